What follows belongs to an exercise in optimizing a design on an open flow for small area; a production flow would make more cautious choices.
At most, simulation tests tie the RTL to the original design; equivalence was not proved.
Order is by start time. A run may have started before the one above it ended, and the first run may already hold edits.
Some runs may be left out. An edit can pass the tests and still lose a function that they never use.
The RTL of run 1 was laid out without a check of its function.

==> run.sh <==
#!/bin/bash
# synth_recipe.tcl (not shown) runs the flow's synth.tcl, then flattens the netlist and writes it again
# the make line also repeats each setting of config.mk as NAME=value (left out here)
make -C /OpenROAD-flow-scripts/flow DESIGN_CONFIG=/design/flow/config.mk WORK_HOME=/design/flow/orfs CLKGATE_MAP_FILE= SYNTH_SCRIPT=/design/flow/synth_recipe.tcl finish
==> config.mk <==
export PLATFORM = sky130hd
export DESIGN_NAME = serial_protocol_converter
export DESIGN_NICKNAME = serial_protocol_converter
export VERILOG_FILES = /design/flow/design.v
export SDC_FILE = /design/flow/constraint.sdc
export NUM_CORES = 4
export LEC_CHECK = 0
export CAP_MARGIN = 20
export CORE_MARGIN = 2
export CORE_UTILIZATION = 40
export SLEW_MARGIN = 20
==> design.v <==
module pwm_module (
    input  wire        clk,
    input  wire        rst_n,
    input  wire [15:0] period,    
    input  wire [15:0] duty,      
    output reg         pwm_out
);
    reg [15:0] cnt;
    wire [31:0] prod = period * {16'd0, duty};  
    wire [31:0] mul = ( {16'd0, period} * {16'd0, duty} );
    wire [15:0] thresh = mul[31:16];  
    always @(posedge clk or negedge rst_n) begin
        if (!rst_n) begin
            cnt <= 16'd0;
            pwm_out <= 1'b0;
        end else begin
            if (period == 16'd0) begin
                cnt <= 16'd0;
                pwm_out <= 1'b0;
            end else begin
                if (cnt >= period - 1) begin
                    cnt <= 16'd0;
                end else begin
                    cnt <= cnt + 1'b1;
                end
                if (thresh == 16'd0) begin
                    pwm_out <= 1'b0;
                end else begin
                    pwm_out <= (cnt < thresh) ? 1'b1 : 1'b0;
                end
            end
        end
    end
endmodule
module i2c_controller (
    input               clk,
    input               rst_n,
    input  [31:0]       config_reg,
    input  [31:0]       tx_data,
    output reg [31:0]   rx_data,
    input               start,
    output reg          done
);
localparam IDLE = 2'd0;
localparam BUSY = 2'd1;
localparam DONE = 2'd2;
reg [1:0] state;
reg [15:0] counter;
always @(posedge clk or negedge rst_n) begin
    if (!rst_n) begin
        state <= IDLE;
        counter <= 16'd0;
        done <= 1'b0;
        rx_data <= 32'd0;
    end else begin
        case (state)
            IDLE: begin
                done <= 1'b0;
                if (start) begin
                    state <= BUSY;
                    counter <= 16'd0;
                end
            end
            BUSY: begin
                counter <= counter + 1'b1;
                if (counter == 16'd200) begin
                    rx_data <= tx_data;  
                    done <= 1'b1;
                    state <= DONE;
                end
            end
            DONE: begin
                done <= 1'b0;
                state <= IDLE;
            end
            default: state <= IDLE;
        endcase
    end
end
endmodule
module uart_controller (
    input               clk,
    input               rst_n,
    input  [31:0]       config_reg,
    input  [31:0]       tx_data,
    output reg [31:0]   rx_data,
    input               tx_start,
    output reg          tx_done,
    output reg          rx_ready,
    output reg          tx,        
    input               rx         
);
parameter DEFAULT_BAUD_DIV = 434;  
wire [15:0] baud_div_w = (config_reg[15:0] == 16'd0) ? DEFAULT_BAUD_DIV[15:0] : config_reg[15:0];
reg [15:0] baud_cnt_tx;
reg [3:0]  tx_bit_idx;
reg [9:0]  tx_shift;  
reg        tx_active;
reg [15:0] baud_cnt_rx;
reg [3:0]  rx_bit_idx;
reg [7:0]  rx_shift;
reg        rx_active;
reg        rx_sync0, rx_sync1;  
reg        rx_sample_en;
reg [15:0] rx_sample_cnt;
always @(posedge clk or negedge rst_n) begin
    if (!rst_n) begin
        rx_sync0 <= 1'b1;
        rx_sync1 <= 1'b1;
    end else begin
        rx_sync0 <= rx;
        rx_sync1 <= rx_sync0;
    end
end
always @(posedge clk or negedge rst_n) begin
    if (!rst_n) begin
        baud_cnt_tx <= 16'd0;
        tx_bit_idx <= 4'd0;
        tx_shift <= 10'b1111111111;
        tx_active <= 1'b0;
        tx <= 1'b1;  
        tx_done <= 1'b0;
    end else begin
        tx_done <= 1'b0;
        if (!tx_active) begin
            if (tx_start) begin
                tx_shift <= {1'b1, tx_data[7:0], 1'b0};
                tx_bit_idx <= 4'd0;
                baud_cnt_tx <= 16'd0;
                tx_active <= 1'b1;
                tx <= 1'b0;  
            end else begin
                tx <= 1'b1;
            end
        end else begin
            if (baud_cnt_tx >= baud_div_w - 1) begin
                baud_cnt_tx <= 16'd0;
                tx <= tx_shift[0];
                tx_shift <= {1'b1, tx_shift[9:1]};  
                tx_bit_idx <= tx_bit_idx + 1'b1;
                if (tx_bit_idx == 4'd9) begin
                    tx_active <= 1'b0;
                    tx_done <= 1'b1;  
                    tx <= 1'b1;  
                end
            end else begin
                baud_cnt_tx <= baud_cnt_tx + 1'b1;
            end
        end
    end
end
localparam RX_STATE_IDLE = 2'd0;
localparam RX_STATE_START = 2'd1;
localparam RX_STATE_DATA = 2'd2;
localparam RX_STATE_STOP = 2'd3;
reg [1:0] rx_state;
always @(posedge clk or negedge rst_n) begin
    if (!rst_n) begin
        rx_state <= RX_STATE_IDLE;
        baud_cnt_rx <= 16'd0;
        rx_bit_idx <= 4'd0;
        rx_shift <= 8'd0;
        rx_active <= 1'b0;
        rx_ready <= 1'b0;
        rx_data <= 32'd0;
    end else begin
        rx_ready <= 1'b0;
        case (rx_state)
            RX_STATE_IDLE: begin
                if (rx_sync1 == 1'b0) begin
                    baud_cnt_rx <= (baud_div_w >> 1);
                    rx_state <= RX_STATE_START;
                end
            end
            RX_STATE_START: begin
                if (baud_cnt_rx == 16'd0) begin
                    if (rx_sync1 == 1'b0) begin
                        rx_bit_idx <= 4'd0;
                        baud_cnt_rx <= baud_div_w - 1;
                        rx_state <= RX_STATE_DATA;
                    end else begin
                        rx_state <= RX_STATE_IDLE;
                    end
                end else begin
                    baud_cnt_rx <= baud_cnt_rx - 1'b1;
                end
            end
            RX_STATE_DATA: begin
                if (baud_cnt_rx == 16'd0) begin
                    rx_shift <= {rx_sync1, rx_shift[7:1]};  
                    rx_bit_idx <= rx_bit_idx + 1'b1;
                    baud_cnt_rx <= baud_div_w - 1;
                    if (rx_bit_idx == 4'd7) begin
                        rx_state <= RX_STATE_STOP;
                    end
                end else begin
                    baud_cnt_rx <= baud_cnt_rx - 1'b1;
                end
            end
            RX_STATE_STOP: begin
                if (baud_cnt_rx == 16'd0) begin
                    rx_data <= {24'd0, rx_shift};  
                    rx_ready <= 1'b1;  
                    rx_state <= RX_STATE_IDLE;
                end else begin
                    baud_cnt_rx <= baud_cnt_rx - 1'b1;
                end
            end
            default: rx_state <= RX_STATE_IDLE;
        endcase
    end
end
endmodule
module serial_protocol_converter (
    input               clk,
    input               rst_n,
    input [7:0]         cmd_opcode,
    input [15:0]        cmd_addr,
    input [31:0]        cmd_data,
    input               cmd_valid,
    output reg          spi_sclk,
    output reg          spi_mosi,
    input               spi_miso,
    output reg [3:0]    spi_cs,
    input               uart_rx,
    output              uart_tx,
    output [7:0]        pwm_out,
    output reg [31:0]   tx_data,
    output reg          tx_en,
    input               tx_done
);
reg [31:0]   spi_config_reg;   
reg [31:0]   spi_tx_reg;       
reg [31:0]   spi_rx_reg;       
reg [31:0]   i2c_config_reg;   
reg [31:0]   i2c_tx_reg;       
wire [31:0]  i2c_rx_reg;       
reg [31:0]   uart_config_reg;  
reg [31:0]   uart_tx_reg;      
wire [31:0]  uart_rx_reg;      
reg [31:0]   pwm_config_reg[7:0];  
wire         i2c_done;
wire         uart_tx_done;
wire         uart_rx_ready;
localparam IDLE   = 3'd0;
localparam SPI_TX = 3'd1;
localparam SPI_RX = 3'd2;
localparam I2C_TX = 3'd3;
localparam I2C_RX = 3'd4;
localparam UART_TX= 3'd5;
localparam UART_RX= 3'd6;
reg [2:0] current_state, next_state;
integer idx;
always @(posedge clk or negedge rst_n) begin
    if (!rst_n) begin
        spi_config_reg <= 32'd0;
        spi_tx_reg <= 32'd0;
        i2c_config_reg <= 32'd0;
        i2c_tx_reg <= 32'd0;
        uart_config_reg <= 32'd0;
        uart_tx_reg <= 32'd0;
        for (idx = 0; idx < 8; idx = idx + 1) begin
            pwm_config_reg[idx] <= 32'd0;
        end
        tx_data <= 32'd0;
        tx_en <= 1'b0;
    end else if (cmd_valid) begin
        case (cmd_opcode)
            8'h01: spi_config_reg <= cmd_data;
            8'h02: spi_tx_reg <= cmd_data;
            8'h03: i2c_config_reg <= cmd_data;
            8'h04: i2c_tx_reg <= cmd_data;
            8'h05: uart_config_reg <= cmd_data;
            8'h06: uart_tx_reg <= cmd_data;
            8'h07: begin
                if (cmd_addr < 8) begin
                    pwm_config_reg[cmd_addr] <= cmd_data;
                end
            end
            8'h08: begin
                case (cmd_addr)
                    16'h0001: tx_data <= spi_rx_reg;
                    16'h0002: tx_data <= i2c_rx_reg;
                    16'h0003: tx_data <= uart_rx_reg;
                    default:  tx_data <= 32'd0;
                endcase
                tx_en <= 1'b1;
            end
            default: ;
        endcase
    end else if (tx_done) begin
        tx_en <= 1'b0;
    end
end
reg [5:0] spi_bit_cnt;
reg [31:0] spi_shift_reg;
always @(posedge clk or negedge rst_n) begin
    if (!rst_n) begin
        spi_sclk <= 1'b0;
        spi_mosi <= 1'b0;
        spi_cs <= 4'hF;
        spi_bit_cnt <= 6'd0;
        spi_shift_reg <= 32'd0;
        spi_rx_reg <= 32'd0;
    end else begin
        case (current_state)
            IDLE: begin
                spi_sclk <= 1'b0;
                if (cmd_valid && cmd_opcode == 8'h02) begin
                    spi_cs <= ~(1 << (cmd_addr[1:0]));  
                    spi_shift_reg <= spi_tx_reg;
                    spi_bit_cnt <= 6'd31;
                end
            end
            SPI_TX: begin
                spi_sclk <= ~spi_sclk;
                if (spi_sclk) begin
                    spi_mosi <= spi_shift_reg[31];
                    spi_shift_reg <= {spi_shift_reg[30:0], spi_miso};
                    if (spi_bit_cnt == 0) begin
                        spi_cs <= 4'hF;
                        spi_rx_reg <= {spi_shift_reg[30:0], spi_miso};
                        spi_bit_cnt <= 6'd0;
                    end else begin
                        spi_bit_cnt <= spi_bit_cnt - 1'b1;
                    end
                end
            end
            default: begin
                spi_sclk <= 1'b0;
                spi_mosi <= 1'b0;
                spi_cs <= 4'hF;
            end
        endcase
    end
end
i2c_controller i2c_controller_inst (
    .clk        (clk),
    .rst_n      (rst_n),
    .config_reg (i2c_config_reg),
    .tx_data    (i2c_tx_reg),
    .rx_data    (i2c_rx_reg),
    .start      (cmd_valid && cmd_opcode == 8'h04),
    .done       (i2c_done)
);
uart_controller uart_controller_inst (
    .clk        (clk),
    .rst_n      (rst_n),
    .config_reg (uart_config_reg),
    .tx_data    (uart_tx_reg),
    .rx_data    (uart_rx_reg),
    .tx_start   (cmd_valid && cmd_opcode == 8'h06),
    .tx_done    (uart_tx_done),
    .rx_ready   (uart_rx_ready),
    .tx         (uart_tx),
    .rx         (uart_rx)
);
generate
    genvar j;
    for (j = 0; j < 8; j = j + 1) begin : pwm_generator
        pwm_module pwm_module_inst (
            .clk        (clk),
            .rst_n      (rst_n),
            .period     (pwm_config_reg[j][31:16]),
            .duty       (pwm_config_reg[j][15:0]),
            .pwm_out    (pwm_out[j])
        );
    end
endgenerate
always @(*) begin
    case (current_state)
        IDLE: begin
            if (cmd_valid && cmd_opcode == 8'h02)
                next_state = SPI_TX;
            else if (cmd_valid && cmd_opcode == 8'h04)
                next_state = I2C_TX;
            else if (cmd_valid && cmd_opcode == 8'h06)
                next_state = UART_TX;
            else
                next_state = IDLE;
        end
        SPI_TX: begin
            if (spi_bit_cnt == 0 && spi_sclk)
                next_state = IDLE;
            else
                next_state = SPI_TX;
        end
        default: next_state = IDLE;
    endcase
end
always @(posedge clk or negedge rst_n) begin
    if (!rst_n)
        current_state <= IDLE;
    else
        current_state <= next_state;
end
endmodule
==> constraint.sdc <==
create_clock -name core_clock -period 10.0 [get_ports {clk}]
set_input_delay 2.0000 -clock core_clock [delete_from_list [all_inputs] [get_ports {clk}]]
set_output_delay 2.0000 -clock core_clock [all_outputs]
set_load 0.01 [all_outputs]
==> results of run 1 <==
cell families (layout without fill, tap and decap cells):
group | Yosys count | count (layout) | share of synthesized area
multiplexers | 407 | 407 | 0.0441
AND/OR/NAND/NOR | 3497 | 3497 | 0.164
AO/OA/AOI/OAI | 1006 | 1006 | 0.0629
XOR/XNOR | 392 | 392 | 0.0333
other | 0 | 14 | 0
flip-flops | 713 | 713 | 0.173
buffers and inverters | 2476 | 2256 | 0.0907
adder cells (fa/ha/maj) | 2646 | 2646 | 0.432
cells in the mapped netlist, types with 12 or more instances:
library cell  instances  area, um2
dfrtp_1             697      17400
and3_1               68        425
clkbuf_1            480       1800
and2_1              939       5870
buf_2                30        150
o21ai_1              22        110
inv_1              1934       7260
dfstp_2              16        420
o22ai_1              18        113
nor4_1               32        200
o21a_1               28        210
a21o_1              153       1150
nand2b_1             44        275
or4_1                14        105
nor2b_1              55        344
mux2_2              387       4360
nand2_1            1539       5780
nand4_1             103        644
nand3_1             136        681
mux2i_1              20        200
xnor2_1             226       1980
buf_1                17       63.8
or3_1                22        138
ha_1               1102      13800
o21bai_1             19        143
xor2_1              165       1450
fa_1               1544      30900
nor2_1              383       1440
o31ai_1              19        143
o211ai_1             20        150
a211oi_1             32        240
a22oi_1              36        270
a31oi_1              52        325
nor3_1               80        400
a21oi_1             256       1280
or2_2                12       75.1
and4_1               19        166
o21ai_0             225       1130
cell usage in the layout (no fill, tap or decap), types with 20 or more instances in the layout:
cell type / netlist / final
inv_1: 1934 / 1934
fa_1: 1544 / 1544
nand2_1: 1539 / 1538
ha_1: 1102 / 1101
and2_1: 939 / 938
dfrtp_1: 697 / 697
mux2_2: 387 / 387
nor2_1: 383 / 375
a21oi_1: 256 / 255
xnor2_1: 226 / 226
o21ai_0: 225 / 225
xor2_1: 165 / 165
a21o_1: 153 / 153
nand3_1: 136 / 135
nand4_1: 103 / 103
clkdlybuf4s50_1: 0 / 98
clkbuf_16: 0 / 86
nor3_1: 80 / 79
and3_1: 68 / 67
nor2b_1: 55 / 55
buf_4: 11 / 53
a31oi_1: 52 / 52
nand2b_1: 44 / 44
a22oi_1: 36 / 36
a211oi_1: 32 / 32
nor4_1: 32 / 32
o21a_1: 28 / 28
or3_1: 22 / 22
o21ai_1: 22 / 22
o211ai_1: 20 / 20
mux2i_1: 20 / 20
worst max-delay path: cells and delay by family, from the launching register on:
family	cells	cell delay (ns)
xor+xnor	1	0.21
compound gates	9	1.86
fa+ha+maj	8	3.67
flops	1	1.08
buf+inv	3	0.14
simple gates	10	1.26
area by class of cell:
cell class | count | area, um2
repair buffers | 166 | 1530
flip-flops and latches | 713 | 17900
diodes | 14 | 35.0
multi-input cells | 7948 | 76300
clock buffers | 111 | 2400
fillers | 25000 | 147000
well taps | 3384 | 4230
inverters | 1935 | 7260
clock inverters | 44 | 524
per-layer routing:
layer	part of all wire	wire [um]
met4	0.041	11400
met5	0.000029	8
met2	0.48	134000
met3	0.056	15600
met1	0.42	117000
metrics by stage:
stage / std cells / util / hold slack [ns] / instance area, um2
6_report: 14300 / 0.429 / 0.428 / 110000
5_1_grt: 14300 / 0.429 / 0.435 / 110000
4_1_cts: 14300 / 0.428 / 0.441 / 110000
3_5_place_dp: 14100 / 0.417 / 0.419 / 107000
3_3_place_gp: 14100 / 0.417 / 0.418 / 107000
2_1_floorplan: 11100 / - / 0.345 / 103000
worst max path at each step:
stage                          start                                        to  depth (start not counted)
2_1_floorplan  pwm_config_reg[4][23]  pwm_generator[4].pwm_module_inst.pwm_out                         31
5_1_grt        pwm_config_reg[0][23]  pwm_generator[0].pwm_module_inst.pwm_out                         32
3_5_place_dp   pwm_config_reg[6][25]  pwm_generator[6].pwm_module_inst.pwm_out                         31
6_report       pwm_config_reg[6][25]  pwm_generator[6].pwm_module_inst.pwm_out                         31
4_1_cts        pwm_config_reg[6][25]  pwm_generator[6].pwm_module_inst.pwm_out                         31
3_3_place_gp   pwm_config_reg[6][25]  pwm_generator[6].pwm_module_inst.pwm_out                         31
==> summary.txt, run 1 <==
number of global-route vias before repair=82.3k; Initial Util=0.403; final setup fails=0; Port Buf Inserts=109; 1st-iter DRT viols=approximately 4.5k; fraction of layout cells with a size suffix above 1=0.0638; Residual DRC=0; Final Max Slew Viols=0; Synth Instances=11.1k; sequential area share after synthesis=0.173; R2R Path End=pwm_generator[6].pwm_module_inst.pwm_out; antenna violations before repair=22; clock latency (worst-skew pair)=0.74 ns; EDFF count, synth=0; clock slew at reported path FFs=0.06 ns; setup bufs post-CTS=0; Clock Path Buffers=3; drt pass-1 iters=5; Required @ worst endpoint=10.60 ns; hold crit path type=reg -> reg; Tcrit/Tclk final=0.836; Worst R2R Setup Slack=1.64 ns; CP Capture Type=flop; Seq cells post-synth=713; GR Util met2=0.369; num ports=110; CTS Root Cell=clkbuf_16; Avg Cell Area, Syn=9.29 um2; Critical Path Slowest Stage Cell=dfrtp_1; Setup TNS=0 ns; Max Freq=120 MHz; Syn Std Cell Area=103,000 um2; cts bufs inserted=86; worst slack at placement=about 1.7 ns; GP Congestion=0.885; Die ar.=about 260,000 um2; Crit Path Class=reg -> reg; worst reg2reg path startpoint=pwm_config_reg[6][25]; Max stage delay on crit path=approximately 1.1 ns; post-cts sizing count=0; status=complete, no violations; synth-to-layout area growth=6.45%; crit path max fanout=22; final WL=about 280 mm; Die Y-Extent=about 500 um; first-pass GRT wire length=roughly 450 mm; Max-slew headroom=0.254; CP dominant cell by count=fa_1; Max-cap violations=0; core area=257,000 um2; Via Count=75.7k; Layout Skew=0.0330 ns; Worst Hold Depth=0; Post-DP HPWL=slightly above 200 mm; crit path launch type=flop; Primary FF master, synth=dfrtp_1; worst-margin pin slew=1.12 ns; GRT Total Usage=0.217; HP Start=uart_controller_inst.rx_sync0; syn nets=~14k; Tmin final=8.36 ns; max FFs per register=between 200 and 300; placement row count=186; largest net degree at the start of global routing=162; GRT met1 Usage=0.277; Sink Count=713; Netlist cell types=101; Endpoint, Worst Hold=uart_controller_inst.rx_sync1; Final Hold Fails=0; CTS tree=yes; async set-or-reset flop fraction in the synthesized netlist=1.00; CP arrival=8.96 ns; GRT busiest layer=met2; grt met3 use=0.0329; antenna-violating nets left=0; routed len/inst=19.4 um; unrepaired setup endpoints after global routing=no; cells on worst reg2reg path=31; nets@finish=around 14k; Die W=a little over 500 um; hold buffers post-CTS=0; yosys warns=6; GR Overflow Total=0; vias per cell=approximately 5.3; H-tree depth=3; post-route setup slack=between 1.5 and 2 ns
Power of run 1 is not shown: the default activity estimate is doubtful for this run.
==> inputs of run 2 (changes only) <==
==> design.v (replaced) <==
module serial_protocol_converter (
    input               clk,
    input               rst_n,
    input [7:0]         cmd_opcode,
    input [15:0]        cmd_addr,
    input [31:0]        cmd_data,
    input               cmd_valid,
    output reg          spi_sclk,
    output reg          spi_mosi,
    input               spi_miso,
    output reg [3:0]    spi_cs,
    input               uart_rx,
    output reg          uart_tx,
    output [7:0]        pwm_out,
    output reg [31:0]   tx_data,
    output reg          tx_en,
    input               tx_done
);
wire op_hi0 = (cmd_opcode[7:4] == 4'h0);
wire cmd_02 = cmd_valid & op_hi0 & (cmd_opcode[3:0] == 4'h2);
wire cmd_04 = cmd_valid & op_hi0 & (cmd_opcode[3:0] == 4'h4);
wire cmd_05 = cmd_valid & op_hi0 & (cmd_opcode[3:0] == 4'h5);
wire cmd_06 = cmd_valid & op_hi0 & (cmd_opcode[3:0] == 4'h6);
wire cmd_07 = cmd_valid & op_hi0 & (cmd_opcode[3:0] == 4'h7);
wire cmd_08 = cmd_valid & op_hi0 & (cmd_opcode[3:0] == 4'h8);
reg [31:0] spi_tx_reg;
reg [31:0] i2c_tx_reg;       
reg        i2c_tx_v;
reg [15:0] uart_div;         
reg [7:0]  uart_tx_reg;
wire        div_zero = (cmd_data[15:0] == 16'd0);
wire [15:0] div_in   = cmd_data[15:0] | (div_zero ? 16'd434 : 16'd0);
always @(posedge clk or negedge rst_n) begin
    if (!rst_n) begin
        spi_tx_reg  <= 32'd0;
        i2c_tx_v    <= 1'b0;
        uart_div    <= 16'd434;
        uart_tx_reg <= 8'd0;
    end else begin
        if (cmd_02) spi_tx_reg  <= cmd_data;
        if (cmd_04) i2c_tx_v    <= 1'b1;
        if (cmd_05) uart_div    <= div_in;
        if (cmd_06) uart_tx_reg <= cmd_data[7:0];
    end
end
always @(posedge clk) begin
    if (cmd_04) i2c_tx_reg <= cmd_data;
end
reg        spi_busy, spi_oth;
reg [4:0]  spi_bit_cnt;
reg [31:0] spi_shift_reg;
reg [31:0] spi_rx_reg;       
reg        spi_rx_v;
wire spi_idle = ~spi_busy & ~spi_oth;
wire spi_last = spi_sclk & (spi_bit_cnt == 5'd0);
wire spi_load = spi_idle & cmd_02;
wire spi_step = spi_busy & spi_sclk;
always @(posedge clk or negedge rst_n) begin
    if (!rst_n) begin
        spi_busy <= 1'b0;
        spi_oth  <= 1'b0;
        spi_sclk <= 1'b0;
        spi_mosi <= 1'b0;
        spi_cs   <= 4'hF;
        spi_rx_v <= 1'b0;
    end else begin
        spi_busy <= spi_idle ? cmd_02 : (spi_busy & ~spi_last);
        spi_oth  <= spi_idle & ~cmd_02 & (cmd_04 | cmd_06);
        spi_sclk <= spi_busy & ~spi_sclk;
        if (spi_oth)
            spi_mosi <= 1'b0;
        else if (spi_step)
            spi_mosi <= spi_shift_reg[31];
        if (spi_oth | (spi_step & (spi_bit_cnt == 5'd0)))
            spi_cs <= 4'hF;
        else if (spi_load)
            spi_cs <= ~(4'b0001 << cmd_addr[1:0]);
        if (spi_step & (spi_bit_cnt == 5'd0))
            spi_rx_v <= 1'b1;
    end
end
always @(posedge clk) begin
    if (spi_load) begin
        spi_shift_reg <= spi_tx_reg;
        spi_bit_cnt   <= 5'd31;
    end else if (spi_step) begin
        spi_shift_reg <= {spi_shift_reg[30:0], spi_miso};
        spi_bit_cnt   <= spi_bit_cnt - 5'd1;
    end
    if (spi_step & (spi_bit_cnt == 5'd0))
        spi_rx_reg <= {spi_shift_reg[30:0], spi_miso};
end
reg        i2c_busy;
reg [7:0]  i2c_cnt;
reg [31:0] i2c_rx_reg;       
reg        i2c_rx_v;
wire i2c_at200 = (i2c_cnt == 8'h0B);
wire i2c_at201 = (i2c_cnt == 8'h16);
always @(posedge clk or negedge rst_n) begin
    if (!rst_n) begin
        i2c_busy <= 1'b0;
        i2c_rx_v <= 1'b0;
    end else begin
        if (!i2c_busy)
            i2c_busy <= cmd_04;
        else if (i2c_at201)
            i2c_busy <= 1'b0;
        if (i2c_busy & i2c_at200)
            i2c_rx_v <= i2c_tx_v;
    end
end
always @(posedge clk) begin
    if (!i2c_busy)
        i2c_cnt <= 8'd0;
    else
        i2c_cnt <= {i2c_cnt[6:0], ~(i2c_cnt[7] ^ i2c_cnt[5] ^ i2c_cnt[4] ^ i2c_cnt[3])};
    if (i2c_busy & i2c_at200)
        i2c_rx_reg <= i2c_tx_reg;
end
reg        utx_active;
reg [15:0] utx_cnt;
reg [9:0]  utx_shift;        
wire [16:0] utx_inc  = {1'b0, utx_cnt} + 17'd1;
wire        utx_tick = (utx_inc >= {1'b0, uart_div});
always @(posedge clk or negedge rst_n) begin
    if (!rst_n) begin
        utx_active <= 1'b0;
        uart_tx    <= 1'b1;
    end else begin
        if (!utx_active) begin
            utx_active <= cmd_06;
            uart_tx    <= ~cmd_06;
        end else if (utx_tick) begin
            uart_tx <= utx_shift[0];
            if (utx_shift[9:1] == 9'd0)
                utx_active <= 1'b0;
        end
    end
end
always @(posedge clk) begin
    if (!utx_active) begin
        utx_cnt   <= 16'd0;
        utx_shift <= {1'b1, uart_tx_reg, 1'b0};
    end else if (utx_tick) begin
        utx_cnt   <= 16'd0;
        utx_shift <= {1'b0, utx_shift[9:1]};
    end else begin
        utx_cnt   <= utx_inc[15:0];
    end
end
localparam RX_IDLE = 2'd0, RX_START = 2'd1, RX_DATA = 2'd2, RX_STOP = 2'd3;
reg        rx_sync0, rx_sync1;
reg [1:0]  rx_state;
reg [15:0] urx_cnt;          
reg [7:0]  rx_shift;         
reg [7:0]  rx_data;          
reg        rx_data_v;
wire urx_hi0  = (urx_cnt[15:1] == 15'd0);
wire urx_zero = urx_hi0 & ~urx_cnt[0];
wire urx_one  = urx_hi0 &  urx_cnt[0];
always @(posedge clk or negedge rst_n) begin
    if (!rst_n) begin
        rx_sync0  <= 1'b1;
        rx_sync1  <= 1'b1;
        rx_state  <= RX_IDLE;
        rx_data_v <= 1'b0;
    end else begin
        rx_sync0 <= uart_rx;
        rx_sync1 <= rx_sync0;
        case (rx_state)
            RX_IDLE:  if (!rx_sync1) rx_state <= RX_START;
            RX_START: if (urx_zero) rx_state <= rx_sync1 ? RX_IDLE : RX_DATA;
            RX_DATA:  if (urx_one & rx_shift[0]) rx_state <= RX_STOP;
            default:  if (urx_one) begin
                          rx_state  <= RX_IDLE;
                          rx_data_v <= 1'b1;
                      end
        endcase
    end
end
always @(posedge clk) begin
    case (rx_state)
        RX_IDLE: urx_cnt <= {1'b0, uart_div[15:1]};
        RX_START: begin
            if (urx_zero) begin
                urx_cnt  <= uart_div;
                rx_shift <= 8'h80;
            end else
                urx_cnt <= urx_cnt - 16'd1;
        end
        RX_DATA: begin
            if (urx_one) begin
                urx_cnt  <= uart_div;
                rx_shift <= {rx_sync1, rx_shift[7:1]};
            end else
                urx_cnt <= urx_cnt - 16'd1;
        end
        default: begin
            if (urx_one)
                rx_data <= rx_shift;
            else
                urx_cnt <= urx_cnt - 16'd1;
        end
    endcase
end
wire addr_hi0 = (cmd_addr[15:2] == 14'd0);
wire sel_spi  = addr_hi0 & (cmd_addr[1:0] == 2'd1) & spi_rx_v;
wire sel_i2c  = addr_hi0 & (cmd_addr[1:0] == 2'd2) & i2c_rx_v;
wire sel_uart = addr_hi0 & (cmd_addr[1:0] == 2'd3) & rx_data_v;
wire [31:0] rd_data = ({32{sel_spi}} & spi_rx_reg)
                    | ({32{sel_i2c}} & i2c_rx_reg)
                    | {24'd0, {8{sel_uart}} & rx_data};
always @(posedge clk or negedge rst_n) begin
    if (!rst_n) begin
        tx_data <= 32'd0;
        tx_en   <= 1'b0;
    end else begin
        if (cmd_08) begin
            tx_data <= rd_data;
            tx_en   <= 1'b1;
        end else if (!cmd_valid && tx_done)
            tx_en   <= 1'b0;
    end
end
wire [31:0] pwm_prod   = cmd_data[31:16] * cmd_data[15:0];
wire        pwm_wr     = cmd_07 & (cmd_addr[15:3] == 13'd0);
reg [7:0]  pwm_v;            
reg [7:0]  pwm_q;
assign pwm_out = pwm_q;
always @(posedge clk or negedge rst_n) begin
    if (!rst_n)
        pwm_v <= 8'd0;
    else if (pwm_wr)
        pwm_v[cmd_addr[2:0]] <= 1'b1;
end
genvar j;
generate
    for (j = 0; j < 8; j = j + 1) begin : pwm_ch
        reg [15:0] period;
        reg [15:0] thresh;   
        reg [15:0] cnt;
        wire        we   = pwm_wr & (cmd_addr[2:0] == j);
        wire [16:0] inc  = {1'b0, cnt} + 17'd1;
        wire        wrap = ~pwm_v[j] | (inc >= {1'b0, period});
        always @(posedge clk) begin
            if (we) begin
                period <= cmd_data[31:16];
                thresh <= pwm_prod[31:16];
            end
            cnt <= wrap ? 16'd0 : inc[15:0];
        end
        always @(posedge clk or negedge rst_n) begin
            if (!rst_n)
                pwm_q[j] <= 1'b0;
            else
                pwm_q[j] <= pwm_v[j] & (cnt < thresh);
        end
    end
endgenerate
endmodule
==> run 2 against run 1 <==
Effect of this change: count of clock-buffer cells in the layout up 1; global-route usage down 1.6 points; final area down 58%; fmax down 5.7%; synthesized cell count down 68%; largest cell class unchanged; highest routed layer is now met4.
==> summary.txt, run 2 <==
count leader, synth=inv_1; crit path launch type=primary input; status=complete, no violations; Endpoint, Worst Hold=rx_sync1; fill count=~9.4k; unrepaired setup endpoints after global routing=no; Synth top cells by count=inv_1 (526), edfxtp_1 (424), ha_1 (382); hold buffers post-CTS=0; Port Buf Inserts=109; GR Overflow Total=0; final WL=between 100 and 150 mm; Post-DP HPWL=72.0 mm; nets@finish=4,412; worst-margin pin slew=1.13 ns; EDFF count, synth=roughly 420; drt pass-1 iters=7; placement row count=116; Max-cap violations=0; Die ar.=104,000 um2; synth-to-layout area growth=13.9%; DP Area=between 40,000 and 50,000 um2; Tmin final=8.86 ns; CTS tree=yes; Setup TNS=0 ns; Synth area leaders=edfxtp_1 (31%), ha_1 (12%), fa_1 (9.5%); Clock Path Buffers=3; crit path max fanout=17; Residual DRC=0; Via Count=~27k; CP dominant cell by count=fa_1; Die Y-Extent=around 320 um; clock slew at reported path FFs=0.06 ns; Syn Std Cell Area=40,600 um2; Max-slew headroom=0.246; R2R Path End=utx_shift[3]; CP Capture Type=flop; cells on worst reg2reg path=14; clock latency (worst-skew pair)=~0.63 ns; H-tree depth=3; core area=between 100,000 and 150,000 um2; Max stage delay on crit path=1.05 ns; crit path buf inv count=2; met2 WL=between 40 and 50 mm; 1st-iter DRT viols=1,948; Initial Util=0.404; Post-Layout Inst Area=46,300 um2; post-cts sizing count=0; Worst Hold Depth=0; GP Congestion=0.839; met1 WL=46.2 mm; Critical Path Slowest Stage Cell=clkdlybuf4s50_1; Netlist cell types=74; worst slack at placement=0.573 ns; Synth Instances=3,619; num ports=110; Final Max Slew Viols=0; CP arrival=9.17 ns; antenna violations before repair=3; GRT Total Usage=0.200; cts bufs inserted=79; Tcrit/Tclk final=0.886; Worst R2R Setup Slack=6.33 ns; Required @ worst endpoint=10.30 ns; wire length on met3=4.74 mm; most common cell after layout, fill and taps aside=inv_1; uppermost layer routed=met4; Die W=between 300 and 400 um; CP Launch Point=cmd_data[14]; Top delay family on crit path=adder cells; first-pass GRT wire length=159 mm; syn nets=between 4k and 5k; most frequent cells in the layout=inv_1 (526), edfxtp_1 (424), ha_1 (382); fraction of layout cells with a size suffix above 1=0.0862; Final Hold Fails=0; area share of the largest cell type after synthesis=0.313; sequential area share after synthesis=0.469; Crit Path Class=in -> reg; setup bufs post-CTS=0; antenna-violating nets left=0; final setup fails=0; number of global-route vias before repair=27.2k; async set-or-reset flop fraction in the synthesized netlist=0.175; Max Freq=113 MHz; Seq cells post-synth=707; critical-path cell list=clkdlybuf4s50_1 > nand2_1 > fa_1 > fa_1 > inv_1 > fa_1 > fa_1 > fa_1 > fa_1 > ha_1 > a2111oi_0 > o21ai_0 > a32oi_1 > o311ai_1 > a21oi_2 > o21ai_0 > xor2_1; largest net degree at the start of global routing=85; post-route setup slack=1.14 ns; routed len/inst=19.5 um; vias per cell=about 5.1; Layout Skew=0.0220 ns; hold crit path type=reg -> reg; Avg Cell Area, Syn=about 11 um2; HP Start=rx_sync0; worst reg2reg path startpoint=utx_cnt[2]; yosys warns=1; Hold WS=0.348 ns; Yosys top cell by area=edfxtp_1; CTS Root Cell=clkbuf_16; FF/Latch Area=19,000 um2; footprint of the multi-input gates=19,200 um2; Sink Count=707; Primary FF master, synth=edfxtp_1
==> run 2: cell types whose count changed after synthesis, moves of 387 or more <==
| cell | delta |
|---|---|
| inv_1 | -1408 |
| fa_1 | -1351 |
| edfxtp_1 | +424 |
| and2_1 | -796 |
| dfrtp_1 | -585 |
| clkbuf_1 | -387 |
| nand2_1 | -1236 |
| ha_1 | -720 |
==> run 2: logic make-up (layout without fill, tap and decap cells) <==
| kind of cell | Yosys count | in the layout | synth area share |
|---|---|---|---|
| and+or+nand+nor | 976 | 976 | 0.123 |
| other | 0 | 3 | 0 |
| AOI/OAI and AO/OA | 487 | 487 | 0.0793 |
| adders and majority gates | 575 | 575 | 0.213 |
| buffers and inverters | 636 | 859 | 0.0602 |
| DFF | 707 | 707 | 0.469 |
| xor gates and xnor gates | 161 | 161 | 0.0347 |
| muxes | 77 | 77 | 0.0213 |
==> run 2: cell type report <==
class	count	share of cell area
Clock buffer	112	0.0503
Timing Repair Buffer	185	0.0362
Inverter	526	0.0427
Tap cell	1357	0.0367
Multi-Input combinational cell	2276	0.415
Antenna cell	3	0.000162
Sequential cell	707	0.411
Clock inverter	36	0.00806
==> run 2: how the worst max path moves through the flow <==
stage,cells past startpoint,to
after floorplan,22,pwm_ch[0].thresh[15]
after global placement,19,pwm_ch[3].thresh[3]
after detailed placement,17,pwm_ch[3].thresh[11]
after CTS,17,pwm_ch[7].thresh[11]
after global routing,17,pwm_ch[7].thresh[11]
final,17,pwm_ch[7].thresh[11]
==> run 2: routing by layer <==
metal  vias to the layer above  track usage
li1                      12700            -
met1                     13100        0.271
met2                       589        0.336
met3                       151       0.0264
met4                         0       0.0572
met5                         -            0
==> run 2: through the flow <==
stage          utilization  std cells
6_report             0.461       5202
5_1_grt              0.461       5199
4_1_cts              0.461       5199
3_5_place_dp         0.434       5051
3_3_place_gp         0.433       5049
2_1_floorplan            -       3619
Power of run 2 is not shown: the default activity estimate is doubtful for this run.
==> inputs of run 3 (changes only) <==
--- a/design.v
+++ b/design.v
@@ -1,2 +1,1137 @@
+module pwm_thresh_mul(input [15:0] a, input [15:0] b, output [15:0] yn);
+wire s1;
+wire c2;
+wire s3;
+wire c4;
+wire s5;
+wire c6;
+wire s7;
+wire c8;
+wire s9;
+wire c10;
+wire s11;
+wire c12;
+wire s13;
+wire c14;
+wire s15;
+wire c16;
+wire s17;
+wire c18;
+wire s19;
+wire c20;
+wire s21;
+wire c22;
+wire s23;
+wire c24;
+wire s25;
+wire c26;
+wire s27;
+wire c28;
+wire s29;
+wire c30;
+wire s31;
+wire c32;
+wire s33;
+wire c34;
+wire s35;
+wire c36;
+wire s37;
+wire c38;
+wire s39;
+wire c40;
+wire s41;
+wire c42;
+wire s43;
+wire c44;
+wire s45;
+wire c46;
+wire s47;
+wire c48;
+wire s49;
+wire c50;
+wire s51;
+wire c52;
+wire s53;
+wire c54;
+wire s55;
+wire c56;
+wire s57;
+wire c58;
+wire s59;
+wire c60;
+wire s61;
+wire c62;
+wire s63;
+wire c64;
+wire s65;
+wire c66;
+wire s67;
+wire c68;
+wire s69;
+wire c70;
+wire s71;
+wire c72;
+wire s73;
+wire c74;
+wire s75;
+wire c76;
+wire s77;
+wire c78;
+wire s79;
+wire c80;
+wire s81;
+wire c82;
+wire s83;
+wire c84;
+wire s85;
+wire c86;
+wire s87;
+wire c88;
+wire s89;
+wire c90;
+wire s91;
+wire c92;
+wire s93;
+wire c94;
+wire s95;
+wire c96;
+wire s97;
+wire c98;
+wire s99;
+wire c100;
+wire s101;
+wire c102;
+wire s103;
+wire c104;
+wire s105;
+wire c106;
+wire s107;
+wire c108;
+wire s109;
+wire c110;
+wire s111;
+wire c112;
+wire s113;
+wire c114;
+wire s115;
+wire c116;
+wire s117;
+wire c118;
+wire s119;
+wire c120;
+wire s121;
+wire c122;
+wire s123;
+wire c124;
+wire s125;
+wire c126;
+wire s127;
+wire c128;
+wire s129;
+wire c130;
+wire s131;
+wire c132;
+wire s133;
+wire c134;
+wire s135;
+wire c136;
+wire s137;
+wire c138;
+wire s139;
+wire c140;
+wire s141;
+wire c142;
+wire s143;
+wire c144;
+wire s145;
+wire c146;
+wire s147;
+wire c148;
+wire s149;
+wire c150;
+wire s151;
+wire c152;
+wire s153;
+wire c154;
+wire s155;
+wire c156;
+wire s157;
+wire c158;
+wire s159;
+wire c160;
+wire s161;
+wire c162;
+wire s163;
+wire c164;
+wire s165;
+wire c166;
+wire s167;
+wire c168;
+wire s169;
+wire c170;
+wire s171;
+wire c172;
+wire s173;
+wire c174;
+wire s175;
+wire c176;
+wire s177;
+wire c178;
+wire s179;
+wire c180;
+wire s181;
+wire c182;
+wire s183;
+wire c184;
+wire s185;
+wire c186;
+wire s187;
+wire c188;
+wire s189;
+wire c190;
+wire s191;
+wire c192;
+wire s193;
+wire c194;
+wire s195;
+wire c196;
+wire s197;
+wire c198;
+wire s199;
+wire c200;
+wire s201;
+wire c202;
+wire s203;
+wire c204;
+wire s205;
+wire c206;
+wire s207;
+wire c208;
+wire s209;
+wire c210;
+wire s211;
+wire c212;
+wire s213;
+wire c214;
+wire s215;
+wire c216;
+wire s217;
+wire c218;
+wire s219;
+wire c220;
+wire s221;
+wire c222;
+wire s223;
+wire c224;
+wire s225;
+wire c226;
+wire s227;
+wire c228;
+wire s229;
+wire c230;
+wire s231;
+wire c232;
+wire s233;
+wire c234;
+wire s235;
+wire c236;
+wire s237;
+wire c238;
+wire s239;
+wire c240;
+wire s241;
+wire c242;
+wire s243;
+wire c244;
+wire s245;
+wire c246;
+wire s247;
+wire c248;
+wire s249;
+wire c250;
+wire s251;
+wire c252;
+wire s253;
+wire c254;
+wire s255;
+wire c256;
+wire s257;
+wire c258;
+wire s259;
+wire c260;
+wire s261;
+wire c262;
+wire s263;
+wire c264;
+wire s265;
+wire c266;
+wire s267;
+wire c268;
+wire s269;
+wire c270;
+wire s271;
+wire c272;
+wire s273;
+wire c274;
+wire s275;
+wire c276;
+wire s277;
+wire c278;
+wire s279;
+wire c280;
+wire s281;
+wire c282;
+wire s283;
+wire c284;
+wire s285;
+wire c286;
+wire s287;
+wire c288;
+wire s289;
+wire c290;
+wire s291;
+wire c292;
+wire s293;
+wire c294;
+wire s295;
+wire c296;
+wire s297;
+wire c298;
+wire s299;
+wire c300;
+wire s301;
+wire c302;
+wire s303;
+wire c304;
+wire s305;
+wire c306;
+wire s307;
+wire c308;
+wire s309;
+wire c310;
+wire s311;
+wire c312;
+wire s313;
+wire c314;
+wire s315;
+wire c316;
+wire s317;
+wire c318;
+wire s319;
+wire c320;
+wire s321;
+wire c322;
+wire s323;
+wire c324;
+wire s325;
+wire c326;
+wire s327;
+wire c328;
+wire s329;
+wire c330;
+wire s331;
+wire c332;
+wire s333;
+wire c334;
+wire s335;
+wire c336;
+wire s337;
+wire c338;
+wire s339;
+wire c340;
+wire s341;
+wire c342;
+wire s343;
+wire c344;
+wire s345;
+wire c346;
+wire s347;
+wire c348;
+wire s349;
+wire c350;
+wire s351;
+wire c352;
+wire s353;
+wire c354;
+wire s355;
+wire c356;
+wire s357;
+wire c358;
+wire s359;
+wire c360;
+wire s361;
+wire c362;
+wire s363;
+wire c364;
+wire s365;
+wire c366;
+wire s367;
+wire c368;
+wire s369;
+wire c370;
+wire s371;
+wire c372;
+wire s373;
+wire c374;
+wire s375;
+wire c376;
+wire s377;
+wire c378;
+wire s379;
+wire c380;
+wire s381;
+wire c382;
+wire s383;
+wire c384;
+wire s385;
+wire c386;
+wire s387;
+wire c388;
+wire s389;
+wire c390;
+wire s391;
+wire c392;
+wire s393;
+wire c394;
+wire s395;
+wire c396;
+wire s397;
+wire c398;
+wire s399;
+wire c400;
+wire s401;
+wire c402;
+wire s403;
+wire c404;
+wire s405;
+wire c406;
+wire s407;
+wire c408;
+wire s409;
+wire c410;
+wire s411;
+wire c412;
+wire s413;
+wire c414;
+wire s415;
+wire c416;
+wire s417;
+wire c418;
+wire s419;
+wire c420;
+wire c421;
+wire c422;
+wire c423;
+wire c424;
+wire c425;
+wire c426;
+wire c427;
+wire c428;
+wire c429;
+wire c430;
+wire c431;
+wire c432;
+wire c433;
+wire c434;
+wire c435;
+wire c436;
+wire [255:0] pn;
+assign pn[0] = ~(a[0] & b[0]);
+assign pn[1] = ~(a[1] & b[0]);
+assign pn[2] = ~(a[2] & b[0]);
+assign pn[3] = ~(a[3] & b[0]);
+assign pn[4] = ~(a[4] & b[0]);
+assign pn[5] = ~(a[5] & b[0]);
+assign pn[6] = ~(a[6] & b[0]);
+assign pn[7] = ~(a[7] & b[0]);
+assign pn[8] = ~(a[8] & b[0]);
+assign pn[9] = ~(a[9] & b[0]);
+assign pn[10] = ~(a[10] & b[0]);
+assign pn[11] = ~(a[11] & b[0]);
+assign pn[12] = ~(a[12] & b[0]);
+assign pn[13] = ~(a[13] & b[0]);
+assign pn[14] = ~(a[14] & b[0]);
+assign pn[15] = ~(a[15] & b[0]);
+assign pn[16] = ~(a[0] & b[1]);
+assign pn[17] = ~(a[1] & b[1]);
+assign pn[18] = ~(a[2] & b[1]);
+assign pn[19] = ~(a[3] & b[1]);
+assign pn[20] = ~(a[4] & b[1]);
+assign pn[21] = ~(a[5] & b[1]);
+assign pn[22] = ~(a[6] & b[1]);
+assign pn[23] = ~(a[7] & b[1]);
+assign pn[24] = ~(a[8] & b[1]);
+assign pn[25] = ~(a[9] & b[1]);
+assign pn[26] = ~(a[10] & b[1]);
+assign pn[27] = ~(a[11] & b[1]);
+assign pn[28] = ~(a[12] & b[1]);
+assign pn[29] = ~(a[13] & b[1]);
+assign pn[30] = ~(a[14] & b[1]);
+assign pn[31] = ~(a[15] & b[1]);
+assign pn[32] = ~(a[0] & b[2]);
+assign pn[33] = ~(a[1] & b[2]);
+assign pn[34] = ~(a[2] & b[2]);
+assign pn[35] = ~(a[3] & b[2]);
+assign pn[36] = ~(a[4] & b[2]);
+assign pn[37] = ~(a[5] & b[2]);
+assign pn[38] = ~(a[6] & b[2]);
+assign pn[39] = ~(a[7] & b[2]);
+assign pn[40] = ~(a[8] & b[2]);
+assign pn[41] = ~(a[9] & b[2]);
+assign pn[42] = ~(a[10] & b[2]);
+assign pn[43] = ~(a[11] & b[2]);
+assign pn[44] = ~(a[12] & b[2]);
+assign pn[45] = ~(a[13] & b[2]);
+assign pn[46] = ~(a[14] & b[2]);
+assign pn[47] = ~(a[15] & b[2]);
+assign pn[48] = ~(a[0] & b[3]);
+assign pn[49] = ~(a[1] & b[3]);
+assign pn[50] = ~(a[2] & b[3]);
+assign pn[51] = ~(a[3] & b[3]);
+assign pn[52] = ~(a[4] & b[3]);
+assign pn[53] = ~(a[5] & b[3]);
+assign pn[54] = ~(a[6] & b[3]);
+assign pn[55] = ~(a[7] & b[3]);
+assign pn[56] = ~(a[8] & b[3]);
+assign pn[57] = ~(a[9] & b[3]);
+assign pn[58] = ~(a[10] & b[3]);
+assign pn[59] = ~(a[11] & b[3]);
+assign pn[60] = ~(a[12] & b[3]);
+assign pn[61] = ~(a[13] & b[3]);
+assign pn[62] = ~(a[14] & b[3]);
+assign pn[63] = ~(a[15] & b[3]);
+assign pn[64] = ~(a[0] & b[4]);
+assign pn[65] = ~(a[1] & b[4]);
+assign pn[66] = ~(a[2] & b[4]);
+assign pn[67] = ~(a[3] & b[4]);
+assign pn[68] = ~(a[4] & b[4]);
+assign pn[69] = ~(a[5] & b[4]);
+assign pn[70] = ~(a[6] & b[4]);
+assign pn[71] = ~(a[7] & b[4]);
+assign pn[72] = ~(a[8] & b[4]);
+assign pn[73] = ~(a[9] & b[4]);
+assign pn[74] = ~(a[10] & b[4]);
+assign pn[75] = ~(a[11] & b[4]);
+assign pn[76] = ~(a[12] & b[4]);
+assign pn[77] = ~(a[13] & b[4]);
+assign pn[78] = ~(a[14] & b[4]);
+assign pn[79] = ~(a[15] & b[4]);
+assign pn[80] = ~(a[0] & b[5]);
+assign pn[81] = ~(a[1] & b[5]);
+assign pn[82] = ~(a[2] & b[5]);
+assign pn[83] = ~(a[3] & b[5]);
+assign pn[84] = ~(a[4] & b[5]);
+assign pn[85] = ~(a[5] & b[5]);
+assign pn[86] = ~(a[6] & b[5]);
+assign pn[87] = ~(a[7] & b[5]);
+assign pn[88] = ~(a[8] & b[5]);
+assign pn[89] = ~(a[9] & b[5]);
+assign pn[90] = ~(a[10] & b[5]);
+assign pn[91] = ~(a[11] & b[5]);
+assign pn[92] = ~(a[12] & b[5]);
+assign pn[93] = ~(a[13] & b[5]);
+assign pn[94] = ~(a[14] & b[5]);
+assign pn[95] = ~(a[15] & b[5]);
+assign pn[96] = ~(a[0] & b[6]);
+assign pn[97] = ~(a[1] & b[6]);
+assign pn[98] = ~(a[2] & b[6]);
+assign pn[99] = ~(a[3] & b[6]);
+assign pn[100] = ~(a[4] & b[6]);
+assign pn[101] = ~(a[5] & b[6]);
+assign pn[102] = ~(a[6] & b[6]);
+assign pn[103] = ~(a[7] & b[6]);
+assign pn[104] = ~(a[8] & b[6]);
+assign pn[105] = ~(a[9] & b[6]);
+assign pn[106] = ~(a[10] & b[6]);
+assign pn[107] = ~(a[11] & b[6]);
+assign pn[108] = ~(a[12] & b[6]);
+assign pn[109] = ~(a[13] & b[6]);
+assign pn[110] = ~(a[14] & b[6]);
+assign pn[111] = ~(a[15] & b[6]);
+assign pn[112] = ~(a[0] & b[7]);
+assign pn[113] = ~(a[1] & b[7]);
+assign pn[114] = ~(a[2] & b[7]);
+assign pn[115] = ~(a[3] & b[7]);
+assign pn[116] = ~(a[4] & b[7]);
+assign pn[117] = ~(a[5] & b[7]);
+assign pn[118] = ~(a[6] & b[7]);
+assign pn[119] = ~(a[7] & b[7]);
+assign pn[120] = ~(a[8] & b[7]);
+assign pn[121] = ~(a[9] & b[7]);
+assign pn[122] = ~(a[10] & b[7]);
+assign pn[123] = ~(a[11] & b[7]);
+assign pn[124] = ~(a[12] & b[7]);
+assign pn[125] = ~(a[13] & b[7]);
+assign pn[126] = ~(a[14] & b[7]);
+assign pn[127] = ~(a[15] & b[7]);
+assign pn[128] = ~(a[0] & b[8]);
+assign pn[129] = ~(a[1] & b[8]);
+assign pn[130] = ~(a[2] & b[8]);
+assign pn[131] = ~(a[3] & b[8]);
+assign pn[132] = ~(a[4] & b[8]);
+assign pn[133] = ~(a[5] & b[8]);
+assign pn[134] = ~(a[6] & b[8]);
+assign pn[135] = ~(a[7] & b[8]);
+assign pn[136] = ~(a[8] & b[8]);
+assign pn[137] = ~(a[9] & b[8]);
+assign pn[138] = ~(a[10] & b[8]);
+assign pn[139] = ~(a[11] & b[8]);
+assign pn[140] = ~(a[12] & b[8]);
+assign pn[141] = ~(a[13] & b[8]);
+assign pn[142] = ~(a[14] & b[8]);
+assign pn[143] = ~(a[15] & b[8]);
+assign pn[144] = ~(a[0] & b[9]);
+assign pn[145] = ~(a[1] & b[9]);
+assign pn[146] = ~(a[2] & b[9]);
+assign pn[147] = ~(a[3] & b[9]);
+assign pn[148] = ~(a[4] & b[9]);
+assign pn[149] = ~(a[5] & b[9]);
+assign pn[150] = ~(a[6] & b[9]);
+assign pn[151] = ~(a[7] & b[9]);
+assign pn[152] = ~(a[8] & b[9]);
+assign pn[153] = ~(a[9] & b[9]);
+assign pn[154] = ~(a[10] & b[9]);
+assign pn[155] = ~(a[11] & b[9]);
+assign pn[156] = ~(a[12] & b[9]);
+assign pn[157] = ~(a[13] & b[9]);
+assign pn[158] = ~(a[14] & b[9]);
+assign pn[159] = ~(a[15] & b[9]);
+assign pn[160] = ~(a[0] & b[10]);
+assign pn[161] = ~(a[1] & b[10]);
+assign pn[162] = ~(a[2] & b[10]);
+assign pn[163] = ~(a[3] & b[10]);
+assign pn[164] = ~(a[4] & b[10]);
+assign pn[165] = ~(a[5] & b[10]);
+assign pn[166] = ~(a[6] & b[10]);
+assign pn[167] = ~(a[7] & b[10]);
+assign pn[168] = ~(a[8] & b[10]);
+assign pn[169] = ~(a[9] & b[10]);
+assign pn[170] = ~(a[10] & b[10]);
+assign pn[171] = ~(a[11] & b[10]);
+assign pn[172] = ~(a[12] & b[10]);
+assign pn[173] = ~(a[13] & b[10]);
+assign pn[174] = ~(a[14] & b[10]);
+assign pn[175] = ~(a[15] & b[10]);
+assign pn[176] = ~(a[0] & b[11]);
+assign pn[177] = ~(a[1] & b[11]);
+assign pn[178] = ~(a[2] & b[11]);
+assign pn[179] = ~(a[3] & b[11]);
+assign pn[180] = ~(a[4] & b[11]);
+assign pn[181] = ~(a[5] & b[11]);
+assign pn[182] = ~(a[6] & b[11]);
+assign pn[183] = ~(a[7] & b[11]);
+assign pn[184] = ~(a[8] & b[11]);
+assign pn[185] = ~(a[9] & b[11]);
+assign pn[186] = ~(a[10] & b[11]);
+assign pn[187] = ~(a[11] & b[11]);
+assign pn[188] = ~(a[12] & b[11]);
+assign pn[189] = ~(a[13] & b[11]);
+assign pn[190] = ~(a[14] & b[11]);
+assign pn[191] = ~(a[15] & b[11]);
+assign pn[192] = ~(a[0] & b[12]);
+assign pn[193] = ~(a[1] & b[12]);
+assign pn[194] = ~(a[2] & b[12]);
+assign pn[195] = ~(a[3] & b[12]);
+assign pn[196] = ~(a[4] & b[12]);
+assign pn[197] = ~(a[5] & b[12]);
+assign pn[198] = ~(a[6] & b[12]);
+assign pn[199] = ~(a[7] & b[12]);
+assign pn[200] = ~(a[8] & b[12]);
+assign pn[201] = ~(a[9] & b[12]);
+assign pn[202] = ~(a[10] & b[12]);
+assign pn[203] = ~(a[11] & b[12]);
+assign pn[204] = ~(a[12] & b[12]);
+assign pn[205] = ~(a[13] & b[12]);
+assign pn[206] = ~(a[14] & b[12]);
+assign pn[207] = ~(a[15] & b[12]);
+assign pn[208] = ~(a[0] & b[13]);
+assign pn[209] = ~(a[1] & b[13]);
+assign pn[210] = ~(a[2] & b[13]);
+assign pn[211] = ~(a[3] & b[13]);
+assign pn[212] = ~(a[4] & b[13]);
+assign pn[213] = ~(a[5] & b[13]);
+assign pn[214] = ~(a[6] & b[13]);
+assign pn[215] = ~(a[7] & b[13]);
+assign pn[216] = ~(a[8] & b[13]);
+assign pn[217] = ~(a[9] & b[13]);
+assign pn[218] = ~(a[10] & b[13]);
+assign pn[219] = ~(a[11] & b[13]);
+assign pn[220] = ~(a[12] & b[13]);
+assign pn[221] = ~(a[13] & b[13]);
+assign pn[222] = ~(a[14] & b[13]);
+assign pn[223] = ~(a[15] & b[13]);
+assign pn[224] = ~(a[0] & b[14]);
+assign pn[225] = ~(a[1] & b[14]);
+assign pn[226] = ~(a[2] & b[14]);
+assign pn[227] = ~(a[3] & b[14]);
+assign pn[228] = ~(a[4] & b[14]);
+assign pn[229] = ~(a[5] & b[14]);
+assign pn[230] = ~(a[6] & b[14]);
+assign pn[231] = ~(a[7] & b[14]);
+assign pn[232] = ~(a[8] & b[14]);
+assign pn[233] = ~(a[9] & b[14]);
+assign pn[234] = ~(a[10] & b[14]);
+assign pn[235] = ~(a[11] & b[14]);
+assign pn[236] = ~(a[12] & b[14]);
+assign pn[237] = ~(a[13] & b[14]);
+assign pn[238] = ~(a[14] & b[14]);
+assign pn[239] = ~(a[15] & b[14]);
+assign pn[240] = ~(a[0] & b[15]);
+assign pn[241] = ~(a[1] & b[15]);
+assign pn[242] = ~(a[2] & b[15]);
+assign pn[243] = ~(a[3] & b[15]);
+assign pn[244] = ~(a[4] & b[15]);
+assign pn[245] = ~(a[5] & b[15]);
+assign pn[246] = ~(a[6] & b[15]);
+assign pn[247] = ~(a[7] & b[15]);
+assign pn[248] = ~(a[8] & b[15]);
+assign pn[249] = ~(a[9] & b[15]);
+assign pn[250] = ~(a[10] & b[15]);
+assign pn[251] = ~(a[11] & b[15]);
+assign pn[252] = ~(a[12] & b[15]);
+assign pn[253] = ~(a[13] & b[15]);
+assign pn[254] = ~(a[14] & b[15]);
+assign pn[255] = ~(a[15] & b[15]);
+assign s1 = ~(pn[13] ^ pn[28]);
+assign c2 = pn[13] | pn[28];
+assign s3 = pn[14] ^ pn[29] ^ pn[44];
+assign c4 = (pn[14] & pn[29]) | (pn[14] & pn[44]) | (pn[29] & pn[44]);
+assign s5 = ~(pn[59] ^ pn[74]);
+assign c6 = pn[59] | pn[74];
+assign s7 = pn[15] ^ pn[30] ^ pn[45];
+assign c8 = (pn[15] & pn[30]) | (pn[15] & pn[45]) | (pn[30] & pn[45]);
+assign s9 = pn[60] ^ pn[75] ^ pn[90];
+assign c10 = (pn[60] & pn[75]) | (pn[60] & pn[90]) | (pn[75] & pn[90]);
+assign s11 = ~(pn[105] ^ pn[120]);
+assign c12 = pn[105] | pn[120];
+assign s13 = pn[31] ^ pn[46] ^ pn[61];
+assign c14 = (pn[31] & pn[46]) | (pn[31] & pn[61]) | (pn[46] & pn[61]);
+assign s15 = pn[76] ^ pn[91] ^ pn[106];
+assign c16 = (pn[76] & pn[91]) | (pn[76] & pn[106]) | (pn[91] & pn[106]);
+assign s17 = ~(pn[121] ^ pn[136]);
+assign c18 = pn[121] | pn[136];
+assign s19 = pn[47] ^ pn[62] ^ pn[77];
+assign c20 = (pn[47] & pn[62]) | (pn[47] & pn[77]) | (pn[62] & pn[77]);
+assign s21 = pn[92] ^ pn[107] ^ pn[122];
+assign c22 = (pn[92] & pn[107]) | (pn[92] & pn[122]) | (pn[107] & pn[122]);
+assign s23 = pn[63] ^ pn[78] ^ pn[93];
+assign c24 = (pn[63] & pn[78]) | (pn[63] & pn[93]) | (pn[78] & pn[93]);
+assign s25 = ~(pn[9] ^ pn[24]);
+assign c26 = pn[9] | pn[24];
+assign s27 = pn[10] ^ pn[25] ^ pn[40];
+assign c28 = (pn[10] & pn[25]) | (pn[10] & pn[40]) | (pn[25] & pn[40]);
+assign s29 = ~(pn[55] ^ pn[70]);
+assign c30 = pn[55] | pn[70];
+assign s31 = pn[11] ^ pn[26] ^ pn[41];
+assign c32 = (pn[11] & pn[26]) | (pn[11] & pn[41]) | (pn[26] & pn[41]);
+assign s33 = pn[56] ^ pn[71] ^ pn[86];
+assign c34 = (pn[56] & pn[71]) | (pn[56] & pn[86]) | (pn[71] & pn[86]);
+assign s35 = ~(pn[101] ^ pn[116]);
+assign c36 = pn[101] | pn[116];
+assign s37 = pn[12] ^ pn[27] ^ pn[42];
+assign c38 = (pn[12] & pn[27]) | (pn[12] & pn[42]) | (pn[27] & pn[42]);
+assign s39 = pn[57] ^ pn[72] ^ pn[87];
+assign c40 = (pn[57] & pn[72]) | (pn[57] & pn[87]) | (pn[72] & pn[87]);
+assign s41 = pn[102] ^ pn[117] ^ pn[132];
+assign c42 = (pn[102] & pn[117]) | (pn[102] & pn[132]) | (pn[117] & pn[132]);
+assign s43 = ~(pn[147] ^ pn[162]);
+assign c44 = pn[147] | pn[162];
+assign s45 = pn[43] ^ pn[58] ^ pn[73];
+assign c46 = (pn[43] & pn[58]) | (pn[43] & pn[73]) | (pn[58] & pn[73]);
+assign s47 = pn[88] ^ pn[103] ^ pn[118];
+assign c48 = (pn[88] & pn[103]) | (pn[88] & pn[118]) | (pn[103] & pn[118]);
+assign s49 = pn[133] ^ pn[148] ^ pn[163];
+assign c50 = (pn[133] & pn[148]) | (pn[133] & pn[163]) | (pn[148] & pn[163]);
+assign s51 = pn[178] ^ pn[193] ^ pn[208];
+assign c52 = (pn[178] & pn[193]) | (pn[178] & pn[208]) | (pn[193] & pn[208]);
+assign s53 = pn[89] ^ pn[104] ^ pn[119];
+assign c54 = (pn[89] & pn[104]) | (pn[89] & pn[119]) | (pn[104] & pn[119]);
+assign s55 = pn[134] ^ pn[149] ^ pn[164];
+assign c56 = (pn[134] & pn[149]) | (pn[134] & pn[164]) | (pn[149] & pn[164]);
+assign s57 = pn[179] ^ pn[194] ^ pn[209];
+assign c58 = (pn[179] & pn[194]) | (pn[179] & pn[209]) | (pn[194] & pn[209]);
+assign s59 = pn[224] ^ s3 ^ s5;
+assign c60 = (pn[224] & s3) | (pn[224] & s5) | (s3 & s5);
+assign s61 = pn[135] ^ pn[150] ^ pn[165];
+assign c62 = (pn[135] & pn[150]) | (pn[135] & pn[165]) | (pn[150] & pn[165]);
+assign s63 = pn[180] ^ pn[195] ^ pn[210];
+assign c64 = (pn[180] & pn[195]) | (pn[180] & pn[210]) | (pn[195] & pn[210]);
+assign s65 = pn[225] ^ pn[240] ^ s7;
+assign c66 = (pn[225] & pn[240]) | (pn[225] & s7) | (pn[240] & s7);
+assign s67 = s9 ^ s11 ^ c4;
+assign c68 = (s9 & s11) | (s9 & c4) | (s11 & c4);
+assign s69 = pn[151] ^ pn[166] ^ pn[181];
+assign c70 = (pn[151] & pn[166]) | (pn[151] & pn[181]) | (pn[166] & pn[181]);
+assign s71 = pn[196] ^ pn[211] ^ pn[226];
+assign c72 = (pn[196] & pn[211]) | (pn[196] & pn[226]) | (pn[211] & pn[226]);
+assign s73 = pn[241] ^ s13 ^ s15;
+assign c74 = (pn[241] & s13) | (pn[241] & s15) | (s13 & s15);
+assign s75 = s17 ^ c8 ^ c10;
+assign c76 = (s17 & c8) | (s17 & c10) | (c8 & c10);
+assign s77 = pn[137] ^ pn[152] ^ pn[167];
+assign c78 = (pn[137] & pn[152]) | (pn[137] & pn[167]) | (pn[152] & pn[167]);
+assign s79 = pn[182] ^ pn[197] ^ pn[212];
+assign c80 = (pn[182] & pn[197]) | (pn[182] & pn[212]) | (pn[197] & pn[212]);
+assign s81 = pn[227] ^ pn[242] ^ s19;
+assign c82 = (pn[227] & pn[242]) | (pn[227] & s19) | (pn[242] & s19);
+assign s83 = s21 ^ c14 ^ c16;
+assign c84 = (s21 & c14) | (s21 & c16) | (c14 & c16);
+assign s85 = pn[108] ^ pn[123] ^ pn[138];
+assign c86 = (pn[108] & pn[123]) | (pn[108] & pn[138]) | (pn[123] & pn[138]);
+assign s87 = pn[153] ^ pn[168] ^ pn[183];
+assign c88 = (pn[153] & pn[168]) | (pn[153] & pn[183]) | (pn[168] & pn[183]);
+assign s89 = pn[198] ^ pn[213] ^ pn[228];
+assign c90 = (pn[198] & pn[213]) | (pn[198] & pn[228]) | (pn[213] & pn[228]);
+assign s91 = pn[243] ^ s23 ^ c20;
+assign c92 = (pn[243] & s23) | (pn[243] & c20) | (s23 & c20);
+assign s93 = pn[79] ^ pn[94] ^ pn[109];
+assign c94 = (pn[79] & pn[94]) | (pn[79] & pn[109]) | (pn[94] & pn[109]);
+assign s95 = pn[124] ^ pn[139] ^ pn[154];
+assign c96 = (pn[124] & pn[139]) | (pn[124] & pn[154]) | (pn[139] & pn[154]);
+assign s97 = pn[169] ^ pn[184] ^ pn[199];
+assign c98 = (pn[169] & pn[184]) | (pn[169] & pn[199]) | (pn[184] & pn[199]);
+assign s99 = pn[214] ^ pn[229] ^ pn[244];
+assign c100 = (pn[214] & pn[229]) | (pn[214] & pn[244]) | (pn[229] & pn[244]);
+assign s101 = pn[95] ^ pn[110] ^ pn[125];
+assign c102 = (pn[95] & pn[110]) | (pn[95] & pn[125]) | (pn[110] & pn[125]);
+assign s103 = pn[140] ^ pn[155] ^ pn[170];
+assign c104 = (pn[140] & pn[155]) | (pn[140] & pn[170]) | (pn[155] & pn[170]);
+assign s105 = pn[185] ^ pn[200] ^ pn[215];
+assign c106 = (pn[185] & pn[200]) | (pn[185] & pn[215]) | (pn[200] & pn[215]);
+assign s107 = pn[111] ^ pn[126] ^ pn[141];
+assign c108 = (pn[111] & pn[126]) | (pn[111] & pn[141]) | (pn[126] & pn[141]);
+assign s109 = pn[156] ^ pn[171] ^ pn[186];
+assign c110 = (pn[156] & pn[171]) | (pn[156] & pn[186]) | (pn[171] & pn[186]);
+assign s111 = pn[127] ^ pn[142] ^ pn[157];
+assign c112 = (pn[127] & pn[142]) | (pn[127] & pn[157]) | (pn[142] & pn[157]);
+assign s113 = ~(pn[6] ^ pn[21]);
+assign c114 = pn[6] | pn[21];
+assign s115 = pn[7] ^ pn[22] ^ pn[37];
+assign c116 = (pn[7] & pn[22]) | (pn[7] & pn[37]) | (pn[22] & pn[37]);
+assign s117 = ~(pn[52] ^ pn[67]);
+assign c118 = pn[52] | pn[67];
+assign s119 = pn[8] ^ pn[23] ^ pn[38];
+assign c120 = (pn[8] & pn[23]) | (pn[8] & pn[38]) | (pn[23] & pn[38]);
+assign s121 = pn[53] ^ pn[68] ^ pn[83];
+assign c122 = (pn[53] & pn[68]) | (pn[53] & pn[83]) | (pn[68] & pn[83]);
+assign s123 = ~(pn[98] ^ pn[113]);
+assign c124 = pn[98] | pn[113];
+assign s125 = pn[39] ^ pn[54] ^ pn[69];
+assign c126 = (pn[39] & pn[54]) | (pn[39] & pn[69]) | (pn[54] & pn[69]);
+assign s127 = pn[84] ^ pn[99] ^ pn[114];
+assign c128 = (pn[84] & pn[99]) | (pn[84] & pn[114]) | (pn[99] & pn[114]);
+assign s129 = pn[129] ^ pn[144] ^ s25;
+assign c130 = (pn[129] & pn[144]) | (pn[129] & s25) | (pn[144] & s25);
+assign s131 = pn[85] ^ pn[100] ^ pn[115];
+assign c132 = (pn[85] & pn[100]) | (pn[85] & pn[115]) | (pn[100] & pn[115]);
+assign s133 = pn[130] ^ pn[145] ^ pn[160];
+assign c134 = (pn[130] & pn[145]) | (pn[130] & pn[160]) | (pn[145] & pn[160]);
+assign s135 = s27 ^ s29 ^ c26;
+assign c136 = (s27 & s29) | (s27 & c26) | (s29 & c26);
+assign s137 = pn[131] ^ pn[146] ^ pn[161];
+assign c138 = (pn[131] & pn[146]) | (pn[131] & pn[161]) | (pn[146] & pn[161]);
+assign s139 = pn[176] ^ s31 ^ s33;
+assign c140 = (pn[176] & s31) | (pn[176] & s33) | (s31 & s33);
+assign s141 = s35 ^ c28 ^ c30;
+assign c142 = (s35 & c28) | (s35 & c30) | (c28 & c30);
+assign s143 = pn[177] ^ pn[192] ^ s37;
+assign c144 = (pn[177] & pn[192]) | (pn[177] & s37) | (pn[192] & s37);
+assign s145 = s39 ^ s41 ^ s43;
+assign c146 = (s39 & s41) | (s39 & s43) | (s41 & s43);
+assign s147 = c32 ^ c34 ^ c36;
+assign c148 = (c32 & c34) | (c32 & c36) | (c34 & c36);
+assign s149 = s1 ^ s45 ^ s47;
+assign c150 = (s1 & s45) | (s1 & s47) | (s45 & s47);
+assign s151 = s49 ^ s51 ^ c38;
+assign c152 = (s49 & s51) | (s49 & c38) | (s51 & c38);
+assign s153 = c40 ^ c42 ^ c44;
+assign c154 = (c40 & c42) | (c40 & c44) | (c42 & c44);
+assign s155 = c2 ^ s53 ^ s55;
+assign c156 = (c2 & s53) | (c2 & s55) | (s53 & s55);
+assign s157 = s57 ^ s59 ^ c46;
+assign c158 = (s57 & s59) | (s57 & c46) | (s59 & c46);
+assign s159 = c48 ^ c50 ^ c52;
+assign c160 = (c48 & c50) | (c48 & c52) | (c50 & c52);
+assign s161 = c6 ^ s61 ^ s63;
+assign c162 = (c6 & s61) | (c6 & s63) | (s61 & s63);
+assign s163 = s65 ^ s67 ^ c54;
+assign c164 = (s65 & s67) | (s65 & c54) | (s67 & c54);
+assign s165 = c56 ^ c58 ^ c60;
+assign c166 = (c56 & c58) | (c56 & c60) | (c58 & c60);
+assign s167 = c12 ^ s69 ^ s71;
+assign c168 = (c12 & s69) | (c12 & s71) | (s69 & s71);
+assign s169 = s73 ^ s75 ^ c62;
+assign c170 = (s73 & s75) | (s73 & c62) | (s75 & c62);
+assign s171 = c64 ^ c66 ^ c68;
+assign c172 = (c64 & c66) | (c64 & c68) | (c66 & c68);
+assign s173 = c18 ^ s77 ^ s79;
+assign c174 = (c18 & s77) | (c18 & s79) | (s77 & s79);
+assign s175 = s81 ^ s83 ^ c70;
+assign c176 = (s81 & s83) | (s81 & c70) | (s83 & c70);
+assign s177 = c72 ^ c74 ^ c76;
+assign c178 = (c72 & c74) | (c72 & c76) | (c74 & c76);
+assign s179 = c22 ^ s85 ^ s87;
+assign c180 = (c22 & s85) | (c22 & s87) | (s85 & s87);
+assign s181 = s89 ^ s91 ^ c78;
+assign c182 = (s89 & s91) | (s89 & c78) | (s91 & c78);
+assign s183 = c80 ^ c82 ^ c84;
+assign c184 = (c80 & c82) | (c80 & c84) | (c82 & c84);
+assign s185 = c24 ^ s93 ^ s95;
+assign c186 = (c24 & s93) | (c24 & s95) | (s93 & s95);
+assign s187 = s97 ^ s99 ^ c86;
+assign c188 = (s97 & s99) | (s97 & c86) | (s99 & c86);
+assign s189 = c88 ^ c90 ^ c92;
+assign c190 = (c88 & c90) | (c88 & c92) | (c90 & c92);
+assign s191 = pn[230] ^ pn[245] ^ s101;
+assign c192 = (pn[230] & pn[245]) | (pn[230] & s101) | (pn[245] & s101);
+assign s193 = s103 ^ s105 ^ c94;
+assign c194 = (s103 & s105) | (s103 & c94) | (s105 & c94);
+assign s195 = c96 ^ c98 ^ c100;
+assign c196 = (c96 & c98) | (c96 & c100) | (c98 & c100);
+assign s197 = pn[201] ^ pn[216] ^ pn[231];
+assign c198 = (pn[201] & pn[216]) | (pn[201] & pn[231]) | (pn[216] & pn[231]);
+assign s199 = pn[246] ^ s107 ^ s109;
+assign c200 = (pn[246] & s107) | (pn[246] & s109) | (s107 & s109);
+assign s201 = c102 ^ c104 ^ c106;
+assign c202 = (c102 & c104) | (c102 & c106) | (c104 & c106);
+assign s203 = pn[172] ^ pn[187] ^ pn[202];
+assign c204 = (pn[172] & pn[187]) | (pn[172] & pn[202]) | (pn[187] & pn[202]);
+assign s205 = pn[217] ^ pn[232] ^ pn[247];
+assign c206 = (pn[217] & pn[232]) | (pn[217] & pn[247]) | (pn[232] & pn[247]);
+assign s207 = s111 ^ c108 ^ c110;
+assign c208 = (s111 & c108) | (s111 & c110) | (c108 & c110);
+assign s209 = pn[143] ^ pn[158] ^ pn[173];
+assign c210 = (pn[143] & pn[158]) | (pn[143] & pn[173]) | (pn[158] & pn[173]);
+assign s211 = pn[188] ^ pn[203] ^ pn[218];
+assign c212 = (pn[188] & pn[203]) | (pn[188] & pn[218]) | (pn[203] & pn[218]);
+assign s213 = pn[233] ^ pn[248] ^ c112;
+assign c214 = (pn[233] & pn[248]) | (pn[233] & c112) | (pn[248] & c112);
+assign s215 = pn[159] ^ pn[174] ^ pn[189];
+assign c216 = (pn[159] & pn[174]) | (pn[159] & pn[189]) | (pn[174] & pn[189]);
+assign s217 = pn[204] ^ pn[219] ^ pn[234];
+assign c218 = (pn[204] & pn[219]) | (pn[204] & pn[234]) | (pn[219] & pn[234]);
+assign s219 = pn[175] ^ pn[190] ^ pn[205];
+assign c220 = (pn[175] & pn[190]) | (pn[175] & pn[205]) | (pn[190] & pn[205]);
+assign s221 = ~(pn[4] ^ pn[19]);
+assign c222 = pn[4] | pn[19];
+assign s223 = pn[5] ^ pn[20] ^ pn[35];
+assign c224 = (pn[5] & pn[20]) | (pn[5] & pn[35]) | (pn[20] & pn[35]);
+assign s225 = ~(pn[50] ^ pn[65]);
+assign c226 = pn[50] | pn[65];
+assign s227 = pn[36] ^ pn[51] ^ pn[66];
+assign c228 = (pn[36] & pn[51]) | (pn[36] & pn[66]) | (pn[51] & pn[66]);
+assign s229 = pn[81] ^ pn[96] ^ s113;
+assign c230 = (pn[81] & pn[96]) | (pn[81] & s113) | (pn[96] & s113);
+assign s231 = pn[82] ^ pn[97] ^ pn[112];
+assign c232 = (pn[82] & pn[97]) | (pn[82] & pn[112]) | (pn[97] & pn[112]);
+assign s233 = s115 ^ s117 ^ c114;
+assign c234 = (s115 & s117) | (s115 & c114) | (s117 & c114);
+assign s235 = pn[128] ^ s119 ^ s121;
+assign c236 = (pn[128] & s119) | (pn[128] & s121) | (s119 & s121);
+assign s237 = s123 ^ c116 ^ c118;
+assign c238 = (s123 & c116) | (s123 & c118) | (c116 & c118);
+assign s239 = s125 ^ s127 ^ s129;
+assign c240 = (s125 & s127) | (s125 & s129) | (s127 & s129);
+assign s241 = c120 ^ c122 ^ c124;
+assign c242 = (c120 & c122) | (c120 & c124) | (c122 & c124);
+assign s243 = s131 ^ s133 ^ s135;
+assign c244 = (s131 & s133) | (s131 & s135) | (s133 & s135);
+assign s245 = c126 ^ c128 ^ c130;
+assign c246 = (c126 & c128) | (c126 & c130) | (c128 & c130);
+assign s247 = s137 ^ s139 ^ s141;
+assign c248 = (s137 & s139) | (s137 & s141) | (s139 & s141);
+assign s249 = c132 ^ c134 ^ c136;
+assign c250 = (c132 & c134) | (c132 & c136) | (c134 & c136);
+assign s251 = s143 ^ s145 ^ s147;
+assign c252 = (s143 & s145) | (s143 & s147) | (s145 & s147);
+assign s253 = c138 ^ c140 ^ c142;
+assign c254 = (c138 & c140) | (c138 & c142) | (c140 & c142);
+assign s255 = s149 ^ s151 ^ s153;
+assign c256 = (s149 & s151) | (s149 & s153) | (s151 & s153);
+assign s257 = c144 ^ c146 ^ c148;
+assign c258 = (c144 & c146) | (c144 & c148) | (c146 & c148);
+assign s259 = s155 ^ s157 ^ s159;
+assign c260 = (s155 & s157) | (s155 & s159) | (s157 & s159);
+assign s261 = c150 ^ c152 ^ c154;
+assign c262 = (c150 & c152) | (c150 & c154) | (c152 & c154);
+assign s263 = s161 ^ s163 ^ s165;
+assign c264 = (s161 & s163) | (s161 & s165) | (s163 & s165);
+assign s265 = c156 ^ c158 ^ c160;
+assign c266 = (c156 & c158) | (c156 & c160) | (c158 & c160);
+assign s267 = s167 ^ s169 ^ s171;
+assign c268 = (s167 & s169) | (s167 & s171) | (s169 & s171);
+assign s269 = c162 ^ c164 ^ c166;
+assign c270 = (c162 & c164) | (c162 & c166) | (c164 & c166);
+assign s271 = s173 ^ s175 ^ s177;
+assign c272 = (s173 & s175) | (s173 & s177) | (s175 & s177);
+assign s273 = c168 ^ c170 ^ c172;
+assign c274 = (c168 & c170) | (c168 & c172) | (c170 & c172);
+assign s275 = s179 ^ s181 ^ s183;
+assign c276 = (s179 & s181) | (s179 & s183) | (s181 & s183);
+assign s277 = c174 ^ c176 ^ c178;
+assign c278 = (c174 & c176) | (c174 & c178) | (c176 & c178);
+assign s279 = s185 ^ s187 ^ s189;
+assign c280 = (s185 & s187) | (s185 & s189) | (s187 & s189);
+assign s281 = c180 ^ c182 ^ c184;
+assign c282 = (c180 & c182) | (c180 & c184) | (c182 & c184);
+assign s283 = s191 ^ s193 ^ s195;
+assign c284 = (s191 & s193) | (s191 & s195) | (s193 & s195);
+assign s285 = c186 ^ c188 ^ c190;
+assign c286 = (c186 & c188) | (c186 & c190) | (c188 & c190);
+assign s287 = s197 ^ s199 ^ s201;
+assign c288 = (s197 & s199) | (s197 & s201) | (s199 & s201);
+assign s289 = c192 ^ c194 ^ c196;
+assign c290 = (c192 & c194) | (c192 & c196) | (c194 & c196);
+assign s291 = s203 ^ s205 ^ s207;
+assign c292 = (s203 & s205) | (s203 & s207) | (s205 & s207);
+assign s293 = c198 ^ c200 ^ c202;
+assign c294 = (c198 & c200) | (c198 & c202) | (c200 & c202);
+assign s295 = s209 ^ s211 ^ s213;
+assign c296 = (s209 & s211) | (s209 & s213) | (s211 & s213);
+assign s297 = c204 ^ c206 ^ c208;
+assign c298 = (c204 & c206) | (c204 & c208) | (c206 & c208);
+assign s299 = pn[249] ^ s215 ^ s217;
+assign c300 = (pn[249] & s215) | (pn[249] & s217) | (s215 & s217);
+assign s301 = c210 ^ c212 ^ c214;
+assign c302 = (c210 & c212) | (c210 & c214) | (c212 & c214);
+assign s303 = pn[220] ^ pn[235] ^ pn[250];
+assign c304 = (pn[220] & pn[235]) | (pn[220] & pn[250]) | (pn[235] & pn[250]);
+assign s305 = s219 ^ c216 ^ c218;
+assign c306 = (s219 & c216) | (s219 & c218) | (c216 & c218);
+assign s307 = pn[191] ^ pn[206] ^ pn[221];
+assign c308 = (pn[191] & pn[206]) | (pn[191] & pn[221]) | (pn[206] & pn[221]);
+assign s309 = pn[236] ^ pn[251] ^ c220;
+assign c310 = (pn[236] & pn[251]) | (pn[236] & c220) | (pn[251] & c220);
+assign s311 = pn[207] ^ pn[222] ^ pn[237];
+assign c312 = (pn[207] & pn[222]) | (pn[207] & pn[237]) | (pn[222] & pn[237]);
+assign s313 = ~(pn[3] ^ pn[18]);
+assign c314 = pn[3] | pn[18];
+assign s315 = pn[34] ^ pn[49] ^ pn[64];
+assign c316 = (pn[34] & pn[49]) | (pn[34] & pn[64]) | (pn[49] & pn[64]);
+assign s317 = pn[80] ^ s223 ^ s225;
+assign c318 = (pn[80] & s223) | (pn[80] & s225) | (s223 & s225);
+assign s319 = s227 ^ s229 ^ c224;
+assign c320 = (s227 & s229) | (s227 & c224) | (s229 & c224);
+assign s321 = s231 ^ s233 ^ c228;
+assign c322 = (s231 & s233) | (s231 & c228) | (s233 & c228);
+assign s323 = s235 ^ s237 ^ c232;
+assign c324 = (s235 & s237) | (s235 & c232) | (s237 & c232);
+assign s325 = s239 ^ s241 ^ c236;
+assign c326 = (s239 & s241) | (s239 & c236) | (s241 & c236);
+assign s327 = s243 ^ s245 ^ c240;
+assign c328 = (s243 & s245) | (s243 & c240) | (s245 & c240);
+assign s329 = s247 ^ s249 ^ c244;
+assign c330 = (s247 & s249) | (s247 & c244) | (s249 & c244);
+assign s331 = s251 ^ s253 ^ c248;
+assign c332 = (s251 & s253) | (s251 & c248) | (s253 & c248);
+assign s333 = s255 ^ s257 ^ c252;
+assign c334 = (s255 & s257) | (s255 & c252) | (s257 & c252);
+assign s335 = s259 ^ s261 ^ c256;
+assign c336 = (s259 & s261) | (s259 & c256) | (s261 & c256);
+assign s337 = s263 ^ s265 ^ c260;
+assign c338 = (s263 & s265) | (s263 & c260) | (s265 & c260);
+assign s339 = s267 ^ s269 ^ c264;
+assign c340 = (s267 & s269) | (s267 & c264) | (s269 & c264);
+assign s341 = s271 ^ s273 ^ c268;
+assign c342 = (s271 & s273) | (s271 & c268) | (s273 & c268);
+assign s343 = s275 ^ s277 ^ c272;
+assign c344 = (s275 & s277) | (s275 & c272) | (s277 & c272);
+assign s345 = s279 ^ s281 ^ c276;
+assign c346 = (s279 & s281) | (s279 & c276) | (s281 & c276);
+assign s347 = s283 ^ s285 ^ c280;
+assign c348 = (s283 & s285) | (s283 & c280) | (s285 & c280);
+assign s349 = s287 ^ s289 ^ c284;
+assign c350 = (s287 & s289) | (s287 & c284) | (s289 & c284);
+assign s351 = s291 ^ s293 ^ c288;
+assign c352 = (s291 & s293) | (s291 & c288) | (s293 & c288);
+assign s353 = s295 ^ s297 ^ c292;
+assign c354 = (s295 & s297) | (s295 & c292) | (s297 & c292);
+assign s355 = s299 ^ s301 ^ c296;
+assign c356 = (s299 & s301) | (s299 & c296) | (s301 & c296);
+assign s357 = s303 ^ s305 ^ c300;
+assign c358 = (s303 & s305) | (s303 & c300) | (s305 & c300);
+assign s359 = s307 ^ s309 ^ c304;
+assign c360 = (s307 & s309) | (s307 & c304) | (s309 & c304);
+assign s361 = pn[252] ^ s311 ^ c308;
+assign c362 = (pn[252] & s311) | (pn[252] & c308) | (s311 & c308);
+assign s363 = pn[223] ^ pn[238] ^ pn[253];
+assign c364 = (pn[223] & pn[238]) | (pn[223] & pn[253]) | (pn[238] & pn[253]);
+assign s365 = ~(pn[2] ^ pn[17]);
+assign c366 = pn[2] | pn[17];
+assign s367 = pn[33] ^ pn[48] ^ s313;
+assign c368 = (pn[33] & pn[48]) | (pn[33] & s313) | (pn[48] & s313);
+assign s369 = s221 ^ s315 ^ c314;
+assign c370 = (s221 & s315) | (s221 & c314) | (s315 & c314);
+assign s371 = c222 ^ s317 ^ c316;
+assign c372 = (c222 & s317) | (c222 & c316) | (s317 & c316);
+assign s373 = c226 ^ s319 ^ c318;
+assign c374 = (c226 & s319) | (c226 & c318) | (s319 & c318);
+assign s375 = c230 ^ s321 ^ c320;
+assign c376 = (c230 & s321) | (c230 & c320) | (s321 & c320);
+assign s377 = c234 ^ s323 ^ c322;
+assign c378 = (c234 & s323) | (c234 & c322) | (s323 & c322);
+assign s379 = c238 ^ s325 ^ c324;
+assign c380 = (c238 & s325) | (c238 & c324) | (s325 & c324);
+assign s381 = c242 ^ s327 ^ c326;
+assign c382 = (c242 & s327) | (c242 & c326) | (s327 & c326);
+assign s383 = c246 ^ s329 ^ c328;
+assign c384 = (c246 & s329) | (c246 & c328) | (s329 & c328);
+assign s385 = c250 ^ s331 ^ c330;
+assign c386 = (c250 & s331) | (c250 & c330) | (s331 & c330);
+assign s387 = c254 ^ s333 ^ c332;
+assign c388 = (c254 & s333) | (c254 & c332) | (s333 & c332);
+assign s389 = c258 ^ s335 ^ c334;
+assign c390 = (c258 & s335) | (c258 & c334) | (s335 & c334);
+assign s391 = c262 ^ s337 ^ c336;
+assign c392 = (c262 & s337) | (c262 & c336) | (s337 & c336);
+assign s393 = c266 ^ s339 ^ c338;
+assign c394 = (c266 & s339) | (c266 & c338) | (s339 & c338);
+assign s395 = c270 ^ s341 ^ c340;
+assign c396 = (c270 & s341) | (c270 & c340) | (s341 & c340);
+assign s397 = c274 ^ s343 ^ c342;
+assign c398 = (c274 & s343) | (c274 & c342) | (s343 & c342);
+assign s399 = c278 ^ s345 ^ c344;
+assign c400 = (c278 & s345) | (c278 & c344) | (s345 & c344);
+assign s401 = c282 ^ s347 ^ c346;
+assign c402 = (c282 & s347) | (c282 & c346) | (s347 & c346);
+assign s403 = c286 ^ s349 ^ c348;
+assign c404 = (c286 & s349) | (c286 & c348) | (s349 & c348);
+assign s405 = c290 ^ s351 ^ c350;
+assign c406 = (c290 & s351) | (c290 & c350) | (s351 & c350);
+assign s407 = c294 ^ s353 ^ c352;
+assign c408 = (c294 & s353) | (c294 & c352) | (s353 & c352);
+assign s409 = c298 ^ s355 ^ c354;
+assign c410 = (c298 & s355) | (c298 & c354) | (s355 & c354);
+assign s411 = c302 ^ s357 ^ c356;
+assign c412 = (c302 & s357) | (c302 & c356) | (s357 & c356);
+assign s413 = c306 ^ s359 ^ c358;
+assign c414 = (c306 & s359) | (c306 & c358) | (s359 & c358);
+assign s415 = c310 ^ s361 ^ c360;
+assign c416 = (c310 & s361) | (c310 & c360) | (s361 & c360);
+assign s417 = c312 ^ s363 ^ c362;
+assign c418 = (c312 & s363) | (c312 & c362) | (s363 & c362);
+assign s419 = pn[239] ^ pn[254] ^ c364;
+assign c420 = (pn[239] & pn[254]) | (pn[239] & c364) | (pn[254] & c364);
+assign c421 = pn[0] | 1'b1;
+assign c422 = (pn[1] & pn[16]) | (pn[1] & c421) | (pn[16] & c421);
+assign c423 = (pn[32] & s365) | (pn[32] & c422) | (s365 & c422);
+assign c424 = (s367 & c366) | (s367 & c423) | (c366 & c423);
+assign c425 = (s369 & c368) | (s369 & c424) | (c368 & c424);
+assign c426 = (s371 & c370) | (s371 & c425) | (c370 & c425);
+assign c427 = (s373 & c372) | (s373 & c426) | (c372 & c426);
+assign c428 = (s375 & c374) | (s375 & c427) | (c374 & c427);
+assign c429 = (s377 & c376) | (s377 & c428) | (c376 & c428);
+assign c430 = (s379 & c378) | (s379 & c429) | (c378 & c429);
+assign c431 = (s381 & c380) | (s381 & c430) | (c380 & c430);
+assign c432 = (s383 & c382) | (s383 & c431) | (c382 & c431);
+assign c433 = (s385 & c384) | (s385 & c432) | (c384 & c432);
+assign c434 = (s387 & c386) | (s387 & c433) | (c386 & c433);
+assign c435 = (s389 & c388) | (s389 & c434) | (c388 & c434);
+assign c436 = (s391 & c390) | (s391 & c435) | (c390 & c435);
+wire [15:0] ux = ~{1'b1, pn[255], s419, s417, s415, s413, s411, s409, s407, s405, s403, s401, s399, s397, s395, s393};
+wire [15:0] uy = ~{1'b1, c420, c418, c416, c414, c412, c410, c408, c406, c404, c402, c400, c398, c396, c394, c392};
+wire [15:0] us = ux + uy + {15'd0, ~c436};
+assign yn = ~us;
+endmodule
 module serial_protocol_converter (
     input               clk,
@@ -121,6 +1256,19 @@
 reg [15:0] utx_cnt;
 reg [9:0]  utx_shift;        
-wire [16:0] utx_inc  = {1'b0, utx_cnt} + 17'd1;
-wire        utx_tick = (utx_inc >= {1'b0, uart_div});
+wire [16:0] utx_ic;
+wire [15:0] utx_inc;
+wire [16:0] utx_gc;
+assign utx_ic[0] = 1'b1;
+assign utx_gc[0] = 1'b1;
+genvar ub;
+generate
+    for (ub = 0; ub < 16; ub = ub + 1) begin : utx_bits
+        assign utx_inc[ub]  = utx_cnt[ub] ^ utx_ic[ub];
+        assign utx_ic[ub+1] = utx_cnt[ub] & utx_ic[ub];
+        assign utx_gc[ub+1] = (utx_inc[ub] & ~uart_div[ub])
+                            | ((utx_inc[ub] | ~uart_div[ub]) & utx_gc[ub]);
+    end
+endgenerate
+wire utx_tick = utx_ic[16] | utx_gc[16];
 always @(posedge clk or negedge rst_n) begin
     if (!rst_n) begin
@@ -146,5 +1294,5 @@
         utx_shift <= {1'b0, utx_shift[9:1]};
     end else begin
-        utx_cnt   <= utx_inc[15:0];
+        utx_cnt   <= utx_inc;
     end
 end
@@ -156,4 +1304,14 @@
 reg [7:0]  rx_data;          
 reg        rx_data_v;
+wire [16:0] urx_bc;
+wire [15:0] urx_dec;
+assign urx_bc[0] = 1'b1;
+genvar rb;
+generate
+    for (rb = 0; rb < 16; rb = rb + 1) begin : urx_bits
+        assign urx_dec[rb]  = urx_cnt[rb] ^ urx_bc[rb];
+        assign urx_bc[rb+1] = ~urx_cnt[rb] & urx_bc[rb];
+    end
+endgenerate
 wire urx_hi0  = (urx_cnt[15:1] == 15'd0);
 wire urx_zero = urx_hi0 & ~urx_cnt[0];
@@ -187,5 +1345,5 @@
                 rx_shift <= 8'h80;
             end else
-                urx_cnt <= urx_cnt - 16'd1;
+                urx_cnt <= urx_dec;
         end
         RX_DATA: begin
@@ -194,5 +1352,5 @@
                 rx_shift <= {rx_sync1, rx_shift[7:1]};
             end else
-                urx_cnt <= urx_cnt - 16'd1;
+                urx_cnt <= urx_dec;
         end
         default: begin
@@ -200,5 +1358,5 @@
                 rx_data <= rx_shift;
             else
-                urx_cnt <= urx_cnt - 16'd1;
+                urx_cnt <= urx_dec;
         end
     endcase
@@ -223,36 +1381,63 @@
     end
 end
-wire [31:0] pwm_prod   = cmd_data[31:16] * cmd_data[15:0];
-wire        pwm_wr     = cmd_07 & (cmd_addr[15:3] == 13'd0);
-reg [7:0]  pwm_v;            
+wire [15:0] pwm_per  = cmd_data[31:16];
+wire [15:0] pwm_ntin;        
+wire        pwm_wr   = cmd_07 & (cmd_addr[15:3] == 13'd0);
+pwm_thresh_mul pwm_mul (
+    .a  (cmd_data[31:16]),
+    .b  (cmd_data[15:0]),
+    .yn (pwm_ntin)
+);
+wire [16:0] pwm_kc;
+wire [15:0] pwm_kin;
+assign pwm_kc[0] = 1'b1;
+genvar kb;
+generate
+    for (kb = 0; kb < 16; kb = kb + 1) begin : pwm_kbits
+        assign pwm_kin[kb]  = ~pwm_per[kb] ^ pwm_kc[kb];
+        assign pwm_kc[kb+1] = ~pwm_per[kb] & pwm_kc[kb];
+    end
+endgenerate
+wire pwm_vin = (pwm_per != 16'd0);
+reg [7:0]  pwm_v;
 reg [7:0]  pwm_q;
 assign pwm_out = pwm_q;
-always @(posedge clk or negedge rst_n) begin
-    if (!rst_n)
-        pwm_v <= 8'd0;
-    else if (pwm_wr)
-        pwm_v[cmd_addr[2:0]] <= 1'b1;
-end
-genvar j;
+genvar j, b;
 generate
     for (j = 0; j < 8; j = j + 1) begin : pwm_ch
-        reg [15:0] period;
-        reg [15:0] thresh;   
-        reg [15:0] cnt;
-        wire        we   = pwm_wr & (cmd_addr[2:0] == j);
-        wire [16:0] inc  = {1'b0, cnt} + 17'd1;
-        wire        wrap = ~pwm_v[j] | (inc >= {1'b0, period});
+        reg  [15:0] pwm_k;
+        reg  [15:0] pwm_nt;
+        reg  [15:0] cnt;
+        wire        we = pwm_wr & (cmd_addr[2:0] == j);
+        wire [16:0] ic;          
+        wire [15:0] inc;
+        wire [16:0] wc;          
+        wire [16:0] tc;          
+        assign ic[0] = 1'b1;
+        assign wc[0] = 1'b1;
+        assign tc[0] = 1'b1;
+        for (b = 0; b < 16; b = b + 1) begin : bits
+            assign inc[b]  = cnt[b] ^ ic[b];
+            assign ic[b+1] = cnt[b] & ic[b];
+            assign wc[b+1] = (cnt[b] & pwm_k[b])  | ((cnt[b] | pwm_k[b])  & wc[b]);
+            assign tc[b+1] = (cnt[b] & pwm_nt[b]) | ((cnt[b] | pwm_nt[b]) & tc[b]);
+        end
+        wire wrap = ~pwm_v[j] | wc[16];
         always @(posedge clk) begin
             if (we) begin
-                period <= cmd_data[31:16];
-                thresh <= pwm_prod[31:16];
+                pwm_k  <= pwm_kin;
+                pwm_nt <= pwm_ntin;
             end
-            cnt <= wrap ? 16'd0 : inc[15:0];
+            cnt <= wrap ? 16'd0 : inc;
         end
         always @(posedge clk or negedge rst_n) begin
-            if (!rst_n)
+            if (!rst_n) begin
+                pwm_v[j] <= 1'b0;
                 pwm_q[j] <= 1'b0;
-            else
-                pwm_q[j] <= pwm_v[j] & (cnt < thresh);
+            end else begin
+                if (we)
+                    pwm_v[j] <= pwm_vin;
+                pwm_q[j] <= pwm_v[j] & ~tc[16];
+            end
         end
     end
==> run 3 against run 2 <==
Effect of this change: still clean; core utilization rose by 0.45 points; sequential cell count did not move; fmax decreased by 5.7%; first-iteration DRC count shrank 18%; setup slack worse by 0.54 ns; die area down 11%.
==> summary.txt, run 3 <==
vias per cell=about 5.4; footprint of the multi-input gates=roughly 16,000 um2; H-tree depth=3; most frequent cells in the layout=edfxtp_1 (424), and2_1 (355), inv_1 (213); CTS Root Cell=clkbuf_16; crit path max fanout=18; Avg Cell Area, Syn=between 10 and 15 um2; Max Freq=106 MHz; Syn Std Cell Area=36,100 um2; CTS tree=yes; cells on worst reg2reg path=21; count leader, synth=edfxtp_1; Via Count=23.3k; EDFF count, synth=approximately 420; hold buffers post-CTS=0; Synth area leaders=edfxtp_1 (35%), fa_1 (11%), dfxtp_1 (8.8%); placement row count=110; 1st-iter DRT viols=between 1.5k and 2k; grt met3 use=0.0319; Worst R2R Setup Slack=5.41 ns; synth-to-layout area growth=15.5%; yosys warns=1; sequential area share after synthesis=0.527; Tcrit/Tclk final=0.940; final WL=92.2 mm; Die W=305 um; setup bufs post-CTS=0; post-cts sizing count=0; worst reg2reg path startpoint=utx_cnt[0]; Residual DRC=0; worst-margin pin slew=1.05 ns; Final Hold Fails=0; post-route setup slack=0.595 ns; GRT busiest layer=met2; largest net degree at the start of global routing=77; Setup TNS=0 ns; Port Buf Inserts=109; core area=89,700 um2; crit path launch type=primary input; Die ar.=between 90,000 and 100,000 um2; GR Util met2=0.334; fill count=8,022; final setup fails=0; GR Overflow Total=0; FF/Latch Area=19,000 um2; R2R Path End=utx_shift[5]; HP Start=rx_sync0; status=complete, no violations; Clock Path Buffers=3; CP Capture Type=flop; antenna violations before repair=13; Netlist cell types=86; syn nets=3,339; Worst Hold Depth=0; clock latency (worst-skew pair)=0.64 ns; GRT Total Usage=0.199; Die Y-Extent=305 um; hold crit path type=reg -> reg; worst slack at placement=-0.00809 ns; fraction of layout cells with a size suffix above 1=0.115; Layout Skew=0.0386 ns; routed len/inst=~21 um; Yosys top cell by area=edfxtp_1; antenna-violating nets left=0; area share of the largest cell type after synthesis=0.352; Max-cap violations=0; number of global-route vias before repair=24.3k; Sink Count=a little over 700; clock slew at reported path FFs=approximately 0.060 ns; async set-or-reset flop fraction in the synthesized netlist=0.175; Synth Instances=about 2.9k; Synth top cells by count=edfxtp_1 (424), and2_1 (355), inv_1 (213); Post-DP HPWL=64.0 mm; Max-slew headroom=0.294; cts bufs inserted=between 70 and 80; CP arrival=9.74 ns; Endpoint, Worst Hold=rx_sync1; GP Congestion=roughly 0.90; Initial Util=0.403; nets@finish=3,514; unrepaired setup endpoints after global routing=no; drt pass-1 iters=5; Tmin final=9.40 ns; most common cell after layout, fill and taps aside=edfxtp_1; num ports=110; Required @ worst endpoint=10.34 ns; DP Area=39,100 um2; Primary FF master, synth=edfxtp_1; Final Max Slew Viols=0; GRT met1 Usage=0.262; Post-Layout Inst Area=41,800 um2; Seq cells post-synth=707; Crit Path Class=in -> reg; first-pass GRT wire length=between 100 and 150 mm
==> run 3: cell count changes in the layout (fill, tap and decap cells not counted), moves of 75 or more <==
cell / delta
nand3_1: -83
ha_1: -197
xnor2_1: -95
nor2b_1: -75
nand2_1: -199
a21o_1: -87
and2_1: +212
inv_1: -313
==> run 3: cell families (layout without fill, tap and decap cells) <==
| logic type | count (synthesis) | in the layout | synth area share |
|---|---|---|---|
| xor gates and xnor gates | 27 | 27 | 0.00654 |
| other | 0 | 1 | 0 |
| DFF | 707 | 707 | 0.527 |
| adders and majority gates | 424 | 424 | 0.185 |
| and+or+nand+nor | 802 | 802 | 0.121 |
| muxes | 92 | 92 | 0.0286 |
| buffers and inverters | 310 | 551 | 0.0328 |
| AOI/OAI and AO/OA | 533 | 533 | 0.0995 |
==> run 3: metal layers <==
metal	share of wire	vias up	wire, um
met4	0.034	8	3100
met2	0.48	574	44400
li1	-	10700	-
met5	0.00051	-	47
met3	0.051	162	4660
met1	0.43	11800	40000
==> run 3: worst max path at each step <==
stage                 startpoint                   end  slack, ns  cells past startpoint
floorplan            cmd_data[0]  pwm_ch[0].pwm_nt[14]       1.12                     30
global placement    cmd_data[25]  pwm_ch[6].pwm_nt[13]     -0.003                     29
detailed placement  cmd_data[25]  pwm_ch[2].pwm_nt[14]     -0.008                     30
CTS                 cmd_data[25]  pwm_ch[6].pwm_nt[13]       0.59                     29
global route        cmd_data[25]  pwm_ch[7].pwm_nt[14]       0.06                     30
finish              cmd_data[26]  pwm_ch[7].pwm_nt[14]       0.60                     28
==> run 3: through the flow <==
stage	std cells	utilization	hold WS [ns]
floorplan	2895	-	0.345
global placement	4165	0.435	0.351
detailed placement	4166	0.435	0.353
CTS	4312	0.465	0.357
global route	4312	0.465	0.364
finish	4313	0.465	0.357
==> run 3: worst max-delay path: stages <==
cell             delay [ns]
clkdlybuf4s50_1        0.50
buf_4                  0.25
and2_1                 0.17
fa_1                   0.49
inv_1                  0.06
fa_1                   0.53
inv_1                  0.06
fa_1                   0.54
fa_1                   0.45
fa_1                   0.59
fa_1                   0.45
nand2_1                0.13
o21a_1                 0.13
o2111ai_1              0.09
o2111a_1               0.20
fa_1                   0.42
fa_1                   0.41
a21o_1                 0.17
a21oi_1                0.22
o21bai_1               0.10
a21oi_1                0.15
buf_4                  0.14
o21bai_1               0.06
a21oi_1                0.25
o211ai_1               0.17
a31o_2                 0.26
a21oi_1                0.18
xor2_1                 0.58
==> run 3: final cells by class <==
cell class                 count  share of cell area
antenna                        1           0.0000599
clock buffer                 110              0.0525
clock inverter                36              0.0118
inverter                     214              0.0192
multi-input combinational   1878               0.384
sequential                   707               0.456
tap                         1176              0.0352
timing repair buffer         191              0.0417
Power of run 3 is not shown: the default activity estimate is doubtful for this run.
==> inputs of run 4 (changes only) <==
==> design.v (replaced) <==
module pwm_thresh_mul(input [15:0] a, input [15:0] b, output [15:0] y);
wire one1;
wire two2;
wire neg3;
wire x4;
wire x5;
wire x6;
wire x7;
wire x8;
wire x9;
wire x10;
wire x11;
wire x12;
wire x13;
wire x14;
wire x15;
wire x16;
wire x17;
wire x18;
wire x19;
wire x20;
wire nn21;
wire one22;
wire two23;
wire neg24;
wire x25;
wire x26;
wire x27;
wire x28;
wire x29;
wire x30;
wire x31;
wire x32;
wire x33;
wire x34;
wire x35;
wire x36;
wire x37;
wire x38;
wire x39;
wire x40;
wire x41;
wire nn42;
wire one43;
wire two44;
wire neg45;
wire x46;
wire x47;
wire x48;
wire x49;
wire x50;
wire x51;
wire x52;
wire x53;
wire x54;
wire x55;
wire x56;
wire x57;
wire x58;
wire x59;
wire x60;
wire x61;
wire x62;
wire nn63;
wire one64;
wire two65;
wire neg66;
wire x67;
wire x68;
wire x69;
wire x70;
wire x71;
wire x72;
wire x73;
wire x74;
wire x75;
wire x76;
wire x77;
wire x78;
wire x79;
wire x80;
wire x81;
wire x82;
wire x83;
wire nn84;
wire one85;
wire two86;
wire neg87;
wire x88;
wire x89;
wire x90;
wire x91;
wire x92;
wire x93;
wire x94;
wire x95;
wire x96;
wire x97;
wire x98;
wire x99;
wire x100;
wire x101;
wire x102;
wire x103;
wire x104;
wire nn105;
wire one106;
wire two107;
wire neg108;
wire x109;
wire x110;
wire x111;
wire x112;
wire x113;
wire x114;
wire x115;
wire x116;
wire x117;
wire x118;
wire x119;
wire x120;
wire x121;
wire x122;
wire x123;
wire x124;
wire x125;
wire nn126;
wire one127;
wire two128;
wire neg129;
wire x130;
wire x131;
wire x132;
wire x133;
wire x134;
wire x135;
wire x136;
wire x137;
wire x138;
wire x139;
wire x140;
wire x141;
wire x142;
wire x143;
wire x144;
wire x145;
wire x146;
wire nn147;
wire one148;
wire two149;
wire neg150;
wire x151;
wire x152;
wire x153;
wire x154;
wire x155;
wire x156;
wire x157;
wire x158;
wire x159;
wire x160;
wire x161;
wire x162;
wire x163;
wire x164;
wire x165;
wire x166;
wire x167;
wire nn168;
wire x169;
wire x170;
wire x171;
wire x172;
wire x173;
wire x174;
wire x175;
wire x176;
wire x177;
wire x178;
wire x179;
wire x180;
wire x181;
wire x182;
wire x183;
wire x184;
wire s185;
wire c186;
wire s187;
wire c188;
wire s189;
wire c190;
wire s191;
wire c192;
wire s193;
wire c194;
wire s195;
wire c196;
wire s197;
wire c198;
wire s199;
wire c200;
wire s201;
wire c202;
wire s203;
wire c204;
wire s205;
wire c206;
wire s207;
wire c208;
wire s209;
wire c210;
wire s211;
wire c212;
wire s213;
wire c214;
wire s215;
wire c216;
wire s217;
wire c218;
wire s219;
wire c220;
wire s221;
wire c222;
wire s223;
wire c224;
wire s225;
wire c226;
wire s227;
wire c228;
wire s229;
wire c230;
wire s231;
wire c232;
wire s233;
wire c234;
wire s235;
wire c236;
wire s237;
wire c238;
wire s239;
wire c240;
wire s241;
wire c242;
wire s243;
wire c244;
wire s245;
wire c246;
wire s247;
wire c248;
wire s249;
wire c250;
wire s251;
wire c252;
wire s253;
wire c254;
wire s255;
wire c256;
wire s257;
wire c258;
wire s259;
wire c260;
wire s261;
wire c262;
wire s263;
wire c264;
wire s265;
wire c266;
wire s267;
wire c268;
wire s269;
wire c270;
wire s271;
wire c272;
wire s273;
wire c274;
wire s275;
wire c276;
wire s277;
wire c278;
wire s279;
wire c280;
wire s281;
wire c282;
wire s283;
wire c284;
wire s285;
wire c286;
wire s287;
wire c288;
wire s289;
wire c290;
wire s291;
wire c292;
wire s293;
wire c294;
wire s295;
wire c296;
wire s297;
wire c298;
wire s299;
wire c300;
wire s301;
wire c302;
wire s303;
wire c304;
wire s305;
wire c306;
wire s307;
wire c308;
wire s309;
wire c310;
wire s311;
wire c312;
wire s313;
wire c314;
wire s315;
wire c316;
wire s317;
wire c318;
wire s319;
wire c320;
wire s321;
wire c322;
wire s323;
wire c324;
wire s325;
wire c326;
wire s327;
wire c328;
wire s329;
wire c330;
wire s331;
wire c332;
wire s333;
wire c334;
wire s335;
wire c336;
wire s337;
wire c338;
wire s339;
wire c340;
wire s341;
wire c342;
wire s343;
wire c344;
wire s345;
wire c346;
wire s347;
wire c348;
wire s349;
wire c350;
wire s351;
wire c352;
wire s353;
wire c354;
wire s355;
wire c356;
wire s357;
wire c358;
wire s359;
wire c360;
wire s361;
wire c362;
wire s363;
wire c364;
wire s365;
wire c366;
wire s367;
wire c368;
wire s369;
wire c370;
wire s371;
wire c372;
wire s373;
wire c374;
wire s375;
wire c376;
wire s377;
wire c378;
wire s379;
wire c380;
wire s381;
wire c382;
wire s383;
wire c384;
wire s385;
wire c386;
wire s387;
wire c388;
wire s389;
wire c390;
wire s391;
wire c392;
wire s393;
wire c394;
wire s395;
wire c396;
wire s397;
wire c398;
wire s399;
wire c400;
wire s401;
wire c402;
wire s403;
wire c404;
wire s405;
wire c406;
wire s407;
wire c408;
wire s409;
wire c410;
wire s411;
wire c412;
wire s413;
wire c414;
wire s415;
wire c416;
wire s417;
wire c418;
wire s419;
wire c420;
wire s421;
wire c422;
wire s423;
wire c424;
wire s425;
wire c426;
wire s427;
wire c428;
wire s429;
wire c430;
wire s431;
wire c432;
wire s433;
wire c434;
wire s435;
wire c436;
wire s437;
wire c438;
wire s439;
wire c440;
wire s441;
wire c442;
wire s443;
wire c444;
wire s445;
wire c446;
wire s447;
wire c448;
wire s449;
wire c450;
wire s451;
wire c452;
wire k453;
wire k454;
wire k455;
wire k456;
wire k457;
wire k458;
wire k459;
wire k460;
wire k461;
wire k462;
wire k463;
wire k464;
wire k465;
wire k466;
wire k467;
wire k468;
assign one1 = b[0] ^ 1'b0;
assign two2 = (b[1] & ~b[0] & ~1'b0) | (~b[1] & b[0] & 1'b0);
assign neg3 = b[1] & ~(b[0] & 1'b0);
assign x4 = ((one1 & a[0]) | (two2 & 1'b0)) ^ neg3;
assign x5 = ((one1 & a[1]) | (two2 & a[0])) ^ neg3;
assign x6 = ((one1 & a[2]) | (two2 & a[1])) ^ neg3;
assign x7 = ((one1 & a[3]) | (two2 & a[2])) ^ neg3;
assign x8 = ((one1 & a[4]) | (two2 & a[3])) ^ neg3;
assign x9 = ((one1 & a[5]) | (two2 & a[4])) ^ neg3;
assign x10 = ((one1 & a[6]) | (two2 & a[5])) ^ neg3;
assign x11 = ((one1 & a[7]) | (two2 & a[6])) ^ neg3;
assign x12 = ((one1 & a[8]) | (two2 & a[7])) ^ neg3;
assign x13 = ((one1 & a[9]) | (two2 & a[8])) ^ neg3;
assign x14 = ((one1 & a[10]) | (two2 & a[9])) ^ neg3;
assign x15 = ((one1 & a[11]) | (two2 & a[10])) ^ neg3;
assign x16 = ((one1 & a[12]) | (two2 & a[11])) ^ neg3;
assign x17 = ((one1 & a[13]) | (two2 & a[12])) ^ neg3;
assign x18 = ((one1 & a[14]) | (two2 & a[13])) ^ neg3;
assign x19 = ((one1 & a[15]) | (two2 & a[14])) ^ neg3;
assign x20 = ((one1 & 1'b0) | (two2 & a[15])) ^ neg3;
assign nn21 = ~neg3;
assign one22 = b[2] ^ b[1];
assign two23 = (b[3] & ~b[2] & ~b[1]) | (~b[3] & b[2] & b[1]);
assign neg24 = b[3] & ~(b[2] & b[1]);
assign x25 = ((one22 & a[0]) | (two23 & 1'b0)) ^ neg24;
assign x26 = ((one22 & a[1]) | (two23 & a[0])) ^ neg24;
assign x27 = ((one22 & a[2]) | (two23 & a[1])) ^ neg24;
assign x28 = ((one22 & a[3]) | (two23 & a[2])) ^ neg24;
assign x29 = ((one22 & a[4]) | (two23 & a[3])) ^ neg24;
assign x30 = ((one22 & a[5]) | (two23 & a[4])) ^ neg24;
assign x31 = ((one22 & a[6]) | (two23 & a[5])) ^ neg24;
assign x32 = ((one22 & a[7]) | (two23 & a[6])) ^ neg24;
assign x33 = ((one22 & a[8]) | (two23 & a[7])) ^ neg24;
assign x34 = ((one22 & a[9]) | (two23 & a[8])) ^ neg24;
assign x35 = ((one22 & a[10]) | (two23 & a[9])) ^ neg24;
assign x36 = ((one22 & a[11]) | (two23 & a[10])) ^ neg24;
assign x37 = ((one22 & a[12]) | (two23 & a[11])) ^ neg24;
assign x38 = ((one22 & a[13]) | (two23 & a[12])) ^ neg24;
assign x39 = ((one22 & a[14]) | (two23 & a[13])) ^ neg24;
assign x40 = ((one22 & a[15]) | (two23 & a[14])) ^ neg24;
assign x41 = ((one22 & 1'b0) | (two23 & a[15])) ^ neg24;
assign nn42 = ~neg24;
assign one43 = b[4] ^ b[3];
assign two44 = (b[5] & ~b[4] & ~b[3]) | (~b[5] & b[4] & b[3]);
assign neg45 = b[5] & ~(b[4] & b[3]);
assign x46 = ((one43 & a[0]) | (two44 & 1'b0)) ^ neg45;
assign x47 = ((one43 & a[1]) | (two44 & a[0])) ^ neg45;
assign x48 = ((one43 & a[2]) | (two44 & a[1])) ^ neg45;
assign x49 = ((one43 & a[3]) | (two44 & a[2])) ^ neg45;
assign x50 = ((one43 & a[4]) | (two44 & a[3])) ^ neg45;
assign x51 = ((one43 & a[5]) | (two44 & a[4])) ^ neg45;
assign x52 = ((one43 & a[6]) | (two44 & a[5])) ^ neg45;
assign x53 = ((one43 & a[7]) | (two44 & a[6])) ^ neg45;
assign x54 = ((one43 & a[8]) | (two44 & a[7])) ^ neg45;
assign x55 = ((one43 & a[9]) | (two44 & a[8])) ^ neg45;
assign x56 = ((one43 & a[10]) | (two44 & a[9])) ^ neg45;
assign x57 = ((one43 & a[11]) | (two44 & a[10])) ^ neg45;
assign x58 = ((one43 & a[12]) | (two44 & a[11])) ^ neg45;
assign x59 = ((one43 & a[13]) | (two44 & a[12])) ^ neg45;
assign x60 = ((one43 & a[14]) | (two44 & a[13])) ^ neg45;
assign x61 = ((one43 & a[15]) | (two44 & a[14])) ^ neg45;
assign x62 = ((one43 & 1'b0) | (two44 & a[15])) ^ neg45;
assign nn63 = ~neg45;
assign one64 = b[6] ^ b[5];
assign two65 = (b[7] & ~b[6] & ~b[5]) | (~b[7] & b[6] & b[5]);
assign neg66 = b[7] & ~(b[6] & b[5]);
assign x67 = ((one64 & a[0]) | (two65 & 1'b0)) ^ neg66;
assign x68 = ((one64 & a[1]) | (two65 & a[0])) ^ neg66;
assign x69 = ((one64 & a[2]) | (two65 & a[1])) ^ neg66;
assign x70 = ((one64 & a[3]) | (two65 & a[2])) ^ neg66;
assign x71 = ((one64 & a[4]) | (two65 & a[3])) ^ neg66;
assign x72 = ((one64 & a[5]) | (two65 & a[4])) ^ neg66;
assign x73 = ((one64 & a[6]) | (two65 & a[5])) ^ neg66;
assign x74 = ((one64 & a[7]) | (two65 & a[6])) ^ neg66;
assign x75 = ((one64 & a[8]) | (two65 & a[7])) ^ neg66;
assign x76 = ((one64 & a[9]) | (two65 & a[8])) ^ neg66;
assign x77 = ((one64 & a[10]) | (two65 & a[9])) ^ neg66;
assign x78 = ((one64 & a[11]) | (two65 & a[10])) ^ neg66;
assign x79 = ((one64 & a[12]) | (two65 & a[11])) ^ neg66;
assign x80 = ((one64 & a[13]) | (two65 & a[12])) ^ neg66;
assign x81 = ((one64 & a[14]) | (two65 & a[13])) ^ neg66;
assign x82 = ((one64 & a[15]) | (two65 & a[14])) ^ neg66;
assign x83 = ((one64 & 1'b0) | (two65 & a[15])) ^ neg66;
assign nn84 = ~neg66;
assign one85 = b[8] ^ b[7];
assign two86 = (b[9] & ~b[8] & ~b[7]) | (~b[9] & b[8] & b[7]);
assign neg87 = b[9] & ~(b[8] & b[7]);
assign x88 = ((one85 & a[0]) | (two86 & 1'b0)) ^ neg87;
assign x89 = ((one85 & a[1]) | (two86 & a[0])) ^ neg87;
assign x90 = ((one85 & a[2]) | (two86 & a[1])) ^ neg87;
assign x91 = ((one85 & a[3]) | (two86 & a[2])) ^ neg87;
assign x92 = ((one85 & a[4]) | (two86 & a[3])) ^ neg87;
assign x93 = ((one85 & a[5]) | (two86 & a[4])) ^ neg87;
assign x94 = ((one85 & a[6]) | (two86 & a[5])) ^ neg87;
assign x95 = ((one85 & a[7]) | (two86 & a[6])) ^ neg87;
assign x96 = ((one85 & a[8]) | (two86 & a[7])) ^ neg87;
assign x97 = ((one85 & a[9]) | (two86 & a[8])) ^ neg87;
assign x98 = ((one85 & a[10]) | (two86 & a[9])) ^ neg87;
assign x99 = ((one85 & a[11]) | (two86 & a[10])) ^ neg87;
assign x100 = ((one85 & a[12]) | (two86 & a[11])) ^ neg87;
assign x101 = ((one85 & a[13]) | (two86 & a[12])) ^ neg87;
assign x102 = ((one85 & a[14]) | (two86 & a[13])) ^ neg87;
assign x103 = ((one85 & a[15]) | (two86 & a[14])) ^ neg87;
assign x104 = ((one85 & 1'b0) | (two86 & a[15])) ^ neg87;
assign nn105 = ~neg87;
assign one106 = b[10] ^ b[9];
assign two107 = (b[11] & ~b[10] & ~b[9]) | (~b[11] & b[10] & b[9]);
assign neg108 = b[11] & ~(b[10] & b[9]);
assign x109 = ((one106 & a[0]) | (two107 & 1'b0)) ^ neg108;
assign x110 = ((one106 & a[1]) | (two107 & a[0])) ^ neg108;
assign x111 = ((one106 & a[2]) | (two107 & a[1])) ^ neg108;
assign x112 = ((one106 & a[3]) | (two107 & a[2])) ^ neg108;
assign x113 = ((one106 & a[4]) | (two107 & a[3])) ^ neg108;
assign x114 = ((one106 & a[5]) | (two107 & a[4])) ^ neg108;
assign x115 = ((one106 & a[6]) | (two107 & a[5])) ^ neg108;
assign x116 = ((one106 & a[7]) | (two107 & a[6])) ^ neg108;
assign x117 = ((one106 & a[8]) | (two107 & a[7])) ^ neg108;
assign x118 = ((one106 & a[9]) | (two107 & a[8])) ^ neg108;
assign x119 = ((one106 & a[10]) | (two107 & a[9])) ^ neg108;
assign x120 = ((one106 & a[11]) | (two107 & a[10])) ^ neg108;
assign x121 = ((one106 & a[12]) | (two107 & a[11])) ^ neg108;
assign x122 = ((one106 & a[13]) | (two107 & a[12])) ^ neg108;
assign x123 = ((one106 & a[14]) | (two107 & a[13])) ^ neg108;
assign x124 = ((one106 & a[15]) | (two107 & a[14])) ^ neg108;
assign x125 = ((one106 & 1'b0) | (two107 & a[15])) ^ neg108;
assign nn126 = ~neg108;
assign one127 = b[12] ^ b[11];
assign two128 = (b[13] & ~b[12] & ~b[11]) | (~b[13] & b[12] & b[11]);
assign neg129 = b[13] & ~(b[12] & b[11]);
assign x130 = ((one127 & a[0]) | (two128 & 1'b0)) ^ neg129;
assign x131 = ((one127 & a[1]) | (two128 & a[0])) ^ neg129;
assign x132 = ((one127 & a[2]) | (two128 & a[1])) ^ neg129;
assign x133 = ((one127 & a[3]) | (two128 & a[2])) ^ neg129;
assign x134 = ((one127 & a[4]) | (two128 & a[3])) ^ neg129;
assign x135 = ((one127 & a[5]) | (two128 & a[4])) ^ neg129;
assign x136 = ((one127 & a[6]) | (two128 & a[5])) ^ neg129;
assign x137 = ((one127 & a[7]) | (two128 & a[6])) ^ neg129;
assign x138 = ((one127 & a[8]) | (two128 & a[7])) ^ neg129;
assign x139 = ((one127 & a[9]) | (two128 & a[8])) ^ neg129;
assign x140 = ((one127 & a[10]) | (two128 & a[9])) ^ neg129;
assign x141 = ((one127 & a[11]) | (two128 & a[10])) ^ neg129;
assign x142 = ((one127 & a[12]) | (two128 & a[11])) ^ neg129;
assign x143 = ((one127 & a[13]) | (two128 & a[12])) ^ neg129;
assign x144 = ((one127 & a[14]) | (two128 & a[13])) ^ neg129;
assign x145 = ((one127 & a[15]) | (two128 & a[14])) ^ neg129;
assign x146 = ((one127 & 1'b0) | (two128 & a[15])) ^ neg129;
assign nn147 = ~neg129;
assign one148 = b[14] ^ b[13];
assign two149 = (b[15] & ~b[14] & ~b[13]) | (~b[15] & b[14] & b[13]);
assign neg150 = b[15] & ~(b[14] & b[13]);
assign x151 = ((one148 & a[0]) | (two149 & 1'b0)) ^ neg150;
assign x152 = ((one148 & a[1]) | (two149 & a[0])) ^ neg150;
assign x153 = ((one148 & a[2]) | (two149 & a[1])) ^ neg150;
assign x154 = ((one148 & a[3]) | (two149 & a[2])) ^ neg150;
assign x155 = ((one148 & a[4]) | (two149 & a[3])) ^ neg150;
assign x156 = ((one148 & a[5]) | (two149 & a[4])) ^ neg150;
assign x157 = ((one148 & a[6]) | (two149 & a[5])) ^ neg150;
assign x158 = ((one148 & a[7]) | (two149 & a[6])) ^ neg150;
assign x159 = ((one148 & a[8]) | (two149 & a[7])) ^ neg150;
assign x160 = ((one148 & a[9]) | (two149 & a[8])) ^ neg150;
assign x161 = ((one148 & a[10]) | (two149 & a[9])) ^ neg150;
assign x162 = ((one148 & a[11]) | (two149 & a[10])) ^ neg150;
assign x163 = ((one148 & a[12]) | (two149 & a[11])) ^ neg150;
assign x164 = ((one148 & a[13]) | (two149 & a[12])) ^ neg150;
assign x165 = ((one148 & a[14]) | (two149 & a[13])) ^ neg150;
assign x166 = ((one148 & a[15]) | (two149 & a[14])) ^ neg150;
assign x167 = ((one148 & 1'b0) | (two149 & a[15])) ^ neg150;
assign nn168 = ~neg150;
assign x169 = b[15] & a[0];
assign x170 = b[15] & a[1];
assign x171 = b[15] & a[2];
assign x172 = b[15] & a[3];
assign x173 = b[15] & a[4];
assign x174 = b[15] & a[5];
assign x175 = b[15] & a[6];
assign x176 = b[15] & a[7];
assign x177 = b[15] & a[8];
assign x178 = b[15] & a[9];
assign x179 = b[15] & a[10];
assign x180 = b[15] & a[11];
assign x181 = b[15] & a[12];
assign x182 = b[15] & a[13];
assign x183 = b[15] & a[14];
assign x184 = b[15] & a[15];
assign s185 = nn21 ^ x40;
assign c186 = nn21 & x40;
assign s187 = x41 ^ x60;
assign c188 = x41 & x60;
assign s189 = x14 ^ x33;
assign c190 = x14 & x33;
assign s191 = x15 ^ x34;
assign c192 = x15 & x34;
assign s193 = x16 ^ x35 ^ x54;
assign c194 = (x16 & x35) | (x16 & x54) | (x35 & x54);
assign s195 = x73 ^ x92;
assign c196 = x73 & x92;
assign s197 = x17 ^ x36 ^ x55;
assign c198 = (x17 & x36) | (x17 & x55) | (x36 & x55);
assign s199 = x74 ^ x93;
assign c200 = x74 & x93;
assign s201 = x18 ^ x37 ^ x56;
assign c202 = (x18 & x37) | (x18 & x56) | (x37 & x56);
assign s203 = x75 ^ x94 ^ x113;
assign c204 = (x75 & x94) | (x75 & x113) | (x94 & x113);
assign s205 = x132 ^ x151;
assign c206 = x132 & x151;
assign s207 = x19 ^ x38 ^ x57;
assign c208 = (x19 & x38) | (x19 & x57) | (x38 & x57);
assign s209 = x76 ^ x95 ^ x114;
assign c210 = (x76 & x95) | (x76 & x114) | (x95 & x114);
assign s211 = x133 ^ x152;
assign c212 = x133 & x152;
assign s213 = x20 ^ x39 ^ x58;
assign c214 = (x20 & x39) | (x20 & x58) | (x39 & x58);
assign s215 = x77 ^ x96 ^ x115;
assign c216 = (x77 & x96) | (x77 & x115) | (x96 & x115);
assign s217 = x134 ^ x153 ^ x169;
assign c218 = (x134 & x153) | (x134 & x169) | (x153 & x169);
assign s219 = x59 ^ x78 ^ x97;
assign c220 = (x59 & x78) | (x59 & x97) | (x78 & x97);
assign s221 = x116 ^ x135 ^ x154;
assign c222 = (x116 & x135) | (x116 & x154) | (x135 & x154);
assign s223 = x170 ^ 1'b1 ^ s185;
assign c224 = (x170 & 1'b1) | (x170 & s185) | (1'b1 & s185);
assign s225 = x79 ^ x98 ^ x117;
assign c226 = (x79 & x98) | (x79 & x117) | (x98 & x117);
assign s227 = x136 ^ x155 ^ x171;
assign c228 = (x136 & x155) | (x136 & x171) | (x155 & x171);
assign s229 = 1'b1 ^ s187 ^ c186;
assign c230 = (1'b1 & s187) | (1'b1 & c186) | (s187 & c186);
assign s231 = nn42 ^ x61 ^ x80;
assign c232 = (nn42 & x61) | (nn42 & x80) | (x61 & x80);
assign s233 = x99 ^ x118 ^ x137;
assign c234 = (x99 & x118) | (x99 & x137) | (x118 & x137);
assign s235 = x156 ^ x172 ^ c188;
assign c236 = (x156 & x172) | (x156 & c188) | (x172 & c188);
assign s237 = x62 ^ x81 ^ x100;
assign c238 = (x62 & x81) | (x62 & x100) | (x81 & x100);
assign s239 = x119 ^ x138 ^ x157;
assign c240 = (x119 & x138) | (x119 & x157) | (x138 & x157);
assign s241 = x173 ^ 1'b1;
assign c242 = x173 & 1'b1;
assign s243 = nn63 ^ x82 ^ x101;
assign c244 = (nn63 & x82) | (nn63 & x101) | (x82 & x101);
assign s245 = x120 ^ x139 ^ x158;
assign c246 = (x120 & x139) | (x120 & x158) | (x139 & x158);
assign s247 = x83 ^ x102 ^ x121;
assign c248 = (x83 & x102) | (x83 & x121) | (x102 & x121);
assign s249 = x140 ^ x159;
assign c250 = x140 & x159;
assign s251 = nn84 ^ x103 ^ x122;
assign c252 = (nn84 & x103) | (nn84 & x122) | (x103 & x122);
assign s253 = x104 ^ x123;
assign c254 = x104 & x123;
assign s255 = x10 ^ x29;
assign c256 = x10 & x29;
assign s257 = x11 ^ x30;
assign c258 = x11 & x30;
assign s259 = x12 ^ x31 ^ x50;
assign c260 = (x12 & x31) | (x12 & x50) | (x31 & x50);
assign s261 = x69 ^ x88;
assign c262 = x69 & x88;
assign s263 = x13 ^ x32 ^ x51;
assign c264 = (x13 & x32) | (x13 & x51) | (x32 & x51);
assign s265 = x70 ^ x89;
assign c266 = x70 & x89;
assign s267 = x52 ^ x71 ^ x90;
assign c268 = (x52 & x71) | (x52 & x90) | (x71 & x90);
assign s269 = x109 ^ neg108 ^ s189;
assign c270 = (x109 & neg108) | (x109 & s189) | (neg108 & s189);
assign s271 = x53 ^ x72 ^ x91;
assign c272 = (x53 & x72) | (x53 & x91) | (x72 & x91);
assign s273 = x110 ^ s191 ^ c190;
assign c274 = (x110 & s191) | (x110 & c190) | (s191 & c190);
assign s275 = x111 ^ x130 ^ neg129;
assign c276 = (x111 & x130) | (x111 & neg129) | (x130 & neg129);
assign s277 = s193 ^ s195 ^ c192;
assign c278 = (s193 & s195) | (s193 & c192) | (s195 & c192);
assign s279 = x112 ^ x131 ^ s197;
assign c280 = (x112 & x131) | (x112 & s197) | (x131 & s197);
assign s281 = s199 ^ c194 ^ c196;
assign c282 = (s199 & c194) | (s199 & c196) | (c194 & c196);
assign s283 = neg150 ^ s201 ^ s203;
assign c284 = (neg150 & s201) | (neg150 & s203) | (s201 & s203);
assign s285 = s205 ^ c198 ^ c200;
assign c286 = (s205 & c198) | (s205 & c200) | (c198 & c200);
assign s287 = s207 ^ s209 ^ s211;
assign c288 = (s207 & s209) | (s207 & s211) | (s209 & s211);
assign s289 = c202 ^ c204 ^ c206;
assign c290 = (c202 & c204) | (c202 & c206) | (c204 & c206);
assign s291 = s213 ^ s215 ^ s217;
assign c292 = (s213 & s215) | (s213 & s217) | (s215 & s217);
assign s293 = c208 ^ c210 ^ c212;
assign c294 = (c208 & c210) | (c208 & c212) | (c210 & c212);
assign s295 = s219 ^ s221 ^ s223;
assign c296 = (s219 & s221) | (s219 & s223) | (s221 & s223);
assign s297 = c214 ^ c216 ^ c218;
assign c298 = (c214 & c216) | (c214 & c218) | (c216 & c218);
assign s299 = s225 ^ s227 ^ s229;
assign c300 = (s225 & s227) | (s225 & s229) | (s227 & s229);
assign s301 = c220 ^ c222 ^ c224;
assign c302 = (c220 & c222) | (c220 & c224) | (c222 & c224);
assign s303 = s231 ^ s233 ^ s235;
assign c304 = (s231 & s233) | (s231 & s235) | (s233 & s235);
assign s305 = c226 ^ c228 ^ c230;
assign c306 = (c226 & c228) | (c226 & c230) | (c228 & c230);
assign s307 = s237 ^ s239 ^ s241;
assign c308 = (s237 & s239) | (s237 & s241) | (s239 & s241);
assign s309 = c232 ^ c234 ^ c236;
assign c310 = (c232 & c234) | (c232 & c236) | (c234 & c236);
assign s311 = x174 ^ s243 ^ s245;
assign c312 = (x174 & s243) | (x174 & s245) | (s243 & s245);
assign s313 = c238 ^ c240 ^ c242;
assign c314 = (c238 & c240) | (c238 & c242) | (c240 & c242);
assign s315 = x175 ^ 1'b1 ^ s247;
assign c316 = (x175 & 1'b1) | (x175 & s247) | (1'b1 & s247);
assign s317 = s249 ^ c244 ^ c246;
assign c318 = (s249 & c244) | (s249 & c246) | (c244 & c246);
assign s319 = x141 ^ x160 ^ x176;
assign c320 = (x141 & x160) | (x141 & x176) | (x160 & x176);
assign s321 = s251 ^ c248 ^ c250;
assign c322 = (s251 & c248) | (s251 & c250) | (c248 & c250);
assign s323 = x142 ^ x161 ^ x177;
assign c324 = (x142 & x161) | (x142 & x177) | (x161 & x177);
assign s325 = 1'b1 ^ s253 ^ c252;
assign c326 = (1'b1 & s253) | (1'b1 & c252) | (s253 & c252);
assign s327 = nn105 ^ x124 ^ x143;
assign c328 = (nn105 & x124) | (nn105 & x143) | (x124 & x143);
assign s329 = x162 ^ x178 ^ c254;
assign c330 = (x162 & x178) | (x162 & c254) | (x178 & c254);
assign s331 = x125 ^ x144 ^ x163;
assign c332 = (x125 & x144) | (x125 & x163) | (x144 & x163);
assign s333 = x179 ^ 1'b1;
assign c334 = x179 & 1'b1;
assign s335 = nn126 ^ x145 ^ x164;
assign c336 = (nn126 & x145) | (nn126 & x164) | (x145 & x164);
assign s337 = x146 ^ x165;
assign c338 = x146 & x165;
assign s339 = x8 ^ x27;
assign c340 = x8 & x27;
assign s341 = x9 ^ x28;
assign c342 = x9 & x28;
assign s343 = x48 ^ x67 ^ neg66;
assign c344 = (x48 & x67) | (x48 & neg66) | (x67 & neg66);
assign s345 = x49 ^ x68 ^ s257;
assign c346 = (x49 & x68) | (x49 & s257) | (x68 & s257);
assign s347 = neg87 ^ s259 ^ s261;
assign c348 = (neg87 & s259) | (neg87 & s261) | (s259 & s261);
assign s349 = s263 ^ s265 ^ c260;
assign c350 = (s263 & s265) | (s263 & c260) | (s265 & c260);
assign s351 = s267 ^ s269 ^ c264;
assign c352 = (s267 & s269) | (s267 & c264) | (s269 & c264);
assign s353 = s271 ^ s273 ^ c268;
assign c354 = (s271 & s273) | (s271 & c268) | (s273 & c268);
assign s355 = s275 ^ s277 ^ c272;
assign c356 = (s275 & s277) | (s275 & c272) | (s277 & c272);
assign s357 = s279 ^ s281 ^ c276;
assign c358 = (s279 & s281) | (s279 & c276) | (s281 & c276);
assign s359 = s283 ^ s285 ^ c280;
assign c360 = (s283 & s285) | (s283 & c280) | (s285 & c280);
assign s361 = s287 ^ s289 ^ c284;
assign c362 = (s287 & s289) | (s287 & c284) | (s289 & c284);
assign s363 = s291 ^ s293 ^ c288;
assign c364 = (s291 & s293) | (s291 & c288) | (s293 & c288);
assign s365 = s295 ^ s297 ^ c292;
assign c366 = (s295 & s297) | (s295 & c292) | (s297 & c292);
assign s367 = s299 ^ s301 ^ c296;
assign c368 = (s299 & s301) | (s299 & c296) | (s301 & c296);
assign s369 = s303 ^ s305 ^ c300;
assign c370 = (s303 & s305) | (s303 & c300) | (s305 & c300);
assign s371 = s307 ^ s309 ^ c304;
assign c372 = (s307 & s309) | (s307 & c304) | (s309 & c304);
assign s373 = s311 ^ s313 ^ c308;
assign c374 = (s311 & s313) | (s311 & c308) | (s313 & c308);
assign s375 = s315 ^ s317 ^ c312;
assign c376 = (s315 & s317) | (s315 & c312) | (s317 & c312);
assign s377 = s319 ^ s321 ^ c316;
assign c378 = (s319 & s321) | (s319 & c316) | (s321 & c316);
assign s379 = s323 ^ s325 ^ c320;
assign c380 = (s323 & s325) | (s323 & c320) | (s325 & c320);
assign s381 = s327 ^ s329 ^ c324;
assign c382 = (s327 & s329) | (s327 & c324) | (s329 & c324);
assign s383 = s331 ^ s333 ^ c328;
assign c384 = (s331 & s333) | (s331 & c328) | (s333 & c328);
assign s385 = x180 ^ s335 ^ c332;
assign c386 = (x180 & s335) | (x180 & c332) | (s335 & c332);
assign s387 = x181 ^ 1'b1 ^ s337;
assign c388 = (x181 & 1'b1) | (x181 & s337) | (1'b1 & s337);
assign s389 = nn147 ^ x166 ^ x182;
assign c390 = (nn147 & x166) | (nn147 & x182) | (x166 & x182);
assign s391 = x167 ^ x183;
assign c392 = x167 & x183;
assign s393 = x6 ^ x25;
assign c394 = x6 & x25;
assign s395 = x7 ^ x26;
assign c396 = x7 & x26;
assign s397 = x46 ^ neg45 ^ s339;
assign c398 = (x46 & neg45) | (x46 & s339) | (neg45 & s339);
assign s399 = x47 ^ s341 ^ c340;
assign c400 = (x47 & s341) | (x47 & c340) | (s341 & c340);
assign s401 = s255 ^ s343 ^ c342;
assign c402 = (s255 & s343) | (s255 & c342) | (s343 & c342);
assign s403 = c256 ^ s345 ^ c344;
assign c404 = (c256 & s345) | (c256 & c344) | (s345 & c344);
assign s405 = c258 ^ s347 ^ c346;
assign c406 = (c258 & s347) | (c258 & c346) | (s347 & c346);
assign s407 = c262 ^ s349 ^ c348;
assign c408 = (c262 & s349) | (c262 & c348) | (s349 & c348);
assign s409 = c266 ^ s351 ^ c350;
assign c410 = (c266 & s351) | (c266 & c350) | (s351 & c350);
assign s411 = c270 ^ s353 ^ c352;
assign c412 = (c270 & s353) | (c270 & c352) | (s353 & c352);
assign s413 = c274 ^ s355 ^ c354;
assign c414 = (c274 & s355) | (c274 & c354) | (s355 & c354);
assign s415 = c278 ^ s357 ^ c356;
assign c416 = (c278 & s357) | (c278 & c356) | (s357 & c356);
assign s417 = c282 ^ s359 ^ c358;
assign c418 = (c282 & s359) | (c282 & c358) | (s359 & c358);
assign s419 = c286 ^ s361 ^ c360;
assign c420 = (c286 & s361) | (c286 & c360) | (s361 & c360);
assign s421 = c290 ^ s363 ^ c362;
assign c422 = (c290 & s363) | (c290 & c362) | (s363 & c362);
assign s423 = c294 ^ s365 ^ c364;
assign c424 = (c294 & s365) | (c294 & c364) | (s365 & c364);
assign s425 = c298 ^ s367 ^ c366;
assign c426 = (c298 & s367) | (c298 & c366) | (s367 & c366);
assign s427 = c302 ^ s369 ^ c368;
assign c428 = (c302 & s369) | (c302 & c368) | (s369 & c368);
assign s429 = c306 ^ s371 ^ c370;
assign c430 = (c306 & s371) | (c306 & c370) | (s371 & c370);
assign s431 = c310 ^ s373 ^ c372;
assign c432 = (c310 & s373) | (c310 & c372) | (s373 & c372);
assign s433 = c314 ^ s375 ^ c374;
assign c434 = (c314 & s375) | (c314 & c374) | (s375 & c374);
assign s435 = c318 ^ s377 ^ c376;
assign c436 = (c318 & s377) | (c318 & c376) | (s377 & c376);
assign s437 = c322 ^ s379 ^ c378;
assign c438 = (c322 & s379) | (c322 & c378) | (s379 & c378);
assign s439 = c326 ^ s381 ^ c380;
assign c440 = (c326 & s381) | (c326 & c380) | (s381 & c380);
assign s441 = c330 ^ s383 ^ c382;
assign c442 = (c330 & s383) | (c330 & c382) | (s383 & c382);
assign s443 = c334 ^ s385 ^ c384;
assign c444 = (c334 & s385) | (c334 & c384) | (s385 & c384);
assign s445 = c336 ^ s387 ^ c386;
assign c446 = (c336 & s387) | (c336 & c386) | (s387 & c386);
assign s447 = c338 ^ s389 ^ c388;
assign c448 = (c338 & s389) | (c338 & c388) | (s389 & c388);
assign s449 = 1'b1 ^ s391 ^ c390;
assign c450 = (1'b1 & s391) | (1'b1 & c390) | (s391 & c390);
assign s451 = nn168 ^ x184 ^ c392;
assign c452 = (nn168 & x184) | (nn168 & c392) | (x184 & c392);
assign k453 = (x4 & neg3) | (x4 & 1'b0) | (neg3 & 1'b0);
assign k454 = (x5 & 1'b0) | (x5 & k453) | (1'b0 & k453);
assign k455 = (neg24 & s393) | (neg24 & k454) | (s393 & k454);
assign k456 = (s395 & c394) | (s395 & k455) | (c394 & k455);
assign k457 = (s397 & c396) | (s397 & k456) | (c396 & k456);
assign k458 = (s399 & c398) | (s399 & k457) | (c398 & k457);
assign k459 = (s401 & c400) | (s401 & k458) | (c400 & k458);
assign k460 = (s403 & c402) | (s403 & k459) | (c402 & k459);
assign k461 = (s405 & c404) | (s405 & k460) | (c404 & k460);
assign k462 = (s407 & c406) | (s407 & k461) | (c406 & k461);
assign k463 = (s409 & c408) | (s409 & k462) | (c408 & k462);
assign k464 = (s411 & c410) | (s411 & k463) | (c410 & k463);
assign k465 = (s413 & c412) | (s413 & k464) | (c412 & k464);
assign k466 = (s415 & c414) | (s415 & k465) | (c414 & k465);
assign k467 = (s417 & c416) | (s417 & k466) | (c416 & k466);
assign k468 = (s419 & c418) | (s419 & k467) | (c418 & k467);
wire [15:0] ux = {s451, s449, s447, s445, s443, s441, s439, s437, s435, s433, s431, s429, s427, s425, s423, s421};
wire [15:0] uy = {c450, c448, c446, c444, c442, c440, c438, c436, c434, c432, c430, c428, c426, c424, c422, c420};
assign y = ux + uy + {15'd0, k468};
endmodule
module serial_protocol_converter (
    input               clk,
    input               rst_n,
    input [7:0]         cmd_opcode,
    input [15:0]        cmd_addr,
    input [31:0]        cmd_data,
    input               cmd_valid,
    output reg          spi_sclk,
    output reg          spi_mosi,
    input               spi_miso,
    output reg [3:0]    spi_cs,
    input               uart_rx,
    output reg          uart_tx,
    output [7:0]        pwm_out,
    output reg [31:0]   tx_data,
    output reg          tx_en,
    input               tx_done
);
wire op_hi0 = (cmd_opcode[7:4] == 4'h0);
wire cmd_02 = cmd_valid & op_hi0 & (cmd_opcode[3:0] == 4'h2);
wire cmd_04 = cmd_valid & op_hi0 & (cmd_opcode[3:0] == 4'h4);
wire cmd_05 = cmd_valid & op_hi0 & (cmd_opcode[3:0] == 4'h5);
wire cmd_06 = cmd_valid & op_hi0 & (cmd_opcode[3:0] == 4'h6);
wire cmd_07 = cmd_valid & op_hi0 & (cmd_opcode[3:0] == 4'h7);
wire cmd_08 = cmd_valid & op_hi0 & (cmd_opcode[3:0] == 4'h8);
reg [31:0] spi_tx_reg;       
reg        spi_tx_v;
reg [31:0] i2c_tx_reg;       
reg        i2c_tx_v;
reg [15:0] uart_div;         
reg [7:0]  uart_tx_reg;      
reg        uart_tx_v;
wire        div_zero = (cmd_data[15:0] == 16'd0);
wire [15:0] div_in   = cmd_data[15:0] | (div_zero ? 16'd434 : 16'd0);
always @(posedge clk or negedge rst_n) begin
    if (!rst_n) begin
        spi_tx_v    <= 1'b0;
        i2c_tx_v    <= 1'b0;
        uart_div    <= 16'd434;
        uart_tx_v   <= 1'b0;
    end else begin
        if (cmd_02) spi_tx_v    <= 1'b1;
        if (cmd_04) i2c_tx_v    <= 1'b1;
        if (cmd_05) uart_div    <= div_in;
        if (cmd_06) uart_tx_v   <= 1'b1;
    end
end
always @(posedge clk) begin
    if (cmd_02) spi_tx_reg  <= cmd_data;
    if (cmd_04) i2c_tx_reg  <= cmd_data;
    if (cmd_06) uart_tx_reg <= cmd_data[7:0];
end
reg        spi_busy, spi_oth;
reg [4:0]  spi_bit_cnt;
reg [31:0] spi_shift_reg;
reg [31:0] spi_rx_reg;       
reg        spi_rx_v;
wire spi_idle = ~spi_busy & ~spi_oth;
wire spi_last = spi_sclk & (spi_bit_cnt == 5'd0);
wire spi_load = spi_idle & cmd_02;
wire spi_step = spi_busy & spi_sclk;
always @(posedge clk or negedge rst_n) begin
    if (!rst_n) begin
        spi_busy <= 1'b0;
        spi_oth  <= 1'b0;
        spi_sclk <= 1'b0;
        spi_mosi <= 1'b0;
        spi_cs   <= 4'hF;
        spi_rx_v <= 1'b0;
    end else begin
        spi_busy <= spi_idle ? cmd_02 : (spi_busy & ~spi_last);
        spi_oth  <= spi_idle & ~cmd_02 & (cmd_04 | cmd_06);
        spi_sclk <= spi_busy & ~spi_sclk;
        if (spi_oth)
            spi_mosi <= 1'b0;
        else if (spi_step)
            spi_mosi <= spi_shift_reg[31];
        if (spi_oth | (spi_step & (spi_bit_cnt == 5'd0)))
            spi_cs <= 4'hF;
        else if (spi_load)
            spi_cs <= ~(4'b0001 << cmd_addr[1:0]);
        if (spi_step & (spi_bit_cnt == 5'd0))
            spi_rx_v <= 1'b1;
    end
end
always @(posedge clk) begin
    if (spi_load) begin
        spi_shift_reg <= spi_tx_reg & {32{spi_tx_v}};
        spi_bit_cnt   <= 5'd31;
    end else if (spi_step) begin
        spi_shift_reg <= {spi_shift_reg[30:0], spi_miso};
        spi_bit_cnt   <= spi_bit_cnt - 5'd1;
    end
    if (spi_step & (spi_bit_cnt == 5'd0))
        spi_rx_reg <= {spi_shift_reg[30:0], spi_miso};
end
reg        i2c_busy;
reg [7:0]  i2c_cnt;
reg [31:0] i2c_rx_reg;       
reg        i2c_rx_v;
wire i2c_at200 = (i2c_cnt == 8'h0B);
wire i2c_at201 = (i2c_cnt == 8'h16);
always @(posedge clk or negedge rst_n) begin
    if (!rst_n) begin
        i2c_busy <= 1'b0;
        i2c_rx_v <= 1'b0;
    end else begin
        if (!i2c_busy)
            i2c_busy <= cmd_04;
        else if (i2c_at201)
            i2c_busy <= 1'b0;
        if (i2c_busy & i2c_at200)
            i2c_rx_v <= i2c_tx_v;
    end
end
always @(posedge clk) begin
    if (!i2c_busy)
        i2c_cnt <= 8'd0;
    else
        i2c_cnt <= {i2c_cnt[6:0], ~(i2c_cnt[7] ^ i2c_cnt[5] ^ i2c_cnt[4] ^ i2c_cnt[3])};
    if (i2c_busy & i2c_at200)
        i2c_rx_reg <= i2c_tx_reg;
end
reg        utx_active;
reg [15:0] utx_cnt;
reg [9:0]  utx_shift;        
wire [16:0] utx_ic;
wire [15:0] utx_inc;
wire [16:0] utx_gc;
assign utx_ic[0] = 1'b1;
assign utx_gc[0] = 1'b1;
genvar ub;
generate
    for (ub = 0; ub < 16; ub = ub + 1) begin : utx_bits
        assign utx_inc[ub]  = utx_cnt[ub] ^ utx_ic[ub];
        assign utx_ic[ub+1] = utx_cnt[ub] & utx_ic[ub];
        assign utx_gc[ub+1] = (utx_inc[ub] & ~uart_div[ub])
                            | ((utx_inc[ub] | ~uart_div[ub]) & utx_gc[ub]);
    end
endgenerate
wire utx_tick = utx_ic[16] | utx_gc[16];
always @(posedge clk or negedge rst_n) begin
    if (!rst_n) begin
        utx_active <= 1'b0;
        uart_tx    <= 1'b1;
    end else begin
        if (!utx_active) begin
            utx_active <= cmd_06;
            uart_tx    <= ~cmd_06;
        end else if (utx_tick) begin
            uart_tx <= utx_shift[0];
            if (utx_shift[9:1] == 9'd0)
                utx_active <= 1'b0;
        end
    end
end
always @(posedge clk) begin
    if (!utx_active) begin
        utx_cnt   <= 16'd0;
        utx_shift <= {1'b1, uart_tx_reg & {8{uart_tx_v}}, 1'b0};
    end else if (utx_tick) begin
        utx_cnt   <= 16'd0;
        utx_shift <= {1'b0, utx_shift[9:1]};
    end else begin
        utx_cnt   <= utx_inc;
    end
end
localparam RX_IDLE = 2'd0, RX_START = 2'd1, RX_DATA = 2'd2, RX_STOP = 2'd3;
reg        rx_sync0, rx_sync1;
reg [1:0]  rx_state;
reg [15:0] urx_cnt;          
reg [7:0]  rx_shift;         
reg [7:0]  rx_data;          
reg        rx_data_v;
wire [16:0] urx_bc;
wire [15:0] urx_dec;
assign urx_bc[0] = 1'b1;
genvar rb;
generate
    for (rb = 0; rb < 16; rb = rb + 1) begin : urx_bits
        assign urx_dec[rb]  = urx_cnt[rb] ^ urx_bc[rb];
        assign urx_bc[rb+1] = ~urx_cnt[rb] & urx_bc[rb];
    end
endgenerate
wire urx_hi0  = (urx_cnt[15:1] == 15'd0);
wire urx_zero = urx_hi0 & ~urx_cnt[0];
wire urx_one  = urx_hi0 &  urx_cnt[0];
always @(posedge clk or negedge rst_n) begin
    if (!rst_n) begin
        rx_sync0  <= 1'b1;
        rx_sync1  <= 1'b1;
        rx_state  <= RX_IDLE;
        rx_data_v <= 1'b0;
    end else begin
        rx_sync0 <= uart_rx;
        rx_sync1 <= rx_sync0;
        case (rx_state)
            RX_IDLE:  if (!rx_sync1) rx_state <= RX_START;
            RX_START: if (urx_zero) rx_state <= rx_sync1 ? RX_IDLE : RX_DATA;
            RX_DATA:  if (urx_one & rx_shift[0]) rx_state <= RX_STOP;
            default:  if (urx_one) begin
                          rx_state  <= RX_IDLE;
                          rx_data_v <= 1'b1;
                      end
        endcase
    end
end
always @(posedge clk) begin
    case (rx_state)
        RX_IDLE: urx_cnt <= {1'b0, uart_div[15:1]};
        RX_START: begin
            if (urx_zero) begin
                urx_cnt  <= uart_div;
                rx_shift <= 8'h80;
            end else
                urx_cnt <= urx_dec;
        end
        RX_DATA: begin
            if (urx_one) begin
                urx_cnt  <= uart_div;
                rx_shift <= {rx_sync1, rx_shift[7:1]};
            end else
                urx_cnt <= urx_dec;
        end
        default: begin
            urx_cnt <= urx_dec;
            if (urx_one)
                rx_data <= rx_shift;
        end
    endcase
end
wire addr_hi0 = (cmd_addr[15:2] == 14'd0);
wire sel_spi  = addr_hi0 & (cmd_addr[1:0] == 2'd1) & spi_rx_v;
wire sel_i2c  = addr_hi0 & (cmd_addr[1:0] == 2'd2) & i2c_rx_v;
wire sel_uart = addr_hi0 & (cmd_addr[1:0] == 2'd3) & rx_data_v;
wire [31:0] rd_data = ({32{sel_spi}} & spi_rx_reg)
                    | ({32{sel_i2c}} & i2c_rx_reg)
                    | {24'd0, {8{sel_uart}} & rx_data};
reg [31:0] tx_data_r;
reg        tx_data_v;
always @(*) tx_data = tx_data_r & {32{tx_data_v}};
always @(posedge clk) begin
    if (cmd_08)
        tx_data_r <= rd_data;
end
always @(posedge clk or negedge rst_n) begin
    if (!rst_n) begin
        tx_data_v <= 1'b0;
        tx_en     <= 1'b0;
    end else begin
        if (cmd_08) begin
            tx_data_v <= 1'b1;
            tx_en     <= 1'b1;
        end else if (!cmd_valid && tx_done)
            tx_en     <= 1'b0;
    end
end
wire [15:0] pwm_per  = cmd_data[31:16];
wire [15:0] pwm_thr;         
wire        pwm_wr   = cmd_07 & (cmd_addr[15:3] == 13'd0);
pwm_thresh_mul pwm_mul (
    .a  (cmd_data[31:16]),
    .b  (cmd_data[15:0]),
    .y  (pwm_thr)
);
wire [16:0] pwm_kc;
wire [15:0] pwm_kin;
assign pwm_kc[0] = 1'b1;
genvar kb;
generate
    for (kb = 0; kb < 16; kb = kb + 1) begin : pwm_kbits
        assign pwm_kin[kb]  = ~pwm_per[kb] ^ pwm_kc[kb];
        assign pwm_kc[kb+1] = ~pwm_per[kb] & pwm_kc[kb];
    end
endgenerate
wire pwm_vin = (pwm_per != 16'd0);
reg [7:0]  pwm_v;
reg [7:0]  pwm_q;
assign pwm_out = pwm_q;
genvar j, b;
generate
    for (j = 0; j < 8; j = j + 1) begin : pwm_ch
        reg  [15:0] pwm_k;
        reg  [15:0] pwm_nt;
        reg  [15:0] cnt;
        wire        we = pwm_wr & (cmd_addr[2:0] == j);
        wire [16:0] ic;          
        wire [15:0] inc;
        wire [16:0] wc;          
        wire [16:0] tc;          
        assign ic[0] = 1'b1;
        assign wc[0] = 1'b1;
        assign tc[0] = 1'b1;
        for (b = 0; b < 16; b = b + 1) begin : bits
            assign inc[b]  = cnt[b] ^ ic[b];
            assign ic[b+1] = cnt[b] & ic[b];
            assign wc[b+1] = (cnt[b] & pwm_k[b])  | ((cnt[b] | pwm_k[b])  & wc[b]);
            assign tc[b+1] = (cnt[b] & pwm_nt[b]) | ((cnt[b] | pwm_nt[b]) & tc[b]);
        end
        wire wrap = ~pwm_v[j] | wc[16];
        always @(posedge clk) begin
            if (we) begin
                pwm_k  <= pwm_kin;
                pwm_nt <= ~pwm_thr;
            end
            cnt <= wrap ? 16'd0 : inc;
        end
        always @(posedge clk or negedge rst_n) begin
            if (!rst_n) begin
                pwm_v[j] <= 1'b0;
                pwm_q[j] <= 1'b0;
            end else begin
                if (we)
                    pwm_v[j] <= pwm_vin;
                pwm_q[j] <= pwm_v[j] & ~tc[16];
            end
        end
    end
endgenerate
endmodule
--- a/config.mk
+++ b/config.mk
@@ -9,3 +9,6 @@
 export CORE_MARGIN = 2
 export CORE_UTILIZATION = 40
+export CTS_BUF_LIST = sky130_fd_sc_hd__clkbuf_8
+export CTS_CLUSTER_DIAMETER = 60
+export CTS_CLUSTER_SIZE = 16
 export SLEW_MARGIN = 20
==> run 4 against run 3 <==
Effect of this change: final area decreased by 5.4%; sequential share of layout area increased by 3.3 points; via count decreased by 0.17%; synthesized area decreased by 2.9%.
==> summary.txt, run 4 <==
Synth Instances=2,876; H-tree depth=2; fraction of layout cells with a size suffix above 1=0.0987; main combinational cell family by area after synthesis=adder cells; GRT Total Usage=0.196; Max Freq=between 100 and 150 MHz; Clock Path Buffers=3; GR Overflow Total=0; Required @ worst endpoint=around 10 ns; async set-or-reset flop fraction in the synthesized netlist=0.0775; sequential area share after synthesis=0.550; Initial Util=0.404; Post-DP HPWL=roughly 61 mm; post-synthesis xor/xnor area fraction=0.0372; status=complete, no violations; worst reg2reg path startpoint=utx_cnt[0]; Max-cap violations=0; Worst Setup EP=pwm_ch[0].pwm_nt[14]; unrepaired setup endpoints after global routing=no; CTS tree=yes; clock slew at reported path FFs=0.11 ns; Final Hold Fails=0; Tcrit/Tclk final=0.939; Netlist cell types=82; CP Launch Point=cmd_data[5]; Worst Hold Depth=0; worst-margin pin slew=1.02 ns; area share of fa/ha/maj cells after synthesis=0.145; post-synthesis mux area share=0.00998; Setup TNS=0 ns; GP Congestion=0.875; count leader, synth=edfxtp_1; Max-slew headroom=0.319; Synth top cells by count=edfxtp_1 (480), inv_1 (212), ha_1 (203); core area=86,900 um2; Crit Path Class=in -> reg; drt pass-1 iters=9; antenna violations before repair=15; first-pass GRT wire length=roughly 140 mm; Die W=300 um; hold crit path type=reg -> reg; number of global-route vias before repair=23.5k; Seq cells post-synth=710; area share of the largest cell type after synthesis=0.411; cts bufs inserted=60; post-synthesis compound-gate area fraction=0.127; final WL=between 80 and 90 mm; Sink Count=710; uppermost layer routed=met5; most frequent cells in the layout=edfxtp_1 (480), inv_1 (234), ha_1 (203); setup bufs post-CTS=0; vias per cell=5.47; clock latency (worst-skew pair)=0.71 ns; final setup fails=0; synth-to-layout area growth=12.5%; routed len/inst=~21 um; met1 WL=39.3 mm; hold buffers post-CTS=0; wire length on met3=5.43 mm; CTS Root Cell=clkbuf_8; Avg Cell Area, Syn=12.2 um2; cells on worst reg2reg path=21; antenna-violating nets left=0; Residual DRC=0; num ports=110; post-cts sizing count=0; Final Max Slew Viols=0; Die Y-Extent=about 300 um; 1st-iter DRT viols=about 1.9k; crit path max fanout=9; CP Capture Type=flop; Primary FF master, synth=edfxtp_1; Syn Std Cell Area=between 30,000 and 40,000 um2; R2R Path End=utx_shift[5]; syn nets=3,244; CP arrival=9.82 ns; Layout Skew=0.0488 ns; met2 WL=40.9 mm; placement row count=108; Die ar.=90,200 um2; nets@finish=3,406; most common cell after layout, fill and taps aside=edfxtp_1; Worst R2R Setup Slack=3.94 ns; Tmin final=9.39 ns; Synth Area in Simple Gates=0.0952; Port Buf Inserts=between 100 and 150; largest net degree at the start of global routing=80; Yosys top cell by area=edfxtp_1; Synth area leaders=edfxtp_1 (41%), dfxtp_1 (10%), ha_1 (7.2%); yosys warns=1; crit path launch type=primary input; Via Count=23.2k; EDFF count, synth=480
-- run 4: cell types whose count changed in the layout (fill, tap and decap cells not counted), moves of 69 or more --
cell,change
a22oi_1,+85
and2_1,-229
clkbuf_16,-79
dfrtp_1,-69
fa_1,-94
mux2_2,-75
nand2_1,+82
-- run 4: critical path: stages --
cell and delay [ns]:
clkdlybuf4s50_1 0.70, nor2b_2 0.39, buf_4 0.23, xor2_1 0.23, fa_1 0.49, fa_1 0.56
inv_1 0.06, fa_1 0.49, a31oi_1 0.15, o22ai_1 0.18, maj3_1 0.41, o311a_1 0.31
a2111oi_0 0.36, nor3_1 0.14, fa_1 0.45, fa_1 0.42, a21o_1 0.17, a21oi_1 0.20
o21bai_1 0.09, a21oi_1 0.20, o21bai_1 0.09, a21oi_1 0.21, o21bai_1 0.09, a21oi_1 0.20
o21ai_0 0.19, a2111oi_0 0.48, nor3_1 0.12, buf_4 0.21
-- run 4: worst min-delay path by stage --
| stage | to | from |
|---|---|---|
| after floorplan | rx_sync1 | rx_sync0 |
| after global placement | rx_sync1 | rx_sync0 |
| after detailed placement | rx_sync1 | rx_sync0 |
| after CTS | rx_sync1 | rx_sync0 |
| after global routing | rx_sync1 | rx_sync0 |
| final | rx_sync1 | rx_sync0 |
-- run 4: cells by family (layout without fill, tap and decap cells) --
| family | count (synthesis) | in the layout |
|---|---|---|
| AOI/OAI and AO/OA | 643 | 643 |
| xor gates and xnor gates | 149 | 149 |
| adders and majority gates | 353 | 353 |
| buffers and inverters | 335 | 549 |
| DFF | 710 | 710 |
| muxes | 33 | 33 |
| other | 0 | 4 |
| and+or+nand+nor | 653 | 653 |
-- run 4: layout make-up --
type                            instances  area, um2
Sequential cell                       710      19300
Inverter                              214        803
Clock buffer                           64        881
Fill cell                            7771      47400
Antenna cell                            4       10.0
Multi-Input combinational cell       1831      14600
Tap cell                             1155       1450
Clock inverter                         50        419
Timing Repair Buffer                  221       1980
-- run 4: per-layer routing --
| layer | GRT usage | vias up |
|---|---|---|
| met1 | 0.278 | 11600 |
| met2 | 0.320 | 656 |
| li1 | - | 10800 |
| met3 | 0.0226 | 129 |
| met4 | 0.0520 | 2 |
| met5 | 0 | - |
-- run 4: per-stage QoR --
| stage | cell area [um2] | std cells | worst slack (ns) | utilization | hold WS [ns] |
|---|---|---|---|---|---|
| floorplan | 35100 | 2876 | 0.618 | - | 0.345 |
| global placement | 38100 | 4129 | 0.179 | 0.439 | 0.346 |
| detailed placement | 38200 | 4131 | 0.0593 | 0.439 | 0.347 |
| CTS | 39500 | 4245 | 0.795 | 0.454 | 0.363 |
| global route | 39500 | 4246 | 0.296 | 0.454 | 0.370 |
| finish | 39500 | 4249 | 0.605 | 0.454 | 0.362 |
Power of run 4 is not shown: the default activity estimate is doubtful for this run.
==> inputs of run 5 (changes only) <==
--- a/config.mk
+++ b/config.mk
@@ -9,6 +9,6 @@
 export CORE_MARGIN = 2
 export CORE_UTILIZATION = 40
-export CTS_BUF_LIST = sky130_fd_sc_hd__clkbuf_8
-export CTS_CLUSTER_DIAMETER = 60
-export CTS_CLUSTER_SIZE = 16
+export CTS_BUF_LIST = sky130_fd_sc_hd__clkbuf_16
+export CTS_CLUSTER_DIAMETER = 100
+export CTS_CLUSTER_SIZE = 30
 export SLEW_MARGIN = 20
==> run 5 against run 4 <==
Effect of this change: still clean; synthesized cell count unchanged; final area down 1.1%; sequential cell count unchanged; first-iteration DRC count up 12%; die area unchanged; sequential share of layout area up 0.56 points; setup slack worse by 0.048 ns; via count down 1.2%; hold slack better by 0.0011 ns.
==> summary.txt, run 5 <==
status=complete, no violations; fill count=between 7k and 8k; Residual DRC=0; Die ar.=90,200 um2; uppermost layer routed=met5; GR Overflow Total=0; met1 WL=39.3 mm; setup bufs post-CTS=0; worst-margin pin slew=about 1 ns; placement row count=108; Max Freq=106 MHz; footprint of the multi-input gates=14,600 um2; num ports=110; clock latency (worst-skew pair)=0.61 ns; fraction of layout cells with a size suffix above 1=0.0816; H-tree depth=1; CTS tree=yes; Max stage delay on crit path=0.60 ns; Syn Std Cell Area=~35,000 um2; Clock Path Buffers=3; Port Buf Inserts=109; Layout Skew=about 0.03 ns; final setup fails=0; Critical Path Slowest Stage Cell=clkdlybuf4s50_1; routed len/inst=between 20 and 25 um; wire length on met3=5.23 mm; first-pass GRT wire length=135 mm; Die W=300 um; CP arrival=9.81 ns; Post-DP HPWL=61.1 mm; largest net degree at the start of global routing=80; Max-slew headroom=0.320; area share of the largest cell type after synthesis=0.411; CP Capture Type=flop; Worst R2R Setup Slack=slightly below 4 ns; Final Hold Fails=0; Synth area leaders=edfxtp_1 (41%), dfxtp_1 (10%), ha_1 (7.2%); Avg Cell Area, Syn=12.2 um2; clock slew at reported path FFs=0.11 ns; GP Congestion=0.875; antenna-violating nets left=0; Max-cap violations=0; Yosys top cell by area=edfxtp_1; Synth Instances=2,876; 1st-iter DRT viols=2,144; Tcrit/Tclk final=0.944; core area=86,900 um2; Crit Path Class=in -> reg; Primary FF master, synth=edfxtp_1; unrepaired setup endpoints after global routing=no; Via Count=23.0k; Die Y-Extent=300 um; GRT Total Usage=0.193; most frequent cells in the layout=edfxtp_1 (480), inv_1 (229), ha_1 (203); Synth top cells by count=edfxtp_1 (480), inv_1 (212), ha_1 (203); nets@finish=3,374; Netlist cell types=82; yosys warns=1; synth-to-layout area growth=11.2%; EDFF count, synth=480; crit path launch type=primary input; Sink Count=around 700; Seq cells post-synth=710; syn nets=between 3k and 4k; drt pass-1 iters=7; post-cts sizing count=0; number of global-route vias before repair=around 23k; async set-or-reset flop fraction in the synthesized netlist=0.0775; most common cell after layout, fill and taps aside=edfxtp_1; met2 WL=39.9 mm; Required @ worst endpoint=between 10 and 15 ns; cts bufs inserted=28; hold buffers post-CTS=0; final WL=86.9 mm; crit path max fanout=9; Initial Util=0.404; hold crit path type=reg -> reg; antenna violations before repair=16; Setup TNS=0 ns; Final Max Slew Viols=0; vias per cell=5.48; Tmin final=9.44 ns; count leader, synth=edfxtp_1; FF/Latch Area=19,300 um2; sequential area share after synthesis=0.550; CTS Root Cell=clkbuf_16
==> run 5: kinds of logic after synthesis <==
group	share of synthesized area
DFF	0.550
and+or+nand+nor	0.0952
muxes	0.00998
AOI/OAI and AO/OA	0.127
xor gates and xnor gates	0.0372
adders and majority gates	0.145
buffers and inverters	0.0363
==> run 5: final cells by class <==
cell class,count,area share
Antenna cell,3,0.000192
Clock buffer,30,0.0192
Clock inverter,21,0.00272
Inverter,214,0.0206
Multi-Input combinational cell,1831,0.375
Sequential cell,710,0.495
Tap cell,1155,0.0370
Timing Repair Buffer,221,0.0508
==> run 5: routing by layer <==
metal / track usage / up-vias
li1: - / 10700
met1: 0.274 / 11400
met2: 0.311 / 638
met3: 0.0214 / 125
met4: 0.0574 / 4
met5: 0 / -
==> run 5: metrics by stage <==
| step | std cells | setup slack (ns) | area, um2 | hold WS [ns] | utilization |
|---|---|---|---|---|---|
| after floorplan | 2876 | 0.618 | 35100 | 0.345 | - |
| after global placement | 4129 | 0.179 | 38100 | 0.346 | 0.439 |
| after detailed placement | 4131 | 0.0593 | 38200 | 0.347 | 0.439 |
| after CTS | 4182 | 0.703 | 39000 | 0.364 | 0.449 |
| after global routing | 4183 | 0.208 | 39000 | 0.372 | 0.449 |
| final | 4185 | 0.557 | 39000 | 0.363 | 0.449 |
==> run 5: path summary, 6_finish.rpt <==
path,from,endpoint,cells after the start
max in group asynchronous,rst_n,utx_active,1
min in group asynchronous,rst_n,tx_en,1
setup / recovery,cmd_data[5],pwm_ch[7].pwm_nt[14],30
hold reg to reg,rx_sync0,rx_sync1,0
setup reg to reg,utx_cnt[0],utx_shift[5],21
hold / removal,rx_sync0,rx_sync1,0
==> run 5: critical path, delay by kind of cell <==
| family | cells | cell delay (ns) |
|---|---|---|
| xor+xnor | 1 | 0.18 |
| buf+inv | 3 | 0.87 |
| compound gates | 17 | 3.52 |
| simple gates | 3 | 0.41 |
| fa+ha+maj | 6 | 2.82 |
Power of run 5 is not shown: the default activity estimate is doubtful for this run.
==> inputs of run 6 (changes only) <==
--- a/config.mk
+++ b/config.mk
@@ -8,5 +8,5 @@
 export CAP_MARGIN = 20
 export CORE_MARGIN = 2
-export CORE_UTILIZATION = 40
+export CORE_UTILIZATION = 60
 export CTS_BUF_LIST = sky130_fd_sc_hd__clkbuf_16
 export CTS_CLUSTER_DIAMETER = 100
==> run 6 against run 5 <==
Effect of this change: via count is 0.51% higher; core utilization is 22 points higher; global-route usage grew 8.9 points; sequential cell count stayed put; critical path type unchanged; critical endpoint is now pwm_ch[1].pwm_nt[14].
==> summary.txt, run 6 <==
status=complete, no violations; Worst R2R Setup Slack=4.01 ns; Avg Cell Area, Syn=between 10 and 15 um2; worst slack at placement=0.0600 ns; number of global-route vias before repair=22.5k; CTS Root Cell=clkbuf_16; async set-or-reset flop fraction in the synthesized netlist=0.0775; post-cts sizing count=0; synth-to-layout area growth=9.65%; nets@finish=~3.4k; CP dominant cell by count=fa_1; Final Hold Fails=0; Initial Util=0.607; Tcrit/Tclk final=0.936; num ports=110; Tmin final=9.36 ns; Die W=around 250 um; cts bufs inserted=29; Port Buf Inserts=roughly 110; sequential area share after synthesis=0.550; Die Y-Extent=around 250 um; drt pass-1 iters=6; yosys warns=1; Syn Std Cell Area=35,100 um2; GRT Total Usage=0.282; Via Count=23.1k; Max Freq=107 MHz; Post-DP HPWL=approximately 59 mm; hold buffers post-CTS=0; cells on worst reg2reg path=21; clock latency (worst-skew pair)=0.65 ns; area share of the largest cell type after synthesis=0.411; final WL=between 80 and 90 mm; Final Max Slew Viols=0; crit path launch type=primary input; GR Overflow Total=0; Synth Instances=2,876; clock slew at reported path FFs=around 0.12 ns; syn nets=3,244; Max-slew headroom=0.267; CP Capture Type=flop; Clock Path Buffers=3; Setup TNS=0 ns; 1st-iter DRT viols=1,919; vias per cell=roughly 6.1; Netlist cell types=82; H-tree depth=1; Hold WS=0.364 ns; crit path max fanout=20; largest net degree at the start of global routing=79; Crit Path Class=in -> reg; Die ar.=60,500 um2; Synth top cells by count=edfxtp_1 (480), inv_1 (212), ha_1 (203); setup bufs post-CTS=0; GP Congestion=between 0.8 and 0.9; first-pass GRT wire length=130 mm; Layout Skew=0.0285 ns; most frequent cells in the layout=edfxtp_1 (480), inv_1 (229), ha_1 (203); Synth area leaders=edfxtp_1 (41%), dfxtp_1 (10%), ha_1 (7.2%); post-route setup slack=between 0.6 and 0.7 ns; CP arrival=9.75 ns; final setup fails=0; Primary FF master, synth=edfxtp_1; Worst Hold Depth=0; Sink Count=710; Yosys top cell by area=edfxtp_1; core area=57,800 um2; hold crit path type=reg -> reg; Required @ worst endpoint=just over 10 ns; Residual DRC=0; Max stage delay on crit path=0.60 ns; Critical Path Slowest Stage Cell=clkdlybuf4s50_1; placement row count=88; CTS tree=yes; Seq cells post-synth=710; EDFF count, synth=480; count leader, synth=edfxtp_1; most common cell after layout, fill and taps aside=edfxtp_1; Max-cap violations=0; routed len/inst=22.1 um; fraction of layout cells with a size suffix above 1=0.0795; antenna violations before repair=7; unrepaired setup endpoints after global routing=no; antenna-violating nets left=0; worst-margin pin slew=between 1 and 1.5 ns
[run 6: cells by family after synthesis]
logic type	count (synthesis)	share of synthesized area
flip-flops	710	0.550
AND/OR/NAND/NOR	653	0.0952
AO/OA/AOI/OAI	643	0.127
adder cells (fa/ha/maj)	353	0.145
buffers and inverters	335	0.0363
XOR/XNOR	149	0.0372
multiplexers	33	0.00998
[run 6: area by class of cell]
class | count | area, um2
clock buffer | 29 | 726
inverter | 214 | 803
fill | 4381 | 19300
antenna | 2 | 5.00
sequential | 710 | 19300
timing repair buffer | 208 | 1850
multi-input combinational | 1831 | 14600
tap | 765 | 957
clock inverter | 25 | 195
[run 6: worst max-delay path: cells and delay by family]
| family | cells | cell delay, ns |
|---|---|---|
| buffers and inverters | 6 | 1.39 |
| adder cells (fa/ha/maj) | 6 | 2.93 |
| AND/OR/NAND/NOR | 5 | 0.82 |
| AO/OA/AOI/OAI | 13 | 2.61 |
[run 6: layer usage]
layer | wire length (um) | track usage
met1 | 37200 | 0.414
met2 | 38600 | 0.447
met3 | 5860 | 0.0372
met4 | 2140 | 0.0695
met5 | 0 | 0
[run 6: worst paths after layout]
kind,from,end
max,cmd_data[1],pwm_ch[1].pwm_nt[14]
min,rx_sync0,rx_sync1
max reg2reg,utx_cnt[0],utx_shift[3]
min reg2reg,rx_sync0,rx_sync1
max in group asynchronous,rst_n,spi_tx_v
min in group asynchronous,rst_n,tx_en
[run 6: per-stage QoR]
stage | utilization | instances | instance area, um2
floorplan | - | 2876 | 35100
global placement | 0.649 | 3727 | 37500
detailed placement | 0.650 | 3728 | 37600
CTS | 0.666 | 3782 | 38500
global route | 0.666 | 3782 | 38500
finish | 0.666 | 3784 | 38500
Power of run 6 is not shown: the default activity estimate is doubtful for this run.
==> inputs of run 7 (changes only) <==
--- a/config.mk
+++ b/config.mk
@@ -6,5 +6,5 @@
 export NUM_CORES = 4
 export LEC_CHECK = 0
-export CAP_MARGIN = 20
+export CAP_MARGIN = 0
 export CORE_MARGIN = 2
 export CORE_UTILIZATION = 60
@@ -12,3 +12,4 @@
 export CTS_CLUSTER_DIAMETER = 100
 export CTS_CLUSTER_SIZE = 30
-export SLEW_MARGIN = 20
+export GPL_TIMING_DRIVEN = 0
+export SLEW_MARGIN = 0
==> run 7 against run 6 <==
Effect of this change: sequential share of layout area shrank 0.34 points; sequential cell count is the same; cell count grew 0.90%; first-iteration DRC count grew 22%; critical endpoint is now pwm_ch[2].pwm_nt[14]; hold slack gained 0.011 ns; setup slack lost 0.34 ns; final area grew 0.67%; core utilization grew 0.44 points; die area is the same.
==> summary.txt, run 7 <==
CP dominant cell by count=fa_1; Worst R2R Setup Slack=3.95 ns; GRT Total Usage=0.289; FF/Latch Area=19,300 um2; first-pass GRT wire length=roughly 130 mm; status=complete, no violations; Synth top cells by count=edfxtp_1 (480), inv_1 (212), ha_1 (203); Critical Path Slowest Stage Cell=clkdlybuf4s50_1; Seq cells post-synth=710; 1st-iter DRT viols=about 2.3k; CTS Root Cell=clkbuf_16; Final Hold Fails=0; Final Max Slew Viols=0; CP Launch Point=cmd_data[29]; Hold WS=0.375 ns; clock latency (worst-skew pair)=0.62 ns; Required @ worst endpoint=10.39 ns; area share of the largest cell type after synthesis=0.411; largest net degree at the start of global routing=37; Crit Path Class=in -> reg; hold buffers post-CTS=0; cts bufs inserted=29; Sink Count=710; async set-or-reset flop fraction in the synthesized netlist=0.0775; footprint of the multi-input gates=14,800 um2; drt pass-1 iters=8; Max-slew headroom=0.0855; R2R Path End=utx_shift[4]; Syn Std Cell Area=~35,000 um2; antenna-violating nets left=0; synth-to-layout area growth=10.4%; antenna violations before repair=12; most common cell after layout, fill and taps aside=edfxtp_1; Netlist cell types=82; count leader, synth=edfxtp_1; final setup fails=0; CP arrival=10.09 ns; fraction of layout cells with a size suffix above 1=0.0806; Post-DP HPWL=63.0 mm; Worst Setup EP=pwm_ch[2].pwm_nt[14]; EDFF count, synth=480; fill count=4,300; Die W=about 250 um; cells on worst reg2reg path=21; clock slew at reported path FFs=0.11 ns; num ports=110; Avg Cell Area, Syn=12.2 um2; Synth area leaders=edfxtp_1 (41%), dfxtp_1 (10%), ha_1 (7.2%); yosys warns=1; CP Capture Type=flop; final WL=85.9 mm; syn nets=roughly 3.2k; Residual DRC=0; vias per cell=6.15; Initial Util=0.607; worst-margin pin slew=1.36 ns; sequential area share after synthesis=0.550; Primary FF master, synth=edfxtp_1; nets@finish=3,397; Clock Path Buffers=3; Die Y-Extent=246 um; Max-cap violations=0; most frequent cells in the layout=edfxtp_1 (480), inv_1 (228), ha_1 (201); unrepaired setup endpoints after global routing=no; Synth Instances=2,876; Layout Skew=between 0.03 and 0.04 ns; hold crit path type=reg -> reg; routed len/inst=22.5 um; Tmin final=9.70 ns; H-tree depth=1; number of global-route vias before repair=~23k; GR Overflow Total=0; Die ar.=between 60,000 and 70,000 um2; Max stage delay on crit path=approximately 0.64 ns; Via Count=between 20k and 25k; CTS tree=yes; Tcrit/Tclk final=0.970; Yosys top cell by area=edfxtp_1; Max Freq=roughly 100 MHz; core area=57,800 um2; crit path launch type=primary input; GP Congestion=slightly below 1; crit path max fanout=10; worst reg2reg path startpoint=utx_cnt[0]; placement row count=88; Port Buf Inserts=107
==> run 7: cell counts after synthesis <==
Identical to the previous run, type by type.
==> run 7: through the flow <==
step	setup WS (ns)	setup TNS, ns	util	cells	area [um2]
2_1_floorplan	0.618	0	-	2876	35100
6_report	0.301	0	0.670	3818	38800
4_1_cts	0.0131	0	0.669	3816	38600
3_5_place_dp	-2.20	-102.61	0.650	3769	37600
3_3_place_gp	-3.29	-161.63	0.642	3748	37100
5_1_grt	0.00567	0	0.670	3818	38800
==> run 7: cell type report <==
cell class,count,area share
antenna,1,0.0000646
multi-input combinational,1831,0.382
clock buffer,29,0.0187
buffer,110,0.0141
inverter,214,0.0207
clock inverter,25,0.00500
sequential,710,0.498
timing repair buffer,133,0.0364
tap,765,0.0247
==> run 7: how the worst min path moves through the flow <==
stage                     startpoint       end  slack, ns  cells past startpoint
after floorplan             rx_sync0  rx_sync1       0.35                      0
after CTS                   rx_sync0  rx_sync1       0.37                      0
after detailed placement    rx_sync0  rx_sync1       0.35                      0
final                       rx_sync0  rx_sync1       0.38                      0
after global routing        rx_sync0  rx_sync1       0.38                      0
after global placement      rx_sync0  rx_sync1       0.35                      0
==> run 7: critical path, delay by kind of cell <==
kind / cells / cell delay (ns)
AOI/OAI and AO/OA: 13 / 2.83
adders and majority gates: 6 / 2.79
buffers and inverters: 5 / 2.06
and+or+nand+nor: 2 / 0.21
muxes: 1 / 0.16
==> run 7: logic make-up after synthesis <==
group	count (synthesis)	share of synthesized area
buffers and inverters	335	0.0363
and+or+nand+nor	653	0.0952
AOI/OAI and AO/OA	643	0.127
xor gates and xnor gates	149	0.0372
adders and majority gates	353	0.145
muxes	33	0.00998
DFF	710	0.550
==> run 7: what timing repair did <==
action	4_1_cts	5_1_grt
resized for setup	101	50
pin swaps	1	4
buffers inserted	1	4
cloned	0	0
setup endpoints to repair	64	40
==> run 7: metal layers <==
metal  wire, um  global-route usage  vias up  part of all wire
met5          0                   0        -                 0
met4       1970              0.0701        0             0.023
met3       6860              0.0462      119             0.080
met2      38600               0.442      832              0.45
met1      38500               0.434    11700              0.45
li1           -                   -    10800                 -
Power of run 7 is not shown: the default activity estimate is doubtful for this run.
==> inputs of run 8 (changes only) <==
--- a/config.mk
+++ b/config.mk
@@ -12,4 +12,3 @@
 export CTS_CLUSTER_DIAMETER = 100
 export CTS_CLUSTER_SIZE = 30
-export GPL_TIMING_DRIVEN = 0
 export SLEW_MARGIN = 0
==> run 8 against run 7 <==
Effect of this change: setup slack better by 0.29 ns; sequential share of layout area rose by 0.42 points; fmax rose by 3.1%; hold slack got worse by 0.012 ns; critical endpoint is now pwm_ch[1].pwm_nt[14]; wire length down 2.7%; still clean on timing, DRC and antenna; highest routed layer unchanged; cell count fell by 0.94%; via count shrank 2.0%.
==> summary.txt, run 8 <==
CP dominant cell by count=a21oi_1; nets@finish=3,361; num ports=110; clock latency (worst-skew pair)=about 0.66 ns; Worst Setup EP=pwm_ch[1].pwm_nt[14]; GP Congestion=slightly below 0.9; Layout Skew=between 0.02 and 0.03 ns; cells on worst reg2reg path=21; Critical Path Slowest Stage Cell=clkdlybuf4s50_1; Die Y-Extent=246 um; Max Freq=roughly 110 MHz; sequential area share after synthesis=0.550; CTS Root Cell=clkbuf_16; Tmin final=9.40 ns; crit path buf inv count=6; Residual DRC=0; Port Buf Inserts=109; number of global-route vias before repair=22.7k; routed len/inst=22.1 um; Setup TNS=0 ns; GR Overflow Total=0; Final Hold Fails=0; final WL=roughly 84 mm; hold crit path type=reg -> reg; Initial Util=0.607; Synth area leaders=edfxtp_1 (41%), dfxtp_1 (10%), ha_1 (7.2%); async set-or-reset flop fraction in the synthesized netlist=0.0775; Worst R2R Setup Slack=a little over 4 ns; most frequent cells in the layout=edfxtp_1 (480), inv_1 (229), ha_1 (203); hold buffers post-CTS=0; footprint of the multi-input gates=approximately 15,000 um2; yosys warns=1; H-tree depth=1; Max-cap violations=0; R2R Path End=utx_shift[3]; status=complete, no violations; post-route insts no fill=3,782; Die W=~250 um; Worst path depth=33; Post-DP HPWL=a little under 60 mm; antenna violations before repair=7; Yosys top cell by area=edfxtp_1; count leader, synth=edfxtp_1; vias per cell=6.08; syn nets=around 3.2k; cts bufs inserted=29; Max-slew headroom=0.167; Tcrit/Tclk final=0.940; Sink Count=710; Required @ worst endpoint=10.39 ns; most common cell after layout, fill and taps aside=edfxtp_1; Placed Cells incl. Taps=roughly 3.7k; CP Capture Type=flop; 1st-iter DRT viols=2,002; GRT Total Usage=0.282; Avg Cell Area, Syn=12.2 um2; Netlist cell types=~80; Crit Path Class=in -> reg; setup bufs post-CTS=0; clock slew at reported path FFs=0.11 ns; Die ar.=about 60,000 um2; core area=57,800 um2; Top delay family on crit path=compound AO/OA/AOI/OAI gates; Synth top cells by count=edfxtp_1 (480), inv_1 (212), ha_1 (203); drt pass-1 iters=9; Seq cells post-synth=710; Primary FF master, synth=edfxtp_1; Syn Std Cell Area=about 35,000 um2; Worst Hold Depth=0; Synth Instances=2,876; unrepaired setup endpoints after global routing=no; fraction of layout cells with a size suffix above 1=0.0782; worst reg2reg path startpoint=utx_cnt[0]; largest net degree at the start of global routing=79; worst-margin pin slew=~1.2 ns; antenna-violating nets left=0; crit path max fanout=14; CP arrival=9.79 ns; CTS tree=yes; crit path launch type=primary input; area share of the largest cell type after synthesis=0.411; first-pass GRT wire length=130 mm; Clock Path Buffers=3; post-cts sizing count=0; FF/Latch Area=19,300 um2; Final Max Slew Viols=0; synth-to-layout area growth=9.45%; final setup fails=0; EDFF count, synth=480; Via Count=23.0k; fill count=4,349; placement row count=88; Max stage delay on crit path=approximately 0.6 ns; CP Launch Point=cmd_data[3]
## run 8: cell type report
cell class              instances  area share
flip-flops and latches        710       0.502
multi-input cells            1831       0.381
repair buffers                207      0.0475
well taps                     765      0.0249
inverters                     214      0.0209
clock buffers                  29      0.0189
clock inverters                25     0.00446
diodes                          1   0.0000651
## run 8: worst min path at each step
stage | start | endpoint | slack, ns
3_3_place_gp | rx_sync0 | rx_sync1 | 0.35
6_report | rx_sync0 | rx_sync1 | 0.36
3_5_place_dp | rx_sync0 | rx_sync1 | 0.35
4_1_cts | rx_sync0 | rx_sync1 | 0.36
5_1_grt | rx_sync0 | rx_sync1 | 0.37
2_1_floorplan | rx_sync0 | rx_sync1 | 0.35
## run 8: layer usage
layer / global-route usage / up-vias / share of wire
met5: 0 / - / 0
li1: - / 10700 / -
met1: 0.408 / 11400 / 0.44
met4: 0.0740 / 0 / 0.029
met2: 0.451 / 752 / 0.46
met3: 0.0402 / 130 / 0.069
## run 8: cell families after synthesis
kind of cell    Yosys count  synth area share
compound gates          643             0.127
xor+xnor                149            0.0372
fa+ha+maj               353             0.145
buf+inv                 335            0.0363
flops                   710             0.550
mux                      33           0.00998
simple gates            653            0.0952
## run 8: through the flow
step	util	hold slack [ns]	cell area [um2]	setup slack, ns
2_1_floorplan	-	0.345	35100	0.618
3_3_place_gp	0.649	0.348	37500	0.0954
3_5_place_dp	0.649	0.347	37500	0.0339
4_1_cts	0.665	0.364	38400	0.702
5_1_grt	0.665	0.372	38400	0.0348
6_report	0.665	0.363	38400	0.595
## run 8: worst reg2reg max path, cell delays in order, from the launching register on
cell      delay, ns
dfxtp_1        0.35
ha_1           0.20
ha_1           0.18
ha_1           0.18
ha_1           0.19
ha_1           0.20
ha_1           0.20
ha_1           0.19
ha_1           0.19
ha_1           0.18
ha_1           0.18
ha_1           0.18
ha_1           0.19
ha_1           0.18
ha_1           0.29
nor2b_1        0.14
o31a_1         0.31
maj3_1         0.36
nor2_1         0.25
nand2_1        0.25
nor2_1         0.50
clkinv_1       0.62
Power of run 8 is not shown: the default activity estimate is doubtful for this run.
==> inputs of run 9 (changes only) <==
==> flow/run.sh (new file) <==
#!/bin/bash
# Own layout flow: the standard flow (standard.sh) with two changes.
#  1. After the standard synthesis, flow/polarity.py re-chooses the polarity of
#     the full-adder cells (a full adder is self-dual) so that fewer inverters
#     are needed between them. Registers and logic function are unchanged.
#  2. Ports are buffered with sky130_fd_sc_hd__buf_1 (every port still gets a
#     buffer, as in the standard flow).
# Each tool's output goes to a log file of its own in this folder.
set -euo pipefail
R=orfs/results/${FLOW_PLATFORM}/serial_protocol_converter/base
bash standard.sh synth > synth.log 2>&1
cp "$R/1_2_yosys.v" "$R/1_2_yosys_std.v"
python3 flow/polarity.py "$R/1_2_yosys_std.v" "$R/1_2_yosys_pol.v" > polarity.log 2>&1
mv "$R/1_2_yosys_pol.v" "$R/1_2_yosys.v"
bash standard.sh BUFFER_PORTS_ARGS="-buffer_cell sky130_fd_sc_hd__buf_1" finish > layout.log 2>&1
==> flow/polarity.py (new file) <==
#!/usr/bin/env python3
"""Full-adder polarity assignment on a mapped sky130 netlist.

A full adder is self-dual: FA(~a,~b,~c) = (~sum, ~carry).  Yosys's adder
extraction picks each adder's polarity on its own, which leaves inverters
between adders.  This script chooses a polarity for every fa cell so that
the fewest inverters are needed, removes the design's inverters (except
those that drive ports or assigns) and rebuilds one inverter per net that
still needs an inverted copy.  The logic function is unchanged.

usage: polarity.py IN.v OUT.v
"""
import re, sys, random

src = open(sys.argv[1]).read()
m = re.search(r'^module\s+(\S+)\s*\((.*?)\);', src, re.S | re.M)
body_start = m.end()
body_end = src.rindex('endmodule')
head, body, tail = src[:body_start], src[body_start:body_end], src[body_end:]

# statements end with ';' ; cell instances contain '(' ... ');'
stmts = []
i = 0
# split body into statements, respecting escaped identifiers (which end at whitespace)
buf = ''
n = len(body)
while i < n:
    ch = body[i]
    if ch == '\\':
        j = i
        while j < n and not body[j].isspace():
            j += 1
        buf += body[i:j]
        i = j
        continue
    buf += ch
    i += 1
    if ch == ';':
        stmts.append(buf)
        buf = ''
trailing = buf

cell_re = re.compile(r'^\s*(\S+)\s+(\S+)\s*\((.*)\)\s*;\s*$', re.S)
pin_re = re.compile(r'\.(\w+)\s*\(\s*((?:\\\S+\s*(?:\[\d+\])?|[^()\s]+(?:\s*\[\d+\])?)?)\s*\)')

def norm(net):
    return re.sub(r'\s+', ' ', net.strip())

cells = []   # dicts: idx, type, name, pins(list of (pin, net)), raw
others = []  # (idx, text)
ports = set()
assign_nets = set()
decl_wires = {}
for k, st in enumerate(stmts):
    s = st.strip()
    if re.match(r'^(input|output|inout)\b', s):
        for w in re.findall(r'(\\\S+|[A-Za-z_][\w$]*)\s*(?:;|,)', s.split(']')[-1] if ']' in s.split()[1] else s):
            pass
        name = s.rstrip(';').split()[-1]
        ports.add(name)
        others.append((k, st)); continue
    if s.startswith('wire') or s.startswith('reg'):
        name = s.rstrip(';').split()[-1]
        decl_wires[name] = k
        others.append((k, st)); continue
    if s.startswith('assign'):
        for tok in re.findall(r'\\\S+|[A-Za-z_][\w$.]*', s[6:]):
            assign_nets.add(tok)
        others.append((k, st)); continue
    mm = cell_re.match(st)
    if mm and mm.group(1).startswith('sky130_fd_sc_hd__'):
        pins = [(p, norm(v)) for p, v in pin_re.findall(mm.group(3))]
        cells.append(dict(idx=k, type=mm.group(1), name=mm.group(2), pins=pins))
    else:
        others.append((k, st))

def base(net):
    # name of the declared vector/scalar a net belongs to
    if net.startswith('\\'):
        return net.split(' ')[0]
    return net.split('[')[0].strip()

OUTP = {'X', 'Y', 'Q', 'Q_N', 'COUT', 'SUM'}
isinv = lambda t: re.match(r'sky130_fd_sc_hd__(clk)?inv_\d+$', t) is not None
isfa = lambda t: t == 'sky130_fd_sc_hd__fa_1' or re.match(r'sky130_fd_sc_hd__fa_\d+$', t) is not None

driver = {}
for c in cells:
    for p, v in c['pins']:
        if p in OUTP and v:
            driver[v] = (c, p)

def keep_inv(c):
    y = dict(c['pins'])['Y']
    return base(y) in ports or y in assign_nets or base(y) in assign_nets

removed = [c for c in cells if isinv(c['type']) and not keep_inv(c)]
removed_ids = set(id(c) for c in removed)

def root(net):
    par = 0
    seen = 0
    while net in driver and id(driver[net][0]) in removed_ids:
        net = dict(driver[net][0]['pins'])['A']
        par ^= 1
        seen += 1
        if seen > 100: raise SystemExit('inverter loop')
    return net, par

fas = [c for c in cells if isfa(c['type'])]
fid = {id(c): i for i, c in enumerate(fas)}
f = [0] * len(fas)

# consumers: (cell, pin index, root, par)
cons = []
for c in cells:
    if id(c) in removed_ids: continue
    for pi, (p, v) in enumerate(c['pins']):
        if p in OUTP or not v: continue
        if re.match(r"^\d+'[hbd]", v): continue
        r, par = root(v)
        cons.append((c, pi, r, par))
by_root = {}
for e in cons:
    by_root.setdefault(e[2], []).append(e)

def fdrv(r):
    d = driver.get(r)
    if d and id(d[0]) in fid: return f[fid[id(d[0])]]
    return 0
def fcons(c):
    return f[fid[id(c)]] if id(c) in fid else 0
def need(r):
    fd = fdrv(r)
    for c, pi, rr, par in by_root.get(r, ()):
        if par ^ fcons(c) != fd: return 1
    return 0

# roots touched by each fa
touch = []
for c in fas:
    rs = set()
    for p, v in c['pins']:
        if not v or re.match(r"^\d+'[hbd]", v): continue
        if p in OUTP: rs.add(v)
        else: rs.add(root(v)[0])
    touch.append(rs)

def cost():
    return sum(need(r) for r in by_root)

before = cost()
best = list(f); bestc = before
rng = random.Random(1)
for restart in range(20):
    if restart:
        f[:] = [rng.randint(0, 1) if rng.random() < 0.3 else b for b in best]
    improved = True
    while improved:
        improved = False
        order = list(range(len(fas))); rng.shuffle(order)
        for i in order:
            old = sum(need(r) for r in touch[i])
            f[i] ^= 1
            new = sum(need(r) for r in touch[i])
            if new < old: improved = True
            elif new == old and rng.random() < 0.1: pass
            else: f[i] ^= 1
    c_ = cost()
    if c_ < bestc: bestc = c_; best = list(f)
f[:] = best
after = cost()

# rewrite
newinv = {}
extra_wires = []
extra_cells = []
def inv_of(r):
    if r not in newinv:
        nm = f'_pol{len(newinv)}_'
        newinv[r] = nm
        extra_wires.append(f'  wire {nm};\n')
        ra = r + ' ' if r.startswith('\\') else r
        extra_cells.append(f'  sky130_fd_sc_hd__inv_1 _polinv{len(newinv)}_ (\n    .A({ra}),\n    .Y({nm})\n  );\n')
    return newinv[r]
newpins = {}
for c, pi, r, par in cons:
    want_phys_inverted = (par ^ fcons(c)) != fdrv(r)
    newpins[(id(c), pi)] = inv_of(r) if want_phys_inverted else r
out_stmts = {}
for c in cells:
    if id(c) in removed_ids:
        out_stmts[c['idx']] = ''
        continue
    fl = fcons(c)
    pins = []
    for pi, (p, v) in enumerate(c['pins']):
        if (id(c), pi) in newpins:
            v = newpins[(id(c), pi)]
        elif fl and re.match(r"^1'h[01]$", v):
            v = "1'h1" if v.endswith('0') else "1'h0"
        if v.startswith('\\'): v += ' '
        pins.append(f'    .{p}({v})')
    out_stmts[c['idx']] = f"\n  {c['type']} {c['name']} (\n" + ',\n'.join(pins) + '\n  );'
# which nets are still used
used = set()
for k, txt in out_stmts.items():
    for v in re.findall(r'\.\w+\(([^()]*)\)', txt):
        used.add(base(norm(v)))
for r in newinv: used.add(base(r))
for k, st in others:
    if not st.strip().startswith('wire'):
        for tok in re.findall(r'\\\S+|[A-Za-z_][\w$]*', st):
            used.add(tok)
res = [head]
for k, st in enumerate(stmts):
    if k in out_stmts:
        res.append(out_stmts[k])
    else:
        s = st.strip()
        if s.startswith('wire'):
            name = s.rstrip(';').split()[-1]
            if name not in used and name not in ports:
                continue
        res.append(st)
res.append('\n' + ''.join(extra_wires) + ''.join(extra_cells))
res.append(trailing)
res.append(tail)
open(sys.argv[2], 'w').write(''.join(res))
print(f'fa cells {len(fas)}, flipped {sum(f)}, inverters removed {len(removed)}, '
      f'kept {sum(1 for c in cells if isinv(c["type"])) - len(removed)}, rebuilt {len(newinv)} '
      f'(needed before {before}, after {after})')
==> standard.sh (new file) <==
#!/bin/bash
# synth_recipe.tcl (not shown) runs the flow's synth.tcl, then flattens the netlist and writes it again
# the make line also repeats each setting of config.mk as NAME=value (left out here)
make -C /OpenROAD-flow-scripts/flow DESIGN_CONFIG=/design/flow/config.mk WORK_HOME=/design/flow/orfs CLKGATE_MAP_FILE= SYNTH_SCRIPT=/design/flow/synth_recipe.tcl "${@:-finish}"
--- a/config.mk
+++ b/config.mk
@@ -6,5 +6,5 @@
 export NUM_CORES = 4
 export LEC_CHECK = 0
-export CAP_MARGIN = 0
+export CAP_MARGIN = 20
 export CORE_MARGIN = 2
 export CORE_UTILIZATION = 60
@@ -12,3 +12,3 @@
 export CTS_CLUSTER_DIAMETER = 100
 export CTS_CLUSTER_SIZE = 30
-export SLEW_MARGIN = 0
+export SLEW_MARGIN = 20
removed: run.sh
==> run 9 against run 8 <==
Effect of this change: fmax increased by 0.77%; first-iteration DRC count increased by 9.2%; synthesized cell count is 1.8% lower; sequential share of layout area is 0.98 points higher; die area shrank 0.54%; final area decreased by 1.9%; clock skew grew 0.0062 ns; register-to-register slack better by 0.37 ns; largest cell class unchanged; still clean on timing, DRC and antenna.
==> summary.txt, run 9 <==
post-cts sizing count=0; CTS tree=yes; Syn Std Cell Area=34,900 um2; core area=between 50,000 and 60,000 um2; Setup TNS=0 ns; final setup fails=0; CTS Root Cell=clkbuf_16; Die W=245 um; antenna-violating nets left=0; crit path launch type=primary input; Layout Skew=0.0337 ns; Avg Cell Area, Syn=approximately 12 um2; syn nets=between 3k and 4k; Port Buf Inserts=109; R2R Path End=utx_shift[6]; Tcrit/Tclk final=0.933; Die ar.=60,100 um2; CP dominant cell by count=a21oi_1; crit path max fanout=12; CP Capture Type=flop; Max Freq=107 MHz; final WL=84.9 mm; unrepaired setup endpoints after global routing=no; cells on worst reg2reg path=21; setup bufs post-CTS=0; H-tree depth=1; yosys warns=1; Worst Hold Depth=0; synth-to-layout area growth=7.96%; HP Start=rx_sync0; Sink Count=710; antenna violations before repair=2; GR Overflow Total=0; CP arrival=around 9.7 ns; Initial Util=0.606; num ports=110; Endpoint, Worst Hold=rx_sync1; Final Max Slew Viols=0; Crit Path Class=in -> reg; clock latency (worst-skew pair)=0.65 ns; vias per cell=6.14; most frequent cells in the layout=edfxtp_1 (480), ha_1 (203), nand2_1 (186); GRT Total Usage=0.287; nets@finish=3,306; Clock Path Buffers=3; Final Hold Fails=0; status=complete, no violations; Max stage delay on crit path=0.54 ns; GP Congestion=0.911; Via Count=22.9k; fraction of layout cells with a size suffix above 1=0.0814; Critical Path Slowest Stage Cell=fa_1; Max-slew headroom=0.304; Post-DP HPWL=59.4 mm; drt pass-1 iters=8; Residual DRC=0; first-pass GRT wire length=~130 mm; Die Y-Extent=245 um; Tmin final=slightly above 9 ns; worst reg2reg path startpoint=utx_cnt[0]; Max-cap violations=0; placement row count=88; most common cell after layout, fill and taps aside=edfxtp_1; cts bufs inserted=30; clock slew at reported path FFs=0.12 ns; hold buffers post-CTS=0; Required @ worst endpoint=10.36 ns; Synth Instances=2,824; hold crit path type=reg -> reg; worst-margin pin slew=1.04 ns; 1st-iter DRT viols=2,187; Worst R2R Setup Slack=4.43 ns; routed len/inst=22.8 um; number of global-route vias before repair=around 22k; largest net degree at the start of global routing=80
[run 9: worst max-delay path by stage]
stage                 from                    to  slack [ns]  cells past startpoint
3_3_place_gp   cmd_data[5]  pwm_ch[6].pwm_nt[14]        0.18                     31
6_report       cmd_data[5]  pwm_ch[7].pwm_nt[14]        0.67                     32
5_1_grt        cmd_data[5]  pwm_ch[7].pwm_nt[14]        0.15                     32
4_1_cts        cmd_data[5]  pwm_ch[4].pwm_nt[14]        0.56                     31
3_5_place_dp   cmd_data[5]  pwm_ch[5].pwm_nt[14]       -0.13                     31
2_1_floorplan  cmd_data[3]  pwm_ch[0].pwm_nt[14]        0.89                     29
[run 9: metal layers]
| layer | global-route usage | part of all wire | vias to the layer above |
|---|---|---|---|
| met2 | 0.456 | 0.46 | 748 |
| met4 | 0.0604 | 0.021 | 0 |
| met5 | 0 | 0 | - |
| met3 | 0.0346 | 0.068 | 94 |
| met1 | 0.426 | 0.45 | 11500 |
| li1 | - | - | 10600 |
[run 9: critical path: cells and delay by family]
kind | cells | cell delay [ns]
compound gates | 14 | 3.04
fa+ha+maj | 6 | 2.21
buf+inv | 7 | 1.10
simple gates | 4 | 1.08
xor+xnor | 1 | 0.27
[run 9: cell type report]
class,instances,area (um2)
diodes,2,5.00
clock buffers,31,776
clock inverters,25,254
fillers,4393,19900
inverters,162,608
multi-input cells,1831,14700
flip-flops and latches,710,19300
well taps,765,957
repair buffers,203,1120
[run 9: stage by stage]
step           hold WS, ns  instances  cell area, um2  setup WS, ns  utilization
2_1_floorplan        0.345       2824           34900         0.885            -
3_3_place_gp         0.347       3670           36600         0.182        0.636
5_1_grt              0.371       3727           37700         0.154        0.654
4_1_cts              0.364       3726           37700         0.559        0.654
3_5_place_dp         0.351       3670           36600        -0.125        0.636
6_report             0.366       3729           37700         0.667        0.655
Power of run 9 is not shown: the default activity estimate is doubtful for this run.
==> inputs of run 10 (changes only) <==
==> flow/run.sh (replaced) <==
#!/bin/bash
# Own layout flow: the standard flow (standard.sh) with three changes.
#  1. After the standard synthesis, flow/polarity.py re-chooses the polarity of
#     the full-adder cells (a full adder is self-dual) so that fewer inverters
#     are needed between them.
#  2. flow/reabc.sh then re-maps the combinational logic between the
#     registers and adder cells with an area-oriented ABC script (area.abc).
#     Registers keep their instances, names and cell types.
#  3. Ports are buffered with sky130_fd_sc_hd__buf_1 (every port still gets a
#     buffer, as in the standard flow).
# Each tool's output goes to a log file of its own in this folder.
set -euo pipefail
R=orfs/results/${FLOW_PLATFORM}/serial_protocol_converter/base
bash standard.sh synth > synth.log 2>&1
cp "$R/1_2_yosys.v" "$R/1_2_yosys_std.v"
python3 flow/polarity.py "$R/1_2_yosys_std.v" "$R/1_2_yosys_pol.v" > polarity.log 2>&1
bash flow/reabc.sh "$R/1_2_yosys_pol.v" "$R/1_2_yosys_abc.v" > reabc.log 2>&1
cp "$R/1_2_yosys_abc.v" "$R/1_2_yosys.v"
bash standard.sh BUFFER_PORTS_ARGS="-buffer_cell sky130_fd_sc_hd__buf_1" finish > layout.log 2>&1
==> flow/area.abc (new file) <==
&get -n
&st
&dch
&nf -R 1000
&st
&dch
&nf -R 1000
&put
==> flow/dont_use.txt (new file) <==
sky130_fd_sc_hd__probe_p_8
sky130_fd_sc_hd__probec_p_8
sky130_fd_sc_hd__lpflow_bleeder_1
sky130_fd_sc_hd__lpflow_clkbufkapwr_1
sky130_fd_sc_hd__lpflow_clkbufkapwr_16
sky130_fd_sc_hd__lpflow_clkbufkapwr_2
sky130_fd_sc_hd__lpflow_clkbufkapwr_4
sky130_fd_sc_hd__lpflow_clkbufkapwr_8
sky130_fd_sc_hd__lpflow_clkinvkapwr_1
sky130_fd_sc_hd__lpflow_clkinvkapwr_16
sky130_fd_sc_hd__lpflow_clkinvkapwr_2
sky130_fd_sc_hd__lpflow_clkinvkapwr_4
sky130_fd_sc_hd__lpflow_clkinvkapwr_8
sky130_fd_sc_hd__lpflow_decapkapwr_12
sky130_fd_sc_hd__lpflow_decapkapwr_3
sky130_fd_sc_hd__lpflow_decapkapwr_4
sky130_fd_sc_hd__lpflow_decapkapwr_6
sky130_fd_sc_hd__lpflow_decapkapwr_8
sky130_fd_sc_hd__lpflow_inputiso0n_1
sky130_fd_sc_hd__lpflow_inputiso0p_1
sky130_fd_sc_hd__lpflow_inputiso1n_1
sky130_fd_sc_hd__lpflow_inputiso1p_1
sky130_fd_sc_hd__lpflow_inputisolatch_1
sky130_fd_sc_hd__lpflow_isobufsrc_1
sky130_fd_sc_hd__lpflow_isobufsrc_16
sky130_fd_sc_hd__lpflow_isobufsrc_2
sky130_fd_sc_hd__lpflow_isobufsrc_4
sky130_fd_sc_hd__lpflow_isobufsrc_8
sky130_fd_sc_hd__lpflow_isobufsrckapwr_16
sky130_fd_sc_hd__lpflow_lsbuf_lh_hl_isowell_tap_1
sky130_fd_sc_hd__lpflow_lsbuf_lh_hl_isowell_tap_2
sky130_fd_sc_hd__lpflow_lsbuf_lh_hl_isowell_tap_4
sky130_fd_sc_hd__lpflow_lsbuf_lh_isowell_4
sky130_fd_sc_hd__lpflow_lsbuf_lh_isowell_tap_1
sky130_fd_sc_hd__lpflow_lsbuf_lh_isowell_tap_2
sky130_fd_sc_hd__lpflow_lsbuf_lh_isowell_tap_4
sky130_fd_sc_hd__fill_1
sky130_fd_sc_hd__fill_2
sky130_fd_sc_hd__fill_4
sky130_fd_sc_hd__fill_8
==> flow/reabc.sh (new file) <==
#!/bin/bash
# usage: reabc.sh IN.v OUT.v
# Re-maps the combinational logic of a mapped netlist with an area-oriented
# ABC script (area.abc). Flip-flops, latches, adder cells and tie cells are
# kept as they are (same instances, same names).
set -euo pipefail
D=$(cd "$(dirname "$0")" && pwd)
YOSYS=${YOSYS:-$FLOW_HOME/../tools/install/yosys/bin/yosys}
LIB=$FLOW_HOME/platforms/sky130hd/lib/sky130_fd_sc_hd__tt_025C_1v80.lib
DU=$(sed -n 's/^\(sky130_fd_sc_hd__[a-z0-9_]*\)$/-dont_use \1/p' "$D/dont_use.txt" | tr '\n' ' ')
"$YOSYS" -p "read_liberty -ignore_miss_func $LIB; read_verilog $1; hierarchy -top $FLOW_TOP;
  setattr -mod -set blackbox 1 sky130_fd_sc_hd__*df* sky130_fd_sc_hd__fa_* sky130_fd_sc_hd__ha_* sky130_fd_sc_hd__conb_* sky130_fd_sc_hd__dl*;
  flatten; opt_clean -purge;
  abc -liberty $LIB $DU -script $D/area.abc -D 10000;
  opt_clean -purge; splitnets; opt_clean -purge;
  hilomap -singleton -hicell sky130_fd_sc_hd__conb_1 HI -locell sky130_fd_sc_hd__conb_1 LO;
  insbuf -buf sky130_fd_sc_hd__buf_1 A X; opt_clean -purge;
  stat -liberty $LIB;
  write_verilog -noattr -noexpr -nohex -nodec $2"
==> run 10 against run 9 <==
Effect of this change: still clean; synthesized area shrank 4.3%; critical path depth down 4; hold slack worse by 0.0033 ns; fmax increased by 1.5%; wire length fell by 5.0%; global-route usage down 0.48 points; first-iteration DRC count grew 0.32%; sequential cell count did not move; cell count fell by 4.4%; count of clock-buffer cells in the layout shrank 2; sequential share of layout area grew 1.9 points; non-clock buffer count is 6 lower; largest cell class unchanged.
==> summary.txt, run 10 <==
largest net degree at the start of global routing=80; Max Freq=109 MHz; antenna-violating nets left=0; setup bufs post-CTS=0; Tmin final=between 9 and 10 ns; crit path max fanout=12; CP arrival=around 9.5 ns; crit path launch type=primary input; worst-margin pin slew=1.08 ns; Avg Cell Area, Syn=13.0 um2; Die Y-Extent=240 um; nets@finish=3,163; Layout Skew=0.0255 ns; hold buffers post-CTS=0; post-cts sizing count=0; Worst Hold Depth=0; GR Overflow Total=0; core area=55,100 um2; Sink Count=710; H-tree depth=1; yosys warns=1; CTS tree=yes; cells on worst reg2reg path=24; status=complete, no violations; CP Capture Type=flop; vias per cell=6.12; Required @ worst endpoint=slightly above 10 ns; GRT busiest layer=met1; Residual DRC=0; num ports=110; cts bufs inserted=28; most common cell after layout, fill and taps aside=edfxtp_1; Top delay family on crit path=adder cells; Worst path depth=28; Post-DP HPWL=58.6 mm; CTS Root Cell=clkbuf_16; Inserted Diodes=0; Synth Instances=2,572; final WL=roughly 81 mm; hold crit path type=reg -> reg; worst slack at placement=roughly 0.24 ns; post-route setup slack=roughly 0.81 ns; final setup fails=0; Final Max Slew Viols=0; fill count=4,249; Max-slew headroom=0.277; number of global-route vias before repair=between 20k and 25k; Crit Path Class=in -> reg; drt pass-1 iters=8; unrepaired setup endpoints after global routing=no; Initial Util=0.606; Clock Path Buffers=3; Max-cap violations=0; final cell utilization of the core=0.660; GRT met1 Usage=0.457; Syn Std Cell Area=33,400 um2; Via Count=approximately 22k; Critical Path Slowest Stage Cell=ha_1; Die ar.=57,600 um2; GRT Total Usage=0.282; antenna violations before repair=2; Tcrit/Tclk final=0.919; routed len/inst=22.6 um; clock latency (worst-skew pair)=~0.63 ns; syn nets=slightly below 3k; clock slew at reported path FFs=between 0.1 and 0.15 ns; Max stage delay on crit path=~0.60 ns; placement row count=86; grt met3 use=0.0317; CP dominant cell by count=fa_1; most frequent cells in the layout=edfxtp_1 (480), ha_1 (203), and2_0 (177); 1st-iter DRT viols=2,194; GR Util met2=0.418; GP Congestion=~0.92; Final Hold Fails=0; Die W=240 um; Port Buf Inserts=109; synth-to-layout area growth=8.87%; crit path buf inv count=3; first-pass GRT wire length=approximately 120 mm; fraction of layout cells with a size suffix above 1=0.0547; Setup TNS=0 ns
## run 10: path summary, 6_finish.rpt
path | start | end | slack, ns
setup / recovery | cmd_data[5] | pwm_ch[5].pwm_nt[14] | 0.81
hold / removal | rx_sync0 | rx_sync1 | 0.36
setup reg to reg | utx_cnt[0] | uart_tx | 5.00
hold reg to reg | rx_sync0 | rx_sync1 | 0.36
max in group asynchronous | rst_n | uart_div[3] | 7.85
min in group asynchronous | rst_n | tx_data_v | 1.55
## run 10: layout make-up
| class | instances | area, um2 | share of cell area |
|---|---|---|---|
| Clock buffer | 29 | 726 | 0.0200 |
| Sequential cell | 710 | 19300 | 0.531 |
| Clock inverter | 23 | 129 | 0.00354 |
| Timing Repair Buffer | 197 | 1110 | 0.0306 |
| Multi-Input combinational cell | 1713 | 13600 | 0.374 |
| Inverter | 145 | 544 | 0.0150 |
| Tap cell | 748 | 936 | 0.0257 |
## run 10: metal layers
layer	up-vias	share of wire	routed length, um
met4	2	0.015	1190
met3	71	0.071	5710
li1	10100	-	-
met1	10900	0.48	39000
met2	748	0.43	34700
met5	-	0.00014	11
## run 10: metrics by stage
| stage | area (um2) | hold slack (ns) | std cells |
|---|---|---|---|
| finish | 36400 | 0.363 | 3565 |
| global route | 36400 | 0.366 | 3565 |
| CTS | 36300 | 0.364 | 3564 |
| detailed placement | 35500 | 0.348 | 3512 |
| global placement | 35400 | 0.345 | 3511 |
| floorplan | 33400 | 0.345 | 2572 |
Power of run 10 is not shown: the default activity estimate is doubtful for this run.
==> inputs of run 11 (changes only) <==
--- a/design.v
+++ b/design.v
@@ -993,10 +993,10 @@
 end
 reg        spi_busy, spi_oth;
-reg [4:0]  spi_bit_cnt;
+reg [4:0]  spi_bit_ncnt;      
 reg [31:0] spi_shift_reg;
 reg [31:0] spi_rx_reg;       
 reg        spi_rx_v;
 wire spi_idle = ~spi_busy & ~spi_oth;
-wire spi_last = spi_sclk & (spi_bit_cnt == 5'd0);
+wire spi_last = spi_sclk & (spi_bit_ncnt == 5'd31);
 wire spi_load = spi_idle & cmd_02;
 wire spi_step = spi_busy & spi_sclk;
@@ -1017,9 +1017,9 @@
         else if (spi_step)
             spi_mosi <= spi_shift_reg[31];
-        if (spi_oth | (spi_step & (spi_bit_cnt == 5'd0)))
+        if (spi_oth | (spi_step & (spi_bit_ncnt == 5'd31)))
             spi_cs <= 4'hF;
         else if (spi_load)
             spi_cs <= ~(4'b0001 << cmd_addr[1:0]);
-        if (spi_step & (spi_bit_cnt == 5'd0))
+        if (spi_step & (spi_bit_ncnt == 5'd31))
             spi_rx_v <= 1'b1;
     end
@@ -1028,10 +1028,10 @@
     if (spi_load) begin
         spi_shift_reg <= spi_tx_reg & {32{spi_tx_v}};
-        spi_bit_cnt   <= 5'd31;
+        spi_bit_ncnt  <= 5'd0;
     end else if (spi_step) begin
         spi_shift_reg <= {spi_shift_reg[30:0], spi_miso};
-        spi_bit_cnt   <= spi_bit_cnt - 5'd1;
+        spi_bit_ncnt  <= spi_bit_ncnt + 5'd1;
     end
-    if (spi_step & (spi_bit_cnt == 5'd0))
+    if (spi_step & (spi_bit_ncnt == 5'd31))
         spi_rx_reg <= {spi_shift_reg[30:0], spi_miso};
 end
@@ -1110,21 +1110,21 @@
 reg        rx_sync0, rx_sync1;
 reg [1:0]  rx_state;
-reg [15:0] urx_cnt;          
+reg [15:0] urx_ncnt;         
 reg [7:0]  rx_shift;         
 reg [7:0]  rx_data;          
 reg        rx_data_v;
-wire [16:0] urx_bc;
-wire [15:0] urx_dec;
-assign urx_bc[0] = 1'b1;
+wire [16:0] urx_ic;
+wire [15:0] urx_inc;
+assign urx_ic[0] = 1'b1;
 genvar rb;
 generate
     for (rb = 0; rb < 16; rb = rb + 1) begin : urx_bits
-        assign urx_dec[rb]  = urx_cnt[rb] ^ urx_bc[rb];
-        assign urx_bc[rb+1] = ~urx_cnt[rb] & urx_bc[rb];
+        assign urx_inc[rb]  = urx_ncnt[rb] ^ urx_ic[rb];
+        assign urx_ic[rb+1] = urx_ncnt[rb] & urx_ic[rb];
     end
 endgenerate
-wire urx_hi0  = (urx_cnt[15:1] == 15'd0);
-wire urx_zero = urx_hi0 & ~urx_cnt[0];
-wire urx_one  = urx_hi0 &  urx_cnt[0];
+wire urx_hi0  = (urx_ncnt[15:1] == 15'h7FFF);
+wire urx_zero = urx_hi0 &  urx_ncnt[0];
+wire urx_one  = urx_hi0 & ~urx_ncnt[0];
 always @(posedge clk or negedge rst_n) begin
     if (!rst_n) begin
@@ -1149,21 +1149,21 @@
 always @(posedge clk) begin
     case (rx_state)
-        RX_IDLE: urx_cnt <= {1'b0, uart_div[15:1]};
+        RX_IDLE: urx_ncnt <= ~{1'b0, uart_div[15:1]};
         RX_START: begin
             if (urx_zero) begin
-                urx_cnt  <= uart_div;
+                urx_ncnt <= ~uart_div;
                 rx_shift <= 8'h80;
             end else
-                urx_cnt <= urx_dec;
+                urx_ncnt <= urx_inc;
         end
         RX_DATA: begin
             if (urx_one) begin
-                urx_cnt  <= uart_div;
+                urx_ncnt <= ~uart_div;
                 rx_shift <= {rx_sync1, rx_shift[7:1]};
             end else
-                urx_cnt <= urx_dec;
+                urx_ncnt <= urx_inc;
         end
         default: begin
-            urx_cnt <= urx_dec;
+            urx_ncnt <= urx_inc;
             if (urx_one)
                 rx_data <= rx_shift;
--- a/config.mk
+++ b/config.mk
@@ -6,9 +6,9 @@
 export NUM_CORES = 4
 export LEC_CHECK = 0
-export CAP_MARGIN = 20
+export CAP_MARGIN = 0
 export CORE_MARGIN = 2
-export CORE_UTILIZATION = 60
+export CORE_UTILIZATION = 80
 export CTS_BUF_LIST = sky130_fd_sc_hd__clkbuf_16
 export CTS_CLUSTER_DIAMETER = 100
 export CTS_CLUSTER_SIZE = 30
-export SLEW_MARGIN = 20
+export SLEW_MARGIN = 0
==> run 11 against run 10 <==
Effect of this change: final area fell by 1.7%; largest cell class unchanged; still clean on timing, DRC and antenna; global-route usage rose by 14 points; setup slack improved by 0.069 ns; critical path type unchanged.
==> summary.txt, run 11 <==
core area=slightly above 40,000 um2; DP Area=35,000 um2; Max Freq=110 MHz; placement row count=74; crit path buf inv count=4; Placed Cells incl. Taps=3,283; Die ar.=around 43,000 um2; Top delay family on crit path=compound AO/OA/AOI/OAI gates; Post-Layout Inst Area=35,800 um2; largest net degree at the start of global routing=56; Final Max Slew Viols=0; H-tree depth=1; Clock Path Buffers=3; crit path launch type=primary input; antenna-violating nets left=0; routed len/inst=roughly 27 um; CP Capture Type=flop; Residual DRC=0; clock slew at reported path FFs=0.11 ns; Required @ worst endpoint=10.33 ns; Via Count=24.2k; clock latency (worst-skew pair)=0.64 ns; Layout Skew=approximately 0.034 ns; most frequent cells in the layout=edfxtp_1 (480), ha_1 (204), nand2_1 (202); synth-to-layout area growth=7.22%; Critical Path Slowest Stage Cell=o21ai_0; Crit Path Class=in -> reg; Synth Instances=2,581; Avg Cell Area, Syn=between 10 and 15 um2; crit path max fanout=10; Port Buf Inserts=109; CP dominant cell by count=fa_1; GRT Total Usage=0.426; final setup fails=0; vias per cell=7.26; Initial Util=0.813; GR Overflow Total=0; Setup TNS=0 ns; most common cell after layout, fill and taps aside=edfxtp_1; hold buffers post-CTS=0; antenna violations before repair=3; number of global-route vias before repair=around 24k; CP arrival=9.45 ns; fraction of layout cells with a size suffix above 1=0.0439; Max-cap violations=0; CTS Root Cell=clkbuf_16; Sink Count=710; cts bufs inserted=27; unrepaired setup endpoints after global routing=no; post-route insts no fill=3,335; Worst R2R Setup Slack=4.39 ns; worst-margin pin slew=~1.3 ns; Die W=208 um; CTS tree=yes; GP Congestion=0.961; nets@finish=3,149; drt pass-1 iters=9; Max stage delay on crit path=roughly 0.72 ns; Tcrit/Tclk final=0.912; setup bufs post-CTS=0; yosys warns=1; Die Y-Extent=208 um; Syn Std Cell Area=~33,000 um2; status=complete, no violations; Max-slew headroom=0.113; post-cts sizing count=0; Tmin final=9.12 ns; Final Hold Fails=0; syn nets=roughly 3.0k; Post-DP HPWL=62.5 mm; first-pass GRT wire length=between 100 and 150 mm; num ports=110; hold crit path type=reg -> reg; final WL=91.6 mm; 1st-iter DRT viols=a little over 4k
[run 11: cell count changes in the layout (fill, tap and decap cells not counted), moves of 12 or more]
cell,delta
nand2_1,+35
and3_1,+12
nand3_1,+32
nor2b_1,+31
buf_4,-22
and2_0,-54
o221ai_1,+17
clkinv_1,-16
nor2_1,+20
o21ai_0,-34
[run 11: area by class of cell]
class,instances,area (um2)
multi-input cells,1738,13600
clock buffers,27,676
well taps,532,666
clock inverters,23,108
diodes,2,5.00
inverters,129,484
repair buffers,174,911
fillers,1786,5260
flip-flops and latches,710,19300
[run 11: worst paths after layout]
| path | startpoint | endpoint | cells past startpoint |
|---|---|---|---|
| hold / removal | rx_sync0 | rx_sync1 | 0 |
| max in group asynchronous | rst_n | uart_div[0] | 2 |
| setup reg to reg | utx_cnt[0] | utx_shift[3] | 19 |
| hold reg to reg | rx_sync0 | rx_sync1 | 0 |
| min in group asynchronous | rst_n | i2c_rx_v | 2 |
| setup / recovery | cmd_data[2] | pwm_ch[1].pwm_nt[14] | 30 |
[run 11: per-stage QoR]
| stage | hold WS [ns] | worst slack [ns] | utilization |
|---|---|---|---|
| 2_1_floorplan | 0.345 | 1.08 | - |
| 3_3_place_gp | 0.346 | 0.696 | 0.852 |
| 3_5_place_dp | 0.354 | 0.428 | 0.852 |
| 4_1_cts | 0.369 | 1.05 | 0.871 |
| 5_1_grt | 0.377 | 0.534 | 0.872 |
| 6_report | 0.370 | 0.876 | 0.872 |
[run 11: layer usage]
layer,vias up,share of wire,track usage
met5,-,0.00028,0
met4,4,0.040,0.153
met3,382,0.15,0.109
met2,2149,0.46,0.666
met1,11600,0.35,0.589
li1,10100,-,-
[run 11: worst register-to-register path: cells and delay by family (launching register included)]
kind	cells	cell delay, ns
fa+ha+maj	15	2.88
buf+inv	1	0.78
flops	1	0.34
compound gates	2	0.45
simple gates	1	0.71
Power of run 11 is not shown: the default activity estimate is doubtful for this run.
==> inputs of run 12 (changes only) <==
==> design.v: back to that of run 4 <==
--- a/config.mk
+++ b/config.mk
@@ -8,5 +8,5 @@
 export CAP_MARGIN = 0
 export CORE_MARGIN = 2
-export CORE_UTILIZATION = 80
+export CORE_UTILIZATION = 70
 export CTS_BUF_LIST = sky130_fd_sc_hd__clkbuf_16
 export CTS_CLUSTER_DIAMETER = 100
==> run 12 against run 11 <==
Effect of this change: first-iteration DRC count down 41%; critical path depth up 1; cell count up 2.8%; die area up 14%; wire length down 14%; global-route usage down 11 points; register-to-register slack better by 0.61 ns; critical path type unchanged; highest routed layer is now met4.
==> summary.txt, run 12 <==
status=complete, no violations; Crit Path Class=in -> reg; unrepaired setup endpoints after global routing=no; Tcrit/Tclk final=0.909; hold buffers post-CTS=0; Tmin final=9.09 ns; hold crit path type=reg -> reg; Die Y-Extent=222 um; clock slew at reported path FFs=0.11 ns; Port Buf Inserts=about 110; Max Freq=around 110 MHz; crit path max fanout=9; GP Congestion=0.906; CP dominant cell by count=fa_1; vias per cell=6.48; worst reg2reg path startpoint=utx_cnt[0]; Max stage delay on crit path=roughly 0.85 ns; GRT busiest layer=met1; H-tree depth=1; grt met3 use=0.0649; CP arrival=9.46 ns; largest net degree at the start of global routing=80; placement row count=80; first-pass GRT wire length=122 mm; Via Count=22.2k; post-cts sizing count=0; Layout Skew=0.0355 ns; Final Max Slew Viols=0; CP Launch Point=cmd_data[2]; footprint of the multi-input gates=around 14,000 um2; yosys warns=1; number of global-route vias before repair=21.4k; Avg Cell Area, Syn=13.0 um2; Die W=222 um; synth-to-layout area growth=8.07%; crit path launch type=primary input; Initial Util=0.704; Max-cap violations=0; Die ar.=between 40,000 and 50,000 um2; clock latency (worst-skew pair)=0.63 ns; Setup TNS=0 ns; most common cell after layout, fill and taps aside=edfxtp_1; drt pass-1 iters=6; core area=47,400 um2; Synth Instances=about 2.6k; num ports=110; antenna violations before repair=1; CTS Root Cell=clkbuf_16; Syn Std Cell Area=33,400 um2; Clock Path Buffers=3; antenna-violating nets left=0; Residual DRC=0; Final Hold Fails=0; final setup fails=0; FF/Latch Area=19,300 um2; GRT Total Usage=0.320; syn nets=2,940; Sink Count=710; GR Util met2=0.480; Critical Path Slowest Stage Cell=o21ai_0; GRT met1 Usage=0.485; worst-margin pin slew=1.37 ns; Worst R2R Setup Slack=approximately 5 ns; nets@finish=about 3.2k; most frequent cells in the layout=edfxtp_1 (480), ha_1 (203), and2_0 (177); routed len/inst=22.9 um; cts bufs inserted=28; fraction of layout cells with a size suffix above 1=0.0505; GR Overflow Total=0; Max-slew headroom=0.0897; CP Capture Type=flop; setup bufs post-CTS=0; Required @ worst endpoint=10.36 ns; CTS tree=yes; fill count=around 3k; 1st-iter DRT viols=2,427; Post-DP HPWL=between 50 and 60 mm; final WL=78.7 mm; HP Start=rx_sync0
run 12: worst paths after layout:
check,endpoint,depth (start not counted)
setup / recovery,pwm_ch[2].pwm_nt[14],31
hold / removal,rx_sync1,0
setup reg to reg,uart_tx,24
hold reg to reg,rx_sync1,0
max in group asynchronous,utx_active,2
min in group asynchronous,tx_en,2
run 12: area by class of cell:
cell class	instances	share of cell area
tap	615	0.0213
antenna	1	0.0000693
clock buffer	28	0.0194
inverter	145	0.0151
timing repair buffer	193	0.0288
clock inverter	24	0.00402
sequential	710	0.535
multi-input combinational	1713	0.376
run 12: critical path: cells and delay by family:
kind,cells,cell delay [ns]
simple gates,5,0.55
xor+xnor,2,0.70
fa+ha+maj,6,2.62
compound gates,15,3.10
buf+inv,3,0.50
run 12: routing by layer:
| metal | wire length, um | part of all wire |
|---|---|---|
| met3 | 8040 | 0.10 |
| met5 | 0 | 0 |
| met1 | 34000 | 0.43 |
| met2 | 34500 | 0.44 |
| met4 | 2040 | 0.026 |
run 12: through the flow:
| stage | utilization | std cells | worst slack [ns] | hold slack (ns) | instance area, um2 |
|---|---|---|---|---|---|
| floorplan | - | 2572 | 0.877 | 0.345 | 33400 |
| global placement | 0.743 | 3376 | 0.317 | 0.346 | 35200 |
| detailed placement | 0.743 | 3376 | 0.271 | 0.347 | 35200 |
| CTS | 0.761 | 3428 | 0.894 | 0.356 | 36100 |
| global route | 0.761 | 3428 | 0.144 | 0.359 | 36100 |
| finish | 0.761 | 3429 | 0.906 | 0.358 | 36100 |
Power of run 12 is not shown: the default activity estimate is doubtful for this run.
==> inputs of run 13 (changes only) <==
==> design.v: back to that of run 11 <==
--- a/flow/run.sh
+++ b/flow/run.sh
@@ -5,5 +5,5 @@
 #     are needed between them.
 #  2. flow/reabc.sh then re-maps the combinational logic between the
-#     registers and adder cells with an area-oriented ABC script (area.abc).
+#     registers and full-adder cells with an area-oriented ABC script (area.abc).
 #     Registers keep their instances, names and cell types.
 #  3. Ports are buffered with sky130_fd_sc_hd__buf_1 (every port still gets a
--- a/flow/reabc.sh
+++ b/flow/reabc.sh
@@ -2,5 +2,5 @@
 # usage: reabc.sh IN.v OUT.v
 # Re-maps the combinational logic of a mapped netlist with an area-oriented
-# ABC script (area.abc). Flip-flops, latches, adder cells and tie cells are
+# ABC script (area.abc). Flip-flops, latches, full-adder cells and tie cells are
 # kept as they are (same instances, same names).
 set -euo pipefail
@@ -10,5 +10,5 @@
 DU=$(sed -n 's/^\(sky130_fd_sc_hd__[a-z0-9_]*\)$/-dont_use \1/p' "$D/dont_use.txt" | tr '\n' ' ')
 "$YOSYS" -p "read_liberty -ignore_miss_func $LIB; read_verilog $1; hierarchy -top $FLOW_TOP;
-  setattr -mod -set blackbox 1 sky130_fd_sc_hd__*df* sky130_fd_sc_hd__fa_* sky130_fd_sc_hd__ha_* sky130_fd_sc_hd__conb_* sky130_fd_sc_hd__dl*;
+  setattr -mod -set blackbox 1 sky130_fd_sc_hd__*df* sky130_fd_sc_hd__fa_* sky130_fd_sc_hd__conb_* sky130_fd_sc_hd__dl*;
   flatten; opt_clean -purge;
   abc -liberty $LIB $DU -script $D/area.abc -D 10000;
==> run 13 against run 12 <==
Effect of this change: die area down 2.2%; non-clock buffer count is 7 lower; critical endpoint is now pwm_ch[6].pwm_nt[14]; via count grew 4.9%; critical path depth decreased by 2; sequential share of layout area grew 1.2 points; cell count up 2.7%; hold slack improved by 0.0066 ns.
==> summary.txt, run 13 <==
status=complete, no violations; final setup fails=0; first-pass GRT wire length=124 mm; CTS tree=yes; hold buffers post-CTS=0; post-route setup slack=0.672 ns; num ports=110; post-cts sizing count=0; Setup TNS=0 ns; Worst Setup EP=pwm_ch[6].pwm_nt[14]; Synth Instances=2,680; Die W=220 um; Clock Path Buffers=3; Final Hold Fails=0; placement row count=between 70 and 80; vias per cell=6.62; Port Buf Inserts=109; Placed Cells incl. Taps=3,469; worst-margin pin slew=1.29 ns; worst slack at placement=0.178 ns; CP Launch Point=cmd_data[3]; Max-cap violations=0; H-tree depth=1; Crit Path Class=in -> reg; yosys warns=1; Max-slew headroom=0.139; cells on worst reg2reg path=15; Required @ worst endpoint=around 10 ns; post-route insts no fill=3,521; final WL=80.0 mm; antenna violations before repair=1; most common cell after layout, fill and taps aside=edfxtp_1; most frequent cells in the layout=edfxtp_1 (480), nand2_1 (237), nor2_1 (216); clock slew at reported path FFs=0.12 ns; crit path buf inv count=3; crit path launch type=primary input; routed len/inst=approximately 23 um; crit path max fanout=15; Sink Count=710; Top delay family on crit path=compound AO/OA/AOI/OAI gates; antenna-violating nets left=0; syn nets=2,845; largest net degree at the start of global routing=50; CP arrival=9.66 ns; Max Freq=107 MHz; nets@finish=3,057; Max stage delay on crit path=0.61 ns; CP Capture Type=flop; GP Congestion=0.943; cts bufs inserted=28; Worst R2R Setup Slack=5.83 ns; CTS Root Cell=clkbuf_16; Initial Util=0.706; Die ar.=48,400 um2; Critical Path Slowest Stage Cell=xor2_1; Layout Skew=0.0167 ns; hold crit path type=reg -> reg; synth-to-layout area growth=8.06%; Syn Std Cell Area=around 33,000 um2; Final Max Slew Viols=0; GR Overflow Total=0; core area=46,300 um2; Inserted Diodes=0; unrepaired setup endpoints after global routing=no; GRT Total Usage=0.334; Post-DP HPWL=56.3 mm; worst reg2reg path startpoint=utx_cnt[0]; Worst path depth=29; CP dominant cell by count=fa_1; number of global-route vias before repair=21.7k; Worst Hold Depth=0; Tmin final=9.33 ns; Tcrit/Tclk final=0.933; Via Count=23.3k; Avg Cell Area, Syn=12.2 um2; setup bufs post-CTS=0; drt pass-1 iters=9; R2R Path End=uart_tx; fraction of layout cells with a size suffix above 1=0.0470; Residual DRC=0; Die Y-Extent=~220 um; 1st-iter DRT viols=2,768; clock latency (worst-skew pair)=0.63 ns
run 13: worst min-delay path by stage:
stage                  start       end  slack (ns)
finish              rx_sync0  rx_sync1        0.36
global route        rx_sync0  rx_sync1        0.37
CTS                 rx_sync0  rx_sync1        0.37
detailed placement  rx_sync0  rx_sync1        0.35
global placement    rx_sync0  rx_sync1        0.35
floorplan           rx_sync0  rx_sync1        0.35
run 13: cell type report:
| class | count | area, um2 |
|---|---|---|
| inverters | 65 | 244 |
| flip-flops and latches | 710 | 19300 |
| well taps | 607 | 759 |
| clock buffers | 28 | 701 |
| repair buffers | 186 | 990 |
| multi-input cells | 1901 | 13100 |
| clock inverters | 24 | 140 |
| fillers | 2978 | 11000 |
run 13: through the flow:
stage / cell area (um2) / hold WS (ns) / utilization
4_1_cts: 35300 / 0.367 / 0.763
2_1_floorplan: 32600 / 0.345 / -
6_report: 35300 / 0.364 / 0.763
3_3_place_gp: 34400 / 0.345 / 0.745
5_1_grt: 35300 / 0.368 / 0.763
3_5_place_dp: 34400 / 0.350 / 0.745
run 13: per-layer routing:
metal,vias up,GRT usage,share of wire
met1,11500,0.517,0.43
met5,-,0,0
met4,0,0.0723,0.023
met3,120,0.0611,0.11
met2,1165,0.499,0.44
li1,10500,-,-
run 13: worst reg2reg max path: stages, from the launching register on:
cell and delay (ns):
dfxtp_1 0.42, and3_1 0.24, and3_1 0.24, nand3_1 0.15, nor2_1 0.23, nand3_1 0.18, nor2_1 0.25, nand3_1 0.18
nor2_1 0.20, xnor2_1 0.20, o22ai_1 0.14, a21oi_1 0.16, a221o_1 0.16, nand3_1 0.81, o22ai_1 0.48, a21oi_1 0.07
Power of run 13 is not shown: the default activity estimate is doubtful for this run.
==> inputs of run 14 (changes only) <==
--- a/config.mk
+++ b/config.mk
@@ -8,5 +8,5 @@
 export CAP_MARGIN = 0
 export CORE_MARGIN = 2
-export CORE_UTILIZATION = 70
+export CORE_UTILIZATION = 75
 export CTS_BUF_LIST = sky130_fd_sc_hd__clkbuf_16
 export CTS_CLUSTER_DIAMETER = 100
==> run 14 against run 13 <==
Effect of this change: still clean; sequential cell count unchanged; first-iteration DRC count increased by 13%; critical path depth increased by 3; global-route usage increased by 3.1 points; final area decreased by 0.28%; count of clock-buffer cells in the layout decreased by 1.
==> summary.txt, run 14 <==
nets@finish=3,054; antenna violations before repair=0; post-cts sizing count=0; Avg Cell Area, Syn=12.2 um2; Tcrit/Tclk final=0.911; clock latency (worst-skew pair)=0.63 ns; syn nets=roughly 2.8k; CTS tree=yes; routed len/inst=23.6 um; GR Overflow Total=0; Final Hold Fails=0; number of global-route vias before repair=22.4k; Die Y-Extent=approximately 210 um; core area=43,000 um2; Max Freq=about 110 MHz; fraction of layout cells with a size suffix above 1=0.0450; crit path launch type=primary input; fill count=between 2k and 2.5k; Tmin final=approximately 9 ns; antenna-violating nets left=0; Layout Skew=0.0302 ns; most frequent cells in the layout=edfxtp_1 (480), nand2_1 (237), nor2_1 (216); Die W=213 um; final setup fails=0; placement row count=76; CP Capture Type=flop; largest net degree at the start of global routing=56; 1st-iter DRT viols=3,139; synth-to-layout area growth=7.76%; yosys warns=1; clock slew at reported path FFs=0.11 ns; Required @ worst endpoint=between 10 and 15 ns; Max-slew headroom=0.129; CP arrival=9.47 ns; vias per cell=between 6 and 7; most common cell after layout, fill and taps aside=edfxtp_1; setup bufs post-CTS=0; Syn Std Cell Area=approximately 33,000 um2; Synth Instances=2,680; Residual DRC=0; Crit Path Class=in -> reg; Setup TNS=0 ns; status=complete, no violations; Final Max Slew Viols=0; worst-margin pin slew=around 1.3 ns; GP Congestion=a little under 1; H-tree depth=1; CTS Root Cell=clkbuf_16; drt pass-1 iters=7; num ports=110; Post-DP HPWL=between 50 and 60 mm; GRT Total Usage=0.366; crit path max fanout=15; Critical Path Slowest Stage Cell=fa_1; cts bufs inserted=27; Sink Count=710; Die ar.=45,200 um2; Via Count=~24k; unrepaired setup endpoints after global routing=no; Port Buf Inserts=109; first-pass GRT wire length=126 mm; Max-cap violations=0; Initial Util=0.760; final WL=82.5 mm; Max stage delay on crit path=0.54 ns; hold buffers post-CTS=0; Inserted Diodes=0; Clock Path Buffers=3; hold crit path type=reg -> reg; CP dominant cell by count=fa_1
-- run 14: final cells by class --
class / count / area (um2) / share of cell area
repair buffers: 184 / 975 / 0.0277
well taps: 585 / 732 / 0.0208
clock buffers: 27 / 676 / 0.0192
inverters: 65 / 244 / 0.00693
multi-input cells: 1901 / 13100 / 0.373
clock inverters: 23 / 110 / 0.00313
flip-flops and latches: 710 / 19300 / 0.549
-- run 14: critical path: cells and delay by family --
kind	cells	cell delay, ns
XOR/XNOR	2	0.70
AO/OA/AOI/OAI	15	2.69
AND/OR/NAND/NOR	6	1.20
buffers and inverters	4	0.74
adder cells (fa/ha/maj)	5	2.13
-- run 14: worst paths after layout --
| kind | endpoint | start | slack, ns | cells past startpoint |
|---|---|---|---|---|
| setup / recovery | pwm_ch[4].pwm_nt[14] | cmd_data[1] | 0.89 | 32 |
| hold / removal | rx_sync1 | rx_sync0 | 0.37 | 0 |
| setup reg to reg | uart_tx | utx_cnt[0] | 5.75 | 15 |
| hold reg to reg | rx_sync1 | rx_sync0 | 0.37 | 0 |
| max in group asynchronous | uart_div[0] | rst_n | 7.88 | 2 |
| min in group asynchronous | pwm_q[2] | rst_n | 1.55 | 2 |
-- run 14: routing by layer --
layer | global-route usage | wire, um | vias to the layer above
met4 | 0.0849 | 1640 | 0
met2 | 0.561 | 37500 | 1544
met5 | 0 | 0 | -
met3 | 0.0517 | 10100 | 146
met1 | 0.563 | 33200 | 11700
li1 | - | - | 10600
-- run 14: per-stage QoR --
step	hold WS [ns]	std cells	worst slack [ns]	cell area [um2]	utilization
floorplan	0.345	2680	1.40	32600	-
global placement	0.346	3445	0.654	34400	0.800
CTS	0.368	3495	1.00	35200	0.819
global route	0.371	3495	0.240	35200	0.819
finish	0.365	3495	0.891	35200	0.819
detailed placement	0.352	3445	0.402	34400	0.800
Power of run 14 is not shown: the default activity estimate is doubtful for this run.
==> inputs of run 15 (changes only) <==
--- a/design.v
+++ b/design.v
@@ -1178,10 +1178,10 @@
                     | ({32{sel_i2c}} & i2c_rx_reg)
                     | {24'd0, {8{sel_uart}} & rx_data};
-reg [31:0] tx_data_r;
+reg [31:0] tx_data_n;        
 reg        tx_data_v;
-always @(*) tx_data = tx_data_r & {32{tx_data_v}};
+always @(*) tx_data = ~(tx_data_n | {32{~tx_data_v}});
 always @(posedge clk) begin
     if (cmd_08)
-        tx_data_r <= rd_data;
+        tx_data_n <= ~rd_data;
 end
 always @(posedge clk or negedge rst_n) begin
==> run 15 against run 14 <==
Effect of this change: global-route usage is 1.4 points higher; still clean; wire length is 2.9% higher; highest routed layer is now met5; first-iteration DRC count is 0.83% lower.
==> summary.txt, run 15 <==
Residual DRC=0; Initial Util=0.757; CTS tree=yes; Critical Path Slowest Stage Cell=xnor2_1; Tcrit/Tclk final=0.904; R2R Path End=utx_shift[5]; CTS Root Cell=clkbuf_16; GRT Total Usage=0.380; fraction of layout cells with a size suffix above 1=0.0507; worst reg2reg path startpoint=utx_cnt[1]; first-pass GRT wire length=129 mm; final WL=84.9 mm; Port Buf Inserts=109; syn nets=2,820; Die W=212 um; Final Hold Fails=0; GR Overflow Total=0; clock slew at reported path FFs=0.11 ns; Via Count=24.0k; GP Congestion=0.968; worst-margin pin slew=approximately 1.3 ns; hold crit path type=reg -> reg; hold buffers post-CTS=0; core area=42,900 um2; placement row count=76; synth-to-layout area growth=8.36%; Final Max Slew Viols=0; Max-cap violations=0; post-cts sizing count=0; most frequent cells in the layout=edfxtp_1 (480), nor2_1 (231), nand2_1 (224); worst slack at placement=0.479 ns; Worst Hold Depth=0; yosys warns=1; Max Freq=111 MHz; Worst R2R Setup Slack=4.84 ns; fill count=2,350; Sink Count=710; num ports=110; Syn Std Cell Area=32,500 um2; clock latency (worst-skew pair)=between 0.6 and 0.7 ns; routed len/inst=24.3 um; setup bufs post-CTS=0; DP Area=between 30,000 and 40,000 um2; drt pass-1 iters=7; Setup TNS=0 ns; CP dominant cell by count=fa_1; Hold WS=roughly 0.37 ns; crit path launch type=primary input; Post-Layout Inst Area=35,200 um2; antenna-violating nets left=0; post-route setup slack=~0.96 ns; Post-DP HPWL=58.5 mm; final setup fails=0; Die ar.=45,000 um2; Tmin final=9.04 ns; Max stage delay on crit path=0.71 ns; Layout Skew=approximately 0.033 ns; Avg Cell Area, Syn=12.2 um2; Die Y-Extent=between 200 and 250 um; Clock Path Buffers=3; cts bufs inserted=28; most common cell after layout, fill and taps aside=edfxtp_1; CP Capture Type=flop; 1st-iter DRT viols=3,113; unrepaired setup endpoints after global routing=no; cells on worst reg2reg path=16; nets@finish=3,041; antenna violations before repair=10; vias per cell=around 6.9; largest net degree at the start of global routing=56; status=complete, no violations; Max-slew headroom=0.103; Endpoint, Worst Hold=rx_sync1; crit path max fanout=9; Synth Instances=2,655; CP arrival=9.36 ns; H-tree depth=1; HP Start=rx_sync0; Crit Path Class=in -> reg; number of global-route vias before repair=23.2k; Required @ worst endpoint=between 10 and 15 ns
[run 15: worst max path at each step]
stage | from | endpoint | slack [ns] | depth (start not counted)
final | cmd_data[2] | pwm_ch[4].pwm_nt[12] | 0.96 | 30
after global routing | cmd_data[1] | pwm_ch[4].pwm_nt[12] | 0.43 | 30
after CTS | cmd_data[3] | pwm_ch[6].pwm_nt[12] | 1.10 | 28
after detailed placement | cmd_data[3] | pwm_ch[3].pwm_nt[12] | 0.48 | 28
after global placement | cmd_data[3] | pwm_ch[3].pwm_nt[12] | 0.60 | 28
after floorplan | cmd_data[1] | pwm_ch[0].pwm_nt[14] | 1.26 | 28
[run 15: routing by layer]
layer  vias up  share of wire  GRT usage
met5         -        0.00015          0
met4         2          0.039      0.145
met3       275           0.12     0.0911
met2      1491           0.47      0.601
met1     11700           0.37      0.516
li1      10500              -          -
[run 15: final cells by class]
cell class / count / area [um2] / area share
Antenna cell: 5 / 12.5 / 0.000356
Clock buffer: 28 / 701 / 0.0199
Clock inverter: 24 / 141 / 0.00402
Inverter: 52 / 195 / 0.00555
Multi-Input combinational cell: 1889 / 13000 / 0.371
Sequential cell: 710 / 19300 / 0.549
Tap cell: 585 / 732 / 0.0208
Timing Repair Buffer: 195 / 1060 / 0.0300
[run 15: critical path: cells and delay by family]
| kind | cells | cell delay, ns |
|---|---|---|
| AND/OR/NAND/NOR | 7 | 1.09 |
| buffers and inverters | 2 | 0.39 |
| AO/OA/AOI/OAI | 13 | 2.13 |
| XOR/XNOR | 2 | 0.89 |
| adder cells (fa/ha/maj) | 6 | 2.85 |
[run 15: per-stage QoR]
stage	utilization	std cells
final	0.820	3488
after global routing	0.820	3483
after CTS	0.820	3483
after detailed placement	0.801	3431
after global placement	0.801	3431
after floorplan	-	2655
Power of run 15 is not shown: the default activity estimate is doubtful for this run.

==> afterwards: timing with drivers on the ports <==
Ports are ideal in the flow. The routed layouts listed here were re-timed in OpenROAD. Step 1 assumes that a clkbuf_16 drives the clock port and a buf_2 every other input. Step 2 times the ports against the registers' clock, not the clock port: input delays grow and output delays shrink by t, the midpoint of the rising clock arrivals with the driver on. a / b / c = ideal ports / drivers / drivers and shift; a / b = the first two.
| run | t, ns | setup WS [ns] | hold WS [ns] | clock arrival spread, ns | worst data-port slew with drivers (ns) |
|---|---|---|---|---|---|
| run 1 | 0.809 | 1.638 / 1.638 / 1.638 | 0.428 / 0.428 / 0.428 | 0.041 / 0.041 | 0.17 |
| run 2 | 0.698 | 1.135 / 1.107 / 0.409 | 0.348 / 0.348 / 0.348 | 0.033 / 0.034 | 0.09 |
| run 3 | 0.689 | 0.595 / 0.607 / -0.082 | 0.357 / 0.357 / 0.357 | 0.039 / 0.040 | 0.17 |
| run 4 | 0.750 | 0.605 / 0.639 / -0.110 | 0.362 / 0.362 / 0.362 | 0.055 / 0.055 | 0.11 |
| run 5 | 0.660 | 0.557 / 0.595 / -0.065 | 0.363 / 0.363 / 0.363 | 0.036 / 0.036 | 0.09 |
| run 6 | 0.704 | 0.639 / 0.677 / -0.027 | 0.364 / 0.364 / 0.364 | 0.029 / 0.028 | 0.12 |
| run 7 | 0.669 | 0.301 / 0.309 / -0.361 | 0.375 / 0.375 / 0.375 | 0.041 / 0.041 | 0.08 |
| run 8 | 0.709 | 0.595 / 0.636 / -0.073 | 0.363 / 0.363 / 0.363 | 0.036 / 0.036 | 0.14 |
| run 9 | 0.703 | 0.667 / 0.709 / 0.006 | 0.366 / 0.366 / 0.366 | 0.039 / 0.039 | 0.09 |
| run 10 | 0.673 | 0.807 / 0.844 / 0.170 | 0.363 / 0.363 / 0.363 | 0.027 / 0.027 | 0.11 |
| run 11 | 0.681 | 0.876 / 0.904 / 0.223 | 0.370 / 0.370 / 0.370 | 0.042 / 0.042 | 0.10 |
| run 12 | 0.674 | 0.906 / 0.942 / 0.268 | 0.358 / 0.358 / 0.358 | 0.038 / 0.038 | 0.10 |
| run 13 | 0.682 | 0.672 / 0.707 / 0.025 | 0.364 / 0.364 / 0.364 | 0.019 / 0.020 | 0.08 |
| run 14 | 0.672 | 0.891 / 0.924 / 0.251 | 0.365 / 0.365 / 0.365 | 0.039 / 0.039 | 0.04 |
| run 15 | 0.673 | 0.964 / 0.995 / 0.321 | 0.366 / 0.366 / 0.366 | 0.046 / 0.045 | 0.11 |
Met with ideal ports but missed after step 2: setup timing in 6 of these runs. The setup slack of run 2, which loses most, moves by -0.028 ns with the drivers and by -0.726 ns with both steps.
